This design comes from an exercise in tuning for small area on the open sky130 flow, not from production work.
At most, simulation tests tie the RTL to the original design; equivalence was not proved.
Runs are listed by start time; runs that overlapped did not see each other's results, and the first one shown may already differ from the original design.
The series may have gaps, and a smaller design here may also do less where the tests do not look.
The RTL of runs 3, 5 and 6 was laid out without a check of its function.
The clock cells of runs 9 to 15 come from the design's own scripts or RTL, not from TritonCTS.
The clock port is modelled as an ideal driver, which makes a skipped or thinned clock tree look cheaper than it is; a real chip needs a root buffer or a tree.
Power is estimated from default activity; no workload was simulated.

`flow/config.mk`:
```
export PLATFORM = sky130hd
export DESIGN_NAME = top_artyz7_nrf24_rx_singlefile
export DESIGN_NICKNAME = top_artyz7_nrf24_rx_singlefile
export VERILOG_FILES = /design/flow/design.v
export SDC_FILE = /design/flow/constraint.sdc
export NUM_CORES = 4
export LEC_CHECK = 0
export CAP_MARGIN = 20
export CORE_MARGIN = 2
export CORE_UTILIZATION = 40
export SLEW_MARGIN = 20
```
`flow/constraint.sdc`:
```
create_clock -name core_clock -period 8.0 [get_ports {clk_125mhz}]
set_input_delay 1.6000 -clock core_clock [delete_from_list [all_inputs] [get_ports {clk_125mhz}]]
set_output_delay 1.6000 -clock core_clock [all_outputs]
set_load 0.01 [all_outputs]
```
`flow/design.v`:
```
`timescale 1ns / 1ps
module PWM_Generator #(
    parameter integer DIV = 25
)(
    input  wire       clk,
    input  wire       reset,      
    input  wire [8:0] duty,       
    output reg        pwm_out
);
    reg [15:0] div_cnt;
    reg [8:0]  counter;           
    always @(posedge clk or posedge reset) begin
        if (reset) begin
            div_cnt <= 16'd0;
            counter <= 9'd0;
            pwm_out <= 1'b0;
        end else begin
            if (div_cnt == DIV-1) begin
                div_cnt <= 16'd0;
                counter <= counter + 9'd1;    
            end else begin
                div_cnt <= div_cnt + 16'd1;
            end
            pwm_out <= (counter < duty);
        end
    end
endmodule
module Motor_Controller(
    input  wire       clk,
    input  wire       reset,         
    input  wire [3:0] cmd_nibble,     
    output reg        motor_in1,
    output reg        motor_in2,
    output reg        motor_in3,
    output reg        motor_in4,
    output wire       motor_pwm_a,    
    output wire       motor_pwm_b     
);
    wire [1:0] speed2 = cmd_nibble[3:2];
    wire [1:0] steer2 = cmd_nibble[1:0];
    reg [8:0] base_duty;
    always @(*) begin
        case (speed2)
            2'b00: base_duty = 9'd0;     
            2'b01: base_duty = 9'd400;   
            2'b10: base_duty = 9'd510;
            2'b11: base_duty = 9'd510;  
            default: base_duty = 9'd0;
        endcase
    end
    reg [8:0] duty_a, duty_b;
    always @(*) begin
        if (base_duty == 0) begin
            duty_a = 9'd0;
            duty_b = 9'd0;
        end else begin
            case (steer2)
                2'b00: begin  
                    duty_a = base_duty;
                    duty_b = base_duty;
                end
                2'b10: begin  
                    duty_a = 9'd0;
                    duty_b = base_duty;
                end
                2'b01: begin  
                    duty_a = base_duty;
                    duty_b = 9'd0;
                end
                default: begin
                    duty_a = base_duty;
                    duty_b = base_duty;
                end
            endcase
        end
    end
    always @(posedge clk or posedge reset) begin
        if (reset) begin
            motor_in1 <= 1'b0; motor_in2 <= 1'b0;
            motor_in3 <= 1'b0; motor_in4 <= 1'b0;
        end else begin
            if (cmd_nibble[3:2] == 2'b11) begin
                motor_in1 <= 1'b0; motor_in2 <= 1'b1;
                motor_in3 <= 1'b0; motor_in4 <= 1'b1;
            end else begin
                motor_in1 <= 1'b1; motor_in2 <= 1'b0;  
                motor_in3 <= 1'b1; motor_in4 <= 1'b0;  
            end
        end
    end
    PWM_Generator #(.DIV(25)) u_pwm_a (
        .clk(clk), .reset(reset), .duty(duty_a), .pwm_out(motor_pwm_a)
    );
    PWM_Generator #(.DIV(25)) u_pwm_b (
        .clk(clk), .reset(reset), .duty(duty_b), .pwm_out(motor_pwm_b)
    );
endmodule
`timescale 1ns/1ps
module spi_byte_master #(
    parameter integer CLK_HZ = 125_000_000,
    parameter integer SCK_HZ = 5_000_000
)(
    input  wire       clk,
    input  wire       reset,       
    input  wire       start,       
    input  wire [7:0] tx_byte,
    output reg  [7:0] rx_byte,
    output reg        busy,
    output reg        done,        
    output reg        sck,
    output reg        mosi,
    input  wire       miso
);
    localparam integer HALF_DIV = (CLK_HZ/(2*SCK_HZ) < 1) ? 1 : (CLK_HZ/(2*SCK_HZ));
    reg [15:0] div_cnt;
    reg [7:0]  sh_tx;
    reg [7:0]  sh_rx;
    reg [2:0]  bit_cnt;
    always @(posedge clk or posedge reset) begin
        if (reset) begin
            div_cnt <= 0;
            sh_tx   <= 0;
            sh_rx   <= 0;
            bit_cnt <= 0;
            sck     <= 1'b0;
            mosi    <= 1'b0;
            rx_byte <= 8'h00;
            busy    <= 1'b0;
            done    <= 1'b0;
        end else begin
            done <= 1'b0;
            if (!busy) begin
                sck <= 1'b0;
                if (start) begin
                    busy    <= 1'b1;
                    div_cnt <= 0;
                    sh_tx   <= tx_byte;
                    sh_rx   <= 8'h00;
                    bit_cnt <= 3'd7;
                    mosi    <= tx_byte[7];   
                end
            end else begin
                if (div_cnt == HALF_DIV-1) begin
                    div_cnt <= 0;
                    sck <= ~sck;
                    if (sck == 1'b0) begin
                        sh_rx <= {sh_rx[6:0], miso};
                    end else begin
                        if (bit_cnt != 0) begin
                            bit_cnt <= bit_cnt - 1'b1;
                            mosi    <= sh_tx[bit_cnt-1];
                        end else begin
                            rx_byte <= sh_rx;
                            busy    <= 1'b0;
                            done    <= 1'b1;
                            sck     <= 1'b0;
                        end
                    end
                end else begin
                    div_cnt <= div_cnt + 1'b1;
                end
            end
        end
    end
endmodule
module top_artyz7_nrf24_rx_singlefile #(
    parameter integer CLK_HZ = 125_000_000,
    parameter [7:0]   RF_CH      = 8'd76,
    parameter integer PAYLOAD_W  = 32,                      
    parameter [39:0]  RX_ADDR_P0 = 40'h65646F4E31,
    parameter integer SPI_HZ     = 5_000_000
)(
    input  wire clk_125mhz,
    input  wire reset_btn,      
    output wire nrf_mosi,
    input  wire nrf_miso,
    output wire nrf_sck,
    output reg  nrf_csn,
    output reg  nrf_ce,
    output reg  [3:0] led,
    output wire       motor_in1,
    output wire       motor_in2,
    output wire       motor_in3,
    output wire       motor_in4,
    output wire       motor_pwm_a,   
    output wire       motor_pwm_b
);
    reg        spi_start;
    reg [7:0]  spi_tx;
    wire [7:0] spi_rx;
    wire       spi_busy;
    wire       spi_done;
    spi_byte_master #(
        .CLK_HZ(CLK_HZ),
        .SCK_HZ(SPI_HZ)
    ) u_spi (
        .clk    (clk_125mhz),
        .reset  (reset_btn),
        .start  (spi_start),
        .tx_byte(spi_tx),
        .rx_byte(spi_rx),
        .busy   (spi_busy),
        .done   (spi_done),
        .sck    (nrf_sck),
        .mosi   (nrf_mosi),
        .miso   (nrf_miso)
    );
    localparam [7:0] CMD_R_RX_PAYLOAD = 8'h61;
    localparam [7:0] CMD_FLUSH_RX     = 8'hE2;
    localparam [7:0] CMD_NOP          = 8'hFF;
    localparam [7:0] CMD_W_REGISTER   = 8'h20;
    localparam [7:0] REG_CONFIG       = 8'h00;
    localparam [7:0] REG_EN_AA        = 8'h01;
    localparam [7:0] REG_EN_RXADDR    = 8'h02;
    localparam [7:0] REG_SETUP_AW     = 8'h03;
    localparam [7:0] REG_RF_CH        = 8'h05;
    localparam [7:0] REG_RF_SETUP     = 8'h06;
    localparam [7:0] REG_STATUS       = 8'h07;
    localparam [7:0] REG_RX_ADDR_P0   = 8'h0A;
    localparam [7:0] REG_RX_PW_P0     = 8'h11;
    reg        frame_start;
    reg [5:0]  frame_len;
    reg [5:0]  frame_idx;
    reg [5:0]  frame_id;
    reg        frame_active;
    reg        frame_done_pulse;
    reg [7:0]  frame_rx_mem [0:40];
    localparam [5:0] F_W_EN_AA       = 6'd1;
    localparam [5:0] F_W_EN_RXADDR   = 6'd2;
    localparam [5:0] F_W_SETUP_AW    = 6'd3;
    localparam [5:0] F_W_RF_CH       = 6'd4;
    localparam [5:0] F_W_RF_SETUP    = 6'd5;
    localparam [5:0] F_W_RX_ADDR0    = 6'd6;
    localparam [5:0] F_W_RX_PW0      = 6'd7;
    localparam [5:0] F_W_CONFIG      = 6'd8;
    localparam [5:0] F_FLUSH_RX      = 6'd9;
    localparam [5:0] F_CLEAR_STATUS  = 6'd10;
    localparam [5:0] F_READ_STATUS   = 6'd11;
    localparam [5:0] F_READ_PAYLOAD  = 6'd12;
    function [7:0] tx_lookup;
        input [5:0] fid;
        input [5:0] idx;
        begin
            tx_lookup = CMD_NOP;
            case (fid)
                F_W_EN_AA: begin
                    if (idx==0) tx_lookup = CMD_W_REGISTER | REG_EN_AA;
                    else        tx_lookup = 8'h00;  
                end
                F_W_EN_RXADDR: begin
                    if (idx==0) tx_lookup = CMD_W_REGISTER | REG_EN_RXADDR;
                    else        tx_lookup = 8'h01;  
                end
                F_W_SETUP_AW: begin
                    if (idx==0) tx_lookup = CMD_W_REGISTER | REG_SETUP_AW;
                    else        tx_lookup = 8'h03;  
                end
                F_W_RF_CH: begin
                    if (idx==0) tx_lookup = CMD_W_REGISTER | REG_RF_CH;
                    else        tx_lookup = RF_CH;
                end
                F_W_RF_SETUP: begin
                    if (idx==0) tx_lookup = CMD_W_REGISTER | REG_RF_SETUP;
                    else        tx_lookup = 8'h03;
                end
                F_W_RX_ADDR0: begin
                    if (idx==0)      tx_lookup = CMD_W_REGISTER | REG_RX_ADDR_P0;
                    else if (idx==1) tx_lookup = RX_ADDR_P0[7:0];
                    else if (idx==2) tx_lookup = RX_ADDR_P0[15:8];
                    else if (idx==3) tx_lookup = RX_ADDR_P0[23:16];
                    else if (idx==4) tx_lookup = RX_ADDR_P0[31:24];
                    else             tx_lookup = RX_ADDR_P0[39:32];
                end
                F_W_RX_PW0: begin
                    if (idx==0) tx_lookup = CMD_W_REGISTER | REG_RX_PW_P0;
                    else        tx_lookup = PAYLOAD_W[7:0];
                end
                F_W_CONFIG: begin
                    if (idx==0) tx_lookup = CMD_W_REGISTER | REG_CONFIG;
                    else        tx_lookup = 8'h0F;
                end
                F_FLUSH_RX: begin
                    tx_lookup = CMD_FLUSH_RX;
                end
                F_CLEAR_STATUS: begin
                    if (idx==0) tx_lookup = CMD_W_REGISTER | REG_STATUS;
                    else        tx_lookup = 8'h70;  
                end
                F_READ_STATUS: begin
                    tx_lookup = CMD_NOP;  
                end
                F_READ_PAYLOAD: begin
                    if (idx==0) tx_lookup = CMD_R_RX_PAYLOAD;
                    else        tx_lookup = CMD_NOP;
                end
                default: tx_lookup = CMD_NOP;
            endcase
        end
    endfunction
    always @(posedge clk_125mhz or posedge reset_btn) begin
        if (reset_btn) begin
            frame_active     <= 1'b0;
            frame_done_pulse <= 1'b0;
            frame_idx        <= 0;
            spi_start        <= 1'b0;
            spi_tx           <= 8'h00;
            nrf_csn          <= 1'b1;
        end else begin
            frame_done_pulse <= 1'b0;
            spi_start        <= 1'b0;
            if (frame_start && !frame_active) begin
                frame_active <= 1'b1;
                frame_idx    <= 0;
                nrf_csn      <= 1'b0;
                spi_tx       <= tx_lookup(frame_id, 0);
                spi_start    <= 1'b1;
            end else if (frame_active) begin
                if (spi_done) begin
                    frame_rx_mem[frame_idx] <= spi_rx;
                    if (frame_idx == frame_len - 1) begin
                        frame_active     <= 1'b0;
                        frame_done_pulse <= 1'b1;
                        nrf_csn          <= 1'b1;
                    end else begin
                        frame_idx <= frame_idx + 1'b1;
                        spi_tx    <= tx_lookup(frame_id, frame_idx + 1'b1);
                        spi_start <= 1'b1;
                    end
                end
            end
        end
    end
    localparam [7:0] ST_RESET         = 8'd0;
    localparam [7:0] ST_STARTUP_DELAY = 8'd1;
    localparam [7:0] ST_DO_FRAME      = 8'd2;
    localparam [7:0] ST_WAIT_FRAME    = 8'd3;
    localparam [7:0] ST_PWRUP_DELAY   = 8'd4;
    localparam [7:0] ST_RUN           = 8'd5;
    reg [7:0] state;
    reg [7:0] state_after_frame;
    localparam integer STARTUP_MS  = 5;
    localparam integer PWRUP_MS    = 3;
    localparam integer STARTUP_CYC = (CLK_HZ/1000)*STARTUP_MS;
    localparam integer PWRUP_CYC   = (CLK_HZ/1000)*PWRUP_MS;
    reg [31:0] delay_cnt;
    localparam integer POLL_MS  = 1;
    localparam integer POLL_CYC = (CLK_HZ/1000)*POLL_MS;
    reg [31:0] poll_cnt;
    reg [7:0] status_byte;
    reg [7:0] payload [0:31];
    integer i;
    task automatic kick_frame;
        input [5:0] fid;
        input [5:0] flen;
        input [7:0] next_st;
        begin
            frame_id          <= fid;
            frame_len         <= flen;
            frame_start       <= 1'b1;
            state             <= ST_WAIT_FRAME;
            state_after_frame <= next_st;
        end
    endtask
    always @(posedge clk_125mhz or posedge reset_btn) begin
        if (reset_btn) begin
            state       <= ST_RESET;
            frame_start <= 1'b0;
            nrf_ce      <= 1'b0;
            led         <= 4'b0000;
            delay_cnt   <= 0;
            poll_cnt    <= 0;
            status_byte <= 8'h00;
            for (i=0; i<32; i=i+1) payload[i] <= 8'h00;
        end else begin
            frame_start <= 1'b0;
            case (state)
                ST_RESET: begin
                    nrf_ce    <= 1'b0;
                    delay_cnt <= 0;
                    poll_cnt  <= 0;
                    state     <= ST_STARTUP_DELAY;
                end
                ST_STARTUP_DELAY: begin
                    if (delay_cnt >= STARTUP_CYC) begin
                        delay_cnt <= 0;
                        kick_frame(F_W_EN_AA,      6'd2, ST_DO_FRAME);
                    end else begin
                        delay_cnt <= delay_cnt + 1'b1;
                    end
                end
                ST_DO_FRAME: begin
                    case (frame_id)
                        F_W_EN_AA:     kick_frame(F_W_EN_RXADDR,  6'd2, ST_DO_FRAME);
                        F_W_EN_RXADDR: kick_frame(F_W_SETUP_AW,   6'd2, ST_DO_FRAME);
                        F_W_SETUP_AW:  kick_frame(F_W_RF_CH,      6'd2, ST_DO_FRAME);
                        F_W_RF_CH:     kick_frame(F_W_RF_SETUP,   6'd2, ST_DO_FRAME);
                        F_W_RF_SETUP:  kick_frame(F_W_RX_ADDR0,   6'd6, ST_DO_FRAME);
                        F_W_RX_ADDR0:  kick_frame(F_W_RX_PW0,     6'd2, ST_DO_FRAME);
                        F_W_RX_PW0:    kick_frame(F_W_CONFIG,     6'd2, ST_DO_FRAME);
                        F_W_CONFIG:    kick_frame(F_FLUSH_RX,     6'd1, ST_DO_FRAME);
                        F_FLUSH_RX:    kick_frame(F_CLEAR_STATUS, 6'd2, ST_PWRUP_DELAY);
                        default:       state <= ST_PWRUP_DELAY;
                    endcase
                end
                ST_WAIT_FRAME: begin
                    if (frame_done_pulse) begin
                        case (frame_id)
                            F_READ_STATUS: begin
                                status_byte <= frame_rx_mem[0];
                                if (frame_rx_mem[0][6]) begin
                                    kick_frame(F_READ_PAYLOAD, (6'd1 + PAYLOAD_W[5:0]), ST_WAIT_FRAME);
                                end else begin
                                    state <= ST_RUN;
                                end
                            end
                            F_READ_PAYLOAD: begin
                                for (i=0; i<32; i=i+1) begin
                                    if (i < PAYLOAD_W) payload[i] <= frame_rx_mem[i+1];
                                end
                                led <= frame_rx_mem[1][3:0];  
                                kick_frame(F_CLEAR_STATUS, 6'd2, ST_RUN);
                            end
                            default: begin
                                state <= state_after_frame;
                            end
                        endcase
                    end
                end
                ST_PWRUP_DELAY: begin
                    if (delay_cnt >= PWRUP_CYC) begin
                        delay_cnt <= 0;
                        nrf_ce    <= 1'b1;    
                        poll_cnt  <= 0;
                        state     <= ST_RUN;
                    end else begin
                        delay_cnt <= delay_cnt + 1'b1;
                    end
                end
                ST_RUN: begin
                    if (poll_cnt >= POLL_CYC) begin
                        poll_cnt <= 0;
                        kick_frame(F_READ_STATUS, 6'd1, ST_RUN);
                    end else begin
                        poll_cnt <= poll_cnt + 1'b1;
                    end
                end
                default: state <= ST_RESET;
            endcase
        end
    end
        Motor_Controller u_motor (
        .clk        (clk_125mhz),
        .reset      (reset_btn),
        .cmd_nibble (led),
        .motor_in1  (motor_in1),
        .motor_in2  (motor_in2),
        .motor_in3  (motor_in3),
        .motor_in4  (motor_in4),
        .motor_pwm_a(motor_pwm_a),
        .motor_pwm_b(motor_pwm_b)
    );
endmodule
```
`flow/run.sh`:
```
#!/bin/bash
# synth_recipe.tcl (not shown) runs the flow's synth.tcl, then flattens the netlist and writes it again
# the make line also repeats each setting of config.mk as NAME=value (left out here)
make -C /OpenROAD-flow-scripts/flow DESIGN_CONFIG=/design/flow/config.mk WORK_HOME=/design/flow/orfs CLKGATE_MAP_FILE= SYNTH_SCRIPT=/design/flow/synth_recipe.tcl finish
```
==> results of run 1 <==
## kinds of logic after synthesis
kind of cell    Yosys count
xor+xnor                 57
compound gates          261
buf+inv                  92
flops                   204
fa+ha+maj                34
simple gates            455
mux                      32
## sequential cells by signal, summed over array words and instances (netlist names), 9 cells and up
register	flops
delay_cnt	32
u_spi.div_cnt	16
poll_cnt	32
u_motor.u_pwm_b.div_cnt	16
u_motor.u_pwm_a.div_cnt	16
u_motor.u_pwm_a.counter	9
u_motor.u_pwm_b.counter	9
## worst max-delay path, cell delays in order
cell and delay, ns:
clkdlybuf4s50_1 0.59, inv_8 0.62, buf_4 0.86
## cells in the mapped netlist, types with 5 or more instances
| cell type | instances | area share |
|---|---|---|
| nor4_1 | 23 | 0.013 |
| nand2_1 | 105 | 0.036 |
| o211a_1 | 5 | 0.0046 |
| xor2_1 | 19 | 0.015 |
| a211oi_1 | 5 | 0.0034 |
| and3_1 | 17 | 0.0097 |
| a41oi_1 | 6 | 0.0048 |
| dfrtp_1 | 187 | 0.43 |
| o211ai_1 | 5 | 0.0034 |
| ha_1 | 34 | 0.039 |
| o21a_1 | 12 | 0.0082 |
| nor3_1 | 30 | 0.014 |
| buf_2 | 9 | 0.0041 |
| a22o_1 | 5 | 0.0040 |
| nand2b_1 | 15 | 0.0085 |
| o21ai_1 | 12 | 0.0055 |
| or3_1 | 6 | 0.0034 |
| a31o_2 | 6 | 0.0048 |
| mux2i_1 | 8 | 0.0073 |
| mux2_2 | 21 | 0.022 |
| nand3_1 | 57 | 0.026 |
| clkbuf_1 | 31 | 0.011 |
| o21ai_0 | 59 | 0.027 |
| nor4b_1 | 5 | 0.0040 |
| inv_1 | 44 | 0.015 |
| o31ai_1 | 6 | 0.0041 |
| nor2_1 | 93 | 0.032 |
| a31oi_1 | 28 | 0.016 |
| xnor2_1 | 38 | 0.030 |
| o22ai_1 | 8 | 0.0046 |
| edfxtp_1 | 16 | 0.044 |
| nor2b_1 | 10 | 0.0057 |
| and2_1 | 30 | 0.017 |
| nand4_1 | 23 | 0.013 |
| a21oi_1 | 55 | 0.025 |
| and4_1 | 10 | 0.0080 |
| a21o_1 | 13 | 0.0089 |
## area by class of cell
class	count	area share
clock buffer	31	0.0555
clock inverter	10	0.00790
inverter	45	0.0145
multi-input combinational	839	0.445
sequential	204	0.425
tap	341	0.0350
timing repair buffer	23	0.0174
## through the flow
stage / util / instance area (um^2)
after floorplan: - / 11000
after global routing: 0.453 / 12200
after CTS: 0.453 / 12200
final: 0.453 / 12200
after detailed placement: 0.424 / 11400
after global placement: 0.424 / 11400
## metal layers
metal | up-vias | track usage
met2 | 158 | 0.258
met5 | - | 0
met4 | 0 | 0.0457
li1 | 4114 | -
met1 | 4030 | 0.236
met3 | 42 | 0.0243
## path summary, 6_finish.rpt
kind	cells past startpoint	end	slack (ns)	from
setup / recovery	3	u_motor.u_pwm_b.div_cnt[1]	4.76	reset_btn
hold / removal	0	frame_rx_mem[1][1]	0.46	u_spi.rx_byte[1]
setup reg to reg	5	led[2]	5.10	frame_id[3]
hold reg to reg	0	frame_rx_mem[1][1]	0.46	u_spi.rx_byte[1]
max in group core_clock	1	led[3]	4.79	led[3]
min in group asynchronous	2	frame_done_pulse	1.77	reset_btn
## placed cells by master, fill, tap and decap left out, types with 24 or more instances in the layout
cell type,instances
xnor2_1,38
inv_1,43
clkbuf_16,24
ha_1,34
nor3_1,30
dfrtp_1,187
a31oi_1,28
and2_1,30
a21oi_1,55
nor2_1,93
nand2_1,105
nand3_1,57
o21ai_0,59
==> impl_metrics.toml, run 1 <==
[synthesis]
synth_ff_type = "dfrtp_1"
muxShareOfSynthArea = 0.0341
ys_seq_area_frac = 0.472
synth_edf_count = 16
synth_cell_types = 87
synth_top_family_by_area = "simple AND/OR/NAND/NOR gates"
synth.avg_cell_area_um2 = 9.69
yosysWarnings = 6
syn_nets = 1172
synth_xor_area_frac = 0.0454
async_flop_share = 0.922
synth_seq_cells = 204
synth_area_um2 = 11000
netlist_instances = 1135
yosys.area_share.simple = 0.219
synthAdderAreaFrac = 0.0387
synth_compound_area_frac = 0.156

[timing]
fin_skew_ns = 0.0115
period_needed_ns = 3.24
worst_slack_ns = 4.76
period_share = 0.405
final-hold-violation-count = 0
fin_setup_tns_ns = 0
max_freq_ghz = 0.308
slew_headroom = 0.299
final_max_slew_viol_count = 0
rsz0062_at_grt = "no"
worst_slew_pin_slew_ns = 1.05
setup_viol = 0
hold-worst-slack_ns = 0.455

[global_route]
antenna_found_initial = 0
grt_pass1_vias = 7968
grt_max_degree = 113
grt_use_total = 0.164
grt_overflow = 0
grt_pass1_wl_um = 39600

[route]
wl_per_cell_um = 15.5
ant_nets = 0
wl_met1_um = 11400
drc = 0
vias_per_cell = 5.59
wl_met2_um = 10300
routed_wl_um = 23200
route.vias.total = 8344
drtIter0Drc = 505
dr.pass1.iters = 5
wl_met3_um = 946
highest_layer = "met4"

[clock_tree]
h-tree-depth = 1
cts-resized-gates = 0
cts_made_buffers = 23
cts_tree = "done"
insertion_delay_ns = 0.53
postCtsSetupRepairBufs = 0
clk_pin_slew_worst_paths_ns = 0.06
hold_buffers = 0
clockBufferDepth = 3
cts_sinks = 204
cts-root-buf = "clkbuf_16"

[hold_path]
hp-class = "reg2reg"

[place]
dpl_worst_slack_ns = 4.06
io_buffers = 16
hpwl_um = 15400
dp.cells = 1452
gp_congestion = 0.827

[final_layout]
fillers = 2545
nets = 1173
fin_cells = 1493
areaGrowthSynthToFinish_pct = 10.9
drive_gt1_frac = 0.0929
seqCellArea_um2 = 5190
multiInputGateArea_um2 = 5420
antenna_cells = 0

[floorplan]
die-width_um = 170
row_count = 60
die_y_um = 170
initial_utilization = 0.408
ioPinCount = 17
die_area_um2 = 28800
coreArea_um2 = 27000

[setup_path]
start_kind = "input port"
crit_path_end_kind = "async pin"
crit_fanout = 112
crit_required_ns = 8.52
arrival_ns = 3.76
critPathKind = "in2async"

[run]
cap_violations = 0

[outcome]
status = "no timing/DRC/antenna violations"
Power of run 1 is not shown: the default activity estimate is doubtful for this run.
==> run 2, diff against run 1 <==
==> flow/design.v (replaced) <==
`timescale 1ns / 1ps
module Motor_Controller(
    input  wire       clk,
    input  wire       reset,         
    input  wire [3:0] cmd_nibble,
    output wire       motor_in1,
    output wire       motor_in2,
    output wire       motor_in3,
    output wire       motor_in4,
    output reg        motor_pwm_a,
    output reg        motor_pwm_b
);
    reg       rev;
    reg [4:0] div_cnt;
    reg [8:0] ramp;
    wire [1:0] speed = cmd_nibble[3:2];
    wire [1:0] steer = cmd_nibble[1:0];
    wire lt400 = (ramp < 9'd400);
    wire lt510 = ~(&ramp[8:1]);
    wire run   = (speed == 2'b01) ? lt400 : (speed[1] & lt510);
    wire div_wrap = (div_cnt == 5'd24);
    always @(posedge clk or posedge reset) begin
        if (reset) begin
            rev         <= 1'b0;
            div_cnt     <= 5'd0;
            ramp        <= 9'd0;
            motor_pwm_a <= 1'b0;
            motor_pwm_b <= 1'b0;
        end else begin
            rev         <= &speed;
            div_cnt     <= div_wrap ? 5'd0 : div_cnt + 5'd1;
            if (div_wrap) ramp <= ramp + 9'd1;
            motor_pwm_a <= run & (steer != 2'b10);
            motor_pwm_b <= run & (steer != 2'b01);
        end
    end
    assign motor_in1 = ~rev;
    assign motor_in2 = rev;
    assign motor_in3 = ~rev;
    assign motor_in4 = rev;
endmodule
`timescale 1ns/1ps
module top_artyz7_nrf24_rx_singlefile (
    input  wire clk_125mhz,
    input  wire reset_btn,      
    output wire nrf_mosi,
    input  wire nrf_miso,
    output wire nrf_sck,
    output reg  nrf_csn,
    output reg  nrf_ce,
    output reg  [3:0] led,
    output wire       motor_in1,
    output wire       motor_in2,
    output wire       motor_in3,
    output wire       motor_in4,
    output wire       motor_pwm_a,
    output wire       motor_pwm_b
);
    localparam [3:0] P_STARTUP  = 4'd0;
    localparam [3:0] P_EN_AA    = 4'd1;
    localparam [3:0] P_EN_RXA   = 4'd2;
    localparam [3:0] P_SETUP_AW = 4'd3;
    localparam [3:0] P_RF_CH    = 4'd4;
    localparam [3:0] P_RF_SETUP = 4'd5;
    localparam [3:0] P_RX_ADDR0 = 4'd6;
    localparam [3:0] P_RX_PW0   = 4'd7;
    localparam [3:0] P_CONFIG   = 4'd8;
    localparam [3:0] P_FLUSH    = 4'd9;
    localparam [3:0] P_CLEAR    = 4'd10;    
    localparam [3:0] P_PWRUP    = 4'd11;
    localparam [3:0] P_RUN      = 4'd12;
    localparam [3:0] P_STATUS   = 4'd13;
    localparam [3:0] P_STAT_RX  = 4'd14;    
    localparam [3:0] P_PAYLOAD  = 4'd15;
    localparam integer N_STARTUP = 625001;   
    localparam integer N_PWRUP   = 375000;
    localparam integer N_POLL    = 125000;
    function [19:0] mr;   
        input integer n;
        integer r;
        begin
            r = n % 194;
            if (r < 14) mr = (n / 194) * 256 + r;
            else        mr = (n / 194) * 256 + ((r - 14) / 12 + 1) * 16 + (r - 14) % 12;
        end
    endfunction
    localparam [19:0] C_STARTUP = mr(N_STARTUP);
    localparam [19:0] C_PWRUP   = mr(N_PWRUP);
    localparam [19:0] C_POLL    = mr(N_POLL);
    reg [3:0]  D;
    reg [3:0]  H;
    reg [11:0] B;
    reg [3:0]  ph;
    reg        mosi;
    reg [3:0]  nib;       
    wire [19:0] cnt = {B, H, D};
    function [7:0] tx_byte;
        input [3:0] p;
        input [5:0] b;
        begin
            case (p)
                P_EN_AA:    tx_byte = (b == 0) ? 8'h21 : 8'h00;
                P_EN_RXA:   tx_byte = (b == 0) ? 8'h22 : 8'h01;
                P_SETUP_AW: tx_byte = (b == 0) ? 8'h23 : 8'h03;
                P_RF_CH:    tx_byte = (b == 0) ? 8'h25 : 8'h4C;
                P_RF_SETUP: tx_byte = (b == 0) ? 8'h26 : 8'h03;
                P_RX_ADDR0: case (b)
                                6'd0:    tx_byte = 8'h2A;
                                6'd1:    tx_byte = 8'h31;
                                6'd2:    tx_byte = 8'h4E;
                                6'd3:    tx_byte = 8'h6F;
                                6'd4:    tx_byte = 8'h64;
                                default: tx_byte = 8'h65;
                            endcase
                P_RX_PW0:   tx_byte = (b == 0) ? 8'h31 : 8'h20;
                P_CONFIG:   tx_byte = (b == 0) ? 8'h20 : 8'h0F;
                P_FLUSH:    tx_byte = 8'hE2;
                P_CLEAR:    tx_byte = (b == 0) ? 8'h27 : 8'h70;
                P_PAYLOAD:  tx_byte = (b == 0) ? 8'h61 : 8'hFF;
                default:    tx_byte = 8'hFF;
            endcase
        end
    endfunction
    function [5:0] frame_len;
        input [3:0] p;
        begin
            case (p)
                P_RX_ADDR0: frame_len = 6'd6;
                P_FLUSH:    frame_len = 6'd1;
                P_STATUS:   frame_len = 6'd1;
                P_STAT_RX:  frame_len = 6'd1;
                P_PAYLOAD:  frame_len = 6'd33;
                default:    frame_len = 6'd2;
            endcase
        end
    endfunction
    wire in_frame = (ph != P_STARTUP) && (ph != P_PWRUP) && (ph != P_RUN);
    wire h0    = (H == 4'd0);
    wire dwrap = h0 ? (D == 4'd13) : (D == 4'd11);
    wire at_len = (B[5:0] == frame_len(ph)) & h0;
    wire [2:0] bsel = h0 ? 3'd7 : (3'd6 - H[3:1]);
    wire [7:0] txb  = tx_byte(ph, B[5:0]);
    wire mosi_ld = ~nrf_csn & ((h0 & (D == 4'd1)) | (H[0] & dwrap & (H != 4'd15)));
    wire init_chain = (ph >= P_EN_AA) && (ph <= P_FLUSH);
    wire fr_end = in_frame & at_len & (D == (init_chain ? 4'd2 : 4'd1));
    wire dl_end = (ph == P_STARTUP) ? (cnt == C_STARTUP) :
                  (ph == P_PWRUP)   ? (cnt == C_PWRUP)   :
                  (ph == P_RUN)     ? (cnt == C_POLL)    : 1'b0;
    wire clr = fr_end | dl_end;
    always @(posedge clk_125mhz or posedge reset_btn) begin
        if (reset_btn) begin
            D       <= 4'd0;
            H       <= 4'd0;
            B       <= 12'd0;
            ph      <= P_STARTUP;
            nrf_csn <= 1'b1;
            nrf_ce  <= 1'b0;
            mosi    <= 1'b0;
            led     <= 4'd0;
        end else begin
            if (clr) begin
                D <= 4'd0; H <= 4'd0; B <= 12'd0;
            end else begin
                D <= dwrap ? 4'd0 : D + 4'd1;
                if (dwrap) H <= H + 4'd1;
                if (dwrap && H == 4'd15) B <= B + 12'd1;
            end
            if (in_frame && h0 && D == 4'd0)
                nrf_csn <= at_len;
            if (mosi_ld) mosi <= txb[bsel];
            if (ph == P_STATUS && B[5:0] == 6'd0 && H == 4'd2 && dwrap && nrf_miso)
                ph <= P_STAT_RX;
            if (fr_end) begin
                case (ph)
                    P_CLEAR:   ph <= nrf_ce ? P_RUN : P_PWRUP;
                    P_STATUS:  ph <= P_RUN;
                    P_STAT_RX: ph <= P_PAYLOAD;
                    P_PAYLOAD: begin ph <= P_CLEAR; led <= nib; end
                    default:   ph <= ph + 4'd1;
                endcase
            end
            if (dl_end) begin
                case (ph)
                    P_STARTUP: ph <= P_EN_AA;
                    P_PWRUP:   begin ph <= P_RUN; nrf_ce <= 1'b1; end
                    default:   ph <= P_STATUS;
                endcase
            end
        end
    end
    always @(posedge clk_125mhz) begin
        if (dwrap && ~H[0] && B[5:0] == 6'd1)
            nib <= {nib[2:0], nrf_miso};
    end
    assign nrf_sck  = H[0] & ~nrf_csn;
    assign nrf_mosi = mosi;
    Motor_Controller u_motor (
        .clk        (clk_125mhz),
        .reset      (reset_btn),
        .cmd_nibble (led),
        .motor_in1  (motor_in1),
        .motor_in2  (motor_in2),
        .motor_in3  (motor_in3),
        .motor_in4  (motor_in4),
        .motor_pwm_a(motor_pwm_a),
        .motor_pwm_b(motor_pwm_b)
    );
endmodule
==> run 2 against run 1 <==
Effect of this change:
- final cell count is 65% lower
- clock skew is 0.00059 ns lower
- clock-buffer cell count shrank 26
- sequential cell count decreased by 152
- routed wire length decreased by 61%
- utilization decreased by 0.81 points
- die area decreased by 66%
- synthesized cell count fell by 64%
- critical path depth is 5 higher
- global-route usage grew 2.4 points
- highest routed layer unchanged
==> impl_metrics.toml, run 2 <==
[outcome]
status = "no timing/DRC/antenna violations"

[synthesis]
synth_seq_cells = 52
synth_edf_count = 4
yosysTopAreaCell = "dfrtp_1"
ys_seq_area_frac = 0.362
async_flop_share = 0.923
synth_cell_types = 70
netlist_top_cells_count = "dfrtp_1, nand2_1, nor2_1"
synth_top_area_share = 0.322
synthAdderAreaFrac = 0.0720
synth.most_common_cell = "dfrtp_1"
muxShareOfSynthArea = 0.0435
synth_xor_area_frac = 0.0672
yosys.area_share.simple = 0.252
yosysWarnings = 2
synth.avg_cell_area_um2 = 8.90
synthTopCellsByArea = "dfrtp_1, ha_1, nand2_1"
synth_area_um2 = 3650
synth_top_family_by_area = "simple AND/OR/NAND/NOR gates"
synth_ff_type = "dfrtp_1"
syn_nets = 434
netlist_instances = 410
synth_compound_area_frac = 0.142

[global_route]
grt_max_degree = 49
grt_pass1_vias = 2949
grt_overflow = 0
grt_use_total = 0.188
antenna_found_initial = 0
grt_pass1_wl_um = 14900

[setup_path]
critPathKind = "reg2reg"
crit_fanout = 22
crit_path_end_kind = "flop"
arrival_ns = 3.52
crit_required_ns = 8.21
start_kind = "flop"

[final_layout]
fillers = 839
fin_cells = 516
top_regs = "B x12, u_motor.ramp x9, u_motor.div_cnt x5"
largest_reg_flops = 12
seqCellArea_um2 = 1320
nets = 431
layout_common_cells = "dfrtp_1, nand2_1, nor2_1"
areaGrowthSynthToFinish_pct = 7.27
top_register = "B"
layout_commonest_cell = "dfrtp_1"
drive_gt1_frac = 0.0711
antenna_cells = 0
multiInputGateArea_um2 = 2110

[floorplan]
die_area_um2 = 9900
initial_utilization = 0.414
ioPinCount = 17
row_count = 34
coreArea_um2 = 8810
die_y_um = 99.5
die-width_um = 99.5

[clock_tree]
clockBufferDepth = 2
clk_pin_slew_worst_paths_ns = 0.10
h-tree-depth = 2
cts-root-buf = "clkbuf_8"
cts_tree = "done"
hold_buffers = 0
insertion_delay_ns = 0.33
cts-resized-gates = 0
cts_made_buffers = 5
cts_sinks = 52
postCtsSetupRepairBufs = 0

[route]
ant_nets = 0
vias_per_cell = 6.03
drtIter0Drc = 267
dr.pass1.iters = 4
routed_wl_um = 8940
drc = 0
route.vias.total = 3111
wl_per_cell_um = 17.3

[timing]
rsz0062_at_grt = "no"
fin_skew_ns = 0.0109
max_freq_ghz = 0.302
setup_viol = 0
fin_setup_tns_ns = 0
period_share = 0.413
slew_headroom = 0.301
final-hold-violation-count = 0
final_max_slew_viol_count = 0
period_needed_ns = 3.31
worst_slew_pin_slew_ns = 1.05

[place]
gp_congestion = 0.981
io_buffers = 16
dp.cells = 508
hpwl_um = 6500

[hold_path]
hp-class = "reg2reg"

[run]
cap_violations = 0
run 2: cells by family after synthesis:
kind of cell	count (synthesis)
AO/OA/AOI/OAI	75
XOR/XNOR	28
adder cells (fa/ha/maj)	21
buffers and inverters	52
flip-flops	52
multiplexers	15
AND/OR/NAND/NOR	167
run 2: final timing paths:
kind / start / end / slack, ns / cells past startpoint
min in group asynchronous: reset_btn / u_motor.div_cnt[2] / 1.71 / 2
max reg2reg: ph[0] / ph[2] / 4.69 / 8
max in group asynchronous: reset_btn / ph[1] / 5.76 / 2
max: ph[0] / ph[2] / 4.69 / 8
min: nib[2] / nib[3] / 0.46 / 0
min reg2reg: nib[2] / nib[3] / 0.46 / 0
run 2: through the flow:
stage	setup WS (ns)	hold slack, ns	area (um^2)	util
after CTS	4.74	0.464	3910	0.444
final	4.69	0.462	3920	0.445
after global placement	4.94	0.446	3820	0.434
after global routing	4.46	0.483	3920	0.445
after floorplan	5.24	0.422	3650	-
after detailed placement	4.77	0.443	3820	0.434
run 2: area by class of cell:
type / instances / share of cell area
inverter: 26 / 0.0252
sequential: 52 / 0.338
timing repair buffer: 16 / 0.0409
clock inverter: 3 / 0.00607
clock buffer: 5 / 0.0176
tap: 108 / 0.0345
multi-input combinational: 306 / 0.538
run 2: metal layers:
| metal | vias up | share of wire | GRT usage | wire length [um] |
|---|---|---|---|---|
| li1 | 1454 | - | - | - |
| met1 | 1538 | 0.45 | 0.253 | 4030 |
| met2 | 108 | 0.47 | 0.310 | 4210 |
| met3 | 11 | 0.063 | 0.0436 | 566 |
| met4 | 0 | 0.014 | 0.0443 | 127 |
| met5 | - | 0 | 0 | 0 |
run 2: critical path: stages (launching register included):
cell       delay [ns]
dfrtp_1          0.43
inv_1            0.15
ha_1             0.40
or3b_2           0.49
a2111oi_0        0.44
a311o_1          0.20
and4_1           0.27
or2_2            0.42
mux2_2           0.39
Power of run 2 is not shown: the default activity estimate is doubtful for this run.
==> run 3, diff against run 2 <==
--- a/flow/design.v
+++ b/flow/design.v
@@ -136,39 +136,39 @@
     endfunction
     wire in_frame = (ph != P_STARTUP) && (ph != P_PWRUP) && (ph != P_RUN);
     wire h0    = (H == 4'd0);
-    wire dwrap = h0 ? (D == 4'd13) : (D == 4'd11);
-    wire at_len = (B[5:0] == frame_len(ph)) & h0;
+    wire dwrap = h0 ? (D[3] & D[2] & D[0]) : (D[3] & D[1] & D[0]);    
+    wire [5:0] flen = frame_len(ph);
+    wire at_len = ((B[5:0] & flen) == flen) & h0;
     wire [2:0] bsel = h0 ? 3'd7 : (3'd6 - H[3:1]);
     wire [7:0] txb  = tx_byte(ph, B[5:0]);
-    wire mosi_ld = ~nrf_csn & ((h0 & (D == 4'd1)) | (H[0] & dwrap & (H != 4'd15)));
+    wire mosi_ld = ~nrf_csn & ((h0 & D[0]) | (H[0] & dwrap & (H != 4'd15)));
     wire init_chain = (ph >= P_EN_AA) && (ph <= P_FLUSH);
-    wire fr_end = in_frame & at_len & (D == (init_chain ? 4'd2 : 4'd1));
-    wire dl_end = (ph == P_STARTUP) ? (cnt == C_STARTUP) :
-                  (ph == P_PWRUP)   ? (cnt == C_PWRUP)   :
-                  (ph == P_RUN)     ? (cnt == C_POLL)    : 1'b0;
+    wire fr_end = in_frame & at_len & (init_chain ? D[1] : D[0]);
+    wire dl_end = (ph == P_STARTUP) ? ((cnt & C_STARTUP) == C_STARTUP) :
+                  (ph == P_PWRUP)   ? ((cnt & C_PWRUP)   == C_PWRUP)   :
+                  (ph == P_RUN)     ? ((cnt & C_POLL)    == C_POLL)    : 1'b0;
     wire clr = fr_end | dl_end;
+    always @(posedge clk_125mhz) begin
+        if (clr | reset_btn) begin
+            D <= 4'd0; H <= 4'd0; B <= 12'd0;
+        end else begin
+            D <= dwrap ? 4'd0 : D + 4'd1;
+            if (dwrap) H <= H + 4'd1;
+            if (dwrap && H == 4'd15) B <= B + 12'd1;
+        end
+    end
     always @(posedge clk_125mhz or posedge reset_btn) begin
         if (reset_btn) begin
-            D       <= 4'd0;
-            H       <= 4'd0;
-            B       <= 12'd0;
             ph      <= P_STARTUP;
             nrf_csn <= 1'b1;
             nrf_ce  <= 1'b0;
             mosi    <= 1'b0;
             led     <= 4'd0;
         end else begin
-            if (clr) begin
-                D <= 4'd0; H <= 4'd0; B <= 12'd0;
-            end else begin
-                D <= dwrap ? 4'd0 : D + 4'd1;
-                if (dwrap) H <= H + 4'd1;
-                if (dwrap && H == 4'd15) B <= B + 12'd1;
-            end
             if (in_frame && h0 && D == 4'd0)
                 nrf_csn <= at_len;
             if (mosi_ld) mosi <= txb[bsel];
-            if (ph == P_STATUS && B[5:0] == 6'd0 && H == 4'd2 && dwrap && nrf_miso)
+            if (ph == P_STATUS && ~B[0] && H == 4'd2 && dwrap && nrf_miso)
                 ph <= P_STAT_RX;
             if (fr_end) begin
                 case (ph)
@@ -189,7 +189,7 @@
         end
     end
     always @(posedge clk_125mhz) begin
-        if (dwrap && ~H[0] && B[5:0] == 6'd1)
+        if (dwrap && ~H[0] && B[5:1] == 5'd0)    
             nib <= {nib[2:0], nrf_miso};
     end
     assign nrf_sck  = H[0] & ~nrf_csn;
==> flow/flow/run.sh (new file) <==
#!/bin/bash
# Own layout flow: the standard ORFS flow with three changes
#  - ABC maps the logic for area (flow/abc_area.script) instead of speed;
#    the register mapping (dfflibmap) is untouched
#  - ports are buffered with the smallest buffer (buf_1)
#  - CTS adds no dummy loads
# Each tool's log is kept in orfs/logs; make's output in make.log.
set -euo pipefail
here=$(pwd)
rm -rf "$here/scripts_mod"
cp -r "$FLOW_HOME/scripts" "$here/scripts_mod"
cp "$here/flow/abc_area.script" "$here/scripts_mod/abc_speed.script"

# The standard flow's make line (standard.sh), with the overrides appended
mk=$(grep -m1 '^make -C' standard.sh | sed 's/ "\${@:-finish}"$//')
eval "$mk" \
  SCRIPTS_DIR="$here/scripts_mod" \
  BUFFER_PORTS_ARGS=\"-buffer_cell sky130_fd_sc_hd__buf_1\" \
  CTS_ARGS=\"-sink_clustering_enable -repair_clock_nets -dont_use_dummy_load\" \
  finish > "$here/make.log" 2>&1

odb=$(ls "$here"/orfs/results/*/top_artyz7_nrf24_rx_singlefile/base/6_final.odb)
: # left out here: write the final layout as DEF
==> flow/flow/abc_area.script (new file) <==
strash
dch -f
amap
topo
==> flow/standard.sh (new file) <==
#!/bin/bash
# synth_recipe.tcl (not shown) runs the flow's synth.tcl, then flattens the netlist and writes it again
# the make line also repeats each setting of config.mk as NAME=value (left out here)
make -C /OpenROAD-flow-scripts/flow DESIGN_CONFIG=/design/flow/config.mk WORK_HOME=/design/flow/orfs CLKGATE_MAP_FILE= SYNTH_SCRIPT=/design/flow/synth_recipe.tcl "${@:-finish}"
removed: flow/run.sh
==> run 3 against run 2 <==
Effect of this change:
- sequential share of layout area increased by 4.0 points
- die area is 18% lower
- non-clock buffer count grew 2
- routed wire length down 25%
- fmax decreased by 13%
- first-iteration DRC count shrank 28%
- largest cell class unchanged
- global-route usage shrank 1.8 points
- register-to-register slack got worse by 0.51 ns
- utilization up 0.12 points
- design area decreased by 17%
- synthesized cell count decreased by 9.0%
==> impl_metrics.toml, run 3 <==
[clock_tree]
clk_pin_slew_worst_paths_ns = 0.07
clockBufferDepth = 2
hold_buffers = 0
h-tree-depth = 2
cts_tree = "done"
postCtsSetupRepairBufs = 0
insertion_delay_ns = 0.30
cts_sinks = 52
cts-root-buf = "clkbuf_8"
cts-resized-gates = 0
cts_made_buffers = 5

[floorplan]
die_y_um = 90.3
die_area_um2 = 8160
row_count = 31
die-width_um = 90.3
initial_utilization = 0.411
ioPinCount = 17
coreArea_um2 = 7250

[power]
p_leak_nw = 1.23
power.density_nw_per_um2 = 131
power_mw = 0.422
ir_drop_uv = 85.2

[final_layout]
nets = 416
largest_reg_flops = 12
layout_common_cells = "nor2_1, clkinv_1, dfrtp_1"
fillers = 718
top_register = "B"
areaGrowthSynthToFinish_pct = 8.48
drive_gt1_frac = 0.0203
antenna_cells = 0
layout_commonest_cell = "nor2_1"
top_regs = "B x12, u_motor.ramp x9, u_motor.div_cnt x5"

[global_route]
grt_pass1_wl_um = 11500
grt_util_met1 = 0.260
met3_usage = 0.0326
top_usage_layer = "met1"
antenna_found_initial = 0
grt_max_degree = 30
grtUsageMet2 = 0.242
grt_pass1_vias = 2395
grt_use_total = 0.170
grt_overflow = 0

[route]
vias_per_cell = 5.31
ant_nets = 0
route.vias.total = 2620
drtIter0Drc = 191
dr.pass1.iters = 5
drc = 0
wl_per_cell_um = 13.6
routed_wl_um = 6680

[synthesis]
yosysTopAreaCell = "dfrtp_1"
synth_seq_cells = 52
yosysWarnings = 2
syn_nets = 393
ys_seq_area_frac = 0.410
synth_area_um2 = 2980
netlist_instances = 373
netlist_top_cells_count = "nor2_1, clkinv_1, dfrtp_1"
synth.most_common_cell = "nor2_1"
synth_edf_count = 4
async_flop_share = 0.538
synth_cell_types = 43
synth_ff_type = "dfrtp_1"
synthTopCellsByArea = "dfrtp_1, dfxtp_1, nor2_1"
synth_top_area_share = 0.227
synth.avg_cell_area_um2 = 7.99

[setup_path]
worstReg2RegStart = "H[1]"
critPathKind = "reg2reg"
r2r_setup_slack_ns = 4.19
crit_path_end_kind = "flop"
crit_end = "B[10]"
worstReg2RegEnd = "B[10]"
crit_fanout = 11
startpoint = "H[1]"
reg2reg_depth = 16
crit_required_ns = 8.19
arrival_ns = 4.00
start_kind = "flop"

[run]
cap_violations = 0

[timing]
period_share = 0.477
fin_skew_ns = 0.0223
rsz0062_at_grt = "no"
period_needed_ns = 3.81
worst_slew_pin_slew_ns = 0.957
setup_viol = 0
final_max_slew_viol_count = 0
final-hold-violation-count = 0
slew_headroom = 0.357
fin_setup_tns_ns = 0
max_freq_ghz = 0.262
worst_slack_ns = 4.19

[place]
gp_congestion = 0.917
dpl_worst_slack_ns = 4.25
hpwl_um = 5190
io_buffers = 16

[outcome]
status = "no timing/DRC/antenna violations"

[hold_path]
hp-class = "reg2reg"
run 3: cell count changes after synthesis, moves of 16 or more:
cell | previous run | this run
inv_1 | 25 | 0
dfxtp_1 | 0 | 20
xnor2_1 | 16 | 0
nor2_1 | 34 | 72
dfrtp_1 | 47 | 27
clkinv_1 | 1 | 63
run 3: stage by stage:
| step | instances | area [um^2] | hold slack, ns | utilization |
|---|---|---|---|---|
| after floorplan | 373 | 2980 | 0.427 | - |
| after global placement | 488 | 3160 | 0.442 | 0.436 |
| after detailed placement | 488 | 3160 | 0.441 | 0.436 |
| after CTS | 493 | 3230 | 0.466 | 0.446 |
| after global routing | 493 | 3230 | 0.491 | 0.446 |
| final | 493 | 3230 | 0.461 | 0.446 |
run 3: power by group:
group,switching (mW),internal [mW],total [mW]
logic,0.0111,0.00538,0.0165
registers,0.00424,0.268,0.272
clock network,0.0765,0.0566,0.133
total,0.0919,0.330,0.422
run 3: worst min path at each step:
stage,slack (ns),cells after the start,start,to
final,0.46,1,B[6],B[6]
after global routing,0.49,0,nib[1],nib[2]
after CTS,0.47,1,B[6],B[6]
after detailed placement,0.44,0,nib[1],nib[2]
after global placement,0.44,0,nib[0],nib[1]
after floorplan,0.43,0,nib[0],nib[1]
run 3: layer usage:
| metal | routed length [um] | part of all wire | vias up |
|---|---|---|---|
| met5 | 0 | 0 | - |
| li1 | - | - | 1356 |
| met2 | 2760 | 0.41 | 70 |
| met1 | 3450 | 0.52 | 1181 |
| met4 | 109 | 0.016 | 0 |
| met3 | 361 | 0.054 | 13 |
run 3: critical path: stages (launching register included):
cell	delay, ns
dfxtp_1	0.44
clkinv_1	0.17
ha_1	0.21
nand3_1	0.14
or2_0	0.17
o2111ai_1	0.42
nor2_1	0.35
clkinv_1	0.17
nor2_1	0.16
clkinv_1	0.10
nor3_1	0.22
clkinv_1	0.12
nor3_1	0.21
clkinv_1	0.12
nor3_1	0.36
a21oi_1	0.13
a311oi_1	0.21
run 3: cells by family (layout without fill, tap and decap cells):
| logic type | after synthesis | after routing | synth area share |
|---|---|---|---|
| fa+ha+maj | 17 | 17 | 0.0714 |
| buf+inv | 65 | 86 | 0.0844 |
| simple gates | 158 | 158 | 0.241 |
| compound gates | 81 | 81 | 0.193 |
| flops | 52 | 52 | 0.410 |
run 3: final cells by class:
cell class                      count  area (um^2)  share of cell area
Clock buffer                        5         68.8              0.0213
Multi-Input combinational cell    256         1510               0.466
Sequential cell                    52         1220               0.378
Tap cell                           99          124              0.0383
Inverter                           63          236              0.0731
Timing Repair Buffer               18         75.1              0.0232
==> run 4, diff against run 3 <==
--- a/flow/design.v
+++ b/flow/design.v
@@ -19,7 +19,7 @@
     wire lt510 = ~(&ramp[8:1]);
     wire run   = (speed == 2'b01) ? lt400 : (speed[1] & lt510);
     wire div_wrap = (div_cnt == 5'd24);
-    always @(posedge clk or posedge reset) begin
+    always @(posedge clk) begin
         if (reset) begin
             rev         <= 1'b0;
             div_cnt     <= 5'd0;
@@ -47,7 +47,7 @@
     input  wire nrf_miso,
     output wire nrf_sck,
     output reg  nrf_csn,
-    output reg  nrf_ce,
+    output wire nrf_ce,
     output reg  [3:0] led,
     output wire       motor_in1,
     output wire       motor_in2,
@@ -66,12 +66,12 @@
     localparam [3:0] P_RX_PW0   = 4'd7;
     localparam [3:0] P_CONFIG   = 4'd8;
     localparam [3:0] P_FLUSH    = 4'd9;
-    localparam [3:0] P_CLEAR    = 4'd10;    
+    localparam [3:0] P_CLEAR    = 4'd10;
     localparam [3:0] P_PWRUP    = 4'd11;
     localparam [3:0] P_RUN      = 4'd12;
     localparam [3:0] P_STATUS   = 4'd13;
-    localparam [3:0] P_STAT_RX  = 4'd14;    
-    localparam [3:0] P_PAYLOAD  = 4'd15;
+    localparam [3:0] P_PAYLOAD  = 4'd14;
+    localparam [3:0] P_CLEAR2   = 4'd15;    
     localparam integer N_STARTUP = 625001;   
     localparam integer N_PWRUP   = 375000;
     localparam integer N_POLL    = 125000;
@@ -92,7 +92,8 @@
     reg [11:0] B;
     reg [3:0]  ph;
     reg        mosi;
-    reg [3:0]  nib;       
+    reg [3:0]  nib;
+    reg        rx_dr;     
     wire [19:0] cnt = {B, H, D};
     function [7:0] tx_byte;
         input [3:0] p;
@@ -115,7 +116,8 @@
                 P_RX_PW0:   tx_byte = (b == 0) ? 8'h31 : 8'h20;
                 P_CONFIG:   tx_byte = (b == 0) ? 8'h20 : 8'h0F;
                 P_FLUSH:    tx_byte = 8'hE2;
-                P_CLEAR:    tx_byte = (b == 0) ? 8'h27 : 8'h70;
+                P_CLEAR,
+                P_CLEAR2:   tx_byte = (b == 0) ? 8'h27 : 8'h70;
                 P_PAYLOAD:  tx_byte = (b == 0) ? 8'h61 : 8'hFF;
                 default:    tx_byte = 8'hFF;
             endcase
@@ -128,7 +130,6 @@
                 P_RX_ADDR0: frame_len = 6'd6;
                 P_FLUSH:    frame_len = 6'd1;
                 P_STATUS:   frame_len = 6'd1;
-                P_STAT_RX:  frame_len = 6'd1;
                 P_PAYLOAD:  frame_len = 6'd33;
                 default:    frame_len = 6'd2;
             endcase
@@ -142,7 +143,9 @@
     wire [2:0] bsel = h0 ? 3'd7 : (3'd6 - H[3:1]);
     wire [7:0] txb  = tx_byte(ph, B[5:0]);
     wire mosi_ld = ~nrf_csn & ((h0 & D[0]) | (H[0] & dwrap & (H != 4'd15)));
-    wire init_chain = (ph >= P_EN_AA) && (ph <= P_FLUSH);
+    wire init_chain = (ph == P_EN_AA) || (ph == P_EN_RXA) || (ph == P_SETUP_AW) ||
+                      (ph == P_RF_CH) || (ph == P_RF_SETUP) || (ph == P_RX_ADDR0) ||
+                      (ph == P_RX_PW0) || (ph == P_CONFIG) || (ph == P_FLUSH);
     wire fr_end = in_frame & at_len & (init_chain ? D[1] : D[0]);
     wire dl_end = (ph == P_STARTUP) ? ((cnt & C_STARTUP) == C_STARTUP) :
                   (ph == P_PWRUP)   ? ((cnt & C_PWRUP)   == C_PWRUP)   :
@@ -157,42 +160,33 @@
             if (dwrap && H == 4'd15) B <= B + 12'd1;
         end
     end
-    always @(posedge clk_125mhz or posedge reset_btn) begin
+    always @(posedge clk_125mhz) begin
         if (reset_btn) begin
             ph      <= P_STARTUP;
             nrf_csn <= 1'b1;
-            nrf_ce  <= 1'b0;
             mosi    <= 1'b0;
             led     <= 4'd0;
         end else begin
             if (in_frame && h0 && D == 4'd0)
                 nrf_csn <= at_len;
             if (mosi_ld) mosi <= txb[bsel];
-            if (ph == P_STATUS && ~B[0] && H == 4'd2 && dwrap && nrf_miso)
-                ph <= P_STAT_RX;
-            if (fr_end) begin
-                case (ph)
-                    P_CLEAR:   ph <= nrf_ce ? P_RUN : P_PWRUP;
-                    P_STATUS:  ph <= P_RUN;
-                    P_STAT_RX: ph <= P_PAYLOAD;
-                    P_PAYLOAD: begin ph <= P_CLEAR; led <= nib; end
-                    default:   ph <= ph + 4'd1;
-                endcase
+            if (fr_end | dl_end) begin
+                if ((ph == P_STATUS && !rx_dr) || ph == P_CLEAR2)
+                    ph <= P_RUN;
+                else
+                    ph <= ph + 4'd1;
             end
-            if (dl_end) begin
-                case (ph)
-                    P_STARTUP: ph <= P_EN_AA;
-                    P_PWRUP:   begin ph <= P_RUN; nrf_ce <= 1'b1; end
-                    default:   ph <= P_STATUS;
-                endcase
-            end
+            if (fr_end && ph == P_PAYLOAD) led <= nib;
         end
     end
     always @(posedge clk_125mhz) begin
         if (dwrap && ~H[0] && B[5:1] == 5'd0)    
             nib <= {nib[2:0], nrf_miso};
+        if (dwrap && H == 4'd2 && ~B[0])
+            rx_dr <= nrf_miso;
     end
     assign nrf_sck  = H[0] & ~nrf_csn;
+    assign nrf_ce   = ph[3] & ph[2];     
     assign nrf_mosi = mosi;
     Motor_Controller u_motor (
         .clk        (clk_125mhz),
==> flow/flow/abc_area.script (replaced) <==
strash
dc2
dch -f
amap
strash
dc2
dch -f
amap
strash
dc2
dch -f
amap
topo
==> run 4 against run 3 <==
Effect of this change:
- sequential power is 2% lower
- sequential share of layout area is 0.99 points lower
- die area decreased by 7.4%
- clock-buffer cell count stayed put
- sequential cell count unchanged
- utilization decreased by 0.48 points
- area after synthesis down 7.8%
- non-clock buffer count decreased by 2
- power shrank 1.1%
- fmax up 8.0%
- combinational power decreased by 18%
- hold slack worse by 0.037 ns
==> impl_metrics.toml, run 4 <==
[place]
gp_congestion = 0.874
io_buffers = 16
dpl_cell_area_um2 = 2890
hpwl_um = 4650

[route]
ant_nets = 0
drc = 0
drtIter0Drc = 134
vias_per_cell = 5.46
dr.pass1.iters = 4
routed_wl_um = 6050
route.vias.total = 2491
wl_per_cell_um = 13.3

[synthesis]
synth_seq_cells = 52
yosysTopAreaCell = "dfxtp_1"
synth_top_family_by_area = "simple AND/OR/NAND/NOR gates"
muxShareOfSynthArea = 0
synth_top_area_share = 0.342
netlist_top_cells_count = "nor2_1, clkinv_1, dfxtp_1"
yosysWarnings = 2
synth_compound_area_frac = 0.214
netlist_instances = 357
synthTopCellsByArea = "dfxtp_1, nor2_1, ha_1"
synth.avg_cell_area_um2 = 7.70
synth_edf_count = 5
ys_seq_area_frac = 0.397
synth_xor_area_frac = 0
synth_ff_type = "dfxtp_1"
synth_cell_types = 31
syn_nets = 377
async_flop_share = 0
synthAdderAreaFrac = 0.0774
synth.most_common_cell = "nor2_1"
yosys.area_share.simple = 0.237
synth_area_um2 = 2750

[hold_path]
hp-class = "reg2reg"

[final_layout]
top_register = "B"
fin_area_um2 = 2960
top_regs = "B x12, u_motor.ramp x9, u_motor.div_cnt x5"
layout_common_cells = "nor2_1, clkinv_1, dfxtp_1"
nets = 398
layout_commonest_cell = "nor2_1"
drive_gt1_frac = 0.0133
areaGrowthSynthToFinish_pct = 7.78
antenna_cells = 0
largest_reg_flops = 12

[timing]
slew_headroom = 0.364
final_max_slew_viol_count = 0
fin_setup_tns_ns = 0
setup_viol = 0
fin_skew_ns = 0.0374
period_share = 0.441
worst_slew_pin_slew_ns = 0.945
period_needed_ns = 3.53
rsz0062_at_grt = "no"
max_freq_ghz = 0.283
final-hold-violation-count = 0

[setup_path]
start_kind = "flop"
reg2reg_depth = 12
crit_end = "B[8]"
worstReg2RegEnd = "B[8]"
crit_path_end_kind = "flop"
worstReg2RegStart = "ph[2]"
crit_required_ns = 8.20
arrival_ns = 3.73
critPathKind = "reg2reg"
startpoint = "ph[2]"
crit_fanout = 16
r2r_setup_slack_ns = 4.47

[power]
p_leak_nw = 0.970
ir_drop_uv = 70.2
power.density_nw_per_um2 = 141

[floorplan]
die_y_um = 86.9
die_area_um2 = 7550
initial_utilization = 0.409
row_count = 30
ioPinCount = 17
coreArea_um2 = 6720
die-width_um = 86.9

[clock_tree]
h-tree-depth = 2
cts_made_buffers = 5
postCtsSetupRepairBufs = 0
cts_sinks = 52
insertion_delay_ns = 0.32
clk_pin_slew_worst_paths_ns = 0.11
cts_tree = "done"
clockBufferDepth = 2
cts-root-buf = "clkbuf_8"
cts-resized-gates = 0
hold_buffers = 0

[global_route]
antenna_found_initial = 0
grt_max_degree = 19
grt_use_total = 0.170
grt_overflow = 0
grt_pass1_vias = 2341
grt_pass1_wl_um = 10500

[outcome]
status = "no timing/DRC/antenna violations"

[run]
cap_violations = 0
==> run 4: cell count changes after synthesis, sizes merged, moves of 4 or more <==
cell,before,now
o22ai,1,9
dfrtp,27,0
a21oi,14,18
clkinv,63,51
nor3,24,14
a31oi,2,6
a211oi,10,15
nand3,10,16
nor4,3,8
dfxtp,20,47
==> run 4: worst min path at each step <==
stage / depth (start not counted) / startpoint / to / slack, ns
floorplan: 0 / nib[0] / nib[1] / 0.42
global placement: 0 / nib[0] / nib[1] / 0.43
detailed placement: 0 / nib[1] / nib[2] / 0.43
CTS: 0 / nib[0] / nib[1] / 0.43
global route: 0 / nib[0] / nib[1] / 0.44
finish: 0 / nib[0] / nib[1] / 0.42
==> run 4: layout make-up <==
cell class,instances,area [um^2]
inverters,51,191
clock buffers,5,68.8
well taps,80,100
multi-input cells,252,1450
flip-flops and latches,52,1090
repair buffers,16,60.1
fillers,686,3760
==> run 4: power breakdown <==
group	internal (mW)	switching, mW	total, mW
clock network	0.0567	0.0798	0.136
registers	0.265	0.00233	0.267
logic	0.00426	0.00930	0.0136
==> run 4: per-layer routing <==
metal / vias up / global-route usage / wire length [um] / part of all wire
met5: - / 0 / 0 / 0
met4: 0 / 0.0384 / 50 / 0.0083
met3: 7 / 0.0284 / 288 / 0.048
met2: 55 / 0.294 / 2860 / 0.47
met1: 1117 / 0.223 / 2850 / 0.47
li1: 1312 / - / - / -
==> run 4: kinds of logic (layout without fill, tap and decap cells) <==
family          Yosys count  in the layout
compound gates           88             88
fa+ha+maj                17             17
buf+inv                  53             72
flops                    52             52
simple gates            147            147
==> run 4: stage by stage <==
stage           util  power (mW)  hold slack [ns]  worst slack (ns)  cells
3_5_place_dp   0.431       0.287            0.433              4.53    451
3_3_place_gp   0.431       0.287            0.428              4.44    451
5_1_grt        0.441       0.434            0.440              3.91    456
2_1_floorplan      -       0.282            0.421              5.10    357
6_report       0.441       0.417            0.424              4.47    456
4_1_cts        0.441       0.421            0.426              4.49    456
==> run 4: critical path: stages (launching register included) <==
cell and delay [ns]:
dfxtp_1 0.41, clkinv_1 0.21, nor2_1 0.24, clkinv_1 0.17, nor2_1 0.17, clkinv_1 0.19
o221ai_1 0.22, a2111oi_0 0.13, o211ai_1 0.15, o221ai_1 0.23, nor2_1 0.36, clkinv_1 0.54
a311oi_1 0.40
==> run 5, diff against run 4 <==
--- a/flow/design.v
+++ b/flow/design.v
@@ -46,7 +46,7 @@
     output wire nrf_mosi,
     input  wire nrf_miso,
     output wire nrf_sck,
-    output reg  nrf_csn,
+    output wire nrf_csn,
     output wire nrf_ce,
     output reg  [3:0] led,
     output wire       motor_in1,
@@ -93,7 +93,6 @@
     reg [3:0]  ph;
     reg        mosi;
     reg [3:0]  nib;
-    reg        rx_dr;     
     wire [19:0] cnt = {B, H, D};
     function [7:0] tx_byte;
         input [3:0] p;
@@ -140,8 +139,44 @@
     wire dwrap = h0 ? (D[3] & D[2] & D[0]) : (D[3] & D[1] & D[0]);    
     wire [5:0] flen = frame_len(ph);
     wire at_len = ((B[5:0] & flen) == flen) & h0;
+    wire cnt0 = (B[5:0] == 6'd0) & (H == 4'd0) & (D == 4'd0);
+    assign nrf_csn = ~in_frame | cnt0 | (at_len & (D[1] | D[0]));
     wire [2:0] bsel = h0 ? 3'd7 : (3'd6 - H[3:1]);
     wire [7:0] txb  = tx_byte(ph, B[5:0]);
+    wire rom_bit =
+        (H[1] & H[2] & B[0] & ~ph[0] & ~ph[1]) |
+        (~ph[1] & ph[2] & ph[3]) |
+        (H[1] & H[3] & ph[0] & ~ph[1] & ph[2]) |
+        (H[2] & H[3] & B[0] & ph[0] & ~ph[1] & ph[2]) |
+        (H[0] & ~H[2] & ~H[3] & ~ph[0] & ph[2] & ph[3]) |
+        (H[3] & ~B[0] & ph[1] & ~ph[2] & ph[3]) |
+        (B[0] & ~ph[0] & ph[2] & ph[3]) |
+        (~H[1] & H[2] & B[0] & ~B[1] & ~B[2] & ~ph[0] & ph[1] & ph[2]) |
+        (B[1] & ph[3]) |
+        (H[0] & ~H[1] & ~H[2] & B[1]) |
+        (B[2] & ph[3]) |
+        (~H[1] & H[2] & ~B[0] & ph[0] & ph[1] & ph[2] & ~ph[3]) |
+        (H[1] & H[3] & ph[0] & ph[1] & ~ph[2]) |
+        (H[1] & ~H[2] & ~H[3] & ~B[0] & ~B[1]) |
+        (H[1] & ~H[2] & ~H[3] & B[0] & ph[1] & ph[2]) |
+        (H[0] & ~H[1] & ~H[2] & B[2]) |
+        (H[0] & ~H[1] & ~H[3] & B[0] & ph[1] & ph[3]) |
+        (H[3] & B[0] & ~ph[1] & ph[3]) |
+        (H[3] & ~B[0] & ph[0] & ph[2] & ph[3]) |
+        (H[2] & H[3] & B[0] & ~ph[0] & ph[1] & ~ph[3]) |
+        (H[1] & H[3] & ~B[0] & ~B[2] & ~ph[0] & ph[1] & ~ph[3]) |
+        (H[1] & B[0] & B[1]) |
+        (H[2] & H[3] & ph[0] & ph[1] & ~ph[2]) |
+        (~H[2] & ~H[3] & ph[0] & ~ph[2] & ph[3]) |
+        (~H[1] & ~H[2] & H[3] & ~B[0] & ~ph[1] & ph[2]) |
+        (H[0] & ~H[1] & ~H[2] & B[0] & ~ph[0] & ~ph[1] & ~ph[3]) |
+        (H[1] & H[2] & ~B[0] & ~B[2] & ~ph[0] & ph[1] & ph[2] & ~ph[3]) |
+        (H[2] & H[3] & ~B[0] & ph[2] & ph[3]) |
+        (H[1] & ~H[2] & ~B[0] & ph[0] & ph[3]) |
+        (H[1] & ~H[2] & ~H[3] & ph[1] & ph[3]) |
+        (H[2] & H[3] & ~B[0] & ~ph[0] & ~ph[1] & ~ph[3]) |
+        (H[2] & H[3] & ~B[0] & ph[0] & ~ph[2] & ~ph[3]) |
+        ((ph == P_PAYLOAD) & (B[5:3] != 3'd0));
     wire mosi_ld = ~nrf_csn & ((h0 & D[0]) | (H[0] & dwrap & (H != 4'd15)));
     wire init_chain = (ph == P_EN_AA) || (ph == P_EN_RXA) || (ph == P_SETUP_AW) ||
                       (ph == P_RF_CH) || (ph == P_RF_SETUP) || (ph == P_RX_ADDR0) ||
@@ -163,15 +198,12 @@
     always @(posedge clk_125mhz) begin
         if (reset_btn) begin
             ph      <= P_STARTUP;
-            nrf_csn <= 1'b1;
             mosi    <= 1'b0;
             led     <= 4'd0;
         end else begin
-            if (in_frame && h0 && D == 4'd0)
-                nrf_csn <= at_len;
-            if (mosi_ld) mosi <= txb[bsel];
+            if (mosi_ld) mosi <= rom_bit;
             if (fr_end | dl_end) begin
-                if ((ph == P_STATUS && !rx_dr) || ph == P_CLEAR2)
+                if ((ph == P_STATUS && !nib[0]) || ph == P_CLEAR2)
                     ph <= P_RUN;
                 else
                     ph <= ph + 4'd1;
@@ -180,12 +212,10 @@
         end
     end
     always @(posedge clk_125mhz) begin
-        if (dwrap && ~H[0] && B[5:1] == 5'd0)    
+        if (dwrap && ~H[0] && B[5:1] == 5'd0 && (B[0] || H[3:2] == 2'd0))
             nib <= {nib[2:0], nrf_miso};
-        if (dwrap && H == 4'd2 && ~B[0])
-            rx_dr <= nrf_miso;
-    end
-    assign nrf_sck  = H[0] & ~nrf_csn;
+    end
+    assign nrf_sck  = H[0] & in_frame;    
     assign nrf_ce   = ph[3] & ph[2];     
     assign nrf_mosi = mosi;
     Motor_Controller u_motor (
--- a/flow/flow/run.sh
+++ b/flow/flow/run.sh
@@ -16,7 +16,7 @@
 eval "$mk" \
   SCRIPTS_DIR="$here/scripts_mod" \
   BUFFER_PORTS_ARGS=\"-buffer_cell sky130_fd_sc_hd__buf_1\" \
-  CTS_ARGS=\"-sink_clustering_enable -repair_clock_nets -dont_use_dummy_load\" \
+  CTS_ARGS=\"-sink_clustering_enable -repair_clock_nets -dont_use_dummy_load -buf_list sky130_fd_sc_hd__clkbuf_8 -sink_clustering_size 30 -sink_clustering_max_diameter 300\" \
   finish > "$here/make.log" 2>&1
 
 odb=$(ls "$here"/orfs/results/*/top_artyz7_nrf24_rx_singlefile/base/6_final.odb)
==> run 5 against run 4 <==
Effect of this change:
- routed wire length decreased by 1.5%
- combinational power about the same
- clock skew decreased by 0.020 ns
- sequential power decreased by 4%
- global-route usage increased by 0.28 points
- clock power about the same
- die area decreased by 6.5%
- hold slack improved by 0.013 ns
- register-to-register slack got worse by 0.45 ns
- still clean
- synthesized cell count decreased by 5.0%
==> impl_metrics.toml, run 5 <==
[outcome]
status = "no timing/DRC/antenna violations"

[power]
p_leak_nw = 0.930
power.density_nw_per_um2 = 145
ir_drop_uv = 84.3

[final_layout]
nets = 378
layout_common_cells = "nor2_1, dfxtp_1, clkinv_1"
antenna_cells = 0
areaGrowthSynthToFinish_pct = 8.50
fin_util = 0.443
top_regs = "B x12, u_motor.ramp x9, u_motor.div_cnt x5"
layout_commonest_cell = "nor2_1"
top_register = "B"
largest_reg_flops = 12
drive_gt1_frac = 0.0167
fin_cells = 436

[timing]
rsz0062_at_grt = "no"
fin_setup_tns_ns = 0
setup_viol = 0
final_max_slew_viol_count = 0
worst_slack_ns = 3.99
max_freq_ghz = 0.250
fin_skew_ns = 0.0179
slew_headroom = 0.583
period_share = 0.501
final-hold-violation-count = 0
period_needed_ns = 4.01
worst_slew_pin_slew_ns = 0.609

[setup_path]
crit_chain = "clkinv_1 > ha_1 > nand2_1 > o21ai_0 > a21oi_1 > o21ai_0 > o21ai_0 > buf_1"
crit_fanout = 11
cpPeakStageDelay_ns = 0.57
crit_required_ns = 6.40
cpMostUsedCell = "o21ai_0"
arrival_ns = 2.41
critPathSlowestCell = "dfxtp_1"
start_kind = "flop"
critPathKind = "reg2out"
crit_path_end_kind = "output pin"

[clock_tree]
postCtsSetupRepairBufs = 0
insertion_delay_ns = 0.30
hold_buffers = 0
cts_tree = "done"
clk_pin_slew_worst_paths_ns = 0.09
cts_sinks = 50
h-tree-depth = 2
clockBufferDepth = 2
cts_made_buffers = 5
cts-root-buf = "clkbuf_8"
cts-resized-gates = 0

[global_route]
grt_overflow = 0
grt_pass1_vias = 2192
grt_use_total = 0.173
grt_max_degree = 16
grt_pass1_wl_um = 10100
antenna_found_initial = 0

[floorplan]
die_area_um2 = 7060
coreArea_um2 = 6280
row_count = 29
ioPinCount = 17
die_y_um = 84.0
die-width_um = 84.0
initial_utilization = 0.408

[synthesis]
synth_ff_type = "dfxtp_1"
syn_nets = 356
synth_seq_cells = 50
netlist_instances = 339
synth_edf_count = 4
yosysWarnings = 2
async_flop_share = 0
synthTopCellsByArea = "dfxtp_1, nor2_1, ha_1"
synth_area_um2 = 2560
yosysTopAreaCell = "dfxtp_1"
netlist_top_cells_count = "nor2_1, dfxtp_1, clkinv_1"
synth.avg_cell_area_um2 = 7.56
synth.most_common_cell = "nor2_1"
ys_seq_area_frac = 0.406
synth_top_area_share = 0.360
synth_cell_types = 33

[route]
highest_layer = "met4"
drtIter0Drc = 185
dr.pass1.iters = 5
wl_met3_um = 285
route.vias.total = 2338
routed_wl_um = 5960
ant_nets = 0
wl_met2_um = 2650
drc = 0
wl_per_cell_um = 13.7
wl_met1_um = 2980
vias_per_cell = 5.36

[place]
hpwl_um = 4430
dp.cells = 431
dpl_worst_slack_ns = 4.06
gp_congestion = 0.922
io_buffers = 16

[run]
cap_violations = 0

[hold_path]
hp-class = "reg2reg"
## run 5: cell count changes in the layout (fill, tap and decap cells not counted), moves of 5 or more
cell and change:
clkinv_1 -8, o21ai_0 +10, o22ai_1 -5, nand2_1 +6, a31oi_1 +5, nor2_1 -5
a211oi_1 -8, nand3_1 -7
## run 5: final timing paths
kind	endpoint	start	slack, ns	cells after the start
min reg2reg	nib[3]	nib[2]	0.44	0
min	nib[3]	nib[2]	0.44	0
max	nrf_csn	ph[0]	3.99	8
max reg2reg	B[11]	H[1]	4.02	15
## run 5: critical path: cells and delay by family, from the launching register on
family / cells / cell delay, ns
buffers and inverters: 2 / 0.45
AO/OA/AOI/OAI: 4 / 0.64
adder cells (fa/ha/maj): 1 / 0.31
AND/OR/NAND/NOR: 1 / 0.13
flip-flops: 1 / 0.57
## run 5: cell families after synthesis
logic type	after synthesis	synth area share
fa+ha+maj	14	0.0684
compound gates	85	0.206
simple gates	144	0.247
flops	50	0.406
buf+inv	45	0.0689
xor+xnor	1	0.00342
## run 5: area by class of cell
type                       count  area, um^2
inverter                      43         161
fill                         637        3500
sequential                    50        1040
tap                           77        96.3
clock buffer                   5        68.8
timing repair buffer          17        67.6
multi-input combinational    244        1340
## run 5: power breakdown
part           switching (mW)  internal, mW  leakage [nW]  total [mW]
logic                 0.00921       0.00426         0.487      0.0135
clock network          0.0762        0.0566        0.0359       0.133
registers             0.00206         0.254         0.408       0.256
total                  0.0875         0.315         0.930       0.402
## run 5: stage by stage
step / hold slack (ns) / instance area, um^2 / power (mW)
floorplan: 0.421 / 2560 / 0.271
global placement: 0.435 / 2710 / 0.276
detailed placement: 0.434 / 2710 / 0.276
CTS: 0.444 / 2780 / 0.410
global route: 0.470 / 2780 / 0.422
finish: 0.437 / 2780 / 0.402
## run 5: per-layer routing
layer,vias up,track usage
met4,0,0.0484
met5,-,0
met3,4,0.0336
li1,1250,-
met1,1024,0.239
met2,60,0.276
==> run 6, diff against run 5 <==
--- a/flow/flow/run.sh
+++ b/flow/flow/run.sh
@@ -16,7 +16,7 @@
 eval "$mk" \
   SCRIPTS_DIR="$here/scripts_mod" \
   BUFFER_PORTS_ARGS=\"-buffer_cell sky130_fd_sc_hd__buf_1\" \
-  CTS_ARGS=\"-sink_clustering_enable -repair_clock_nets -dont_use_dummy_load -buf_list sky130_fd_sc_hd__clkbuf_8 -sink_clustering_size 30 -sink_clustering_max_diameter 300\" \
+  CTS_ARGS=\"-sink_clustering_enable -repair_clock_nets -dont_use_dummy_load -buf_list sky130_fd_sc_hd__clkbuf_16 -sink_clustering_size 60 -sink_clustering_max_diameter 300\" \
   finish > "$here/make.log" 2>&1
 
 odb=$(ls "$here"/orfs/results/*/top_artyz7_nrf24_rx_singlefile/base/6_final.odb)
==> run 6 against run 5 <==
Effect of this change:
- still clean on timing, DRC and antenna
- area after synthesis stayed put
- combinational power is essentially flat
- sequential power barely moved
- power is 15% higher
- critical endpoint is now B[11]
- largest power group unchanged
- highest routed layer unchanged
==> impl_metrics.toml, run 6 <==
[outcome]
status = "no timing/DRC/antenna violations"

[global_route]
grt_use_total = 0.176
grt_pass1_vias = 2191
antenna_found_initial = 0
grt_pass1_wl_um = 10100
grt_overflow = 0
grt_max_degree = 16

[setup_path]
crit_path_end_kind = "flop"
arrival_ns = 4.18
critPathKind = "reg2reg"
crit_fanout = 9
start_kind = "flop"
crit_required_ns = 8.19
r2r_setup_slack_ns = 4.01

[timing]
max_freq_ghz = 0.251
rsz0062_at_grt = "no"
slew_headroom = 0.590
period_needed_ns = 3.99
fin_setup_tns_ns = 0
fin_skew_ns = 0.0124
final_max_slew_viol_count = 0
hold-worst-slack_ns = 0.434
worst_slew_pin_slew_ns = 0.599
final-hold-violation-count = 0
period_share = 0.499
setup_viol = 0

[floorplan]
die_area_um2 = 7060
coreArea_um2 = 6280
ioPinCount = 17
initial_utilization = 0.408
die-width_um = 84.0
die_y_um = 84.0
row_count = 29

[place]
io_buffers = 16
dp.cells = 431
hpwl_um = 4430
gp_congestion = 0.922

[final_layout]
top_register = "B"
layout_common_cells = "nor2_1, dfxtp_1, clkinv_1"
areaGrowthSynthToFinish_pct = 10.7
fin_util = 0.452
layout_commonest_cell = "nor2_1"
drive_gt1_frac = 0.0167
largest_reg_flops = 12
multiInputGateArea_um2 = 1340
top_regs = "B x12, u_motor.ramp x9, u_motor.div_cnt x5"
antenna_cells = 0
nets = 378
seqCellArea_um2 = 1040
fillers = 629
fin_cells = 436

[hold_path]
hp-class = "reg2reg"

[run]
cap_violations = 0

[synthesis]
netlist_top_cells_count = "nor2_1, dfxtp_1, clkinv_1"
synthTopCellsByArea = "dfxtp_1, nor2_1, ha_1"
synth_top_area_share = 0.360
ys_seq_area_frac = 0.406
syn_nets = 356
synth_ff_type = "dfxtp_1"
synth.most_common_cell = "nor2_1"
yosysWarnings = 2
synth_seq_cells = 50
synth.avg_cell_area_um2 = 7.56
synth_cell_types = 33
async_flop_share = 0
synth_area_um2 = 2560
yosysTopAreaCell = "dfxtp_1"
netlist_instances = 339
synth_edf_count = 4

[clock_tree]
cts_sinks = 50
cts_made_buffers = 5
clockBufferDepth = 2
cts_tree = "done"
cts-resized-gates = 0
cts-root-buf = "clkbuf_16"
clk_pin_slew_worst_paths_ns = 0.07
insertion_delay_ns = 0.28
postCtsSetupRepairBufs = 0
h-tree-depth = 2
hold_buffers = 0

[route]
drc = 0
wl_per_cell_um = 13.7
route.vias.total = 2371
dr.pass1.iters = 4
ant_nets = 0
vias_per_cell = 5.44
routed_wl_um = 5960
drtIter0Drc = 175

[power]
power.density_nw_per_um2 = 163
ir_drop_uv = 114
power_mw = 0.461
p_leak_nw = 0.956
==> run 6: cell counts after synthesis <==
Identical to the previous run, type by type.
==> run 6: per-layer routing <==
layer | vias to the layer above | global-route usage | part of all wire | wire, um
li1 | 1250 | - | - | -
met1 | 1046 | 0.239 | 0.49 | 2900
met2 | 71 | 0.276 | 0.45 | 2680
met3 | 4 | 0.0396 | 0.051 | 302
met4 | 0 | 0.0572 | 0.011 | 68
met5 | - | 0 | 0 | 0
==> run 6: final cells by class <==
type                    count  area share
multi-input cells         244       0.474
flip-flops and latches     50       0.367
well taps                  77      0.0340
inverters                  43      0.0569
repair buffers             17      0.0238
clock buffers               5      0.0441
==> run 6: final timing paths <==
path	from	end	cells after the start
max	H[1]	B[11]	15
min reg2reg	nib[2]	nib[3]	0
max reg2reg	H[1]	B[11]	15
min	nib[2]	nib[3]	0
==> run 6: cells by family after synthesis <==
family / Yosys count / synth area share
AOI/OAI and AO/OA: 85 / 0.206
and+or+nand+nor: 144 / 0.247
adders and majority gates: 14 / 0.0684
buffers and inverters: 45 / 0.0689
DFF: 50 / 0.406
xor gates and xnor gates: 1 / 0.00342
==> run 6: critical path: stages (launching register included) <==
cell,delay (ns)
dfxtp_1,0.38
clkinv_1,0.25
ha_1,0.26
nand2_1,0.13
nor2_1,0.07
a2111oi_0,0.49
clkinv_1,0.41
nor2_1,0.39
clkinv_1,0.18
nor4_1,0.44
nand3_1,0.16
nor2_1,0.17
and3_1,0.21
and3_1,0.18
nor2_1,0.04
a211oi_1,0.15
==> run 6: per-stage QoR <==
step | cell area (um^2) | setup slack (ns)
after floorplan | 2560 | 4.68
after global placement | 2710 | 4.26
after detailed placement | 2710 | 4.06
after CTS | 2840 | 4.04
after global routing | 2840 | 3.53
final | 2840 | 4.01
==> run 6: where the power goes <==
| part | switching, mW | internal (mW) | total [mW] | leakage (nW) |
|---|---|---|---|---|
| combinational | 0.00925 | 0.00426 | 0.0135 | 0.487 |
| clock | 0.0807 | 0.111 | 0.191 | 0.0616 |
| sequential | 0.00205 | 0.254 | 0.256 | 0.408 |
==> run 7, diff against run 6 <==
--- a/flow/design.v
+++ b/flow/design.v
@@ -56,22 +56,22 @@
     output wire       motor_pwm_a,
     output wire       motor_pwm_b
 );
-    localparam [3:0] P_STARTUP  = 4'd0;
-    localparam [3:0] P_EN_AA    = 4'd1;
-    localparam [3:0] P_EN_RXA   = 4'd2;
-    localparam [3:0] P_SETUP_AW = 4'd3;
-    localparam [3:0] P_RF_CH    = 4'd4;
-    localparam [3:0] P_RF_SETUP = 4'd5;
-    localparam [3:0] P_RX_ADDR0 = 4'd6;
-    localparam [3:0] P_RX_PW0   = 4'd7;
-    localparam [3:0] P_CONFIG   = 4'd8;
-    localparam [3:0] P_FLUSH    = 4'd9;
-    localparam [3:0] P_CLEAR    = 4'd10;
-    localparam [3:0] P_PWRUP    = 4'd11;
-    localparam [3:0] P_RUN      = 4'd12;
-    localparam [3:0] P_STATUS   = 4'd13;
-    localparam [3:0] P_PAYLOAD  = 4'd14;
-    localparam [3:0] P_CLEAR2   = 4'd15;    
+    localparam [3:0] P_STARTUP  = 4'd8;
+    localparam [3:0] P_EN_AA    = 4'd9;
+    localparam [3:0] P_EN_RXA   = 4'd10;
+    localparam [3:0] P_SETUP_AW = 4'd11;
+    localparam [3:0] P_RF_CH    = 4'd12;
+    localparam [3:0] P_RF_SETUP = 4'd13;
+    localparam [3:0] P_RX_ADDR0 = 4'd14;
+    localparam [3:0] P_RX_PW0   = 4'd15;
+    localparam [3:0] P_CONFIG   = 4'd0;
+    localparam [3:0] P_FLUSH    = 4'd1;
+    localparam [3:0] P_CLEAR    = 4'd2;
+    localparam [3:0] P_PWRUP    = 4'd3;
+    localparam [3:0] P_RUN      = 4'd4;
+    localparam [3:0] P_STATUS   = 4'd5;
+    localparam [3:0] P_PAYLOAD  = 4'd6;
+    localparam [3:0] P_CLEAR2   = 4'd7;    
     localparam integer N_STARTUP = 625001;   
     localparam integer N_PWRUP   = 375000;
     localparam integer N_POLL    = 125000;
@@ -145,37 +145,38 @@
     wire [7:0] txb  = tx_byte(ph, B[5:0]);
     wire rom_bit =
         (H[1] & H[2] & B[0] & ~ph[0] & ~ph[1]) |
-        (~ph[1] & ph[2] & ph[3]) |
+        (~ph[1] & ph[2] & ~ph[3]) |
         (H[1] & H[3] & ph[0] & ~ph[1] & ph[2]) |
         (H[2] & H[3] & B[0] & ph[0] & ~ph[1] & ph[2]) |
-        (H[0] & ~H[2] & ~H[3] & ~ph[0] & ph[2] & ph[3]) |
-        (H[3] & ~B[0] & ph[1] & ~ph[2] & ph[3]) |
-        (B[0] & ~ph[0] & ph[2] & ph[3]) |
+        (H[0] & ~H[2] & ~H[3] & ~ph[0] & ph[2] & ~ph[3]) |
+        (H[3] & ~B[0] & ph[1] & ~ph[2] & ~ph[3]) |
+        (B[0] & ~ph[0] & ph[2] & ~ph[3]) |
         (~H[1] & H[2] & B[0] & ~B[1] & ~B[2] & ~ph[0] & ph[1] & ph[2]) |
-        (B[1] & ph[3]) |
+        (B[1] & ~ph[3]) |
         (H[0] & ~H[1] & ~H[2] & B[1]) |
-        (B[2] & ph[3]) |
-        (~H[1] & H[2] & ~B[0] & ph[0] & ph[1] & ph[2] & ~ph[3]) |
+        (B[2] & ~ph[3]) |
+        (~H[1] & H[2] & ~B[0] & ph[0] & ph[1] & ph[2] & ph[3]) |
         (H[1] & H[3] & ph[0] & ph[1] & ~ph[2]) |
         (H[1] & ~H[2] & ~H[3] & ~B[0] & ~B[1]) |
         (H[1] & ~H[2] & ~H[3] & B[0] & ph[1] & ph[2]) |
         (H[0] & ~H[1] & ~H[2] & B[2]) |
-        (H[0] & ~H[1] & ~H[3] & B[0] & ph[1] & ph[3]) |
-        (H[3] & B[0] & ~ph[1] & ph[3]) |
-        (H[3] & ~B[0] & ph[0] & ph[2] & ph[3]) |
-        (H[2] & H[3] & B[0] & ~ph[0] & ph[1] & ~ph[3]) |
-        (H[1] & H[3] & ~B[0] & ~B[2] & ~ph[0] & ph[1] & ~ph[3]) |
+        (H[0] & ~H[1] & ~H[3] & B[0] & ph[1] & ~ph[3]) |
+        (H[3] & B[0] & ~ph[1] & ~ph[3]) |
+        (H[3] & ~B[0] & ph[0] & ph[1] & ~ph[3]) |
+        (H[2] & H[3] & B[0] & ~ph[0] & ph[1] & ph[3]) |
+        (H[1] & H[3] & ~B[0] & ~B[2] & ~ph[0] & ph[1] & ph[3]) |
         (H[1] & B[0] & B[1]) |
+        (~H[2] & ~H[3] & ph[0] & ~ph[1] & ~ph[3]) |
         (H[2] & H[3] & ph[0] & ph[1] & ~ph[2]) |
-        (~H[2] & ~H[3] & ph[0] & ~ph[2] & ph[3]) |
+        (~H[1] & ~H[2] & H[3] & ~ph[0] & ~ph[1] & ph[3]) |
+        (H[1] & H[2] & ~B[0] & ~B[2] & ~ph[0] & ph[1] & ph[2] & ph[3]) |
+        (H[1] & ~H[2] & ph[0] & ~ph[2] & ~ph[3]) |
+        (H[2] & H[3] & ~B[0] & ph[2] & ~ph[3]) |
+        (H[1] & ~H[2] & ~H[3] & ph[1] & ~ph[3]) |
         (~H[1] & ~H[2] & H[3] & ~B[0] & ~ph[1] & ph[2]) |
-        (H[0] & ~H[1] & ~H[2] & B[0] & ~ph[0] & ~ph[1] & ~ph[3]) |
-        (H[1] & H[2] & ~B[0] & ~B[2] & ~ph[0] & ph[1] & ph[2] & ~ph[3]) |
-        (H[2] & H[3] & ~B[0] & ph[2] & ph[3]) |
-        (H[1] & ~H[2] & ~B[0] & ph[0] & ph[3]) |
-        (H[1] & ~H[2] & ~H[3] & ph[1] & ph[3]) |
-        (H[2] & H[3] & ~B[0] & ~ph[0] & ~ph[1] & ~ph[3]) |
-        (H[2] & H[3] & ~B[0] & ph[0] & ~ph[2] & ~ph[3]) |
+        (H[2] & H[3] & ~B[0] & ph[0] & ~ph[2] & ph[3]) |
+        (H[2] & H[3] & ~B[0] & ~ph[0] & ~ph[1] & ph[2]) |
+        (H[0] & ~H[1] & ~H[2] & B[0] & ~ph[0] & ~ph[1] & ph[2]) |
         ((ph == P_PAYLOAD) & (B[5:3] != 3'd0));
     wire mosi_ld = ~nrf_csn & ((h0 & D[0]) | (H[0] & dwrap & (H != 4'd15)));
     wire init_chain = (ph == P_EN_AA) || (ph == P_EN_RXA) || (ph == P_SETUP_AW) ||
@@ -216,7 +217,8 @@
             nib <= {nib[2:0], nrf_miso};
     end
     assign nrf_sck  = H[0] & in_frame;    
-    assign nrf_ce   = ph[3] & ph[2];     
+    wire [3:0] ph_rel = ph - P_RUN;
+    assign nrf_ce   = (ph_rel[3:2] == 2'b00);     
     assign nrf_mosi = mosi;
     Motor_Controller u_motor (
         .clk        (clk_125mhz),
--- a/flow/flow/run.sh
+++ b/flow/flow/run.sh
@@ -16,7 +16,7 @@
 eval "$mk" \
   SCRIPTS_DIR="$here/scripts_mod" \
   BUFFER_PORTS_ARGS=\"-buffer_cell sky130_fd_sc_hd__buf_1\" \
-  CTS_ARGS=\"-sink_clustering_enable -repair_clock_nets -dont_use_dummy_load -buf_list sky130_fd_sc_hd__clkbuf_16 -sink_clustering_size 60 -sink_clustering_max_diameter 300\" \
+  CTS_ARGS=\"-sink_clustering_enable -repair_clock_nets -dont_use_dummy_load\" \
   finish > "$here/make.log" 2>&1
 
 odb=$(ls "$here"/orfs/results/*/top_artyz7_nrf24_rx_singlefile/base/6_final.odb)
==> run 7 against run 6 <==
Effect of this change:
- critical path type is now reg2out
- fmax is 4.7% lower
- via count shrank 2.4%
- clock-buffer cell count unchanged
- still clean on timing, DRC and antenna
==> impl_metrics.toml, run 7 <==
[power]
power.density_nw_per_um2 = 145
p_leak_nw = 0.884
power_mw = 0.397
ir_drop_uv = 83.3

[global_route]
grt_max_degree = 17
grt_overflow = 0
grt_use_total = 0.165
grt_pass1_wl_um = 9520
grt_pass1_vias = 2076
antenna_found_initial = 0

[clock_tree]
cts-resized-gates = 0
hold_buffers = 0
h-tree-depth = 2
cts_sinks = 50
cts_tree = "done"
insertion_delay_ns = 0.30
postCtsSetupRepairBufs = 0
clk_pin_slew_worst_paths_ns = 0.09
clockBufferDepth = 2
cts_made_buffers = 5
cts-root-buf = "clkbuf_8"

[timing]
period_needed_ns = 4.18
fin_skew_ns = 0.0195
hold-worst-slack_ns = 0.460
rsz0062_at_grt = "no"
worst_slack_ns = 3.82
max_freq_ghz = 0.239
final_max_slew_viol_count = 0
period_share = 0.523
worst_slew_pin_slew_ns = 0.827
slew_headroom = 0.442
final-hold-violation-count = 0
setup_viol = 0
fin_setup_tns_ns = 0

[setup_path]
r2r_setup_slack_ns = 4.50
reg2reg_depth = 13
critPathKind = "reg2out"
arrival_ns = 2.58
start_kind = "flop"
crit_fanout = 12
crit_path_end_kind = "output pin"
worstReg2RegEnd = "ph[3]"
crit_required_ns = 6.40
worstReg2RegStart = "ph[1]"

[final_layout]
drive_gt1_frac = 0.0175
top_regs = "B x12, u_motor.ramp x9, u_motor.div_cnt x5"
fin_area_um2 = 2740
areaGrowthSynthToFinish_pct = 8.53
fin_cells = 418
layout_common_cells = "nor2_1, dfxtp_1, clkinv_1"
antenna_cells = 0
layout_commonest_cell = "nor2_1"
fin_util = 0.457
nets = 362
largest_reg_flops = 12
fillers = 608
top_register = "B"

[synthesis]
synth.avg_cell_area_um2 = 7.81
synthTopCellsByArea = "dfxtp_1, nor2_1, ha_1"
yosysWarnings = 2
synth_ff_type = "dfxtp_1"
synth_top_area_share = 0.365
netlist_top_cells_count = "nor2_1, dfxtp_1, clkinv_1"
synth_area_um2 = 2520
ys_seq_area_frac = 0.413
synth_edf_count = 4
synth.most_common_cell = "nor2_1"
syn_nets = 340
yosysTopAreaCell = "dfxtp_1"
netlist_instances = 323
async_flop_share = 0
synth_cell_types = 34
synth_seq_cells = 50

[route]
drtIter0Drc = 137
wl_per_cell_um = 13.6
route.vias.total = 2315
vias_per_cell = 5.54
routed_wl_um = 5680
drc = 0
ant_nets = 0
dr.pass1.iters = 4

[place]
hpwl_um = 4330
io_buffers = 16
gp_congestion = 0.993
dpl_cell_area_um2 = 2670
dp.cells = 413
dpl_worst_slack_ns = 4.13

[floorplan]
die_area_um2 = 6960
die_y_um = 83.4
coreArea_um2 = 5990
die-width_um = 83.4
ioPinCount = 17
initial_utilization = 0.421
row_count = 28

[hold_path]
holdPathEnd = "u_motor.div_cnt[0]"
hp-class = "reg2reg"
worst_hold_startpoint = "u_motor.div_cnt[0]"
whs_path_depth = 1

[outcome]
status = "no timing/DRC/antenna violations"

[run]
cap_violations = 0
## run 7: cell types whose count changed after synthesis, moves of 3 or more
| cell | change |
|---|---|
| a211oi_1 | +7 |
| o21ai_0 | -5 |
| clkinv_1 | -4 |
| nand2_1 | -5 |
| nor2b_1 | +3 |
| a31oi_1 | -6 |
| nand4_1 | -3 |
| nand3_1 | -3 |
## run 7: final cells by class
| cell class | instances | area, um^2 | area share |
|---|---|---|---|
| clock buffer | 5 | 68.8 | 0.0251 |
| inverter | 39 | 146 | 0.0535 |
| multi-input combinational | 232 | 1320 | 0.482 |
| sequential | 50 | 1040 | 0.380 |
| tap | 75 | 93.8 | 0.0343 |
| timing repair buffer | 17 | 67.6 | 0.0247 |
## run 7: cells by family after synthesis
group	Yosys count	share of synthesized area
buf+inv	41	0.0640
flops	50	0.413
fa+ha+maj	14	0.0694
compound gates	83	0.218
simple gates	135	0.236
## run 7: routing by layer
metal,global-route usage,vias to the layer above,wire length [um]
li1,-,1195,-
met1,0.221,1041,2770
met2,0.269,74,2530
met3,0.0318,5,306
met4,0.0484,0,69
met5,0,-,0
## run 7: worst max path at each step
stage	from	endpoint	slack, ns	cells after the start
floorplan	ph[1]	nrf_csn	4.49	7
global placement	ph[1]	nrf_csn	4.21	8
detailed placement	ph[1]	nrf_csn	4.13	8
CTS	ph[1]	nrf_csn	3.82	8
global route	ph[1]	nrf_csn	3.57	8
finish	ph[1]	nrf_csn	3.82	8
## run 7: critical path, stage by stage, from the launching register on
cell	delay, ns
dfxtp_1	0.47
clkinv_1	0.36
ha_1	0.32
clkinv_1	0.06
o21ai_0	0.08
a2111oi_0	0.41
o21ai_0	0.18
o21ai_0	0.23
buf_1	0.21
## run 7: power breakdown
group | switching (mW) | internal, mW | total (mW)
registers | 0.00228 | 0.254 | 0.256
logic | 0.00780 | 0.00385 | 0.0117
clock network | 0.0727 | 0.0565 | 0.129
total | 0.0827 | 0.314 | 0.397
==> run 8, diff against run 7 <==
--- a/flow/design.v
+++ b/flow/design.v
@@ -18,21 +18,20 @@
     wire lt400 = (ramp < 9'd400);
     wire lt510 = ~(&ramp[8:1]);
     wire run   = (speed == 2'b01) ? lt400 : (speed[1] & lt510);
-    wire div_wrap = (div_cnt == 5'd24);
+    wire div_wrap = div_cnt[4] & div_cnt[3];    
     always @(posedge clk) begin
         if (reset) begin
-            rev         <= 1'b0;
-            div_cnt     <= 5'd0;
-            ramp        <= 9'd0;
-            motor_pwm_a <= 1'b0;
-            motor_pwm_b <= 1'b0;
+            div_cnt <= 5'd0;
+            ramp    <= 9'd0;
         end else begin
-            rev         <= &speed;
-            div_cnt     <= div_wrap ? 5'd0 : div_cnt + 5'd1;
+            div_cnt <= div_wrap ? 5'd0 : div_cnt + 5'd1;
             if (div_wrap) ramp <= ramp + 9'd1;
-            motor_pwm_a <= run & (steer != 2'b10);
-            motor_pwm_b <= run & (steer != 2'b01);
-        end
+        end
+    end
+    always @(posedge clk) begin
+        rev         <= &speed;
+        motor_pwm_a <= run & (steer != 2'b10);
+        motor_pwm_b <= run & (steer != 2'b01);
     end
     assign motor_in1 = ~rev;
     assign motor_in2 = rev;
@@ -56,22 +55,22 @@
     output wire       motor_pwm_a,
     output wire       motor_pwm_b
 );
-    localparam [3:0] P_STARTUP  = 4'd8;
-    localparam [3:0] P_EN_AA    = 4'd9;
-    localparam [3:0] P_EN_RXA   = 4'd10;
-    localparam [3:0] P_SETUP_AW = 4'd11;
-    localparam [3:0] P_RF_CH    = 4'd12;
-    localparam [3:0] P_RF_SETUP = 4'd13;
-    localparam [3:0] P_RX_ADDR0 = 4'd14;
-    localparam [3:0] P_RX_PW0   = 4'd15;
-    localparam [3:0] P_CONFIG   = 4'd0;
-    localparam [3:0] P_FLUSH    = 4'd1;
-    localparam [3:0] P_CLEAR    = 4'd2;
-    localparam [3:0] P_PWRUP    = 4'd3;
-    localparam [3:0] P_RUN      = 4'd4;
-    localparam [3:0] P_STATUS   = 4'd5;
-    localparam [3:0] P_PAYLOAD  = 4'd6;
-    localparam [3:0] P_CLEAR2   = 4'd7;    
+    localparam [3:0] P_STARTUP  = 4'd5;
+    localparam [3:0] P_EN_AA    = 4'd11;
+    localparam [3:0] P_EN_RXA   = 4'd7;
+    localparam [3:0] P_SETUP_AW = 4'd15;
+    localparam [3:0] P_RF_CH    = 4'd14;
+    localparam [3:0] P_RF_SETUP = 4'd12;
+    localparam [3:0] P_RX_ADDR0 = 4'd9;
+    localparam [3:0] P_RX_PW0   = 4'd3;
+    localparam [3:0] P_CONFIG   = 4'd6;
+    localparam [3:0] P_FLUSH    = 4'd13;
+    localparam [3:0] P_CLEAR    = 4'd10;
+    localparam [3:0] P_PWRUP    = 4'd4;
+    localparam [3:0] P_RUN      = 4'd8;
+    localparam [3:0] P_STATUS   = 4'd0;
+    localparam [3:0] P_PAYLOAD  = 4'd1;
+    localparam [3:0] P_CLEAR2   = 4'd2;    
     localparam integer N_STARTUP = 625001;   
     localparam integer N_PWRUP   = 375000;
     localparam integer N_POLL    = 125000;
@@ -144,39 +143,36 @@
     wire [2:0] bsel = h0 ? 3'd7 : (3'd6 - H[3:1]);
     wire [7:0] txb  = tx_byte(ph, B[5:0]);
     wire rom_bit =
-        (H[1] & H[2] & B[0] & ~ph[0] & ~ph[1]) |
-        (~ph[1] & ph[2] & ~ph[3]) |
-        (H[1] & H[3] & ph[0] & ~ph[1] & ph[2]) |
-        (H[2] & H[3] & B[0] & ph[0] & ~ph[1] & ph[2]) |
-        (H[0] & ~H[2] & ~H[3] & ~ph[0] & ph[2] & ~ph[3]) |
-        (H[3] & ~B[0] & ph[1] & ~ph[2] & ~ph[3]) |
-        (B[0] & ~ph[0] & ph[2] & ~ph[3]) |
-        (~H[1] & H[2] & B[0] & ~B[1] & ~B[2] & ~ph[0] & ph[1] & ph[2]) |
+        (H[2] & H[3] & B[0] & ~ph[1]) |
+        (H[0] & ~H[2] & ~H[3] & ~ph[1] & ~ph[3]) |
+        (~H[2] & ~H[3] & ph[0] & ~ph[1] & ph[2]) |
+        (B[0] & ~ph[1] & ~ph[3]) |
         (B[1] & ~ph[3]) |
         (H[0] & ~H[1] & ~H[2] & B[1]) |
         (B[2] & ~ph[3]) |
-        (~H[1] & H[2] & ~B[0] & ph[0] & ph[1] & ph[2] & ph[3]) |
-        (H[1] & H[3] & ph[0] & ph[1] & ~ph[2]) |
+        (H[3] & ~B[0] & ~ph[0] & ~ph[2]) |
+        (H[1] & H[2] & B[0] & ~ph[0] & ph[1] & ph[2]) |
+        (H[3] & B[0] & ~ph[0] & ph[2] & ~ph[3]) |
+        (~H[1] & H[2] & ~B[0] & ph[0] & ph[1] & ~ph[2] & ~ph[3]) |
+        (H[1] & ~H[2] & ~H[3] & ~ph[2] & ~ph[3]) |
+        (H[1] & H[3] & ph[0] & ph[2] & ph[3]) |
         (H[1] & ~H[2] & ~H[3] & ~B[0] & ~B[1]) |
-        (H[1] & ~H[2] & ~H[3] & B[0] & ph[1] & ph[2]) |
         (H[0] & ~H[1] & ~H[2] & B[2]) |
-        (H[0] & ~H[1] & ~H[3] & B[0] & ph[1] & ~ph[3]) |
-        (H[3] & B[0] & ~ph[1] & ~ph[3]) |
-        (H[3] & ~B[0] & ph[0] & ph[1] & ~ph[3]) |
-        (H[2] & H[3] & B[0] & ~ph[0] & ph[1] & ph[3]) |
-        (H[1] & H[3] & ~B[0] & ~B[2] & ~ph[0] & ph[1] & ph[3]) |
+        (H[0] & ~H[1] & ~H[3] & B[0] & ~ph[0] & ~ph[2]) |
+        (~ph[0] & ~ph[1] & ~ph[3]) |
         (H[1] & B[0] & B[1]) |
-        (~H[2] & ~H[3] & ph[0] & ~ph[1] & ~ph[3]) |
-        (H[2] & H[3] & ph[0] & ph[1] & ~ph[2]) |
-        (~H[1] & ~H[2] & H[3] & ~ph[0] & ~ph[1] & ph[3]) |
-        (H[1] & H[2] & ~B[0] & ~B[2] & ~ph[0] & ph[1] & ph[2] & ph[3]) |
-        (H[1] & ~H[2] & ph[0] & ~ph[2] & ~ph[3]) |
-        (H[2] & H[3] & ~B[0] & ph[2] & ~ph[3]) |
-        (H[1] & ~H[2] & ~H[3] & ph[1] & ~ph[3]) |
-        (~H[1] & ~H[2] & H[3] & ~B[0] & ~ph[1] & ph[2]) |
-        (H[2] & H[3] & ~B[0] & ph[0] & ~ph[2] & ph[3]) |
-        (H[2] & H[3] & ~B[0] & ~ph[0] & ~ph[1] & ph[2]) |
-        (H[0] & ~H[1] & ~H[2] & B[0] & ~ph[0] & ~ph[1] & ph[2]) |
+        (H[2] & H[3] & ~B[0] & ph[1] & ph[3]) |
+        (H[1] & H[3] & ~B[0] & ~B[2] & ~ph[1] & ph[3]) |
+        (H[2] & H[3] & B[0] & ph[0] & ph[2]) |
+        (H[1] & ~H[2] & ~H[3] & B[0] & ~ph[1] & ~ph[2]) |
+        (~H[1] & ~H[2] & H[3] & ~B[0] & ~ph[0] & ph[3]) |
+        (H[1] & H[2] & ~B[0] & ~B[2] & ~ph[1] & ~ph[2] & ph[3]) |
+        (H[0] & ~H[1] & ~H[2] & B[0] & ~ph[0] & ph[1] & ph[2] & ph[3]) |
+        (H[1] & H[3] & ~ph[0] & ~ph[1]) |
+        (H[2] & H[3] & ~ph[1] & ~ph[3]) |
+        (H[1] & ~H[2] & ~B[0] & ph[0] & ph[2]) |
+        (H[1] & ~H[2] & ~H[3] & ~ph[0] & ~ph[2]) |
+        (~H[1] & H[2] & B[0] & ~B[1] & ~B[2] & ph[0] & ~ph[1]) |
         ((ph == P_PAYLOAD) & (B[5:3] != 3'd0));
     wire mosi_ld = ~nrf_csn & ((h0 & D[0]) | (H[0] & dwrap & (H != 4'd15)));
     wire init_chain = (ph == P_EN_AA) || (ph == P_EN_RXA) || (ph == P_SETUP_AW) ||
@@ -187,6 +183,20 @@
                   (ph == P_PWRUP)   ? ((cnt & C_PWRUP)   == C_PWRUP)   :
                   (ph == P_RUN)     ? ((cnt & C_POLL)    == C_POLL)    : 1'b0;
     wire clr = fr_end | dl_end;
+    reg fb;
+    always @(*) begin
+        case (ph)
+            4'd5: fb = 1'b1;
+            4'd11: fb = 1'b1;
+            4'd7: fb = 1'b1;
+            4'd12: fb = 1'b1;
+            4'd9: fb = 1'b1;
+            4'd6: fb = 1'b1;
+            4'd0: fb = 1'b1;
+            4'd2: fb = 1'b1;
+            default: fb = 1'b0;
+        endcase
+    end
     always @(posedge clk_125mhz) begin
         if (clr | reset_btn) begin
             D <= 4'd0; H <= 4'd0; B <= 12'd0;
@@ -207,7 +217,7 @@
                 if ((ph == P_STATUS && !nib[0]) || ph == P_CLEAR2)
                     ph <= P_RUN;
                 else
-                    ph <= ph + 4'd1;
+                    ph <= {ph[2:0], fb};
             end
             if (fr_end && ph == P_PAYLOAD) led <= nib;
         end
@@ -217,8 +227,7 @@
             nib <= {nib[2:0], nrf_miso};
     end
     assign nrf_sck  = H[0] & in_frame;    
-    wire [3:0] ph_rel = ph - P_RUN;
-    assign nrf_ce   = (ph_rel[3:2] == 2'b00);     
+    assign nrf_ce   = (ph == P_RUN) | (ph == P_STATUS) | (ph == P_PAYLOAD) | (ph == P_CLEAR2);
     assign nrf_mosi = mosi;
     Motor_Controller u_motor (
         .clk        (clk_125mhz),
==> run 8 against run 7 <==
Effect of this change:
- critical path depth fell by 1
- still clean
- register-to-register slack got worse by 0.12 ns
- routed wire length fell by 1.5%
- first-iteration DRC count rose by 100%
- clock skew rose by 0.0064 ns
- design area fell by 3.2%
- synthesized cell count fell by 4.0%
- via count fell by 1.6%
- largest power group unchanged
- die area fell by 3.0%
- fmax rose by 2.8%
- power rose by 2.6%
- utilization fell by 0.94 points
==> impl_metrics.toml, run 8 <==
[final_layout]
layout_common_cells = "nor2_1, dfxtp_1, clkinv_1"
top_regs = "B x12, u_motor.ramp x9, u_motor.div_cnt x5"
largest_reg_flops = 12
fin_util = 0.448
drive_gt1_frac = 0.0152
top_register = "B"
fillers = 599
areaGrowthSynthToFinish_pct = 8.50
fin_area_um2 = 2650
antenna_cells = 0
seqCellArea_um2 = 1060
nets = 343
layout_commonest_cell = "nor2_1"
multiInputGateArea_um2 = 1220

[synthesis]
synth_top_area_share = 0.385
yosysTopAreaCell = "dfxtp_1"
syn_nets = 322
synth_ff_type = "dfxtp_1"
yosysWarnings = 2
ys_seq_area_frac = 0.434
synth.avg_cell_area_um2 = 7.88
async_flop_share = 0
synth_cell_types = 37
netlist_instances = 310
synth_seq_cells = 51
synth_area_um2 = 2440
synthTopCellsByArea = "dfxtp_1, nor2_1, clkinv_1"
synth_edf_count = 4
synth.most_common_cell = "nor2_1"
netlist_top_cells_count = "nor2_1, dfxtp_1, clkinv_1"

[power]
power_mw = 0.407
p_sw_mw = 0.0880
power.density_nw_per_um2 = 154
clkPwrFrac = 0.330
p_leak_nw = 0.874
comb_power_share = 0.029
power.internal_mw = 0.319
sw_frac_of_total = 0.216
ir_drop_uv = 72.7
seqPwrFrac = 0.641

[outcome]
status = "no timing/DRC/antenna violations"

[timing]
period_needed_ns = 4.07
max_freq_ghz = 0.246
fin_skew_ns = 0.0258
slew_headroom = 0.400
final-hold-violation-count = 0
rsz0062_at_grt = "no"
period_share = 0.509
fin_setup_tns_ns = 0
setup_viol = 0
final_max_slew_viol_count = 0
worst_slew_pin_slew_ns = 0.888

[route]
routed_wl_um = 5600
route.vias.total = 2278
vias_per_cell = 5.64
wl_per_cell_um = 13.9
drtIter0Drc = 274
drc = 0
dr.pass1.iters = 4
ant_nets = 0

[setup_path]
crit_path_end_kind = "output pin"
reg2reg_depth = 17
start_kind = "flop"
crit_required_ns = 6.40
arrival_ns = 2.47
critPathKind = "reg2out"
crit_fanout = 10

[clock_tree]
cts-root-buf = "clkbuf_8"
cts_sinks = 51
h-tree-depth = 2
cts_tree = "done"
hold_buffers = 0
clockBufferDepth = 2
insertion_delay_ns = 0.31
postCtsSetupRepairBufs = 0
cts-resized-gates = 0
clk_pin_slew_worst_paths_ns = 0.08
cts_made_buffers = 5

[hold_path]
whs_path_depth = 2
hp-class = "reg2reg"

[run]
cap_violations = 0

[global_route]
antenna_found_initial = 0
grt_pass1_vias = 2082
grt_max_degree = 19
grt_overflow = 0
grt_pass1_wl_um = 9590
grt_use_total = 0.183

[floorplan]
coreArea_um2 = 5920
initial_utilization = 0.413
row_count = 28
die-width_um = 82.1
ioPinCount = 17
die_y_um = 82.1
die_area_um2 = 6750

[place]
gp_congestion = 0.939
hpwl_um = 4210
dpl_cell_area_um2 = 2580
io_buffers = 16
==> run 8: cell count changes in the layout (fill, tap and decap cells not counted), moves of 3 or more <==
cell	change
nor4_1	-5
a211oi_1	-5
nor2_1	-8
or4_1	+3
o41ai_1	-3
ha_1	-5
o221ai_1	+3
nor3_1	+3
==> run 8: critical path, stage by stage, from the launching register on <==
cell and delay, ns:
dfxtp_1 0.59, nand2_1 0.28, nor2_1 0.18, o21ai_0 0.15
a21oi_1 0.17, o221ai_1 0.16, o21ai_0 0.45, buf_1 0.21
==> run 8: cell type report <==
class,count,share of cell area
inverters,40,0.0567
well taps,75,0.0354
clock buffers,5,0.0260
flip-flops and latches,51,0.400
repair buffers,16,0.0227
multi-input cells,217,0.459
==> run 8: kinds of logic after synthesis <==
| group | share of synthesized area |
|---|---|
| simple gates | 0.234 |
| compound gates | 0.218 |
| flops | 0.434 |
| buf+inv | 0.0676 |
| fa+ha+maj | 0.0461 |
==> run 8: path summary, 6_finish.rpt <==
check / endpoint / slack (ns) / start
max: nrf_csn / 3.93 / ph[0]
min: B[11] / 0.46 / B[11]
max reg2reg: B[11] / 4.38 / H[1]
min reg2reg: B[11] / 0.46 / B[11]
==> run 8: per-layer routing <==
layer / track usage / vias to the layer above / part of all wire
met5: 0 / - / 0
met4: 0.0650 / 0 / 0.014
met3: 0.0402 / 13 / 0.067
met2: 0.280 / 76 / 0.43
met1: 0.253 / 1028 / 0.49
li1: - / 1161 / -
==> run 8: power groups by stage <==
stage	Combinational, mW	Clock [mW]	Sequential, mW
detailed placement	0.0118	0	0.267
finish	0.0117	0.135	0.261
global placement	0.0117	0	0.267
floorplan	0.00781	0	0.267
CTS	0.0117	0.139	0.261
global route	0.0136	0.150	0.262
==> run 8: stage by stage <==
| stage | setup slack (ns) | hold slack [ns] | instances |
|---|---|---|---|
| floorplan | 4.90 | 0.418 | 310 |
| global placement | 4.24 | 0.438 | 399 |
| detailed placement | 4.32 | 0.443 | 399 |
| CTS | 3.98 | 0.463 | 404 |
| global route | 3.70 | 0.486 | 404 |
| finish | 3.93 | 0.460 | 404 |
==> run 9, diff against run 8 <==
==> flow/flow/run.sh (replaced) <==
#!/bin/bash
# Own layout flow: the standard ORFS flow with these changes
#  - ABC maps the logic for area (flow/abc_area.script) instead of speed;
#    the register mapping (dfflibmap) is untouched
#  - ports are buffered with the smallest buffer (buf_1)
#  - the clock tree is three clkbuf_8, each driving a third of the
#    flip-flops (flow/manual_cts.tcl), instead of TritonCTS's tree
# Each tool's log is kept in orfs/logs; make's output in make.log.
set -euo pipefail
here=$(pwd)
rm -rf "$here/scripts_mod"
cp -r "$FLOW_HOME/scripts" "$here/scripts_mod"
cp "$here/flow/abc_area.script" "$here/scripts_mod/abc_speed.script"
sed -i 's|^log_cmd clock_tree_synthesis {\*}\$cts_args|source $::env(MANUAL_CTS_TCL)|' "$here/scripts_mod/cts.tcl"
grep -q MANUAL_CTS_TCL "$here/scripts_mod/cts.tcl"

export MANUAL_CTS_TCL="$here/flow/manual_cts.tcl"
export CTS_CLK_NET=clk_125mhz CTS_BUF=sky130_fd_sc_hd__clkbuf_8 CTS_K=3

# The standard flow's make line (standard.sh), with the overrides appended
mk=$(grep -m1 '^make -C' standard.sh | sed 's/ "\${@:-finish}"$//')
eval "$mk" \
  SCRIPTS_DIR="$here/scripts_mod" \
  BUFFER_PORTS_ARGS=\"-buffer_cell sky130_fd_sc_hd__buf_1\" \
  finish > "$here/make.log" 2>&1

odb=$(ls "$here"/orfs/results/*/top_artyz7_nrf24_rx_singlefile/base/6_final.odb)
: # left out here: write the final layout as DEF
==> flow/flow/manual_cts.tcl (new file) <==
# Clock tree: the clock port drives CTS_K buffers (CTS_BUF); the flip-flops
# are split by x position into CTS_K equal groups, each driven by one
# buffer placed at its group's centre.  Replaces clock_tree_synthesis in
# ORFS's cts.tcl; the rest of that step (legalisation, hold repair) runs
# as usual.
set block [ord::get_db_block]
set clk_port_net [$block findNet $::env(CTS_CLK_NET)]
set master [[ord::get_db] findMaster $::env(CTS_BUF)]
set K $::env(CTS_K)
$clk_port_net setSigType CLOCK
set its {}
foreach it [$clk_port_net getITerms] {
  lappend its [list [lindex [[$it getInst] getLocation] 0] $it]
}
set its [lsort -integer -index 0 $its]
set n [llength $its]
puts "manual CTS: $n sinks, $K x $::env(CTS_BUF)"
for {set k 0} {$k < $K} {incr k} {
  set buf [odb::dbInst_create $block $master clkbuf_m$k]
  set net [odb::dbNet_create $block clknet_m$k]
  $net setSigType CLOCK
  set sx 0; set sy 0; set m 0
  for {set i [expr {$k * $n / $K}]} {$i < [expr {($k + 1) * $n / $K}]} {incr i} {
    set it [lindex $its $i 1]
    set loc [[$it getInst] getLocation]
    incr sx [lindex $loc 0]; incr sy [lindex $loc 1]; incr m
    $it disconnect
    $it connect $net
  }
  [$buf findITerm A] connect $clk_port_net
  [$buf findITerm X] connect $net
  $buf setLocation [expr {$sx / $m}] [expr {$sy / $m}]
  $buf setPlacementStatus PLACED
}
set_propagated_clock [all_clocks]
==> run 9 against run 8 <==
Effect of this change:
- largest power group unchanged
- critical endpoint unchanged
- utilization down 0.46 points
- register-to-register slack about the same
- clock skew down 0.022 ns
- sequential cell count unchanged
- still clean
- global-route usage down 1.2 points
- final cell count down 0.50%
- sequential share of layout area up 0.42 points
- fmax up 2.3%
- routed wire length down 1.2%
- hold slack better by 0.00085 ns
==> impl_metrics.toml, run 9 <==
[hold_path]
hp-class = "reg2reg"

[timing]
final-hold-violation-count = 0
rsz0062_at_grt = "no"
slew_headroom = 0.396
fin_skew_ns = 0.00379
period_needed_ns = 3.98
worst_slew_pin_slew_ns = 0.894
max_freq_ghz = 0.251
final_max_slew_viol_count = 0
fin_setup_tns_ns = 0
setup_viol = 0
period_share = 0.497

[final_layout]
layout_commonest_cell = "nor2_1"
areaGrowthSynthToFinish_pct = 7.38
antenna_cells = 0
top_regs = "B x12, u_motor.ramp x9, u_motor.div_cnt x5"
layout_common_cells = "nor2_1, dfxtp_1, clkinv_1"
largest_reg_flops = 12
top_register = "B"
nets = 341
fin_util = 0.443
drive_gt1_frac = 0.00917

[power]
clkPwrFrac = 0.261
seqPwrFrac = 0.708
p_leak_nw = 0.859
power.internal_mw = 0.298
p_sw_mw = 0.0716
sw_frac_of_total = 0.194
power.density_nw_per_um2 = 141
ir_drop_uv = 112
comb_power_share = 0.031

[clock_tree]
hold_buffers = 0
insertion_delay_ns = 0.16
clk_pin_slew_worst_paths_ns = 0.10
cts-resized-gates = 0
postCtsSetupRepairBufs = 0

[synthesis]
netlist_instances = 310
synth.most_common_cell = "nor2_1"
async_flop_share = 0
ys_seq_area_frac = 0.434
netlist_top_cells_count = "nor2_1, dfxtp_1, clkinv_1"
synth_area_um2 = 2440
synth_cell_types = 37
yosysWarnings = 2
synth_seq_cells = 51
synthTopCellsByArea = "dfxtp_1, nor2_1, clkinv_1"
syn_nets = 322
synth_edf_count = 4
synth_ff_type = "dfxtp_1"
synth_top_area_share = 0.385
synth.avg_cell_area_um2 = 7.88
yosysTopAreaCell = "dfxtp_1"

[setup_path]
worstReg2RegEnd = "B[11]"
r2r_setup_slack_ns = 4.38
critPathKind = "reg2out"
cpMostUsedCell = "o21ai_0"
cpPeakStageDelay_ns = 0.60
crit_required_ns = 6.40
crit_path_end_kind = "output pin"
start_kind = "flop"
startpoint = "ph[0]"
arrival_ns = 2.38
worstReg2RegStart = "H[1]"
critPathSlowestCell = "dfxtp_1"
crit_chain = "nand2_1 > nor2_1 > o21ai_0 > a21oi_1 > o221ai_1 > o21ai_0 > buf_1"
crit_fanout = 10
crit_end = "nrf_csn"
reg2reg_depth = 17

[place]
gp_congestion = 0.939
hpwl_um = 4210
io_buffers = 16

[global_route]
top_usage_layer = "met2"
grt_pass1_wl_um = 9470
antenna_found_initial = 0
grt_pass1_vias = 2076
grt_util_met1 = 0.247
grt_max_degree = 18
grt_overflow = 0
grt_use_total = 0.171
met3_usage = 0.0141
grtUsageMet2 = 0.282

[route]
ant_nets = 0
wl_per_cell_um = 13.8
dr.pass1.iters = 5
vias_per_cell = 5.67
drc = 0
route.vias.total = 2278
drtIter0Drc = 279
routed_wl_um = 5530

[outcome]
status = "no timing/DRC/antenna violations"

[floorplan]
die_y_um = 82.1
coreArea_um2 = 5920
row_count = 28
initial_utilization = 0.413
die-width_um = 82.1
ioPinCount = 17
die_area_um2 = 6750

[run]
cap_violations = 0
==> run 9: cell count changes in the layout (fill, tap and decap cells not counted) <==
cell | previous run | this run
clkbuf_8 | 5 | 3
==> run 9: per-stage QoR <==
step / std cells / setup slack, ns / instance area, um^2 / total power, mW / hold slack, ns
6_report: 402 / 4.02 / 2620 / 0.369 / 0.461
5_1_grt: 402 / 3.80 / 2620 / 0.385 / 0.485
4_1_cts: 402 / 4.10 / 2620 / 0.374 / 0.465
3_5_place_dp: 399 / 4.32 / 2580 / 0.279 / 0.443
3_3_place_gp: 399 / 4.24 / 2580 / 0.279 / 0.438
2_1_floorplan: 310 / 4.90 / 2440 / 0.274 / 0.418
==> run 9: cells by family after synthesis <==
kind of cell	after synthesis	share of synthesized area
buffers and inverters	42	0.0676
AO/OA/AOI/OAI	80	0.218
adder cells (fa/ha/maj)	9	0.0461
AND/OR/NAND/NOR	128	0.234
flip-flops	51	0.434
==> run 9: power groups by stage <==
stage | combinational [mW] | sequential (mW) | clock, mW
finish | 0.0115 | 0.261 | 0.0965
global route | 0.0136 | 0.262 | 0.109
global placement | 0.0117 | 0.267 | 0
CTS | 0.0117 | 0.261 | 0.101
detailed placement | 0.0118 | 0.267 | 0
floorplan | 0.00781 | 0.267 | 0
==> run 9: final cells by class <==
type	count	area, um^2
buffer	3	41.3
timing repair buffer	16	60.1
multi-input combinational	217	1220
sequential	51	1060
inverter	40	150
tap	75	93.8
fill	598	3300
==> run 9: worst max-delay path, delay by kind of cell (launching register included) <==
kind / cells / cell delay [ns]
buf+inv: 1 / 0.21
simple gates: 2 / 0.45
flops: 1 / 0.60
compound gates: 4 / 0.96
==> run 9: worst min path at each step <==
stage	from	endpoint	slack, ns	cells past startpoint
2_1_floorplan	u_motor.div_cnt[0]	u_motor.div_cnt[0]	0.42	1
3_3_place_gp	u_motor.div_cnt[0]	u_motor.div_cnt[0]	0.44	1
3_5_place_dp	nib[2]	nib[3]	0.44	0
4_1_cts	B[11]	B[11]	0.47	2
5_1_grt	nib[1]	nib[2]	0.49	0
6_report	nib[2]	nib[3]	0.46	0
==> run 9: routing by layer <==
layer  part of all wire  vias to the layer above
met5                  0                        -
met4              0.016                        0
met3              0.068                       15
met2               0.43                      100
met1               0.49                     1007
li1                   -                     1156
==> run 10, diff against run 9 <==
==> flow/flow/abc_area.script (replaced) <==
strash
&get -n
&deepsyn -J 50 -T 120
&dch -f
&nf -a -R 1000
&put
topo
==> run 10 against run 9 <==
Effect of this change:
- first-iteration DRC count decreased by 45%
- fmax up 6.9%
- combinational power is essentially flat
==> impl_metrics.toml, run 10 <==
[route]
highest_layer = "met4"
wl_met3_um = 224
wl_met2_um = 2430
ant_nets = 0
vias_per_cell = 5.64
dr.pass1.iters = 5
drc = 0
route.vias.total = 2087
routed_wl_um = 5270
drtIter0Drc = 154
wl_met1_um = 2560
wl_per_cell_um = 14.2

[floorplan]
coreArea_um2 = 5850
die-width_um = 81.2
initial_utilization = 0.407
ioPinCount = 17
row_count = 28
die_area_um2 = 6590
die_y_um = 81.2

[synthesis]
netlist_top_cells_count = "dfxtp_1, nor2_1, a21oi_1"
synth_seq_cells = 51
synth_cell_types = 43
yosysTopAreaCell = "dfxtp_1"
synth.most_common_cell = "dfxtp_1"
netlist_instances = 277
synth_edf_count = 4
synth_area_um2 = 2380
synthAdderAreaFrac = 0.0472
synthTopCellsByArea = "dfxtp_1, nor2_1, a21oi_1"
synth_compound_area_frac = 0.175
synth.avg_cell_area_um2 = 8.60
syn_nets = 289
synth_xor_area_frac = 0.0294
synth_ff_type = "dfxtp_1"
yosys.area_share.simple = 0.261
yosysWarnings = 2
async_flop_share = 0
synth_top_family_by_area = "simple AND/OR/NAND/NOR gates"
synth_top_area_share = 0.395
ys_seq_area_frac = 0.445
muxShareOfSynthArea = 0.0168

[setup_path]
cpPeakStageDelay_ns = 0.57
critPathSlowestCell = "a211oi_2"
worstSetupPathDepth = 14
crit_fanout = 9
crit_chain = "clkinv_1 > ha_1 > nand2_1 > nor2_1 > a211oi_2 > nand2_1 > nor2_1 > and3_1 > and3_1 > and3_1 > and3_1 > and2_0 > o21bai_1 > a21oi_1"
reg2reg_depth = 14
worstReg2RegEnd = "B[11]"
crit_family = "simple AND/OR/NAND/NOR gates"
start_kind = "flop"
critPathKind = "reg2reg"
worstReg2RegStart = "H[1]"
crit_path_end_kind = "flop"
cpMostUsedCell = "and3_1"
critPathBufInv = 1
r2r_setup_slack_ns = 4.28
arrival_ns = 3.81
crit_required_ns = 8.09

[run]
cap_violations = 0

[place]
hpwl_um = 3820
gp_congestion = 0.917
io_buffers = 16

[final_layout]
drive_gt1_frac = 0.0169
areaGrowthSynthToFinish_pct = 8.08
nets = 309
top_regs = "B x12, u_motor.ramp x9, u_motor.div_cnt x5"
layout_common_cells = "dfxtp_1, nor2_1, a21oi_1"
top_register = "B"
largest_reg_flops = 12
antenna_cells = 0
fin_util = 0.440
layout_commonest_cell = "dfxtp_1"

[power]
p_leak_nw = 0.926
p_sw_mw = 0.0737
ir_drop_uv = 168
seqPwrFrac = 0.704
comb_power_share = 0.030
power.internal_mw = 0.299
sw_frac_of_total = 0.198
clkPwrFrac = 0.265
power.density_nw_per_um2 = 144

[timing]
worst_slew_pin_slew_ns = 0.767
fin_skew_ns = 0.00788
period_share = 0.465
rsz0062_at_grt = "no"
max_freq_ghz = 0.269
final_max_slew_viol_count = 0
slew_headroom = 0.475
period_needed_ns = 3.72
fin_setup_tns_ns = 0
setup_viol = 0
final-hold-violation-count = 0

[hold_path]
hp-class = "reg2reg"
worst_hold_startpoint = "nib[1]"
whs_path_depth = 0
holdPathEnd = "nib[2]"

[global_route]
grt_pass1_wl_um = 8720
grt_overflow = 0
grt_use_total = 0.159
grt_pass1_vias = 1841
antenna_found_initial = 0
grt_max_degree = 22

[clock_tree]
insertion_delay_ns = 0.16
hold_buffers = 0
clk_pin_slew_worst_paths_ns = 0.11
cts-resized-gates = 0
postCtsSetupRepairBufs = 0

[outcome]
status = "no timing/DRC/antenna violations"
==> run 10: cell count changes in the layout (fill, tap and decap cells not counted), moves of 4 or more <==
cell,before,now
a22oi_1,7,1
nor2b_1,2,6
xor2_1,0,5
and3_1,5,12
o21ai_0,15,11
mux2i_1,0,4
a21oi_1,21,25
clkinv_1,40,12
a211oi_1,9,0
nor3b_1,0,4
nor2_1,58,35
nor3_1,18,24
nand2_1,23,19
a22o_1,0,4
==> run 10: power by group through the flow <==
| stage | clock network (mW) | registers (mW) | logic [mW] |
|---|---|---|---|
| CTS | 0.102 | 0.262 | 0.0113 |
| detailed placement | 0 | 0.268 | 0.0113 |
| global route | 0.110 | 0.263 | 0.0134 |
| global placement | 0 | 0.268 | 0.0113 |
| finish | 0.0988 | 0.262 | 0.0113 |
| floorplan | 0 | 0.267 | 0.00730 |
==> run 10: per-stage QoR <==
stage / instance area (um^2) / worst slack (ns) / instances / power [mW] / hold slack [ns]
3_5_place_dp: 2530 / 4.00 / 367 / 0.279 / 0.448
5_1_grt: 2580 / 3.96 / 370 / 0.386 / 0.496
3_3_place_gp: 2530 / 4.05 / 367 / 0.279 / 0.446
4_1_cts: 2570 / 3.96 / 370 / 0.375 / 0.471
2_1_floorplan: 2380 / 4.77 / 277 / 0.274 / 0.427
6_report: 2580 / 4.28 / 370 / 0.372 / 0.467
==> run 10: cell type report <==
| class | instances | area, um^2 |
|---|---|---|
| Sequential cell | 51 | 1060 |
| Buffer | 3 | 41.3 |
| Inverter | 12 | 45.0 |
| Fill cell | 598 | 3270 |
| Multi-Input combinational cell | 212 | 1270 |
| Tap cell | 75 | 93.8 |
| Timing Repair Buffer | 17 | 67.6 |
==> run 10: worst max-delay path by stage <==
stage | startpoint | end | slack (ns)
3_3_place_gp | H[1] | B[11] | 4.05
2_1_floorplan | H[1] | B[11] | 4.77
4_1_cts | H[1] | B[11] | 3.96
3_5_place_dp | H[1] | B[11] | 4.00
5_1_grt | H[1] | B[11] | 3.96
6_report | H[1] | B[11] | 4.28
==> run 10: layer usage <==
layer | GRT usage | vias to the layer above
met5 | 0 | -
met4 | 0.0203 | 0
met3 | 0.0133 | 6
met2 | 0.274 | 52
met1 | 0.223 | 975
li1 | - | 1054
==> run 10: kinds of logic (layout without fill, tap and decap cells) <==
| group | Yosys count | in the layout |
|---|---|---|
| AND/OR/NAND/NOR | 125 | 125 |
| multiplexers | 4 | 4 |
| buffers and inverters | 14 | 32 |
| XOR/XNOR | 8 | 8 |
| AO/OA/AOI/OAI | 66 | 66 |
| flip-flops | 51 | 51 |
| adder cells (fa/ha/maj) | 9 | 9 |
==> run 11, diff against run 10 <==
--- a/flow/design.v
+++ b/flow/design.v
@@ -8,7 +8,10 @@
     output wire       motor_in3,
     output wire       motor_in4,
     output reg        motor_pwm_a,
-    output reg        motor_pwm_b
+    output reg        motor_pwm_b,
+    output wire [8:0] ramp_o,        
+    output wire [4:0] div_o,         
+    output wire       wrap_o
 );
     reg       rev;
     reg [4:0] div_cnt;
@@ -33,6 +36,9 @@
         motor_pwm_a <= run & (steer != 2'b10);
         motor_pwm_b <= run & (steer != 2'b01);
     end
+    assign ramp_o = ramp;
+    assign div_o  = div_cnt;
+    assign wrap_o = div_wrap & (&ramp);
     assign motor_in1 = ~rev;
     assign motor_in2 = rev;
     assign motor_in3 = ~rev;
@@ -71,10 +77,9 @@
     localparam [3:0] P_STATUS   = 4'd0;
     localparam [3:0] P_PAYLOAD  = 4'd1;
     localparam [3:0] P_CLEAR2   = 4'd2;    
-    localparam integer N_STARTUP = 625001;   
     localparam integer N_PWRUP   = 375000;
     localparam integer N_POLL    = 125000;
-    function [19:0] mr;   
+    function [18:0] mr;   
         input integer n;
         integer r;
         begin
@@ -83,16 +88,18 @@
             else        mr = (n / 194) * 256 + ((r - 14) / 12 + 1) * 16 + (r - 14) % 12;
         end
     endfunction
-    localparam [19:0] C_STARTUP = mr(N_STARTUP);
-    localparam [19:0] C_PWRUP   = mr(N_PWRUP);
-    localparam [19:0] C_POLL    = mr(N_POLL);
+    localparam [18:0] C_PWRUP   = mr(N_PWRUP);
+    localparam [18:0] C_POLL    = mr(N_POLL);
     reg [3:0]  D;
     reg [3:0]  H;
-    reg [11:0] B;
+    reg [10:0] B;
     reg [3:0]  ph;
     reg        mosi;
     reg [3:0]  nib;
-    wire [19:0] cnt = {B, H, D};
+    wire [18:0] cnt = {B, H, D};
+    wire [8:0]  pwm_ramp;
+    wire [4:0]  pwm_div;
+    wire        pwm_wrap;
     function [7:0] tx_byte;
         input [3:0] p;
         input [5:0] b;
@@ -179,7 +186,8 @@
                       (ph == P_RF_CH) || (ph == P_RF_SETUP) || (ph == P_RX_ADDR0) ||
                       (ph == P_RX_PW0) || (ph == P_CONFIG) || (ph == P_FLUSH);
     wire fr_end = in_frame & at_len & (init_chain ? D[1] : D[0]);
-    wire dl_end = (ph == P_STARTUP) ? ((cnt & C_STARTUP) == C_STARTUP) :
+    wire st_end = B[5] & B[4] & pwm_ramp[8] & pwm_ramp[7] & pwm_ramp[5] & pwm_ramp[3] & pwm_div[0];
+    wire dl_end = (ph == P_STARTUP) ? st_end :
                   (ph == P_PWRUP)   ? ((cnt & C_PWRUP)   == C_PWRUP)   :
                   (ph == P_RUN)     ? ((cnt & C_POLL)    == C_POLL)    : 1'b0;
     wire clr = fr_end | dl_end;
@@ -199,11 +207,11 @@
     end
     always @(posedge clk_125mhz) begin
         if (clr | reset_btn) begin
-            D <= 4'd0; H <= 4'd0; B <= 12'd0;
+            D <= 4'd0; H <= 4'd0; B <= 11'd0;
         end else begin
             D <= dwrap ? 4'd0 : D + 4'd1;
             if (dwrap) H <= H + 4'd1;
-            if (dwrap && H == 4'd15) B <= B + 12'd1;
+            if (ph == P_STARTUP ? pwm_wrap : (dwrap && H == 4'd15)) B <= B + 11'd1;
         end
     end
     always @(posedge clk_125mhz) begin
@@ -238,6 +246,9 @@
         .motor_in3  (motor_in3),
         .motor_in4  (motor_in4),
         .motor_pwm_a(motor_pwm_a),
-        .motor_pwm_b(motor_pwm_b)
+        .motor_pwm_b(motor_pwm_b),
+        .ramp_o     (pwm_ramp),
+        .div_o      (pwm_div),
+        .wrap_o     (pwm_wrap)
     );
 endmodule
--- a/flow/flow/run.sh
+++ b/flow/flow/run.sh
@@ -2,6 +2,8 @@
 # Own layout flow: the standard ORFS flow with these changes
 #  - ABC maps the logic for area (flow/abc_area.script) instead of speed;
 #    the register mapping (dfflibmap) is untouched
+#  - no separate half/full adder mapping before ABC (ADDER_MAP_FILE empty):
+#    ABC maps the counters with the rest of the logic
 #  - ports are buffered with the smallest buffer (buf_1)
 #  - the clock tree is three clkbuf_8, each driving a third of the
 #    flip-flops (flow/manual_cts.tcl), instead of TritonCTS's tree
@@ -21,6 +23,7 @@
 mk=$(grep -m1 '^make -C' standard.sh | sed 's/ "\${@:-finish}"$//')
 eval "$mk" \
   SCRIPTS_DIR="$here/scripts_mod" \
+  ADDER_MAP_FILE= \
   BUFFER_PORTS_ARGS=\"-buffer_cell sky130_fd_sc_hd__buf_1\" \
   finish > "$here/make.log" 2>&1
 
==> flow/flow/abc_area.script (replaced) <==
strash
&get -n
&deepsyn -J 300 -T 900
&dch -f
&nf -a -R 1000
&put
topo
==> run 11 against run 10 <==
Effect of this change:
- die area fell by 7.7%
- clock power about the same
- utilization rose by 1.5 points
- first-iteration DRC count fell by 17%
- global-route usage up 0.14 points
- sequential cell count decreased by 1
- sequential power shrank 2%
==> impl_metrics.toml, run 11 <==
[hold_path]
whs_path_depth = 0
hp-class = "reg2reg"

[final_layout]
top_regs = "B x11, u_motor.ramp x9, u_motor.div_cnt x5"
layout_common_cells = "dfxtp_1, nor2_1, nor3_1"
fin_util = 0.456
fillers = 541
layout_commonest_cell = "dfxtp_1"
top_register = "B"
drive_gt1_frac = 0.0147
fin_cells = 343
nets = 278
antenna_cells = 0
fin_area_um2 = 2370
largest_reg_flops = 11
areaGrowthSynthToFinish_pct = 8.22

[timing]
final_max_slew_viol_count = 0
period_share = 0.530
slew_headroom = 0.464
worst_slack_ns = 3.76
period_needed_ns = 4.24
fin_skew_ns = 0.0171
final-hold-violation-count = 0
fin_setup_tns_ns = 0
worst_slew_pin_slew_ns = 0.805
max_freq_ghz = 0.236
rsz0062_at_grt = "no"
setup_viol = 0

[setup_path]
startpoint = "H[1]"
crit_end = "nrf_csn"
arrival_ns = 2.64
critPathKind = "reg2out"
worstSetupPathDepth = 10
cpMostUsedCell = "o21ai_0"
crit_family = "simple AND/OR/NAND/NOR gates"
crit_chain = "nand2b_1 > o21ai_0 > o21a_1 > a21oi_1 > o21ai_0 > o21ai_0 > nor2b_1 > or4_1 > o21ai_0 > buf_1"
cpPeakStageDelay_ns = 0.54
reg2reg_depth = 13
critPathSlowestCell = "or4_1"
crit_required_ns = 6.40
crit_path_end_kind = "output pin"
worstReg2RegEnd = "B[10]"
start_kind = "flop"
crit_fanout = 13
worstReg2RegStart = "H[1]"
critPathBufInv = 1
r2r_setup_slack_ns = 4.02

[global_route]
grt_use_total = 0.160
grt_pass1_wl_um = 8270
grt_overflow = 0
grt_pass1_vias = 1713
antenna_found_initial = 0
grt_max_degree = 18

[clock_tree]
clk_pin_slew_worst_paths_ns = 0.12
hold_buffers = 0
postCtsSetupRepairBufs = 0
insertion_delay_ns = 0.17
cts-resized-gates = 0

[route]
highest_layer = "met4"
drc = 0
wl_met2_um = 2170
dr.pass1.iters = 4
wl_met3_um = 243
wl_per_cell_um = 14.1
vias_per_cell = 5.60
ant_nets = 0
drtIter0Drc = 128
routed_wl_um = 4830
route.vias.total = 1920
wl_met1_um = 2370

[synthesis]
synth_ff_type = "dfxtp_1"
synth_cell_types = 41
netlist_instances = 256
muxShareOfSynthArea = 0.00914
ys_seq_area_frac = 0.475
async_flop_share = 0
synth.avg_cell_area_um2 = 8.56
synth_edf_count = 4
synth.most_common_cell = "dfxtp_1"
netlist_top_cells_count = "dfxtp_1, nor2_1, nor3_1"
synth_seq_cells = 50
syn_nets = 259
synthTopCellsByArea = "dfxtp_1, nor2_1, nor3_1"
synthAdderAreaFrac = 0
synth_compound_area_frac = 0.205
yosysWarnings = 2
synth_xor_area_frac = 0.0200
synth_top_family_by_area = "simple AND/OR/NAND/NOR gates"
synth_area_um2 = 2190
yosysTopAreaCell = "dfxtp_1"
synth_top_area_share = 0.420
yosys.area_share.simple = 0.272

[floorplan]
coreArea_um2 = 5200
die_area_um2 = 6080
die_y_um = 78.0
ioPinCount = 17
die-width_um = 78.0
row_count = 26
initial_utilization = 0.421

[place]
io_buffers = 16
gp_congestion = 0.880
dpl_cell_area_um2 = 2320
dpl_worst_slack_ns = 4.01
dp.cells = 340
hpwl_um = 3410

[power]
power.density_nw_per_um2 = 155
power.internal_mw = 0.292
p_sw_mw = 0.0747
clkPwrFrac = 0.275
seqPwrFrac = 0.699
ir_drop_uv = 119
p_leak_nw = 0.831
sw_frac_of_total = 0.203
comb_power_share = 0.026

[outcome]
status = "no timing/DRC/antenna violations"

[run]
cap_violations = 0
run 11: cell types whose count changed in the layout (fill, tap and decap cells not counted), sizes merged, moves of 4 or more:
cell | previous run | this run
o21ai | 11 | 15
xor2 | 5 | 0
ha | 9 | 0
nand2 | 19 | 14
o21a | 1 | 6
nor2 | 35 | 39
clkinv | 12 | 7
a31oi | 7 | 2
and2 | 4 | 9
run 11: cell families (layout without fill, tap and decap cells):
logic type | after synthesis | count (layout)
AO/OA/AOI/OAI | 69 | 69
XOR/XNOR | 5 | 5
buffers and inverters | 9 | 26
flip-flops | 50 | 50
multiplexers | 2 | 2
AND/OR/NAND/NOR | 121 | 121
run 11: metal layers:
metal  GRT usage  up-vias
li1            -      978
met1       0.242      891
met2       0.258       46
met3      0.0128        5
met4      0.0193        0
met5           0        -
run 11: layout make-up:
| cell class | instances | area, um^2 | area share |
|---|---|---|---|
| timing repair buffer | 16 | 60.1 | 0.0253 |
| multi-input combinational | 197 | 1110 | 0.470 |
| buffer | 3 | 41.3 | 0.0174 |
| sequential | 50 | 1040 | 0.439 |
| inverter | 7 | 26.3 | 0.0111 |
| tap | 70 | 87.6 | 0.0369 |
run 11: how the worst min path moves through the flow:
stage | startpoint | end | slack [ns]
finish | nib[1] | nib[2] | 0.47
global route | nib[1] | nib[2] | 0.48
CTS | nib[1] | nib[2] | 0.47
detailed placement | nib[1] | nib[2] | 0.44
global placement | nib[1] | nib[2] | 0.44
floorplan | nib[1] | nib[2] | 0.43
run 11: per-stage QoR:
step                hold WS [ns]  total power, mW
floorplan                  0.427            0.268
global placement           0.437            0.272
detailed placement         0.443            0.272
CTS                        0.471            0.373
global route               0.484            0.382
finish                     0.469            0.367
run 11: worst register-to-register path, delay by kind of cell (launching register included):
kind,cells,cell delay [ns]
flops,1,0.45
compound gates,2,0.59
simple gates,11,2.80
run 11: power by group through the flow:
stage | registers [mW] | clock network [mW] | logic, mW
2_1_floorplan | 0.262 | 0 | 0.00661
3_3_place_gp | 0.262 | 0 | 0.00964
3_5_place_dp | 0.262 | 0 | 0.00968
4_1_cts | 0.257 | 0.106 | 0.00975
5_1_grt | 0.257 | 0.114 | 0.0110
6_report | 0.257 | 0.101 | 0.00972
==> run 12, diff against run 11 <==
--- a/flow/design.v
+++ b/flow/design.v
@@ -95,7 +95,6 @@
     reg [10:0] B;
     reg [3:0]  ph;
     reg        mosi;
-    reg [3:0]  nib;
     wire [18:0] cnt = {B, H, D};
     wire [8:0]  pwm_ramp;
     wire [4:0]  pwm_div;
@@ -205,13 +204,18 @@
             default: fb = 1'b0;
         endcase
     end
+    wire rx_shift = in_frame & dwrap & ~H[0] & (B[5:1] == 5'd0) & (B[0] | (H[3:2] == 2'd0));
+    wire [3:0] nib = B[10:7];
     always @(posedge clk_125mhz) begin
         if (clr | reset_btn) begin
             D <= 4'd0; H <= 4'd0; B <= 11'd0;
         end else begin
             D <= dwrap ? 4'd0 : D + 4'd1;
             if (dwrap) H <= H + 4'd1;
-            if (ph == P_STARTUP ? pwm_wrap : (dwrap && H == 4'd15)) B <= B + 11'd1;
+            if (rx_shift)
+                B[10:7] <= {B[9:7], nrf_miso};
+            else if (ph == P_STARTUP ? pwm_wrap : (dwrap && H == 4'd15))
+                B <= B + 11'd1;
         end
     end
     always @(posedge clk_125mhz) begin
@@ -229,10 +233,6 @@
             end
             if (fr_end && ph == P_PAYLOAD) led <= nib;
         end
-    end
-    always @(posedge clk_125mhz) begin
-        if (dwrap && ~H[0] && B[5:1] == 5'd0 && (B[0] || H[3:2] == 2'd0))
-            nib <= {nib[2:0], nrf_miso};
     end
     assign nrf_sck  = H[0] & in_frame;    
     assign nrf_ce   = (ph == P_RUN) | (ph == P_STATUS) | (ph == P_PAYLOAD) | (ph == P_CLEAR2);
==> flow/flow/abc_area.script (replaced) <==
strash
&get -n
&deepsyn -J 300 -S 2 -T 900
&dch -f
&nf -a -R 1000
&put
topo
==> run 12 against run 11 <==
Effect of this change:
- via count up 1.1%
- register-to-register slack better by 0.77 ns
- clock power down 7%
- design area down 4.2%
- fmax up 17%
- power down 8.0%
- critical path type unchanged
- critical endpoint unchanged
- highest routed layer unchanged
==> impl_metrics.toml, run 12 <==
[outcome]
status = "no timing/DRC/antenna violations"

[synthesis]
synth_compound_area_frac = 0.209
synthTopCellsByArea = "dfxtp_1, nor2_1, nor3_1"
synth_top_family_by_area = "simple AND/OR/NAND/NOR gates"
netlist_top_cells_count = "dfxtp_1, nor2_1, nor3_1"
synth.avg_cell_area_um2 = 8.04
synth_cell_types = 35
yosys.area_share.simple = 0.314
netlist_instances = 261
synth_area_um2 = 2100
synth_seq_cells = 46
synth_edf_count = 0
yosysTopAreaCell = "dfxtp_1"
synthAdderAreaFrac = 0
synth_top_area_share = 0.439
yosysWarnings = 2
synth_xor_area_frac = 0.0167
async_flop_share = 0
ys_seq_area_frac = 0.439
syn_nets = 264
synth.most_common_cell = "dfxtp_1"
synth_ff_type = "dfxtp_1"
muxShareOfSynthArea = 0

[route]
wl_per_cell_um = 13.5
dr.pass1.iters = 4
drtIter0Drc = 96
routed_wl_um = 4720
vias_per_cell = 5.58
ant_nets = 0
drc = 0
route.vias.total = 1942

[floorplan]
die_area_um2 = 5840
row_count = 26
die-width_um = 76.4
initial_utilization = 0.413
coreArea_um2 = 5070
die_y_um = 76.4
ioPinCount = 17

[timing]
period_needed_ns = 3.64
max_freq_ghz = 0.275
period_share = 0.455
final-hold-violation-count = 0
rsz0062_at_grt = "no"
final_max_slew_viol_count = 0
fin_skew_ns = 0.00368
slew_headroom = 0.507
setup_viol = 0
fin_setup_tns_ns = 0
worst_slew_pin_slew_ns = 0.739
worst_slack_ns = 4.36
hold-worst-slack_ns = 0.497

[power]
ir_drop_uv = 116
power.density_nw_per_um2 = 149
p_leak_nw = 0.778

[global_route]
antenna_found_initial = 0
grt_overflow = 0
grt_pass1_wl_um = 8230
grt_pass1_vias = 1764
grt_use_total = 0.162
grt_max_degree = 21

[hold_path]
hp-class = "reg2reg"
worst_hold_startpoint = "led[0]"

[setup_path]
crit_path_end_kind = "output pin"
arrival_ns = 2.04
startpoint = "H[3]"
worstReg2RegStart = "ph[3]"
crit_fanout = 7
start_kind = "flop"
critPathKind = "reg2out"
crit_required_ns = 6.40

[final_layout]
layout_common_cells = "dfxtp_1, nor2_1, nor3_1"
fin_util = 0.448
fillers = 559
antenna_cells = 0
drive_gt1_frac = 0.0108
largest_reg_flops = 11
nets = 283
top_register = "B"
areaGrowthSynthToFinish_pct = 8.29
seqCellArea_um2 = 921
fin_area_um2 = 2270
layout_commonest_cell = "dfxtp_1"
top_regs = "B x11, u_motor.ramp x9, u_motor.div_cnt x5"
multiInputGateArea_um2 = 1130

[clock_tree]
postCtsSetupRepairBufs = 0
hold_buffers = 0
cts-resized-gates = 0
insertion_delay_ns = 0.15
clk_pin_slew_worst_paths_ns = 0.10

[place]
dpl_cell_area_um2 = 2230
io_buffers = 16
gp_congestion = 0.886
hpwl_um = 3450
dpl_worst_slack_ns = 4.47

[run]
cap_violations = 0
==> run 12: cells by family after synthesis <==
logic type             count (synthesis)
buffers and inverters                 10
XOR/XNOR                               4
flip-flops                            46
AND/OR/NAND/NOR                      131
AO/OA/AOI/OAI                         70
==> run 12: final timing paths <==
path	endpoint	cells past startpoint	slack, ns
worst min register to register	u_motor.motor_pwm_a	2	0.50
worst max register to register	fb	13	4.79
worst min-delay path	u_motor.motor_pwm_a	2	0.50
worst max-delay path	nrf_csn	6	4.36
==> run 12: layout make-up <==
type,count,area share
multi-input cells,205,0.498
flip-flops and latches,46,0.405
well taps,70,0.0385
repair buffers,16,0.0264
plain buffers,3,0.0182
inverters,8,0.0132
==> run 12: layer usage <==
| layer | track usage | wire length (um) | up-vias |
|---|---|---|---|
| li1 | - | - | 999 |
| met1 | 0.233 | 2290 | 887 |
| met2 | 0.278 | 2140 | 54 |
| met3 | 0.0107 | 252 | 2 |
| met4 | 0.0109 | 32 | 0 |
| met5 | 0 | 0 | - |
==> run 12: report_power, final <==
part	total [mW]	switching (mW)	internal, mW
Combinational	0.00922	0.00556	0.00366
Clock	0.0936	0.0589	0.0348
Sequential	0.235	0.00365	0.231
Total	0.338	0.0681	0.270
==> run 12: worst max-delay path, cell delays in order, from the launching register on <==
cell	delay, ns
dfxtp_1	0.39
nor4_1	0.63
o211ai_1	0.19
a211oi_1	0.27
o21ai_0	0.13
nand2_1	0.11
buf_1	0.16
==> run 12: through the flow <==
stage                     power (mW)  cells
after floorplan                0.246    261
after global placement         0.249    345
after CTS                      0.341    348
after global routing           0.353    348
final                          0.338    348
after detailed placement       0.249    345
==> run 13, diff against run 12 <==
--- a/flow/design.v
+++ b/flow/design.v
@@ -61,22 +61,22 @@
     output wire       motor_pwm_a,
     output wire       motor_pwm_b
 );
-    localparam [3:0] P_STARTUP  = 4'd5;
-    localparam [3:0] P_EN_AA    = 4'd11;
-    localparam [3:0] P_EN_RXA   = 4'd7;
-    localparam [3:0] P_SETUP_AW = 4'd15;
-    localparam [3:0] P_RF_CH    = 4'd14;
-    localparam [3:0] P_RF_SETUP = 4'd12;
-    localparam [3:0] P_RX_ADDR0 = 4'd9;
-    localparam [3:0] P_RX_PW0   = 4'd3;
-    localparam [3:0] P_CONFIG   = 4'd6;
-    localparam [3:0] P_FLUSH    = 4'd13;
-    localparam [3:0] P_CLEAR    = 4'd10;
-    localparam [3:0] P_PWRUP    = 4'd4;
-    localparam [3:0] P_RUN      = 4'd8;
-    localparam [3:0] P_STATUS   = 4'd0;
-    localparam [3:0] P_PAYLOAD  = 4'd1;
-    localparam [3:0] P_CLEAR2   = 4'd2;    
+    localparam [3:0] P_STARTUP  = 4'd11;
+    localparam [3:0] P_EN_AA    = 4'd6;
+    localparam [3:0] P_EN_RXA   = 4'd12;
+    localparam [3:0] P_SETUP_AW = 4'd9;
+    localparam [3:0] P_RF_CH    = 4'd3;
+    localparam [3:0] P_RF_SETUP = 4'd7;
+    localparam [3:0] P_RX_ADDR0 = 4'd15;
+    localparam [3:0] P_RX_PW0   = 4'd14;
+    localparam [3:0] P_CONFIG   = 4'd13;
+    localparam [3:0] P_FLUSH    = 4'd10;
+    localparam [3:0] P_CLEAR    = 4'd4;
+    localparam [3:0] P_PWRUP    = 4'd8;
+    localparam [3:0] P_RUN      = 4'd0;
+    localparam [3:0] P_STATUS   = 4'd1;
+    localparam [3:0] P_PAYLOAD  = 4'd2;
+    localparam [3:0] P_CLEAR2   = 4'd5;    
     localparam integer N_PWRUP   = 375000;
     localparam integer N_POLL    = 125000;
     function [18:0] mr;   
@@ -149,36 +149,37 @@
     wire [2:0] bsel = h0 ? 3'd7 : (3'd6 - H[3:1]);
     wire [7:0] txb  = tx_byte(ph, B[5:0]);
     wire rom_bit =
-        (H[2] & H[3] & B[0] & ~ph[1]) |
-        (H[0] & ~H[2] & ~H[3] & ~ph[1] & ~ph[3]) |
-        (~H[2] & ~H[3] & ph[0] & ~ph[1] & ph[2]) |
-        (B[0] & ~ph[1] & ~ph[3]) |
-        (B[1] & ~ph[3]) |
+        (H[3] & ~B[0] & ~ph[1] & ~ph[3]) |
+        (H[2] & H[3] & B[0] & ~ph[1] & ph[3]) |
+        (~ph[1] & ~ph[2] & ~ph[3]) |
+        (H[1] & H[2] & B[0] & ph[0] & ~ph[1] & ph[2] & ph[3]) |
+        (H[3] & B[0] & ph[0] & ~ph[1] & ph[2] & ph[3]) |
+        (H[0] & ~H[2] & ~H[3] & ~ph[0] & ~ph[2]) |
+        (~H[1] & H[2] & ~B[0] & ~ph[0] & ph[1] & ph[2] & ph[3]) |
+        (B[0] & ~ph[0] & ~ph[2]) |
+        (~H[1] & H[2] & B[0] & ~B[1] & ~B[2] & ph[0] & ph[1] & ph[3]) |
+        (H[1] & H[3] & ph[0] & ph[1] & ph[2] & ~ph[3]) |
+        (H[2] & H[3] & B[0] & ph[0] & ph[1] & ph[2]) |
         (H[0] & ~H[1] & ~H[2] & B[1]) |
         (B[2] & ~ph[3]) |
-        (H[3] & ~B[0] & ~ph[0] & ~ph[2]) |
-        (H[1] & H[2] & B[0] & ~ph[0] & ph[1] & ph[2]) |
-        (H[3] & B[0] & ~ph[0] & ph[2] & ~ph[3]) |
-        (~H[1] & H[2] & ~B[0] & ph[0] & ph[1] & ~ph[2] & ~ph[3]) |
-        (H[1] & ~H[2] & ~H[3] & ~ph[2] & ~ph[3]) |
-        (H[1] & H[3] & ph[0] & ph[2] & ph[3]) |
         (H[1] & ~H[2] & ~H[3] & ~B[0] & ~B[1]) |
+        (B[1] & ~ph[3]) |
         (H[0] & ~H[1] & ~H[2] & B[2]) |
-        (H[0] & ~H[1] & ~H[3] & B[0] & ~ph[0] & ~ph[2]) |
-        (~ph[0] & ~ph[1] & ~ph[3]) |
-        (H[1] & B[0] & B[1]) |
-        (H[2] & H[3] & ~B[0] & ph[1] & ph[3]) |
-        (H[1] & H[3] & ~B[0] & ~B[2] & ~ph[1] & ph[3]) |
-        (H[2] & H[3] & B[0] & ph[0] & ph[2]) |
-        (H[1] & ~H[2] & ~H[3] & B[0] & ~ph[1] & ~ph[2]) |
-        (~H[1] & ~H[2] & H[3] & ~B[0] & ~ph[0] & ph[3]) |
-        (H[1] & H[2] & ~B[0] & ~B[2] & ~ph[1] & ~ph[2] & ph[3]) |
-        (H[0] & ~H[1] & ~H[2] & B[0] & ~ph[0] & ph[1] & ph[2] & ph[3]) |
-        (H[1] & H[3] & ~ph[0] & ~ph[1]) |
-        (H[2] & H[3] & ~ph[1] & ~ph[3]) |
-        (H[1] & ~H[2] & ~B[0] & ph[0] & ph[2]) |
-        (H[1] & ~H[2] & ~H[3] & ~ph[0] & ~ph[2]) |
-        (~H[1] & H[2] & B[0] & ~B[1] & ~B[2] & ph[0] & ~ph[1]) |
+        (H[0] & ~H[2] & ~H[3] & B[0] & ~ph[1] & ~ph[3]) |
+        (H[1] & ~H[2] & ~H[3] & B[0] & ph[1] & ph[3]) |
+        (H[1] & H[3] & ~ph[2] & ph[3]) |
+        (~H[2] & H[3] & B[1]) |
+        (H[1] & H[2] & B[1]) |
+        (H[2] & H[3] & ~B[0] & ~ph[2] & ~ph[3]) |
+        (~H[1] & ~H[2] & H[3] & ~B[0] & ph[0] & ~ph[3]) |
+        (H[0] & ~H[1] & ~H[3] & B[0] & ~ph[1] & ~ph[3]) |
+        (H[0] & ~H[1] & ~H[2] & B[0] & ~ph[2] & ~ph[3]) |
+        (H[1] & ~B[0] & ~B[1] & ~B[2] & ph[0] & ph[1] & ph[3]) |
+        (H[2] & H[3] & ~ph[1] & ~ph[2]) |
+        (~H[0] & ph[1] & ~ph[2] & ph[3]) |
+        (H[2] & H[3] & ~B[0] & ~ph[0] & ~ph[3]) |
+        (H[1] & H[3] & ~B[0] & ~ph[0] & ~ph[1]) |
+        (H[1] & H[2] & B[0] & ph[1] & ~ph[2]) |
         ((ph == P_PAYLOAD) & (B[5:3] != 3'd0));
     wire mosi_ld = ~nrf_csn & ((h0 & D[0]) | (H[0] & dwrap & (H != 4'd15)));
     wire init_chain = (ph == P_EN_AA) || (ph == P_EN_RXA) || (ph == P_SETUP_AW) ||
@@ -193,14 +194,14 @@
     reg fb;
     always @(*) begin
         case (ph)
-            4'd5: fb = 1'b1;
-            4'd11: fb = 1'b1;
-            4'd7: fb = 1'b1;
             4'd12: fb = 1'b1;
             4'd9: fb = 1'b1;
-            4'd6: fb = 1'b1;
+            4'd3: fb = 1'b1;
+            4'd7: fb = 1'b1;
+            4'd14: fb = 1'b1;
             4'd0: fb = 1'b1;
             4'd2: fb = 1'b1;
+            4'd5: fb = 1'b1;
             default: fb = 1'b0;
         endcase
     end
==> flow/flow/abc_area.script (replaced) <==
strash
&get -n
&deepsyn -J 300 -T 900
&dch -f
&nf -a -R 1000
&put
topo
==> run 13 against run 12 <==
Effect of this change:
- still clean
- via count shrank 1.7%
- global-route usage decreased by 0.094 points
- routed wire length decreased by 0.36%
- combinational power is 8% higher
- clock skew increased by 0.0082 ns
- register-to-register slack worse by 1.2 ns
- first-iteration DRC count grew 110%
- critical path type is now reg2reg
==> impl_metrics.toml, run 13 <==
[final_layout]
drive_gt1_frac = 0.0145
antenna_cells = 0
nets = 281
areaGrowthSynthToFinish_pct = 8.66
layout_commonest_cell = "dfxtp_1"
layout_common_cells = "dfxtp_1, nor2_1, nor3_1"
top_register = "B"
fin_util = 0.448
largest_reg_flops = 11
top_regs = "B x11, u_motor.ramp x9, u_motor.div_cnt x5"

[setup_path]
critPathSlowestCell = "nor4_1"
start_kind = "flop"
arrival_ns = 4.40
crit_path_end_kind = "flop"
r2r_setup_slack_ns = 3.62
crit_chain = "nor4_1 > nand3_1 > o21ai_0 > and3_1 > and3_1 > and2_0 > nor2_1 > a21oi_1 > and2_0 > and3_1 > and2_0 > and3_1 > and2_0 > o21ai_0 > nand3_1 > nand2_1 > o21bai_1 > o21a_1 > xor2_1 > nor2_1"
reg2reg_depth = 20
crit_fanout = 11
crit_required_ns = 8.02
cpPeakStageDelay_ns = 0.63
worstReg2RegStart = "H[1]"
crit_end = "B[10]"
startpoint = "H[1]"
critPathKind = "reg2reg"
worstReg2RegEnd = "B[10]"

[global_route]
grt_overflow = 0
grt_pass1_wl_um = 8090
grt_max_degree = 20
grt_use_total = 0.161
grt_pass1_vias = 1686
antenna_found_initial = 0

[floorplan]
die_area_um2 = 5830
row_count = 26
ioPinCount = 17
initial_utilization = 0.413
die-width_um = 76.4
die_y_um = 76.4
coreArea_um2 = 5070

[place]
gp_congestion = 0.839
io_buffers = 16
hpwl_um = 3420

[synthesis]
ys_seq_area_frac = 0.440
async_flop_share = 0
synth.avg_cell_area_um2 = 8.12
synth_cell_types = 41
synth_edf_count = 0
yosysWarnings = 2
netlist_instances = 258
synthTopCellsByArea = "dfxtp_1, nor2_1, nor3_1"
yosysTopAreaCell = "dfxtp_1"
synth_top_area_share = 0.440
synth_ff_type = "dfxtp_1"
synth_area_um2 = 2090
syn_nets = 261
synth.most_common_cell = "dfxtp_1"
synth_seq_cells = 46
netlist_top_cells_count = "dfxtp_1, nor2_1, nor3_1"

[power]
ir_drop_uv = 117
power_mw = 0.338
p_leak_nw = 0.799
power.density_nw_per_um2 = 149

[route]
routed_wl_um = 4700
wl_per_cell_um = 13.6
vias_per_cell = 5.52
drtIter0Drc = 203
ant_nets = 0
dr.pass1.iters = 4
drc = 0
route.vias.total = 1909

[timing]
rsz0062_at_grt = "no"
period_share = 0.548
worst_slew_pin_slew_ns = 0.925
setup_viol = 0
period_needed_ns = 4.38
fin_skew_ns = 0.0119
final-hold-violation-count = 0
slew_headroom = 0.383
final_max_slew_viol_count = 0
max_freq_ghz = 0.228
fin_setup_tns_ns = 0

[hold_path]
hp-class = "reg2reg"
worst_hold_startpoint = "B[6]"

[clock_tree]
postCtsSetupRepairBufs = 0
hold_buffers = 0
cts-resized-gates = 0
clk_pin_slew_worst_paths_ns = 0.10
insertion_delay_ns = 0.16

[outcome]
status = "no timing/DRC/antenna violations"

[run]
cap_violations = 0
-- run 13: layout make-up --
class	instances	area [um^2]
sequential	46	921
inverter	8	30.0
buffer	3	41.3
timing repair buffer	17	67.6
fill	529	2800
multi-input combinational	202	1130
tap	70	87.6
-- run 13: worst max-delay path, delay by kind of cell (launching register included) --
family                    cells  cell delay [ns]
DFF                           1             0.42
xor gates and xnor gates      1             0.15
AOI/OAI and AO/OA             5             0.77
and+or+nand+nor              14             2.88
-- run 13: per-stage QoR --
stage / worst slack (ns) / cell area, um^2 / instances / hold WS, ns
after detailed placement: 3.67 / 2230 / 343 / 0.475
final: 3.62 / 2280 / 346 / 0.492
after floorplan: 4.20 / 2090 / 258 / 0.436
after CTS: 3.63 / 2280 / 346 / 0.495
after global placement: 3.86 / 2230 / 343 / 0.478
after global routing: 3.02 / 2280 / 346 / 0.507
-- run 13: cells by family after synthesis --
| group | count (synthesis) | synth area share |
|---|---|---|
| flip-flops | 46 | 0.440 |
| AO/OA/AOI/OAI | 71 | 0.220 |
| XOR/XNOR | 5 | 0.0209 |
| multiplexers | 1 | 0.00478 |
| buffers and inverters | 10 | 0.0215 |
| AND/OR/NAND/NOR | 125 | 0.293 |
-- run 13: layer usage --
layer  share of wire  GRT usage
met5               0          0
met3           0.048     0.0118
met4           0.016     0.0255
met2            0.44      0.274
met1            0.50      0.227
-- run 13: how the worst min path moves through the flow --
| stage | endpoint | cells after the start |
|---|---|---|
| after floorplan | ph[0] | 2 |
| after global placement | u_motor.div_cnt[0] | 1 |
| after detailed placement | ph[0] | 2 |
| after CTS | B[6] | 2 |
| after global routing | B[6] | 2 |
| final | B[6] | 2 |
-- run 13: power by group --
part           internal (mW)  switching (mW)  leakage, nW
Sequential             0.231         0.00298        0.372
Clock                 0.0348          0.0591       0.0216
Combinational        0.00387         0.00614        0.406
==> run 14, diff against run 13 <==
--- a/flow/design.v
+++ b/flow/design.v
@@ -191,20 +191,7 @@
                   (ph == P_PWRUP)   ? ((cnt & C_PWRUP)   == C_PWRUP)   :
                   (ph == P_RUN)     ? ((cnt & C_POLL)    == C_POLL)    : 1'b0;
     wire clr = fr_end | dl_end;
-    reg fb;
-    always @(*) begin
-        case (ph)
-            4'd12: fb = 1'b1;
-            4'd9: fb = 1'b1;
-            4'd3: fb = 1'b1;
-            4'd7: fb = 1'b1;
-            4'd14: fb = 1'b1;
-            4'd0: fb = 1'b1;
-            4'd2: fb = 1'b1;
-            4'd5: fb = 1'b1;
-            default: fb = 1'b0;
-        endcase
-    end
+    wire fb = (ph == 4'd12) | (ph == 4'd9) | (ph == 4'd3) | (ph == 4'd7) | (ph == 4'd14) | (ph == 4'd0) | (ph == 4'd2) | (ph == 4'd5);
     wire rx_shift = in_frame & dwrap & ~H[0] & (B[5:1] == 5'd0) & (B[0] | (H[3:2] == 2'd0));
     wire [3:0] nib = B[10:7];
     always @(posedge clk_125mhz) begin
==> flow/flow/abc_area.script (replaced) <==
strash
&get -n
&deepsyn -J 300 -S 2 -T 900
&dch -f
&nf -a -R 1000
&put
topo
==> run 14 against run 13 <==
Effect of this change:
- fmax up 7.5%
- sequential cell count down 1
- sequential power down 2%
- die area down 1.4%
- critical path depth down 4
- via count down 0.79%
- synthesized cell count up 1.9%
- power down 2.6%
- clock skew down 0.0073 ns
==> impl_metrics.toml, run 14 <==
[hold_path]
worst_hold_startpoint = "u_motor.div_cnt[0]"
hp-class = "reg2reg"
holdPathEnd = "u_motor.div_cnt[0]"
whs_path_depth = 1

[route]
routed_wl_um = 4490
drtIter0Drc = 78
vias_per_cell = 5.40
route.vias.total = 1894
wl_per_cell_um = 12.8
dr.pass1.iters = 4
ant_nets = 0
drc = 0

[floorplan]
die-width_um = 75.8
die_area_um2 = 5750
ioPinCount = 17
row_count = 26
initial_utilization = 0.409
die_y_um = 75.8
coreArea_um2 = 5040

[setup_path]
start_kind = "flop"
crit_chain = "nor4_1 > o2111a_1 > and2_0 > and3_1 > nand2_1 > o21ai_0 > and2_0 > and3_1 > and2_0 > and3_1 > and3_1 > nor2_1 > nor2_1 > o21ai_0 > a21oi_1 > o21a_1"
crit_path_end_kind = "flop"
cpMostUsedCell = "and3_1"
arrival_ns = 4.18
worstReg2RegStart = "H[3]"
startpoint = "H[3]"
crit_fanout = 9
crit_required_ns = 8.10
reg2reg_depth = 16
critPathSlowestCell = "nor4_1"
worstReg2RegEnd = "B[10]"
cpPeakStageDelay_ns = 0.62
critPathKind = "reg2reg"
r2r_setup_slack_ns = 3.92

[synthesis]
synth_edf_count = 0
synthTopCellsByArea = "dfxtp_1, nor2_1, a21oi_1"
synth.most_common_cell = "dfxtp_1"
ys_seq_area_frac = 0.437
async_flop_share = 0
yosysWarnings = 2
synth_area_um2 = 2060
netlist_top_cells_count = "dfxtp_1, nor2_1, a21oi_1"
synth_ff_type = "dfxtp_1"
netlist_instances = 263
synth_cell_types = 40
syn_nets = 266
synth_top_area_share = 0.437
synth_seq_cells = 45
yosysTopAreaCell = "dfxtp_1"
synth.avg_cell_area_um2 = 7.84

[timing]
slew_headroom = 0.517
worst_slew_pin_slew_ns = 0.725
period_share = 0.510
worst_slack_ns = 3.92
fin_setup_tns_ns = 0
fin_skew_ns = 0.00462
period_needed_ns = 4.08
max_freq_ghz = 0.245
setup_viol = 0
hold-worst-slack_ns = 0.489
rsz0062_at_grt = "no"
final-hold-violation-count = 0
final_max_slew_viol_count = 0

[place]
gp_congestion = 0.912
io_buffers = 16
dpl_cell_area_um2 = 2200
dpl_worst_slack_ns = 4.00
hpwl_um = 3310

[final_layout]
fillers = 535
nets = 286
layout_commonest_cell = "dfxtp_1"
drive_gt1_frac = 0.0142
largest_reg_flops = 11
antenna_cells = 0
top_register = "B"
fin_area_um2 = 2240
layout_common_cells = "dfxtp_1, nor2_1, a21oi_1"
top_regs = "B x11, u_motor.ramp x9, u_motor.div_cnt x5"
areaGrowthSynthToFinish_pct = 8.79

[run]
cap_violations = 0

[global_route]
grt_util_met1 = 0.237
antenna_found_initial = 0
grt_max_degree = 21
grt_pass1_vias = 1653
grtUsageMet2 = 0.265
grt_use_total = 0.160
met3_usage = 0.0106
top_usage_layer = "met2"
grt_overflow = 0
grt_pass1_wl_um = 7520

[outcome]
status = "no timing/DRC/antenna violations"

[clock_tree]
cts-resized-gates = 0
clk_pin_slew_worst_paths_ns = 0.09
postCtsSetupRepairBufs = 0
hold_buffers = 0
insertion_delay_ns = 0.15

[power]
p_leak_nw = 0.784
ir_drop_uv = 118
power_mw = 0.329
power.density_nw_per_um2 = 147
-- run 14: cell families after synthesis --
group | Yosys count | synth area share
AOI/OAI and AO/OA | 72 | 0.210
DFF | 45 | 0.437
xor gates and xnor gates | 4 | 0.0170
buffers and inverters | 12 | 0.0255
and+or+nand+nor | 129 | 0.306
muxes | 1 | 0.00546
-- run 14: metal layers --
metal,vias up,wire [um]
met3,7,270
met4,0,55
li1,990,-
met1,840,2220
met5,-,0
met2,57,1950
-- run 14: worst max-delay path by stage --
stage          endpoint  depth (start not counted)  slack, ns
6_report          B[10]                         16       3.92
3_5_place_dp      B[10]                         16       4.00
2_1_floorplan     B[10]                         16       4.54
4_1_cts           B[10]                         16       3.97
5_1_grt           B[10]                         16       3.41
3_3_place_gp      B[10]                         16       4.22
-- run 14: area by class of cell --
| class | count | area [um^2] | share of cell area |
|---|---|---|---|
| tap | 70 | 87.6 | 0.0390 |
| timing repair buffer | 17 | 67.6 | 0.0301 |
| sequential | 45 | 901 | 0.401 |
| buffer | 3 | 41.3 | 0.0184 |
| inverter | 10 | 37.5 | 0.0167 |
| multi-input combinational | 206 | 1110 | 0.494 |
-- run 14: critical path, delay by kind of cell, from the launching register on --
| family | cells | cell delay (ns) |
|---|---|---|
| AOI/OAI and AO/OA | 5 | 1.05 |
| DFF | 1 | 0.40 |
| and+or+nand+nor | 11 | 2.59 |
-- run 14: power breakdown --
group | internal (mW) | switching (mW) | total [mW]
Sequential | 0.226 | 0.00383 | 0.230
Combinational | 0.00444 | 0.00585 | 0.0103
Clock | 0.0346 | 0.0543 | 0.0889
-- run 14: per-stage QoR --
stage | utilization | cells
floorplan | - | 263
global placement | 0.437 | 348
detailed placement | 0.437 | 348
CTS | 0.445 | 351
global route | 0.445 | 351
finish | 0.445 | 351
==> run 15, diff against run 14 <==
--- a/flow/flow/run.sh
+++ b/flow/flow/run.sh
@@ -17,7 +17,7 @@
 grep -q MANUAL_CTS_TCL "$here/scripts_mod/cts.tcl"
 
 export MANUAL_CTS_TCL="$here/flow/manual_cts.tcl"
-export CTS_CLK_NET=clk_125mhz CTS_BUF=sky130_fd_sc_hd__clkbuf_8 CTS_K=3
+export CTS_CLK_NET=clk_125mhz CTS_BUF=sky130_fd_sc_hd__clkbuf_4 CTS_K=4
 
 # The standard flow's make line (standard.sh), with the overrides appended
 mk=$(grep -m1 '^make -C' standard.sh | sed 's/ "\${@:-finish}"$//')
--- a/flow/config.mk
+++ b/flow/config.mk
@@ -7,5 +7,5 @@
 export LEC_CHECK = 0
 export CAP_MARGIN = 20
 export CORE_MARGIN = 2
-export CORE_UTILIZATION = 40
+export CORE_UTILIZATION = 70
 export SLEW_MARGIN = 20
==> run 15 against run 14 <==
Effect of this change:
- largest power group unchanged
- synthesized cell count is the same
- combinational power is essentially flat
- still clean on timing, DRC and antenna
- clock skew increased by 0.013 ns
- sequential cell count stayed put
- final cell count decreased by 11%
- die area decreased by 41%
- fmax decreased by 1.9%
- hold slack barely moved
- power shrank 3.4%
==> impl_metrics.toml, run 15 <==
[place]
hpwl_um = 3300
dpl_cell_area_um2 = 2150
dpl_worst_slack_ns = 3.97
gp_congestion = 0.893
io_buffers = 16

[global_route]
grt_pass1_vias = 1729
grt_use_total = 0.274
grt_max_degree = 21
grt_overflow = 0
grt_pass1_wl_um = 7630
antenna_found_initial = 0

[route]
drtIter0Drc = 143
route.vias.total = 1956
ant_nets = 0
dr.pass1.iters = 6
wl_per_cell_um = 14.3
routed_wl_um = 4450
drc = 0
vias_per_cell = 6.27

[outcome]
status = "no timing/DRC/antenna violations"

[floorplan]
row_count = 19
coreArea_um2 = 2780
die-width_um = 58.3
die_y_um = 58.3
ioPinCount = 17
die_area_um2 = 3400
initial_utilization = 0.742

[power]
p_leak_nw = 0.776
ir_drop_uv = 188
power.density_nw_per_um2 = 146
power_mw = 0.318

[synthesis]
synth.avg_cell_area_um2 = 7.84
yosysTopAreaCell = "dfxtp_1"
synth_top_area_share = 0.437
synth_seq_cells = 45
synth_edf_count = 0
syn_nets = 266
async_flop_share = 0
netlist_top_cells_count = "dfxtp_1, nor2_1, a21oi_1"
synth_area_um2 = 2060
synthTopCellsByArea = "dfxtp_1, nor2_1, a21oi_1"
synth_ff_type = "dfxtp_1"
synth_cell_types = 40
yosysWarnings = 2
netlist_instances = 263
ys_seq_area_frac = 0.437
synth.most_common_cell = "dfxtp_1"

[final_layout]
layout_commonest_cell = "dfxtp_1"
nets = 286
layout_common_cells = "dfxtp_1, nor2_1, a21oi_1"
antenna_cells = 0
top_regs = "B x11, u_motor.ramp x9, u_motor.div_cnt x5"
fin_area_um2 = 2180
areaGrowthSynthToFinish_pct = 5.52
largest_reg_flops = 11
fin_util = 0.783
top_register = "B"
drive_gt1_frac = 0.0142
fillers = 225

[timing]
worst_slew_pin_slew_ns = 0.740
worst_slack_ns = 3.84
period_share = 0.520
fin_setup_tns_ns = 0
setup_viol = 0
max_freq_ghz = 0.240
final-hold-violation-count = 0
rsz0062_at_grt = "no"
fin_skew_ns = 0.0180
final_max_slew_viol_count = 0
slew_headroom = 0.507
period_needed_ns = 4.16

[run]
cap_violations = 0

[hold_path]
hp-class = "reg2reg"

[setup_path]
arrival_ns = 4.28
crit_path_end_kind = "flop"
crit_required_ns = 8.12
critPathKind = "reg2reg"
start_kind = "flop"
crit_fanout = 9

[clock_tree]
hold_buffers = 0
insertion_delay_ns = 0.18
postCtsSetupRepairBufs = 0
cts-resized-gates = 0
clk_pin_slew_worst_paths_ns = 0.12
==> run 15: changes by cell type in the layout (fill, tap and decap cells not counted), sizes merged <==
cell,change
buf,-1
clkbuf,+1
==> run 15: per-stage QoR <==
| stage | hold slack, ns | cells |
|---|---|---|
| after floorplan | 0.445 | 263 |
| after CTS | 0.495 | 312 |
| after global routing | 0.523 | 312 |
| after detailed placement | 0.473 | 308 |
| final | 0.489 | 312 |
| after global placement | 0.465 | 308 |
==> run 15: layout make-up <==
| type | count | area (um^2) | area share |
|---|---|---|---|
| Multi-Input combinational cell | 206 | 1110 | 0.510 |
| Sequential cell | 45 | 901 | 0.414 |
| Timing Repair Buffer | 16 | 60.1 | 0.0276 |
| Tap cell | 31 | 38.8 | 0.0178 |
| Inverter | 10 | 37.5 | 0.0172 |
| Buffer | 4 | 30.0 | 0.0138 |
==> run 15: critical path, cell delays in order, from the launching register on <==
cell	delay [ns]
dfxtp_1	0.42
nor4_1	0.60
o2111a_1	0.31
and2_0	0.29
and3_1	0.24
nand2_1	0.10
o21ai_0	0.28
and2_0	0.24
and3_1	0.22
and2_0	0.25
and3_1	0.25
and3_1	0.20
nor2_1	0.07
nor2_1	0.20
o21ai_0	0.14
a21oi_1	0.16
o21a_1	0.14
==> run 15: cells by family (layout without fill, tap and decap cells) <==
kind of cell,count (synthesis),count (layout),synth area share
and+or+nand+nor,129,129,0.306
DFF,45,45,0.437
xor gates and xnor gates,4,4,0.0170
muxes,1,1,0.00546
buffers and inverters,12,30,0.0255
AOI/OAI and AO/OA,72,72,0.210
==> run 15: power breakdown <==
| group | switching (mW) | leakage (nW) | internal [mW] | total, mW |
|---|---|---|---|---|
| combinational | 0.00613 | 0.394 | 0.00411 | 0.0102 |
| clock | 0.0535 | 0.0184 | 0.0240 | 0.0776 |
| sequential | 0.00389 | 0.364 | 0.226 | 0.230 |
==> run 15: layer usage <==
metal / track usage / wire length (um) / vias up
met1: 0.394 / 2000 / 883
li1: - / - / 988
met4: 0.0532 / 60 / 0
met2: 0.459 / 2090 / 77
met3: 0.0198 / 299 / 8
met5: 0 / 0 / -
==> run 15: final timing paths <==
check                           from                 end  slack [ns]  cells past startpoint
hold / removal    u_motor.div_cnt[0]  u_motor.div_cnt[0]        0.49                      1
hold reg to reg   u_motor.div_cnt[0]  u_motor.div_cnt[0]        0.49                      1
setup reg to reg                H[3]               B[10]        3.84                     16
setup / recovery                H[3]               B[10]        3.84                     16

[afterwards: timing with drivers on the ports]
In the flow no input, the clock included, has a driving cell. The finished layouts below were timed again as built, in two steps.
Step 1, drivers: a clkbuf_16 drives clk_125mhz and a buf_2 each remaining input, both assumed.
Step 2 times the ports against the registers' clock, not the clock port: input delays grow and output delays shrink by t, the midpoint of the rising clock arrivals with the driver on.
a / b / c = ideal ports / drivers / drivers and shift; a / b = the first two.
run	shift t [ns]	setup slack, ns	worst setup path at the end	worst register clock-pin slew, ns	worst slew at a driven data input, ns
run 1	0.571	4.758 / 4.739 / 4.188	input, reset recovery	0.06 / 0.06	0.06
run 2	0.354	4.692 / 4.692 / 4.692	register to register	0.11 / 0.11	0.04
run 3	0.321	4.187 / 4.187 / 4.187	register to register	0.10 / 0.10	0.03
run 4	0.327	4.471 / 4.471 / 4.471	register to register	0.11 / 0.11	0.03
run 5	0.315	3.994 / 3.968 / 4.016	register to register	0.09 / 0.09	0.04
run 6	0.309	4.011 / 3.977 / 4.011	register to register	0.07 / 0.07	0.04
run 7	0.315	3.816 / 3.787 / 4.101	register to output	0.09 / 0.09	0.03
run 8	0.326	3.932 / 3.902 / 4.228	register to output	0.10 / 0.10	0.03
run 9	0.204	4.024 / 3.975 / 4.179	register to output	0.10 / 0.10	0.03
run 10	0.202	4.280 / 4.280 / 4.280	register to register	0.11 / 0.11	0.03
run 11	0.205	3.758 / 3.713 / 3.918	register to output	0.12 / 0.12	0.03
run 12	0.196	4.362 / 4.319 / 4.509	input to register	0.10 / 0.10	0.03
run 13	0.195	3.616 / 3.616 / 3.616	register to register	0.10 / 0.10	0.03
run 14	0.197	3.920 / 3.920 / 3.920	register to register	0.09 / 0.09	0.03
run 15	0.211	3.840 / 3.840 / 3.840	register to register	0.12 / 0.12	0.03
After both steps every run listed still meets setup and hold. The setup slack of run 1, which loses most, moves by -0.019 ns with the drivers and by -0.570 ns with both steps. Setup slack includes reset recovery checks.
